Context: an optimization exercise on an open-source flow, tuned for small area. The choices shown serve that exercise and are no tape-out recipe. Where RTL was checked, it was by simulation tests only, not by an equivalence proof against the original. Runs are listed by start time; runs that overlapped did not see each other's results, and the first one shown may already differ from the original design. The series may have gaps, and a smaller design here may also do less where the tests do not look. Function not checked in runs 4 and 7: the RTL went through the layout flow alone. Power figures rest on the tool's default switching activity, not on a simulated workload.

==> flow/design.v <==
module tv80_alu ( 
  Q, F_Out, 
  Arith16, Z16, ALU_Op, IR, ISet, BusA, BusB, F_In
  );
  parameter		Mode   = 0;
  parameter		Flag_C = 0;
  parameter		Flag_N = 1;
  parameter		Flag_P = 2;
  parameter		Flag_X = 3;
  parameter		Flag_H = 4;
  parameter		Flag_Y = 5;
  parameter		Flag_Z = 6;
  parameter		Flag_S = 7;
  input 		Arith16;
  input 		Z16;
  input [3:0]           ALU_Op ;
  input [5:0]           IR;
  input [1:0]           ISet;
  input [7:0]           BusA;
  input [7:0]           BusB;
  input [7:0]           F_In;
  output [7:0]          Q;
  output [7:0]          F_Out;
  reg [7:0]             Q;
  reg [7:0]             F_Out;
  function [4:0] AddSub4;
    input [3:0] A;
    input [3:0] B;
    input Sub;
    input Carry_In;
    begin
      AddSub4 = { 1'b0, A } + { 1'b0, (Sub)?~B:B } + {4'h0,Carry_In};
    end
  endfunction  
  function [3:0] AddSub3;
    input [2:0] A;
    input [2:0] B;
    input Sub;
    input Carry_In;
    begin
      AddSub3 = { 1'b0, A } + { 1'b0, (Sub)?~B:B } + {3'h0,Carry_In};
    end
  endfunction  
  function [1:0] AddSub1;
    input A;
    input B;
    input Sub;
    input Carry_In;
    begin
      AddSub1 = { 1'b0, A } + { 1'b0, (Sub)?~B:B } + {1'h0,Carry_In};
    end
  endfunction  
  reg UseCarry;
  reg Carry7_v;
  reg OverFlow_v;
  reg HalfCarry_v;
  reg Carry_v;
  reg [7:0] Q_v;
  reg [7:0] BitMask;
  always @( ALU_Op or BusA or BusB or F_In or IR)
    begin
      case (IR[5:3])
        3'b000 : BitMask = 8'b00000001;
        3'b001 : BitMask = 8'b00000010;
        3'b010 : BitMask = 8'b00000100; 
        3'b011 : BitMask = 8'b00001000; 
        3'b100 : BitMask = 8'b00010000; 
        3'b101 : BitMask = 8'b00100000; 
        3'b110 : BitMask = 8'b01000000; 
        default: BitMask = 8'b10000000; 
      endcase  
      UseCarry = ~ ALU_Op[2] && ALU_Op[0];
      { HalfCarry_v, Q_v[3:0] } = AddSub4(BusA[3:0], BusB[3:0], ALU_Op[1], ALU_Op[1] ^ (UseCarry && F_In[Flag_C]) );
      { Carry7_v, Q_v[6:4]  } = AddSub3(BusA[6:4], BusB[6:4], ALU_Op[1], HalfCarry_v);
      { Carry_v, Q_v[7] } = AddSub1(BusA[7], BusB[7], ALU_Op[1], Carry7_v);
      OverFlow_v = Carry_v ^ Carry7_v;
    end  
  reg [7:0] Q_t;
  reg [8:0] DAA_Q;
  always @ ( ALU_Op or Arith16 or BitMask or BusA or BusB
	    or Carry_v or F_In or HalfCarry_v or IR or ISet
	    or OverFlow_v or Q_v or Z16)
    begin
      Q_t = 8'hxx;
      DAA_Q = {9{1'bx}};
      F_Out = F_In;
      case (ALU_Op)
	4'b0000, 4'b0001,  4'b0010, 4'b0011, 4'b0100, 4'b0101, 4'b0110, 4'b0111 :
          begin
	    F_Out[Flag_N] = 1'b0;
	    F_Out[Flag_C] = 1'b0;
	    case (ALU_Op[2:0])
	      3'b000, 3'b001 :  
                begin
		  Q_t = Q_v;
		  F_Out[Flag_C] = Carry_v;
		  F_Out[Flag_H] = HalfCarry_v;
		  F_Out[Flag_P] = OverFlow_v;
                end
	      3'b010, 3'b011, 3'b111 :  
                begin
		  Q_t = Q_v;
		  F_Out[Flag_N] = 1'b1;
		  F_Out[Flag_C] = ~ Carry_v;
		  F_Out[Flag_H] = ~ HalfCarry_v;
		  F_Out[Flag_P] = OverFlow_v;
                end
	      3'b100 :  
                begin
		  Q_t[7:0] = BusA & BusB;
		  F_Out[Flag_H] = 1'b1;
                end
	      3'b101 :  
                begin
		  Q_t[7:0] = BusA ^ BusB;
		  F_Out[Flag_H] = 1'b0;
                end
	      default :  
                begin
		  Q_t[7:0] = BusA | BusB;
		  F_Out[Flag_H] = 1'b0;
                end
	    endcase  
	    if (ALU_Op[2:0] == 3'b111 ) 
              begin  
		F_Out[Flag_X] = BusB[3];
		F_Out[Flag_Y] = BusB[5];
	      end 
            else 
              begin
		F_Out[Flag_X] = Q_t[3];
		F_Out[Flag_Y] = Q_t[5];
	      end
	    if (Q_t[7:0] == 8'b00000000 ) 
              begin
		F_Out[Flag_Z] = 1'b1;
		if (Z16 == 1'b1 ) 
                  begin
		    F_Out[Flag_Z] = F_In[Flag_Z];	 
		  end
	      end 
            else 
              begin
		F_Out[Flag_Z] = 1'b0;
	      end  
	    F_Out[Flag_S] = Q_t[7];
	    case (ALU_Op[2:0])
	      3'b000, 3'b001, 3'b010, 3'b011, 3'b111 :  
                ;
	      default :
	        F_Out[Flag_P] = ~(^Q_t);                    
	    endcase  
	    if (Arith16 == 1'b1 ) 
              begin
		F_Out[Flag_S] = F_In[Flag_S];
		F_Out[Flag_Z] = F_In[Flag_Z];
		F_Out[Flag_P] = F_In[Flag_P];
	      end
          end  
	4'b1100 :
          begin
	    F_Out[Flag_H] = F_In[Flag_H];
	    F_Out[Flag_C] = F_In[Flag_C];
	    DAA_Q[7:0] = BusA;
	    DAA_Q[8] = 1'b0;
	    if (F_In[Flag_N] == 1'b0 ) 
              begin
		if (DAA_Q[3:0] > 9 || F_In[Flag_H] == 1'b1 ) 
                  begin
		    if ((DAA_Q[3:0] > 9) ) 
                      begin
			F_Out[Flag_H] = 1'b1;
		      end 
                    else 
                      begin
			F_Out[Flag_H] = 1'b0;
		      end
		    DAA_Q = DAA_Q + 6;
		  end  
		if (DAA_Q[8:4] > 9 || F_In[Flag_C] == 1'b1 ) 
                  begin
		    DAA_Q = DAA_Q + 96;  
		  end
	      end 
            else 
              begin
		if (DAA_Q[3:0] > 9 || F_In[Flag_H] == 1'b1 ) 
                  begin
		    if (DAA_Q[3:0] > 5 ) 
                      begin
			F_Out[Flag_H] = 1'b0;
		      end
		    DAA_Q[7:0] = DAA_Q[7:0] - 6;
		  end
		if (BusA > 153 || F_In[Flag_C] == 1'b1 ) 
                  begin
		    DAA_Q = DAA_Q - 352;  
		  end
	      end  
	    F_Out[Flag_X] = DAA_Q[3];
	    F_Out[Flag_Y] = DAA_Q[5];
	    F_Out[Flag_C] = F_In[Flag_C] || DAA_Q[8];
	    Q_t = DAA_Q[7:0];
	    if (DAA_Q[7:0] == 8'b00000000 ) 
              begin
		F_Out[Flag_Z] = 1'b1;
	      end 
            else 
              begin
		F_Out[Flag_Z] = 1'b0;
	      end
	    F_Out[Flag_S] = DAA_Q[7];
	    F_Out[Flag_P] = ~ (^DAA_Q);
          end  
	4'b1101, 4'b1110 :
          begin
	    Q_t[7:4] = BusA[7:4];
	    if (ALU_Op[0] == 1'b1 ) 
              begin
		Q_t[3:0] = BusB[7:4];
	      end 
            else 
              begin
		Q_t[3:0] = BusB[3:0];
	      end
	    F_Out[Flag_H] = 1'b0;
	    F_Out[Flag_N] = 1'b0;
	    F_Out[Flag_X] = Q_t[3];
	    F_Out[Flag_Y] = Q_t[5];
	    if (Q_t[7:0] == 8'b00000000 ) 
              begin
		F_Out[Flag_Z] = 1'b1;
	      end 
            else 
              begin
		F_Out[Flag_Z] = 1'b0;
	      end
	    F_Out[Flag_S] = Q_t[7];
            F_Out[Flag_P] = ~(^Q_t);
          end  
	4'b1001 :
          begin
	    Q_t[7:0] = BusB & BitMask;
	    F_Out[Flag_S] = Q_t[7];
	    if (Q_t[7:0] == 8'b00000000 ) 
              begin
		F_Out[Flag_Z] = 1'b1;
		F_Out[Flag_P] = 1'b1;
	      end 
            else 
              begin
		F_Out[Flag_Z] = 1'b0;
		F_Out[Flag_P] = 1'b0;
	      end
	    F_Out[Flag_H] = 1'b1;
	    F_Out[Flag_N] = 1'b0;
	    F_Out[Flag_X] = 1'b0;
	    F_Out[Flag_Y] = 1'b0;
	    if (IR[2:0] != 3'b110 ) 
              begin
		F_Out[Flag_X] = BusB[3];
		F_Out[Flag_Y] = BusB[5];
	      end
          end  
	4'b1010 :
	  Q_t[7:0] = BusB | BitMask;
	4'b1011 :
	  Q_t[7:0] = BusB & ~ BitMask;
	4'b1000 :
          begin
	    case (IR[5:3])
	      3'b000 :  
                begin
		  Q_t[7:1] = BusA[6:0];
		  Q_t[0] = BusA[7];
		  F_Out[Flag_C] = BusA[7];
                end
	      3'b010 :  
                begin
		  Q_t[7:1] = BusA[6:0];
		  Q_t[0] = F_In[Flag_C];
		  F_Out[Flag_C] = BusA[7];
                end
	      3'b001 :  
                begin
		  Q_t[6:0] = BusA[7:1];
		  Q_t[7] = BusA[0];
		  F_Out[Flag_C] = BusA[0];
                end
	      3'b011 :  
                begin                        
		  Q_t[6:0] = BusA[7:1];
		  Q_t[7] = F_In[Flag_C];
		  F_Out[Flag_C] = BusA[0];
                end
	      3'b100 :  
                begin
		  Q_t[7:1] = BusA[6:0];
		  Q_t[0] = 1'b0;
		  F_Out[Flag_C] = BusA[7];
                end
	      3'b110 :  
                begin
		  if (Mode == 3 ) 
                    begin
		      Q_t[7:4] = BusA[3:0];
		      Q_t[3:0] = BusA[7:4];
		      F_Out[Flag_C] = 1'b0;                            
		    end 
                  else 
                    begin
		      Q_t[7:1] = BusA[6:0];
		      Q_t[0] = 1'b1;
		      F_Out[Flag_C] = BusA[7];
		    end  
                end  
	      3'b101 :  
                begin
		  Q_t[6:0] = BusA[7:1];
		  Q_t[7] = BusA[7];
		  F_Out[Flag_C] = BusA[0];
                end
	      default :  
                begin
		  Q_t[6:0] = BusA[7:1];
		  Q_t[7] = 1'b0;
		  F_Out[Flag_C] = BusA[0];
                end
	    endcase  
	    F_Out[Flag_H] = 1'b0;
	    F_Out[Flag_N] = 1'b0;
	    F_Out[Flag_X] = Q_t[3];
	    F_Out[Flag_Y] = Q_t[5];
	    F_Out[Flag_S] = Q_t[7];
	    if (Q_t[7:0] == 8'b00000000 ) 
              begin
		F_Out[Flag_Z] = 1'b1;
	      end 
            else 
              begin
		F_Out[Flag_Z] = 1'b0;
	      end
            F_Out[Flag_P] = ~(^Q_t);
	    if (ISet == 2'b00 ) 
              begin
		F_Out[Flag_P] = F_In[Flag_P];
		F_Out[Flag_S] = F_In[Flag_S];
		F_Out[Flag_Z] = F_In[Flag_Z];
	      end
          end  
	default :
	  ;
      endcase  
      Q = Q_t;
    end  
endmodule  
module tv80_reg ( 
  DOBH, DOAL, DOCL, DOBL, DOCH, DOAH, 
  AddrC, AddrA, AddrB, DIH, DIL, clk, CEN, WEH, WEL
  );
    input  [2:0] AddrC;
    output [7:0] DOBH;
    input  [2:0] AddrA;
    input  [2:0] AddrB;
    input  [7:0] DIH;
    output [7:0] DOAL;
    output [7:0] DOCL;
    input  [7:0] DIL;
    output [7:0] DOBL;
    output [7:0] DOCH;
    output [7:0] DOAH;
    input  clk, CEN, WEH, WEL;
  reg [7:0] RegsH [0:7];
  reg [7:0] RegsL [0:7];
  always @(posedge clk)
    begin
      if (CEN)
        begin
          if (WEH) RegsH[AddrA] <= DIH;
          if (WEL) RegsL[AddrA] <= DIL;
        end
    end
  assign DOAH = RegsH[AddrA];
  assign DOAL = RegsL[AddrA];
  assign DOBH = RegsH[AddrB];
  assign DOBL = RegsL[AddrB];
  assign DOCH = RegsH[AddrC];
  assign DOCL = RegsL[AddrC];
  wire [7:0] B = RegsH[0];
  wire [7:0] C = RegsL[0];
  wire [7:0] D = RegsH[1];
  wire [7:0] E = RegsL[1];
  wire [7:0] H = RegsH[2];
  wire [7:0] L = RegsL[2];
  wire [15:0] IX = { RegsH[3], RegsL[3] };
  wire [15:0] IY = { RegsH[7], RegsL[7] };
endmodule
module tv80_mcode
  ( 
  MCycles, TStates, Prefix, Inc_PC, Inc_WZ, IncDec_16, Read_To_Reg,
  Read_To_Acc, Set_BusA_To, Set_BusB_To, ALU_Op, Save_ALU, PreserveC,
  Arith16, Set_Addr_To, IORQ, Jump, JumpE, JumpXY, Call, RstP, LDZ,
  LDW, LDSPHL, Special_LD, ExchangeDH, ExchangeRp, ExchangeAF,
  ExchangeRS, I_DJNZ, I_CPL, I_CCF, I_SCF, I_RETN, I_BT, I_BC, I_BTR,
  I_RLD, I_RRD, I_INRC, SetDI, SetEI, IMode, Halt, NoRead, Write,
  IR, ISet, MCycle, F, NMICycle, IntCycle
  );
  parameter             Mode   = 0;
  parameter             Flag_C = 0;
  parameter             Flag_N = 1;
  parameter             Flag_P = 2;
  parameter             Flag_X = 3;
  parameter             Flag_H = 4;
  parameter             Flag_Y = 5;
  parameter             Flag_Z = 6;
  parameter             Flag_S = 7;
  input [7:0]           IR;
  input [1:0]           ISet                    ;
  input [6:0]           MCycle                  ;
  input [7:0]           F                       ;
  input                 NMICycle                ;
  input                 IntCycle                ;
  output [2:0]          MCycles                 ;
  output [2:0]          TStates                 ;
  output [1:0]          Prefix                  ;  
  output                Inc_PC                  ;
  output                Inc_WZ                  ;
  output [3:0]          IncDec_16               ;  
  output                Read_To_Reg             ;
  output                Read_To_Acc             ;
  output [3:0]          Set_BusA_To     ;  
  output [3:0]          Set_BusB_To     ;  
  output [3:0]          ALU_Op                  ;
  output                Save_ALU                ;
  output                PreserveC               ;
  output                Arith16                 ;
  output [2:0]          Set_Addr_To             ;  
  output                IORQ                    ;
  output                Jump                    ;
  output                JumpE                   ;
  output                JumpXY                  ;
  output                Call                    ;
  output                RstP                    ;
  output                LDZ                     ;
  output                LDW                     ;
  output                LDSPHL                  ;
  output [2:0]          Special_LD              ;  
  output                ExchangeDH              ;
  output                ExchangeRp              ;
  output                ExchangeAF              ;
  output                ExchangeRS              ;
  output                I_DJNZ                  ;
  output                I_CPL                   ;
  output                I_CCF                   ;
  output                I_SCF                   ;
  output                I_RETN                  ;
  output                I_BT                    ;
  output                I_BC                    ;
  output                I_BTR                   ;
  output                I_RLD                   ;
  output                I_RRD                   ;
  output                I_INRC                  ;
  output                SetDI                   ;
  output                SetEI                   ;
  output [1:0]          IMode                   ;
  output                Halt                    ;
  output                NoRead                  ;
  output                Write   ;
  reg [2:0]             MCycles                 ;
  reg [2:0]             TStates                 ;
  reg [1:0]             Prefix                  ;  
  reg                   Inc_PC                  ;
  reg                   Inc_WZ                  ;
  reg [3:0]             IncDec_16               ;  
  reg                   Read_To_Reg             ;
  reg                   Read_To_Acc             ;
  reg [3:0]             Set_BusA_To     ;  
  reg [3:0]             Set_BusB_To     ;  
  reg [3:0]             ALU_Op                  ;
  reg                   Save_ALU                ;
  reg                   PreserveC               ;
  reg                   Arith16                 ;
  reg [2:0]             Set_Addr_To             ;  
  reg                   IORQ                    ;
  reg                   Jump                    ;
  reg                   JumpE                   ;
  reg                   JumpXY                  ;
  reg                   Call                    ;
  reg                   RstP                    ;
  reg                   LDZ                     ;
  reg                   LDW                     ;
  reg                   LDSPHL                  ;
  reg [2:0]             Special_LD              ;  
  reg                   ExchangeDH              ;
  reg                   ExchangeRp              ;
  reg                   ExchangeAF              ;
  reg                   ExchangeRS              ;
  reg                   I_DJNZ                  ;
  reg                   I_CPL                   ;
  reg                   I_CCF                   ;
  reg                   I_SCF                   ;
  reg                   I_RETN                  ;
  reg                   I_BT                    ;
  reg                   I_BC                    ;
  reg                   I_BTR                   ;
  reg                   I_RLD                   ;
  reg                   I_RRD                   ;
  reg                   I_INRC                  ;
  reg                   SetDI                   ;
  reg                   SetEI                   ;
  reg [1:0]             IMode                   ;
  reg                   Halt                    ;
  reg                   NoRead                  ;
  reg                   Write   ;
  parameter             aNone   = 3'b111;
  parameter             aBC     = 3'b000;
  parameter             aDE     = 3'b001;
  parameter             aXY     = 3'b010;
  parameter             aIOA    = 3'b100;
  parameter             aSP     = 3'b101;
  parameter             aZI     = 3'b110;
  function is_cc_true;
    input [7:0] FF;
    input [2:0] cc;
    begin
      if (Mode == 3 )
        begin
          case (cc)
            3'b000  : is_cc_true = FF[7] == 1'b0;  
            3'b001  : is_cc_true = FF[7] == 1'b1;  
            3'b010  : is_cc_true = FF[4] == 1'b0;  
            3'b011  : is_cc_true = FF[4] == 1'b1;  
            3'b100  : is_cc_true = 0;
            3'b101  : is_cc_true = 0;
            3'b110  : is_cc_true = 0;
            3'b111  : is_cc_true = 0;
          endcase
        end
      else
        begin
          case (cc)
            3'b000  : is_cc_true = FF[6] == 1'b0;  
            3'b001  : is_cc_true = FF[6] == 1'b1;  
            3'b010  : is_cc_true = FF[0] == 1'b0;  
            3'b011  : is_cc_true = FF[0] == 1'b1;  
            3'b100  : is_cc_true = FF[2] == 1'b0;  
            3'b101  : is_cc_true = FF[2] == 1'b1;  
            3'b110  : is_cc_true = FF[7] == 1'b0;  
            3'b111  : is_cc_true = FF[7] == 1'b1;  
          endcase
        end
    end
  endfunction  
  reg [2:0] DDD;
  reg [2:0] SSS;
  reg [1:0] DPAIR;
  always @ ( F or IR or ISet or IntCycle or MCycle
            or NMICycle)
    begin
      DDD = IR[5:3];
      SSS = IR[2:0];
      DPAIR = IR[5:4];
      MCycles = 3'b001;
      if (MCycle[0] )
        begin
          TStates = 3'b100;
        end
      else
        begin
          TStates = 3'b011;
        end
      Prefix = 2'b00;
      Inc_PC = 1'b0;
      Inc_WZ = 1'b0;
      IncDec_16 = 4'b0000;
      Read_To_Acc = 1'b0;
      Read_To_Reg = 1'b0;
      Set_BusB_To = 4'b0000;
      Set_BusA_To = 4'b0000;
      ALU_Op = { 1'b0, IR[5:3] };
      Save_ALU = 1'b0;
      PreserveC = 1'b0;
      Arith16 = 1'b0;
      IORQ = 1'b0;
      Set_Addr_To = aNone;
      Jump = 1'b0;
      JumpE = 1'b0;
      JumpXY = 1'b0;
      Call = 1'b0;
      RstP = 1'b0;
      LDZ = 1'b0;
      LDW = 1'b0;
      LDSPHL = 1'b0;
      Special_LD = 3'b000;
      ExchangeDH = 1'b0;
      ExchangeRp = 1'b0;
      ExchangeAF = 1'b0;
      ExchangeRS = 1'b0;
      I_DJNZ = 1'b0;
      I_CPL = 1'b0;
      I_CCF = 1'b0;
      I_SCF = 1'b0;
      I_RETN = 1'b0;
      I_BT = 1'b0;
      I_BC = 1'b0;
      I_BTR = 1'b0;
      I_RLD = 1'b0;
      I_RRD = 1'b0;
      I_INRC = 1'b0;
      SetDI = 1'b0;
      SetEI = 1'b0;
      IMode = 2'b11;
      Halt = 1'b0;
      NoRead = 1'b0;
      Write = 1'b0;
      case (ISet)
        2'b00  :
          begin
            casez (IR)
              8'b01zzzzzz :
                begin
                  if (IR[5:0] == 6'b110110)
                    Halt = 1'b1;
                  else if (IR[2:0] == 3'b110)
                    begin
                      MCycles = 3'b010;
                      if (MCycle[0])
                        Set_Addr_To = aXY;
                      if (MCycle[1])
                        begin
                          Set_BusA_To[2:0] = DDD;
                          Read_To_Reg = 1'b1;
                        end
                    end  
                  else if (IR[5:3] == 3'b110)
                    begin
                      MCycles = 3'b010;
                      if (MCycle[0])
                        begin
                          Set_Addr_To = aXY;
                          Set_BusB_To[2:0] = SSS;
                          Set_BusB_To[3] = 1'b0;
                        end
                      if (MCycle[1])
                        Write = 1'b1;
                    end  
                  else
                    begin
                      Set_BusB_To[2:0] = SSS;
                      ExchangeRp = 1'b1;
                      Set_BusA_To[2:0] = DDD;
                      Read_To_Reg = 1'b1;
                    end  
                end  
              8'b00zzz110 :
                begin
                  if (IR[5:3] == 3'b110)
                    begin
                      MCycles = 3'b011;
                      if (MCycle[1])
                        begin
                          Inc_PC = 1'b1;
                          Set_Addr_To = aXY;
                          Set_BusB_To[2:0] = SSS;
                          Set_BusB_To[3] = 1'b0;
                        end
                      if (MCycle[2])
                        Write = 1'b1;
                    end  
                  else
                    begin
                      MCycles = 3'b010;
                      if (MCycle[1])
                        begin
                          Inc_PC = 1'b1;
                          Set_BusA_To[2:0] = DDD;
                          Read_To_Reg = 1'b1;
                        end
                    end
                end
              8'b00001010  :
                begin
                  MCycles = 3'b010;
                  if (MCycle[0])
                    Set_Addr_To = aBC;
                  if (MCycle[1])
                    Read_To_Acc = 1'b1;
                end  
              8'b00011010  :
                begin
                  MCycles = 3'b010;
                  if (MCycle[0])
                    Set_Addr_To = aDE;
                  if (MCycle[1])
                    Read_To_Acc = 1'b1;
                end  
              8'b00111010  :
                begin
                  if (Mode == 3 )
                    begin
                      MCycles = 3'b010;
                      if (MCycle[0])
                        Set_Addr_To = aXY;
                      if (MCycle[1])
                        begin
                          Read_To_Acc = 1'b1;
                          IncDec_16 = 4'b1110;
                        end
                    end
                  else
                    begin
                      MCycles = 3'b100;
                      if (MCycle[1])
                        begin
                          Inc_PC = 1'b1;
                          LDZ = 1'b1;
                        end
                      if (MCycle[2])
                        begin
                          Set_Addr_To = aZI;
                          Inc_PC = 1'b1;
                        end
                      if (MCycle[3])
                        begin
                          Read_To_Acc = 1'b1;
                        end
                    end  
                end  
              8'b00000010  :
                begin
                  MCycles = 3'b010;
                  if (MCycle[0])
                    begin
                      Set_Addr_To = aBC;
                      Set_BusB_To = 4'b0111;
                    end
                  if (MCycle[1])
                    begin
                      Write = 1'b1;
                    end
                end  
              8'b00010010  :
                begin
                  MCycles = 3'b010;
                  case (1'b1)  
                    MCycle[0] :
                      begin
                        Set_Addr_To = aDE;
                        Set_BusB_To = 4'b0111;
                      end
                    MCycle[1] :
                      Write = 1'b1;
                    default :;
                  endcase  
                end  
              8'b00110010  :
                begin
                  if (Mode == 3 )
                    begin
                      MCycles = 3'b010;
                      case (1'b1)  
                        MCycle[0] :
                          begin
                            Set_Addr_To = aXY;
                            Set_BusB_To = 4'b0111;
                          end
                        MCycle[1] :
                          begin
                            Write = 1'b1;
                            IncDec_16 = 4'b1110;
                          end
                        default :;
                      endcase  
                    end
                  else
                    begin
                      MCycles = 3'b100;
                      case (1'b1)  
                        MCycle[1] :
                          begin
                            Inc_PC = 1'b1;
                            LDZ = 1'b1;
                          end
                        MCycle[2] :
                          begin
                            Set_Addr_To = aZI;
                            Inc_PC = 1'b1;
                            Set_BusB_To = 4'b0111;
                          end
                        MCycle[3] :
                          begin
                            Write = 1'b1;
                          end
                        default :;
                      endcase
                    end  
                end  
              8'b00000001,8'b00010001,8'b00100001,8'b00110001  :
                begin
                  MCycles = 3'b011;
                  case (1'b1)  
                    MCycle[1] :
                      begin
                        Inc_PC = 1'b1;
                        Read_To_Reg = 1'b1;
                        if (DPAIR == 2'b11 )
                          begin
                            Set_BusA_To[3:0] = 4'b1000;
                          end
                        else
                          begin
                            Set_BusA_To[2:1] = DPAIR;
                            Set_BusA_To[0] = 1'b1;
                          end
                      end  
                    MCycle[2] :
                      begin
                        Inc_PC = 1'b1;
                        Read_To_Reg = 1'b1;
                        if (DPAIR == 2'b11 )
                          begin
                            Set_BusA_To[3:0] = 4'b1001;
                          end
                        else
                          begin
                            Set_BusA_To[2:1] = DPAIR;
                            Set_BusA_To[0] = 1'b0;
                          end
                      end  
                    default :;
                  endcase  
                end  
              8'b00101010  :
                begin
                  if (Mode == 3 )
                    begin
                      MCycles = 3'b010;
                      case (1'b1)  
                        MCycle[0] :
                          Set_Addr_To = aXY;
                        MCycle[1] :
                          begin
                            Read_To_Acc = 1'b1;
                            IncDec_16 = 4'b0110;
                          end
                        default :;
                      endcase
                    end
                  else
                    begin
                      MCycles = 3'b101;
                      case (1'b1)  
                        MCycle[1] :
                          begin
                            Inc_PC = 1'b1;
                            LDZ = 1'b1;
                          end
                        MCycle[2] :
                          begin
                            Set_Addr_To = aZI;
                            Inc_PC = 1'b1;
                            LDW = 1'b1;
                          end
                        MCycle[3] :
                          begin
                            Set_BusA_To[2:0] = 3'b101;  
                            Read_To_Reg = 1'b1;
                            Inc_WZ = 1'b1;
                            Set_Addr_To = aZI;
                          end
                        MCycle[4] :
                          begin
                            Set_BusA_To[2:0] = 3'b100;  
                            Read_To_Reg = 1'b1;
                          end
                        default :;
                      endcase
                    end  
                end  
              8'b00100010  :
                begin
                  if (Mode == 3 )
                    begin
                      MCycles = 3'b010;
                      case (1'b1)  
                        MCycle[0] :
                          begin
                            Set_Addr_To = aXY;
                            Set_BusB_To = 4'b0111;
                          end
                        MCycle[1] :
                          begin
                            Write = 1'b1;
                            IncDec_16 = 4'b0110;
                          end
                        default :;
                      endcase
                    end
                  else
                    begin
                      MCycles = 3'b101;
                      case (1'b1)  
                        MCycle[1] :
                          begin
                            Inc_PC = 1'b1;
                            LDZ = 1'b1;
                          end
                        MCycle[2] :
                          begin
                            Set_Addr_To = aZI;
                            Inc_PC = 1'b1;
                            LDW = 1'b1;
                            Set_BusB_To = 4'b0101;  
                          end
                        MCycle[3] :
                          begin
                            Inc_WZ = 1'b1;
                            Set_Addr_To = aZI;
                            Write = 1'b1;
                            Set_BusB_To = 4'b0100;  
                          end
                        MCycle[4] :
                          Write = 1'b1;
                        default :;
                      endcase
                    end  
                end  
              8'b11111001  :
                begin
                  TStates = 3'b110;
                  LDSPHL = 1'b1;
                end
              8'b11zz0101 :
                begin
                  MCycles = 3'b011;
                  case (1'b1)  
                    MCycle[0] :
                      begin
                        TStates = 3'b101;
                        IncDec_16 = 4'b1111;
                        Set_Addr_To = aSP;
                        if (DPAIR == 2'b11 )
                          begin
                            Set_BusB_To = 4'b0111;
                          end
                        else
                          begin
                            Set_BusB_To[2:1] = DPAIR;
                            Set_BusB_To[0] = 1'b0;
                            Set_BusB_To[3] = 1'b0;
                          end
                      end  
                    MCycle[1] :
                      begin
                        IncDec_16 = 4'b1111;
                        Set_Addr_To = aSP;
                        if (DPAIR == 2'b11 )
                          begin
                            Set_BusB_To = 4'b1011;
                          end
                        else
                          begin
                            Set_BusB_To[2:1] = DPAIR;
                            Set_BusB_To[0] = 1'b1;
                            Set_BusB_To[3] = 1'b0;
                          end
                        Write = 1'b1;
                      end  
                    MCycle[2] :
                      Write = 1'b1;
                    default :;
                  endcase  
                end  
              8'b11zz0001 :
                begin
                  MCycles = 3'b011;
                  case (1'b1)  
                    MCycle[0] :
                      Set_Addr_To = aSP;
                    MCycle[1] :
                      begin
                        IncDec_16 = 4'b0111;
                        Set_Addr_To = aSP;
                        Read_To_Reg = 1'b1;
                        if (DPAIR == 2'b11 )
                          begin
                            Set_BusA_To[3:0] = 4'b1011;
                          end
                        else
                          begin
                            Set_BusA_To[2:1] = DPAIR;
                            Set_BusA_To[0] = 1'b1;
                          end
                      end  
                    MCycle[2] :
                      begin
                        IncDec_16 = 4'b0111;
                        Read_To_Reg = 1'b1;
                        if (DPAIR == 2'b11 )
                          begin
                            Set_BusA_To[3:0] = 4'b0111;
                          end
                        else
                          begin
                            Set_BusA_To[2:1] = DPAIR;
                            Set_BusA_To[0] = 1'b0;
                          end
                      end  
                    default :;
                  endcase  
                end  
              8'b11101011  :
                begin
                  if (Mode != 3 )
                    begin
                      ExchangeDH = 1'b1;
                    end
                end
              8'b00001000  :
                begin
                  if (Mode == 3 )
                    begin
                      MCycles = 3'b101;
                      case (1'b1)  
                        MCycle[1] :
                          begin
                            Inc_PC = 1'b1;
                            LDZ = 1'b1;
                          end
                        MCycle[2] :
                          begin
                            Set_Addr_To = aZI;
                            Inc_PC = 1'b1;
                            LDW = 1'b1;
                            Set_BusB_To = 4'b1000;
                          end
                        MCycle[3] :
                          begin
                            Inc_WZ = 1'b1;
                            Set_Addr_To = aZI;
                            Write = 1'b1;
                            Set_BusB_To = 4'b1001;
                          end
                        MCycle[4] :
                          Write = 1'b1;
                        default :;
                      endcase
                    end
                  else if (Mode < 2 )
                    begin
                      ExchangeAF = 1'b1;
                    end
                end  
              8'b11011001  :
                begin
                  if (Mode == 3 )
                    begin
                      MCycles = 3'b011;
                      case (1'b1)  
                        MCycle[0] :
                          Set_Addr_To = aSP;
                        MCycle[1] :
                          begin
                            IncDec_16 = 4'b0111;
                            Set_Addr_To = aSP;
                            LDZ = 1'b1;
                          end
                        MCycle[2] :
                          begin
                            Jump = 1'b1;
                            IncDec_16 = 4'b0111;
                            I_RETN = 1'b1;
                            SetEI = 1'b1;
                          end
                        default :;
                      endcase
                    end
                  else if (Mode < 2 )
                    begin
                      ExchangeRS = 1'b1;
                    end
                end  
              8'b11100011  :
                begin
                  if (Mode != 3 )
                    begin
                      MCycles = 3'b101;
                      case (1'b1)  
                        MCycle[0] :
                          Set_Addr_To = aSP;
                        MCycle[1] :
                          begin
                            Read_To_Reg = 1'b1;
                            Set_BusA_To = 4'b0101;
                            Set_BusB_To = 4'b0101;
                            Set_Addr_To = aSP;
                          end
                        MCycle[2] :
                          begin
                            IncDec_16 = 4'b0111;
                            Set_Addr_To = aSP;
                            TStates = 3'b100;
                            Write = 1'b1;
                          end
                        MCycle[3] :
                          begin
                            Read_To_Reg = 1'b1;
                            Set_BusA_To = 4'b0100;
                            Set_BusB_To = 4'b0100;
                            Set_Addr_To = aSP;
                          end
                        MCycle[4] :
                          begin
                            IncDec_16 = 4'b1111;
                            TStates = 3'b101;
                            Write = 1'b1;
                          end
                        default :;
                      endcase
                    end  
                end  
              8'b10zzzzzz :
                begin
                  if (IR[2:0] == 3'b110)
                    begin
                      MCycles = 3'b010;
                      case (1'b1)  
                        MCycle[0] :
                          Set_Addr_To = aXY;
                        MCycle[1] :
                          begin
                            Read_To_Reg = 1'b1;
                            Save_ALU = 1'b1;
                            Set_BusB_To[2:0] = SSS;
                            Set_BusA_To[2:0] = 3'b111;
                          end
                        default :;
                      endcase  
                    end  
                  else
                    begin
                      Set_BusB_To[2:0] = SSS;
                      Set_BusA_To[2:0] = 3'b111;
                      Read_To_Reg = 1'b1;
                      Save_ALU = 1'b1;
                    end  
                end  
              8'b11zzz110 :
                begin
                  MCycles = 3'b010;
                  if (MCycle[1] )
                    begin
                      Inc_PC = 1'b1;
                      Read_To_Reg = 1'b1;
                      Save_ALU = 1'b1;
                      Set_BusB_To[2:0] = SSS;
                      Set_BusA_To[2:0] = 3'b111;
                    end
                end
              8'b00zzz100 :
                begin
                  if (IR[5:3] == 3'b110)
                    begin
                      MCycles = 3'b011;
                      case (1'b1)  
                        MCycle[0] :
                          Set_Addr_To = aXY;
                        MCycle[1] :
                          begin
                            TStates = 3'b100;
                            Set_Addr_To = aXY;
                            Read_To_Reg = 1'b1;
                            Save_ALU = 1'b1;
                            PreserveC = 1'b1;
                            ALU_Op = 4'b0000;
                            Set_BusB_To = 4'b1010;
                            Set_BusA_To[2:0] = DDD;
                          end  
                        MCycle[2] :
                          Write = 1'b1;
                        default :;
                      endcase  
                    end  
                  else
                    begin
                      Set_BusB_To = 4'b1010;
                      Set_BusA_To[2:0] = DDD;
                      Read_To_Reg = 1'b1;
                      Save_ALU = 1'b1;
                      PreserveC = 1'b1;
                      ALU_Op = 4'b0000;
                    end
                end
              8'b00zzz101 :
                begin
                  if (IR[5:3] == 3'b110)
                    begin
                      MCycles = 3'b011;
                      case (1'b1)  
                        MCycle[0] :
                          Set_Addr_To = aXY;
                        MCycle[1] :
                          begin
                            TStates = 3'b100;
                            Set_Addr_To = aXY;
                            ALU_Op = 4'b0010;
                            Read_To_Reg = 1'b1;
                            Save_ALU = 1'b1;
                            PreserveC = 1'b1;
                            Set_BusB_To = 4'b1010;
                            Set_BusA_To[2:0] = DDD;
                          end  
                        MCycle[2] :
                          Write = 1'b1;
                        default :;
                      endcase  
                    end
                  else
                    begin
                      Set_BusB_To = 4'b1010;
                      Set_BusA_To[2:0] = DDD;
                      Read_To_Reg = 1'b1;
                      Save_ALU = 1'b1;
                      PreserveC = 1'b1;
                      ALU_Op = 4'b0010;
                    end
                end
              8'b00100111  :
                begin
                  Set_BusA_To[2:0] = 3'b111;
                  Read_To_Reg = 1'b1;
                  ALU_Op = 4'b1100;
                  Save_ALU = 1'b1;
                end
              8'b00101111  :
                I_CPL = 1'b1;
              8'b00111111  :
                I_CCF = 1'b1;
              8'b00110111  :
                I_SCF = 1'b1;
              8'b00000000  :
                begin
                  if (NMICycle == 1'b1 )
                    begin
                      MCycles = 3'b011;
                      case (1'b1)  
                        MCycle[0] :
                          begin
                            TStates = 3'b101;
                            IncDec_16 = 4'b1111;
                            Set_Addr_To = aSP;
                            Set_BusB_To = 4'b1101;
                          end
                        MCycle[1] :
                          begin
                            TStates = 3'b100;
                            Write = 1'b1;
                            IncDec_16 = 4'b1111;
                            Set_Addr_To = aSP;
                            Set_BusB_To = 4'b1100;
                          end
                        MCycle[2] :
                          begin
                            TStates = 3'b100;
                            Write = 1'b1;
                          end
                        default :;
                      endcase  
                    end
                  else if (IntCycle == 1'b1 )
                    begin
                      MCycles = 3'b101;
                      case (1'b1)  
                        MCycle[0] :
                          begin
                            LDZ = 1'b1;
                            TStates = 3'b101;
                            IncDec_16 = 4'b1111;
                            Set_Addr_To = aSP;
                            Set_BusB_To = 4'b1101;
                          end
                        MCycle[1] :
                          begin
                            TStates = 3'b100;
                            Write = 1'b1;
                            IncDec_16 = 4'b1111;
                            Set_Addr_To = aSP;
                            Set_BusB_To = 4'b1100;
                          end
                        MCycle[2] :
                          begin
                            TStates = 3'b100;
                            Write = 1'b1;
                          end
                        MCycle[3] :
                          begin
                            Inc_PC = 1'b1;
                            LDZ = 1'b1;
                          end
                        MCycle[4] :
                          Jump = 1'b1;
                        default :;
                      endcase
                    end
                end  
              8'b11110011  :
                SetDI = 1'b1;
              8'b11111011  :
                SetEI = 1'b1;
              8'b00zz1001  :
                begin
                  MCycles = 3'b011;
                  case (1'b1)  
                    MCycle[1] :
                      begin
                        NoRead = 1'b1;
                        ALU_Op = 4'b0000;
                        Read_To_Reg = 1'b1;
                        Save_ALU = 1'b1;
                        Set_BusA_To[2:0] = 3'b101;
                        case (IR[5:4])
                          0,1,2  :
                            begin
                              Set_BusB_To[2:1] = IR[5:4];
                              Set_BusB_To[0] = 1'b1;
                            end
                          default :
                            Set_BusB_To = 4'b1000;
                        endcase  
                        TStates = 3'b100;
                        Arith16 = 1'b1;
                      end  
                    MCycle[2] :
                      begin
                        NoRead = 1'b1;
                        Read_To_Reg = 1'b1;
                        Save_ALU = 1'b1;
                        ALU_Op = 4'b0001;
                        Set_BusA_To[2:0] = 3'b100;
                        case (IR[5:4])
                          0,1,2  :
                            Set_BusB_To[2:1] = IR[5:4];
                          default :
                            Set_BusB_To = 4'b1001;
                        endcase
                        Arith16 = 1'b1;
                      end  
                    default :;
                  endcase  
                end  
              8'b00zz0011 :
                begin
                  TStates = 3'b110;
                  IncDec_16[3:2] = 2'b01;
                  IncDec_16[1:0] = DPAIR;
                end
              8'b00zz1011 :
                begin
                  TStates = 3'b110;
                  IncDec_16[3:2] = 2'b11;
                  IncDec_16[1:0] = DPAIR;
                end
              8'b00000111,
                  8'b00010111,
                  8'b00001111,
                  8'b00011111 :
                    begin
                      Set_BusA_To[2:0] = 3'b111;
                      ALU_Op = 4'b1000;
                      Read_To_Reg = 1'b1;
                      Save_ALU = 1'b1;
                    end  
              8'b11000011  :
                begin
                  MCycles = 3'b011;
                  if (MCycle[1])
                    begin
                      Inc_PC = 1'b1;
                      LDZ = 1'b1;
                    end
                  if (MCycle[2])
                    begin
                      Inc_PC = 1'b1;
                      Jump = 1'b1;
                    end
                end  
              8'b11zzz010  :
                begin
                  if (IR[5] == 1'b1 && Mode == 3 )
                    begin
                      case (IR[4:3])
                        2'b00  :
                          begin
                            MCycles = 3'b010;
                            case (1'b1)  
                              MCycle[0] :
                                begin
                                  Set_Addr_To = aBC;
                                  Set_BusB_To   = 4'b0111;
                                end
                              MCycle[1] :
                                begin
                                  Write = 1'b1;
                                  IORQ = 1'b1;
                                end
                              default :;
                            endcase  
                          end  
                        2'b01  :
                          begin
                            MCycles = 3'b100;
                            case (1'b1)  
                              MCycle[1] :
                                begin
                                  Inc_PC = 1'b1;
                                  LDZ = 1'b1;
                                end
                              MCycle[2] :
                                begin
                                  Set_Addr_To = aZI;
                                  Inc_PC = 1'b1;
                                  Set_BusB_To = 4'b0111;
                                end
                              MCycle[3] :
                                Write = 1'b1;
                              default :;
                            endcase  
                          end  
                        2'b10  :
                          begin
                            MCycles = 3'b010;
                            case (1'b1)  
                              MCycle[0] :
                                Set_Addr_To = aBC;
                              MCycle[1] :
                                begin
                                  Read_To_Acc = 1'b1;
                                  IORQ = 1'b1;
                                end
                              default :;
                            endcase  
                          end  
                        2'b11  :
                          begin
                            MCycles = 3'b100;
                            case (1'b1)  
                              MCycle[1] :
                                begin
                                  Inc_PC = 1'b1;
                                  LDZ = 1'b1;
                                end
                              MCycle[2] :
                                begin
                                  Set_Addr_To = aZI;
                                  Inc_PC = 1'b1;
                                end
                              MCycle[3] :
                                Read_To_Acc = 1'b1;
                              default :;
                            endcase  
                          end
                      endcase
                    end
                  else
                    begin
                      MCycles = 3'b011;
                      case (1'b1)  
                        MCycle[1] :
                          begin
                            Inc_PC = 1'b1;
                            LDZ = 1'b1;
                          end
                        MCycle[2] :
                          begin
                            Inc_PC = 1'b1;
                            if (is_cc_true(F, IR[5:3]) )
                              begin
                                Jump = 1'b1;
                              end
                          end
                        default :;
                      endcase
                    end  
                end  
              8'b00011000  :
                begin
                  if (Mode != 2 )
                    begin
                      MCycles = 3'b011;
                      case (1'b1)  
                        MCycle[1] :
                          Inc_PC = 1'b1;
                        MCycle[2] :
                          begin
                            NoRead = 1'b1;
                            JumpE = 1'b1;
                            TStates = 3'b101;
                          end
                        default :;
                      endcase
                    end  
                end  
              8'b001zz000  :
                begin
                  if (Mode != 2 )
                    begin
                      MCycles = 3'd3;
                      case (1'b1)  
                        MCycle[1] :
                          begin
                            Inc_PC = 1'b1;
                            case (IR[4:3])
                              0 : MCycles = (F[Flag_Z]) ? 3'd2 : 3'd3;
                              1 : MCycles = (!F[Flag_Z]) ? 3'd2 : 3'd3;
                              2 : MCycles = (F[Flag_C]) ? 3'd2 : 3'd3;
                              3 : MCycles = (!F[Flag_C]) ? 3'd2 : 3'd3;
                            endcase
                          end
                        MCycle[2] :
                          begin
                            NoRead = 1'b1;
                            JumpE = 1'b1;
                            TStates = 3'd5;
                          end
                        default :;
                      endcase
                    end  
                end  
              8'b11101001  :
                JumpXY = 1'b1;
              8'b00010000  :
                begin
                  if (Mode == 3 )
                    begin
                      I_DJNZ = 1'b1;
                    end
                  else if (Mode < 2 )
                    begin
                      MCycles = 3'b011;
                      case (1'b1)  
                        MCycle[0] :
                          begin
                            TStates = 3'b101;
                            I_DJNZ = 1'b1;
                            Set_BusB_To = 4'b1010;
                            Set_BusA_To[2:0] = 3'b000;
                            Read_To_Reg = 1'b1;
                            Save_ALU = 1'b1;
                            ALU_Op = 4'b0010;
                          end
                        MCycle[1] :
                          begin
                            I_DJNZ = 1'b1;
                            Inc_PC = 1'b1;
                          end
                        MCycle[2] :
                          begin
                            NoRead = 1'b1;
                            JumpE = 1'b1;
                            TStates = 3'b101;
                          end
                        default :;
                      endcase
                    end  
                end  
              8'b11001101  :
                begin
                  MCycles = 3'b101;
                  case (1'b1)  
                    MCycle[1] :
                      begin
                        Inc_PC = 1'b1;
                        LDZ = 1'b1;
                      end
                    MCycle[2] :
                      begin
                        IncDec_16 = 4'b1111;
                        Inc_PC = 1'b1;
                        TStates = 3'b100;
                        Set_Addr_To = aSP;
                        LDW = 1'b1;
                        Set_BusB_To = 4'b1101;
                      end
                    MCycle[3] :
                      begin
                        Write = 1'b1;
                        IncDec_16 = 4'b1111;
                        Set_Addr_To = aSP;
                        Set_BusB_To = 4'b1100;
                      end
                    MCycle[4] :
                      begin
                        Write = 1'b1;
                        Call = 1'b1;
                      end
                    default :;
                  endcase  
                end  
              8'b11zzz100  :
                begin
                  if (IR[5] == 1'b0 || Mode != 3 )
                    begin
                      MCycles = 3'b101;
                      case (1'b1)  
                        MCycle[1] :
                          begin
                            Inc_PC = 1'b1;
                            LDZ = 1'b1;
                          end
                        MCycle[2] :
                          begin
                            Inc_PC = 1'b1;
                            LDW = 1'b1;
                            if (is_cc_true(F, IR[5:3]) )
                              begin
                                IncDec_16 = 4'b1111;
                                Set_Addr_To = aSP;
                                TStates = 3'b100;
                                Set_BusB_To = 4'b1101;
                              end
                            else
                              begin
                                MCycles = 3'b011;
                              end  
                          end  
                        MCycle[3] :
                          begin
                            Write = 1'b1;
                            IncDec_16 = 4'b1111;
                            Set_Addr_To = aSP;
                            Set_BusB_To = 4'b1100;
                          end
                        MCycle[4] :
                          begin
                            Write = 1'b1;
                            Call = 1'b1;
                          end
                        default :;
                      endcase
                    end  
                end  
              8'b11001001  :
                begin
                  MCycles = 3'b011;
                  case (1'b1)  
                    MCycle[0] :
                      begin
                        TStates = 3'b101;
                        Set_Addr_To = aSP;
                      end
                    MCycle[1] :
                      begin
                        IncDec_16 = 4'b0111;
                        Set_Addr_To = aSP;
                        LDZ = 1'b1;
                      end
                    MCycle[2] :
                      begin
                        Jump = 1'b1;
                        IncDec_16 = 4'b0111;
                      end
                    default :;
                  endcase  
                end  
              8'b11000000,8'b11001000,8'b11010000,8'b11011000,8'b11100000,8'b11101000,8'b11110000,8'b11111000  :
                begin
                  if (IR[5] == 1'b1 && Mode == 3 )
                    begin
                      case (IR[4:3])
                        2'b00  :
                          begin
                            MCycles = 3'b011;
                            case (1'b1)  
                              MCycle[1] :
                                begin
                                  Inc_PC = 1'b1;
                                  Set_Addr_To = aIOA;
                                  Set_BusB_To   = 4'b0111;
                                end
                              MCycle[2] :
                                Write = 1'b1;
                              default :;
                            endcase  
                          end  
                        2'b01  :
                          begin
                            MCycles = 3'b011;
                            case (1'b1)  
                              MCycle[1] :
                                begin
                                  ALU_Op = 4'b0000;
                                  Inc_PC = 1'b1;
                                  Read_To_Reg = 1'b1;
                                  Save_ALU = 1'b1;
                                  Set_BusA_To = 4'b1000;
                                  Set_BusB_To = 4'b0110;
                                end
                              MCycle[2] :
                                begin
                                  NoRead = 1'b1;
                                  Read_To_Reg = 1'b1;
                                  Save_ALU = 1'b1;
                                  ALU_Op = 4'b0001;
                                  Set_BusA_To = 4'b1001;
                                  Set_BusB_To = 4'b1110;         
                                end
                              default :;
                            endcase  
                          end  
                        2'b10  :
                          begin
                            MCycles = 3'b011;
                            case (1'b1)  
                              MCycle[1] :
                                begin
                                  Inc_PC = 1'b1;
                                  Set_Addr_To = aIOA;
                                end
                              MCycle[2] :
                                Read_To_Acc = 1'b1;
                              default :;
                            endcase  
                          end  
                        2'b11  :
                          begin
                            MCycles = 3'b101;
                            case (1'b1)  
                              MCycle[1] :
                                begin
                                  Inc_PC = 1'b1;
                                  LDZ = 1'b1;
                                end
                              MCycle[2] :
                                begin
                                  Set_Addr_To = aZI;
                                  Inc_PC = 1'b1;
                                  LDW = 1'b1;
                                end
                              MCycle[3] :
                                begin
                                  Set_BusA_To[2:0] = 3'b101;  
                                  Read_To_Reg = 1'b1;
                                  Inc_WZ = 1'b1;
                                  Set_Addr_To = aZI;
                                end
                              MCycle[4] :
                                begin
                                  Set_BusA_To[2:0] = 3'b100;  
                                  Read_To_Reg = 1'b1;
                                end
                              default :;
                            endcase  
                          end  
                      endcase  
                    end
                  else
                    begin
                      MCycles = 3'b011;
                      case (1'b1)  
                        MCycle[0] :
                          begin
                            if (is_cc_true(F, IR[5:3]) )
                              begin
                                Set_Addr_To = aSP;
                              end
                            else
                              begin
                                MCycles = 3'b001;
                              end
                            TStates = 3'b101;
                          end  
                        MCycle[1] :
                          begin
                            IncDec_16 = 4'b0111;
                            Set_Addr_To = aSP;
                            LDZ = 1'b1;
                          end
                        MCycle[2] :
                          begin
                            Jump = 1'b1;
                            IncDec_16 = 4'b0111;
                          end
                        default :;
                      endcase
                    end  
                end  
              8'b11000111,8'b11001111,8'b11010111,8'b11011111,8'b11100111,8'b11101111,8'b11110111,8'b11111111  :
                begin
                  MCycles = 3'b011;
                  case (1'b1)  
                    MCycle[0] :
                      begin
                        TStates = 3'b101;
                        IncDec_16 = 4'b1111;
                        Set_Addr_To = aSP;
                        Set_BusB_To = 4'b1101;
                      end
                    MCycle[1] :
                      begin
                        Write = 1'b1;
                        IncDec_16 = 4'b1111;
                        Set_Addr_To = aSP;
                        Set_BusB_To = 4'b1100;
                      end
                    MCycle[2] :
                      begin
                        Write = 1'b1;
                        RstP = 1'b1;
                      end
                    default :;
                  endcase  
                end  
              8'b11011011  :
                begin
                  if (Mode != 3 )
                    begin
                      MCycles = 3'b011;
                      case (1'b1)  
                        MCycle[1] :
                          begin
                            Inc_PC = 1'b1;
                            Set_Addr_To = aIOA;
                          end
                        MCycle[2] :
                          begin
                            Read_To_Acc = 1'b1;
                            IORQ = 1'b1;
                          end
                        default :;
                      endcase
                    end  
                end  
              8'b11010011  :
                begin
                  if (Mode != 3 )
                    begin
                      MCycles = 3'b011;
                      case (1'b1)  
                        MCycle[1] :
                          begin
                            Inc_PC = 1'b1;
                            Set_Addr_To = aIOA;
                            Set_BusB_To = 4'b0111;
                          end
                        MCycle[2] :
                          begin
                            Write = 1'b1;
                            IORQ = 1'b1;
                          end
                        default :;
                      endcase
                    end  
                end  
              8'b11001011  :
                begin
                  if (Mode != 2 )
                    begin
                      Prefix = 2'b01;
                    end
                end
              8'b11101101  :
                begin
                  if (Mode < 2 )
                    begin
                      Prefix = 2'b10;
                    end
                end
              8'b11011101,8'b11111101  :
                begin
                  if (Mode < 2 )
                    begin
                      Prefix = 2'b11;
                    end
                end
            endcase  
          end  
        2'b01  :
          begin
            Set_BusA_To[2:0] = IR[2:0];
            Set_BusB_To[2:0] = IR[2:0];
            casez (IR)
              8'b00000000,8'b00000001,8'b00000010,8'b00000011,8'b00000100,8'b00000101,8'b00000111,
              8'b00010000,8'b00010001,8'b00010010,8'b00010011,8'b00010100,8'b00010101,8'b00010111,
              8'b00001000,8'b00001001,8'b00001010,8'b00001011,8'b00001100,8'b00001101,8'b00001111,
              8'b00011000,8'b00011001,8'b00011010,8'b00011011,8'b00011100,8'b00011101,8'b00011111,
              8'b00100000,8'b00100001,8'b00100010,8'b00100011,8'b00100100,8'b00100101,8'b00100111,
              8'b00101000,8'b00101001,8'b00101010,8'b00101011,8'b00101100,8'b00101101,8'b00101111,
              8'b00110000,8'b00110001,8'b00110010,8'b00110011,8'b00110100,8'b00110101,8'b00110111,
              8'b00111000,8'b00111001,8'b00111010,8'b00111011,8'b00111100,8'b00111101,8'b00111111 :
                begin
                  if (MCycle[0] ) begin
                    ALU_Op = 4'b1000;
                    Read_To_Reg = 1'b1;
                    Save_ALU = 1'b1;
                  end
                end  
              8'b00zzz110  :
                begin
                  MCycles = 3'b011;
                  case (1'b1)  
                    MCycle[0], MCycle[6] :
                      Set_Addr_To = aXY;
                    MCycle[1] :
                      begin
                        ALU_Op = 4'b1000;
                        Read_To_Reg = 1'b1;
                        Save_ALU = 1'b1;
                        Set_Addr_To = aXY;
                        TStates = 3'b100;
                      end
                    MCycle[2] :
                      Write = 1'b1;
                    default :;
                  endcase  
                end  
              8'b01000000,8'b01000001,8'b01000010,8'b01000011,8'b01000100,8'b01000101,8'b01000111,
                  8'b01001000,8'b01001001,8'b01001010,8'b01001011,8'b01001100,8'b01001101,8'b01001111,
                  8'b01010000,8'b01010001,8'b01010010,8'b01010011,8'b01010100,8'b01010101,8'b01010111,
                  8'b01011000,8'b01011001,8'b01011010,8'b01011011,8'b01011100,8'b01011101,8'b01011111,
                  8'b01100000,8'b01100001,8'b01100010,8'b01100011,8'b01100100,8'b01100101,8'b01100111,
                  8'b01101000,8'b01101001,8'b01101010,8'b01101011,8'b01101100,8'b01101101,8'b01101111,
                  8'b01110000,8'b01110001,8'b01110010,8'b01110011,8'b01110100,8'b01110101,8'b01110111,
                  8'b01111000,8'b01111001,8'b01111010,8'b01111011,8'b01111100,8'b01111101,8'b01111111 :
                    begin
                      if (MCycle[0] )
                        begin
                          Set_BusB_To[2:0] = IR[2:0];
                          ALU_Op = 4'b1001;
                        end
                    end  
              8'b01000110,8'b01001110,8'b01010110,8'b01011110,8'b01100110,8'b01101110,8'b01110110,8'b01111110  :
                begin
                  MCycles = 3'b010;
                  case (1'b1)  
                    MCycle[0], MCycle[6] :
                      Set_Addr_To = aXY;
                    MCycle[1] :
                      begin
                        ALU_Op = 4'b1001;
                        TStates = 3'b100;
                      end
                    default :;
                  endcase  
                end  
              8'b11000000,8'b11000001,8'b11000010,8'b11000011,8'b11000100,8'b11000101,8'b11000111,
                  8'b11001000,8'b11001001,8'b11001010,8'b11001011,8'b11001100,8'b11001101,8'b11001111,
                  8'b11010000,8'b11010001,8'b11010010,8'b11010011,8'b11010100,8'b11010101,8'b11010111,
                  8'b11011000,8'b11011001,8'b11011010,8'b11011011,8'b11011100,8'b11011101,8'b11011111,
                  8'b11100000,8'b11100001,8'b11100010,8'b11100011,8'b11100100,8'b11100101,8'b11100111,
                  8'b11101000,8'b11101001,8'b11101010,8'b11101011,8'b11101100,8'b11101101,8'b11101111,
                  8'b11110000,8'b11110001,8'b11110010,8'b11110011,8'b11110100,8'b11110101,8'b11110111,
                  8'b11111000,8'b11111001,8'b11111010,8'b11111011,8'b11111100,8'b11111101,8'b11111111 :
                    begin
                      if (MCycle[0] )
                        begin
                          ALU_Op = 4'b1010;
                          Read_To_Reg = 1'b1;
                          Save_ALU = 1'b1;
                        end
                    end  
              8'b11000110,8'b11001110,8'b11010110,8'b11011110,8'b11100110,8'b11101110,8'b11110110,8'b11111110  :
                begin
                  MCycles = 3'b011;
                  case (1'b1)  
                    MCycle[0], MCycle[6] :
                      Set_Addr_To = aXY;
                    MCycle[1] :
                      begin
                        ALU_Op = 4'b1010;
                        Read_To_Reg = 1'b1;
                        Save_ALU = 1'b1;
                        Set_Addr_To = aXY;
                        TStates = 3'b100;
                      end
                    MCycle[2] :
                      Write = 1'b1;
                    default :;
                  endcase  
                end  
              8'b10000000,8'b10000001,8'b10000010,8'b10000011,8'b10000100,8'b10000101,8'b10000111,
                  8'b10001000,8'b10001001,8'b10001010,8'b10001011,8'b10001100,8'b10001101,8'b10001111,
                  8'b10010000,8'b10010001,8'b10010010,8'b10010011,8'b10010100,8'b10010101,8'b10010111,
                  8'b10011000,8'b10011001,8'b10011010,8'b10011011,8'b10011100,8'b10011101,8'b10011111,
                  8'b10100000,8'b10100001,8'b10100010,8'b10100011,8'b10100100,8'b10100101,8'b10100111,
                  8'b10101000,8'b10101001,8'b10101010,8'b10101011,8'b10101100,8'b10101101,8'b10101111,
                  8'b10110000,8'b10110001,8'b10110010,8'b10110011,8'b10110100,8'b10110101,8'b10110111,
                  8'b10111000,8'b10111001,8'b10111010,8'b10111011,8'b10111100,8'b10111101,8'b10111111 :
                    begin
                      if (MCycle[0] )
                        begin
                          ALU_Op = 4'b1011;
                          Read_To_Reg = 1'b1;
                          Save_ALU = 1'b1;
                        end
                    end  
              8'b10000110,8'b10001110,8'b10010110,8'b10011110,8'b10100110,8'b10101110,8'b10110110,8'b10111110  :
                begin
                  MCycles = 3'b011;
                  case (1'b1)  
                    MCycle[0], MCycle[6] :
                      Set_Addr_To = aXY;
                    MCycle[1] :
                      begin
                        ALU_Op = 4'b1011;
                        Read_To_Reg = 1'b1;
                        Save_ALU = 1'b1;
                        Set_Addr_To = aXY;
                        TStates = 3'b100;
                      end
                    MCycle[2] :
                      Write = 1'b1;
                    default :;
                  endcase  
                end  
            endcase  
          end  
        default :
          begin : default_ed_block
            casez (IR)
              8'b01010111  :
                begin
                  Special_LD = 3'b100;
                  TStates = 3'b101;
                end
              8'b01011111  :
                begin
                  Special_LD = 3'b101;
                  TStates = 3'b101;
                end
              8'b01000111  :
                begin
                  Special_LD = 3'b110;
                  TStates = 3'b101;
                end
              8'b01001111  :
                begin
                  Special_LD = 3'b111;
                  TStates = 3'b101;
                end
              8'b01001011,8'b01011011,8'b01101011,8'b01111011  :
                begin
                  MCycles = 3'b101;
                  case (1'b1)  
                    MCycle[1] :
                      begin
                        Inc_PC = 1'b1;
                        LDZ = 1'b1;
                      end
                    MCycle[2] :
                      begin
                        Set_Addr_To = aZI;
                        Inc_PC = 1'b1;
                        LDW = 1'b1;
                      end
                    MCycle[3] :
                      begin
                        Read_To_Reg = 1'b1;
                        if (IR[5:4] == 2'b11 )
                          begin
                            Set_BusA_To = 4'b1000;
                          end
                        else
                          begin
                            Set_BusA_To[2:1] = IR[5:4];
                            Set_BusA_To[0] = 1'b1;
                          end
                        Inc_WZ = 1'b1;
                        Set_Addr_To = aZI;
                      end  
                    MCycle[4] :
                      begin
                        Read_To_Reg = 1'b1;
                        if (IR[5:4] == 2'b11 )
                          begin
                            Set_BusA_To = 4'b1001;
                          end
                        else
                          begin
                            Set_BusA_To[2:1] = IR[5:4];
                            Set_BusA_To[0] = 1'b0;
                          end
                      end  
                    default :;
                  endcase  
                end  
              8'b01000011,8'b01010011,8'b01100011,8'b01110011  :
                begin
                  MCycles = 3'b101;
                  case (1'b1)  
                    MCycle[1] :
                      begin
                        Inc_PC = 1'b1;
                        LDZ = 1'b1;
                      end
                    MCycle[2] :
                      begin
                        Set_Addr_To = aZI;
                        Inc_PC = 1'b1;
                        LDW = 1'b1;
                        if (IR[5:4] == 2'b11 )
                          begin
                            Set_BusB_To = 4'b1000;
                          end
                        else
                          begin
                            Set_BusB_To[2:1] = IR[5:4];
                            Set_BusB_To[0] = 1'b1;
                            Set_BusB_To[3] = 1'b0;
                          end
                      end  
                    MCycle[3] :
                      begin
                        Inc_WZ = 1'b1;
                        Set_Addr_To = aZI;
                        Write = 1'b1;
                        if (IR[5:4] == 2'b11 )
                          begin
                            Set_BusB_To = 4'b1001;
                          end
                        else
                          begin
                            Set_BusB_To[2:1] = IR[5:4];
                            Set_BusB_To[0] = 1'b0;
                            Set_BusB_To[3] = 1'b0;
                          end
                      end  
                    MCycle[4] :
                      begin
                        Write = 1'b1;
                      end
                    default :;
                  endcase  
                end  
              8'b10100000 , 8'b10101000 , 8'b10110000 , 8'b10111000  :
                begin
                  MCycles = 3'b100;
                  case (1'b1)  
                    MCycle[0] :
                      begin
                        Set_Addr_To = aXY;
                        IncDec_16 = 4'b1100;  
                      end
                    MCycle[1] :
                      begin
                        Set_BusB_To = 4'b0110;
                        Set_BusA_To[2:0] = 3'b111;
                        ALU_Op = 4'b0000;
                        Set_Addr_To = aDE;
                        if (IR[3] == 1'b0 )
                          begin
                            IncDec_16 = 4'b0110;  
                          end
                        else
                          begin
                            IncDec_16 = 4'b1110;
                          end
                      end  
                    MCycle[2] :
                      begin
                        I_BT = 1'b1;
                        TStates = 3'b101;
                        Write = 1'b1;
                        if (IR[3] == 1'b0 )
                          begin
                            IncDec_16 = 4'b0101;  
                          end
                        else
                          begin
                            IncDec_16 = 4'b1101;
                          end
                      end  
                    MCycle[3] :
                      begin
                        NoRead = 1'b1;
                        TStates = 3'b101;
                      end
                    default :;
                  endcase  
                end  
              8'b10100001 , 8'b10101001 , 8'b10110001 , 8'b10111001  :
                begin
                  MCycles = 3'b100;
                  case (1'b1)  
                    MCycle[0] :
                      begin
                        Set_Addr_To = aXY;
                        IncDec_16 = 4'b1100;  
                      end
                    MCycle[1] :
                      begin
                        Set_BusB_To = 4'b0110;
                        Set_BusA_To[2:0] = 3'b111;
                        ALU_Op = 4'b0111;
                        Save_ALU = 1'b1;
                        PreserveC = 1'b1;
                        if (IR[3] == 1'b0 )
                          begin
                            IncDec_16 = 4'b0110;
                          end
                        else
                          begin
                            IncDec_16 = 4'b1110;
                          end
                      end  
                    MCycle[2] :
                      begin
                        NoRead = 1'b1;
                        I_BC = 1'b1;
                        TStates = 3'b101;
                      end
                    MCycle[3] :
                      begin
                        NoRead = 1'b1;
                        TStates = 3'b101;
                      end
                    default :;
                  endcase  
                end  
              8'b01000100,8'b01001100,8'b01010100,8'b01011100,8'b01100100,8'b01101100,8'b01110100,8'b01111100  :
                begin
                  ALU_Op = 4'b0010;
                  Set_BusB_To = 4'b0111;
                  Set_BusA_To = 4'b1010;
                  Read_To_Acc = 1'b1;
                  Save_ALU = 1'b1;
                end
              8'b01000110,8'b01001110,8'b01100110,8'b01101110  :
                begin
                  IMode = 2'b00;
                end
              8'b01010110,8'b01110110  :
                IMode = 2'b01;
              8'b01011110,8'b01110111  :
                IMode = 2'b10;
              8'b01001010,8'b01011010,8'b01101010,8'b01111010  :
                begin
                  MCycles = 3'b011;
                  case (1'b1)  
                    MCycle[1] :
                      begin
                        NoRead = 1'b1;
                        ALU_Op = 4'b0001;
                        Read_To_Reg = 1'b1;
                        Save_ALU = 1'b1;
                        Set_BusA_To[2:0] = 3'b101;
                        case (IR[5:4])
                          0,1,2  :
                            begin
                              Set_BusB_To[2:1] = IR[5:4];
                              Set_BusB_To[0] = 1'b1;
                            end
                          default :
                            Set_BusB_To = 4'b1000;
                        endcase
                        TStates = 3'b100;
                      end  
                    MCycle[2] :
                      begin
                        NoRead = 1'b1;
                        Read_To_Reg = 1'b1;
                        Save_ALU = 1'b1;
                        ALU_Op = 4'b0001;
                        Set_BusA_To[2:0] = 3'b100;
                        case (IR[5:4])
                          0,1,2  :
                            begin
                              Set_BusB_To[2:1] = IR[5:4];
                              Set_BusB_To[0] = 1'b0;
                            end
                          default :
                            Set_BusB_To = 4'b1001;
                        endcase  
                      end  
                    default :;
                  endcase  
                end  
              8'b01000010,8'b01010010,8'b01100010,8'b01110010  :
                begin
                  MCycles = 3'b011;
                  case (1'b1)  
                    MCycle[1] :
                      begin
                        NoRead = 1'b1;
                        ALU_Op = 4'b0011;
                        Read_To_Reg = 1'b1;
                        Save_ALU = 1'b1;
                        Set_BusA_To[2:0] = 3'b101;
                        case (IR[5:4])
                          0,1,2  :
                            begin
                              Set_BusB_To[2:1] = IR[5:4];
                              Set_BusB_To[0] = 1'b1;
                            end
                          default :
                            Set_BusB_To = 4'b1000;
                        endcase
                        TStates = 3'b100;
                      end  
                    MCycle[2] :
                      begin
                        NoRead = 1'b1;
                        ALU_Op = 4'b0011;
                        Read_To_Reg = 1'b1;
                        Save_ALU = 1'b1;
                        Set_BusA_To[2:0] = 3'b100;
                        case (IR[5:4])
                          0,1,2  :
                            Set_BusB_To[2:1] = IR[5:4];
                          default :
                            Set_BusB_To = 4'b1001;
                        endcase
                      end  
                    default :;
                  endcase  
                end  
              8'b01101111  :
                begin
                  MCycles = 3'b100;
                  case (1'b1)  
                    MCycle[1] :
                      begin
                        NoRead = 1'b1;
                        Set_Addr_To = aXY;
                      end
                    MCycle[2] :
                      begin
                        Read_To_Reg = 1'b1;
                        Set_BusB_To[2:0] = 3'b110;
                        Set_BusA_To[2:0] = 3'b111;
                        ALU_Op = 4'b1101;
                        TStates = 3'b100;
                        Set_Addr_To = aXY;
                        Save_ALU = 1'b1;
                      end
                    MCycle[3] :
                      begin
                        I_RLD = 1'b1;
                        Write = 1'b1;
                      end
                    default :;
                  endcase  
                end  
              8'b01100111  :
                begin
                  MCycles = 3'b100;
                  case (1'b1)  
                    MCycle[1] :
                      Set_Addr_To = aXY;
                    MCycle[2] :
                      begin
                        Read_To_Reg = 1'b1;
                        Set_BusB_To[2:0] = 3'b110;
                        Set_BusA_To[2:0] = 3'b111;
                        ALU_Op = 4'b1110;
                        TStates = 3'b100;
                        Set_Addr_To = aXY;
                        Save_ALU = 1'b1;
                      end
                    MCycle[3] :
                      begin
                        I_RRD = 1'b1;
                        Write = 1'b1;
                      end
                    default :;
                  endcase  
                end  
              8'b01000101,8'b01001101,8'b01010101,8'b01011101,8'b01100101,8'b01101101,8'b01110101,8'b01111101  :
                begin
                  MCycles = 3'b011;
                  case (1'b1)  
                    MCycle[0] :
                      Set_Addr_To = aSP;
                    MCycle[1] :
                      begin
                        IncDec_16 = 4'b0111;
                        Set_Addr_To = aSP;
                        LDZ = 1'b1;
                      end
                    MCycle[2] :
                      begin
                        Jump = 1'b1;
                        IncDec_16 = 4'b0111;
                        I_RETN = 1'b1;
                      end
                    default :;
                  endcase  
                end  
              8'b01000000,8'b01001000,8'b01010000,8'b01011000,8'b01100000,8'b01101000,8'b01110000,8'b01111000  :
                begin
                  MCycles = 3'b010;
                  case (1'b1)  
                    MCycle[0] :
                      Set_Addr_To = aBC;
                    MCycle[1] :
                      begin
                        IORQ = 1'b1;
                        if (IR[5:3] != 3'b110 )
                          begin
                            Read_To_Reg = 1'b1;
                            Set_BusA_To[2:0] = IR[5:3];
                          end
                        I_INRC = 1'b1;
                      end
                    default :;
                  endcase  
                end  
              8'b01000001,8'b01001001,8'b01010001,8'b01011001,8'b01100001,8'b01101001,8'b01110001,8'b01111001  :
                begin
                  MCycles = 3'b010;
                  case (1'b1)  
                    MCycle[0] :
                      begin
                        Set_Addr_To = aBC;
                        Set_BusB_To[2:0]        = IR[5:3];
                        if (IR[5:3] == 3'b110 )
                          begin
                            Set_BusB_To[3] = 1'b1;
                          end
                      end
                    MCycle[1] :
                      begin
                        Write = 1'b1;
                        IORQ = 1'b1;
                      end
                    default :;
                  endcase  
                end  
              8'b10100010 , 8'b10101010 , 8'b10110010 , 8'b10111010  :
                begin
                  MCycles = 3'b100;
                  case (1'b1)  
                    MCycle[0] :
                      begin
                        Set_Addr_To = aBC;
                        Set_BusB_To = 4'b1010;
                        Set_BusA_To = 4'b0000;
                        Read_To_Reg = 1'b1;
                        Save_ALU = 1'b1;
                        ALU_Op = 4'b0010;
                      end
                    MCycle[1] :
                      begin
                        IORQ = 1'b1;
                        Set_BusB_To = 4'b0110;
                        Set_Addr_To = aXY;
                      end
                    MCycle[2] :
                      begin
                        if (IR[3] == 1'b0 )
                          begin
			    IncDec_16 = 4'b0110;
                          end
                        else
                          begin
			    IncDec_16 = 4'b1110;
                          end
                        TStates = 3'b100;
                        Write = 1'b1;
                        I_BTR = 1'b1;
                      end  
                    MCycle[3] :
                      begin
                        NoRead = 1'b1;
                        TStates = 3'b101;
                      end
                    default :;
                  endcase  
                end  
              8'b10100011 , 8'b10101011 , 8'b10110011 , 8'b10111011  :
                begin
                  MCycles = 3'b100;
                  case (1'b1)  
                    MCycle[0] :
                      begin
                        TStates = 3'b101;
                        Set_Addr_To = aXY;
                        Set_BusB_To = 4'b1010;
                        Set_BusA_To = 4'b0000;
                        Read_To_Reg = 1'b1;
                        Save_ALU = 1'b1;
                        ALU_Op = 4'b0010;
                      end
                    MCycle[1] :
                      begin
                        Set_BusB_To = 4'b0110;
                        Set_Addr_To = aBC;
                        if (IR[3] == 1'b0 )
                          begin
                            IncDec_16 = 4'b0110;
                          end
                        else
                          begin
                            IncDec_16 = 4'b1110;
                          end
                      end
                    MCycle[2] :
                      begin
                        if (IR[3] == 1'b0 )
                          begin
                            IncDec_16 = 4'b0010;
                          end
                        else
                          begin
                            IncDec_16 = 4'b1010;
                          end
                        IORQ = 1'b1;
                        Write = 1'b1;
                        I_BTR = 1'b1;
                      end  
                    MCycle[3] :
                      begin
                        NoRead = 1'b1;
                        TStates = 3'b101;
                      end
                    default :;
                  endcase  
                end  
              default : ;
            endcase  
          end  
      endcase  
      if (Mode == 1 )
        begin
          if (MCycle[0] )
            begin
            end
          else
            begin
              TStates = 3'b011;
            end
        end
      if (Mode == 3 )
        begin
          if (MCycle[0] )
            begin
            end
          else
            begin
              TStates = 3'b100;
            end
        end
      if (Mode < 2 )
        begin
          if (MCycle[5] )
            begin
              Inc_PC = 1'b1;
              if (Mode == 1 )
                begin
                  Set_Addr_To = aXY;
                  TStates = 3'b100;
                  Set_BusB_To[2:0] = SSS;
                  Set_BusB_To[3] = 1'b0;
                end
              if (IR == 8'b00110110 || IR == 8'b11001011 )
                begin
                  Set_Addr_To = aNone;
                end
            end
          if (MCycle[6] )
            begin
              if (Mode == 0 )
                begin
                  TStates = 3'b101;
                end
              if (ISet != 2'b01 )
                begin
                  Set_Addr_To = aXY;
                end
              Set_BusB_To[2:0] = SSS;
              Set_BusB_To[3] = 1'b0;
              if (IR == 8'b00110110 || ISet == 2'b01 )
                begin
                  Inc_PC = 1'b1;
                end
              else
                begin
                  NoRead = 1'b1;
                end
            end
        end  
    end  
endmodule  
module tv80_core ( 
  m1_n, iorq, no_read, write, rfsh_n, halt_n, busak_n, A, dout, mc,
  ts, intcycle_n, IntE, stop,
  reset_n, clk, cen, wait_n, int_n, nmi_n, busrq_n, dinst, di
  );
  parameter Mode = 1;    
  parameter IOWait = 1;  
  parameter Flag_C = 0;
  parameter Flag_N = 1;
  parameter Flag_P = 2;
  parameter Flag_X = 3;
  parameter Flag_H = 4;
  parameter Flag_Y = 5;
  parameter Flag_Z = 6;
  parameter Flag_S = 7;
  input     reset_n;
  input     clk;
  input     cen;
  input     wait_n;
  input     int_n;
  input     nmi_n;
  input     busrq_n;
  output    m1_n;
  output    iorq;
  output    no_read;
  output    write;
  output    rfsh_n;
  output    halt_n;
  output    busak_n;
  output [15:0] A;
  input [7:0]   dinst;
  input [7:0]   di;
  output [7:0]  dout;
  output [6:0]  mc;
  output [6:0]  ts;
  output        intcycle_n;
  output        IntE;
  output        stop;
  reg    m1_n;
  reg    iorq;
  reg    halt_n;
  reg    busak_n;
  reg [15:0] A;
  reg [7:0]  dout;
  reg [6:0]  mc;
  reg [6:0]  ts;
  reg   intcycle_n;
  reg   IntE;
  reg   stop;
  parameter     aNone    = 3'b111;
  parameter     aBC      = 3'b000;
  parameter     aDE      = 3'b001;
  parameter     aXY      = 3'b010;
  parameter     aIOA     = 3'b100;
  parameter     aSP      = 3'b101;
  parameter     aZI      = 3'b110;
  reg [7:0]     ACC, F;
  reg [7:0]     Ap, Fp;
  reg [7:0]     I;
  reg [15:0]    SP, PC;
  reg [7:0]     RegDIH;
  reg [7:0]     RegDIL;
  wire [15:0]   RegBusA;
  wire [15:0]   RegBusB;
  wire [15:0]   RegBusC;
  reg [2:0]     RegAddrA_r;
  reg [2:0]     RegAddrA;
  reg [2:0]     RegAddrB_r;
  reg [2:0]     RegAddrB;
  reg [2:0]     RegAddrC;
  reg           RegWEH;
  reg           RegWEL;
  reg           Alternate;
  reg [15:0]    TmpAddr;         
  reg [7:0]     IR;              
  reg [1:0]     ISet;            
  reg [15:0]    RegBusA_r;
  reg [15:0]    ID16;
  reg [7:0]     Save_Mux;
  reg [6:0]     tstate;
  reg [6:0]     mcycle;
  reg           last_mcycle, last_tstate;
  reg           IntE_FF1;
  reg           IntE_FF2;
  reg           Halt_FF;
  reg           BusReq_s;
  reg           BusAck;
  reg           ClkEn;
  reg           NMI_s;
  reg           INT_s;
  reg [1:0]     IStatus;
  reg [7:0]     DI_Reg;
  reg           T_Res;
  reg [1:0]     XY_State;
  reg [2:0]     Pre_XY_F_M;
  reg           NextIs_XY_Fetch;
  reg           XY_Ind;
  reg           No_BTR;
  reg           BTR_r;
  reg           Auto_Wait;
  reg           Auto_Wait_t1;
  reg           Auto_Wait_t2;
  reg           IncDecZ;
  reg [7:0]     BusB;
  reg [7:0]     BusA;
  wire [7:0]    ALU_Q;
  wire [7:0]    F_Out;
  reg [4:0]     Read_To_Reg_r;
  reg           Arith16_r;
  reg           Z16_r;
  reg [3:0]     ALU_Op_r;
  reg           Save_ALU_r;
  reg           PreserveC_r;
  reg [2:0]     mcycles;
  wire [2:0]    mcycles_d;
  wire [2:0]    tstates;
  reg           IntCycle;
  reg           NMICycle;
  wire          Inc_PC;
  wire          Inc_WZ;
  wire [3:0]    IncDec_16;
  wire [1:0]    Prefix;
  wire          Read_To_Acc;
  wire          Read_To_Reg;
  wire [3:0]     Set_BusB_To;
  wire [3:0]     Set_BusA_To;
  wire [3:0]     ALU_Op;
  wire           Save_ALU;
  wire           PreserveC;
  wire           Arith16;
  wire [2:0]     Set_Addr_To;
  wire           Jump;
  wire           JumpE;
  wire           JumpXY;
  wire           Call;
  wire           RstP;
  wire           LDZ;
  wire           LDW;
  wire           LDSPHL;
  wire           iorq_i;
  wire [2:0]     Special_LD;
  wire           ExchangeDH;
  wire           ExchangeRp;
  wire           ExchangeAF;
  wire           ExchangeRS;
  wire           I_DJNZ;
  wire           I_CPL;
  wire           I_CCF;
  wire           I_SCF;
  wire           I_RETN;
  wire           I_BT;
  wire           I_BC;
  wire           I_BTR;
  wire           I_RLD;
  wire           I_RRD;
  wire           I_INRC;
  wire           SetDI;
  wire           SetEI;
  wire [1:0]     IMode;
  wire           Halt;
  reg [15:0]     PC16;
  reg [15:0]     PC16_B;
  reg [15:0]     SP16, SP16_A, SP16_B;
  reg [15:0]     ID16_B;
  reg            Oldnmi_n;
  tv80_mcode #(Mode, Flag_C, Flag_N, Flag_P, Flag_X, Flag_H, Flag_Y, Flag_Z, Flag_S) i_mcode
    (
     .IR                   (IR),
     .ISet                 (ISet),
     .MCycle               (mcycle),
     .F                    (F),
     .NMICycle             (NMICycle),
     .IntCycle             (IntCycle),
     .MCycles              (mcycles_d),
     .TStates              (tstates),
     .Prefix               (Prefix),
     .Inc_PC               (Inc_PC),
     .Inc_WZ               (Inc_WZ),
     .IncDec_16            (IncDec_16),
     .Read_To_Acc          (Read_To_Acc),
     .Read_To_Reg          (Read_To_Reg),
     .Set_BusB_To          (Set_BusB_To),
     .Set_BusA_To          (Set_BusA_To),
     .ALU_Op               (ALU_Op),
     .Save_ALU             (Save_ALU),
     .PreserveC            (PreserveC),
     .Arith16              (Arith16),
     .Set_Addr_To          (Set_Addr_To),
     .IORQ                 (iorq_i),
     .Jump                 (Jump),
     .JumpE                (JumpE),
     .JumpXY               (JumpXY),
     .Call                 (Call),
     .RstP                 (RstP),
     .LDZ                  (LDZ),
     .LDW                  (LDW),
     .LDSPHL               (LDSPHL),
     .Special_LD           (Special_LD),
     .ExchangeDH           (ExchangeDH),
     .ExchangeRp           (ExchangeRp),
     .ExchangeAF           (ExchangeAF),
     .ExchangeRS           (ExchangeRS),
     .I_DJNZ               (I_DJNZ),
     .I_CPL                (I_CPL),
     .I_CCF                (I_CCF),
     .I_SCF                (I_SCF),
     .I_RETN               (I_RETN),
     .I_BT                 (I_BT),
     .I_BC                 (I_BC),
     .I_BTR                (I_BTR),
     .I_RLD                (I_RLD),
     .I_RRD                (I_RRD),
     .I_INRC               (I_INRC),
     .SetDI                (SetDI),
     .SetEI                (SetEI),
     .IMode                (IMode),
     .Halt                 (Halt),
     .NoRead               (no_read),
     .Write                (write)
     );
  tv80_alu #(Mode, Flag_C, Flag_N, Flag_P, Flag_X, Flag_H, Flag_Y, Flag_Z, Flag_S) i_alu
    (
     .Arith16              (Arith16_r),
     .Z16                  (Z16_r),
     .ALU_Op               (ALU_Op_r),
     .IR                   (IR[5:0]),
     .ISet                 (ISet),
     .BusA                 (BusA),
     .BusB                 (BusB),
     .F_In                 (F),
     .Q                    (ALU_Q),
     .F_Out                (F_Out)
     );
  function [6:0] number_to_bitvec;
    input [2:0] num;
    begin
      case (num)
        1 : number_to_bitvec = 7'b0000001;
        2 : number_to_bitvec = 7'b0000010;
        3 : number_to_bitvec = 7'b0000100;
        4 : number_to_bitvec = 7'b0001000;
        5 : number_to_bitvec = 7'b0010000;
        6 : number_to_bitvec = 7'b0100000;
        7 : number_to_bitvec = 7'b1000000;
        default : number_to_bitvec = 7'bx;
      endcase  
    end
  endfunction  
  function [2:0] mcyc_to_number;
    input [6:0] mcyc;
    begin
      casez (mcyc)
        7'b1zzzzzz : mcyc_to_number = 3'h7;
        7'b01zzzzz : mcyc_to_number = 3'h6;
        7'b001zzzz : mcyc_to_number = 3'h5;
        7'b0001zzz : mcyc_to_number = 3'h4;
        7'b00001zz : mcyc_to_number = 3'h3;
        7'b000001z : mcyc_to_number = 3'h2;
        7'b0000001 : mcyc_to_number = 3'h1;
        default : mcyc_to_number = 3'h1;
      endcase
    end
  endfunction
  always @( mcycle or mcycles or tstate or tstates)
    begin
      case (mcycles)
        1 : last_mcycle = mcycle[0];
        2 : last_mcycle = mcycle[1];
        3 : last_mcycle = mcycle[2];
        4 : last_mcycle = mcycle[3];
        5 : last_mcycle = mcycle[4];
        6 : last_mcycle = mcycle[5];
        7 : last_mcycle = mcycle[6];
        default : last_mcycle = 1'bx;
      endcase  
      case (tstates)
        0 : last_tstate = tstate[0];
        1 : last_tstate = tstate[1];
        2 : last_tstate = tstate[2];
        3 : last_tstate = tstate[3];
        4 : last_tstate = tstate[4];
        5 : last_tstate = tstate[5];
        6 : last_tstate = tstate[6];
        default : last_tstate = 1'bx;
      endcase
    end  
  always @( ALU_Q or BusAck or BusB or DI_Reg
	   or ExchangeRp or IR or Save_ALU_r or Set_Addr_To or XY_Ind
	   or XY_State or cen or last_tstate or mcycle)
    begin
      ClkEn = cen && ~ BusAck;
      if (last_tstate)
        T_Res = 1'b1;
      else T_Res = 1'b0;
      if (XY_State != 2'b00 && XY_Ind == 1'b0 &&
          ((Set_Addr_To == aXY) ||
           (mcycle[0] && IR == 8'b11001011) ||
           (mcycle[0] && IR == 8'b00110110)))
        NextIs_XY_Fetch = 1'b1;
      else
        NextIs_XY_Fetch = 1'b0;
      if (ExchangeRp)
        Save_Mux = BusB;
      else if (!Save_ALU_r)
        Save_Mux = DI_Reg;
      else
        Save_Mux = ALU_Q;
    end  
  always @ (posedge clk or negedge reset_n)
    begin
      if (reset_n == 1'b0 )
        begin
          PC <= 0;   
          A <= 0;
          TmpAddr <= 0;
          IR <= 8'b00000000;
          ISet <= 2'b00;
          XY_State <= 2'b00;
          IStatus <= 2'b00;
          mcycles <= 3'b000;
          dout <= 8'b00000000;
          ACC <= 8'hFF;
          F <= 8'hFF;
          Ap <= 8'hFF;
          Fp <= 8'hFF;
          I <= 0;
          SP <= 16'hFFFF;
          Alternate <= 1'b0;
          Read_To_Reg_r <= 5'b00000;
          Arith16_r <= 1'b0;
          BTR_r <= 1'b0;
          Z16_r <= 1'b0;
          ALU_Op_r <= 4'b0000;
          Save_ALU_r <= 1'b0;
          PreserveC_r <= 1'b0;
          XY_Ind <= 1'b0;
        end
      else
        begin
          if (ClkEn == 1'b1 )
            begin
              ALU_Op_r <= 4'b0000;
              Save_ALU_r <= 1'b0;
              Read_To_Reg_r <= 5'b00000;
              mcycles <= mcycles_d;
              if (IMode != 2'b11 )
                begin
                  IStatus <= IMode;
                end
              Arith16_r <= Arith16;
              PreserveC_r <= PreserveC;
              if (ISet == 2'b10 && ALU_Op[2] == 1'b0 && ALU_Op[0] == 1'b1 && mcycle[2] )
                begin
                  Z16_r <= 1'b1;
                end
              else
                begin
                  Z16_r <= 1'b0;
                end
              if (mcycle[0] && (tstate[1] | tstate[2] | tstate[3] ))
                begin
                  if (tstate[2] && wait_n == 1'b1 )
                    begin
                      if (Jump == 1'b0 && Call == 1'b0 && NMICycle == 1'b0 && IntCycle == 1'b0 && ~ (Halt_FF == 1'b1 || Halt == 1'b1) )
                        begin
                          PC <= PC16;
                        end
                      if (IntCycle == 1'b1 && IStatus == 2'b01 )
                        begin
                          IR <= 8'b11111111;
                        end
                      else if (Halt_FF == 1'b1 || (IntCycle == 1'b1 && IStatus == 2'b10) || NMICycle == 1'b1 )
                        begin
                          IR <= 8'b00000000;
			  TmpAddr[7:0] <= dinst;  
                        end
                      else
                        begin
                          IR <= dinst;
                        end
                      ISet <= 2'b00;
                      if (Prefix != 2'b00 )
                        begin
                          if (Prefix == 2'b11 )
                            begin
                              if (IR[5] == 1'b1 )
                                begin
                                  XY_State <= 2'b10;
                                end
                              else
                                begin
                                  XY_State <= 2'b01;
                                end
                            end
                          else
                            begin
                              if (Prefix == 2'b10 )
                                begin
                                  XY_State <= 2'b00;
                                  XY_Ind <= 1'b0;
                                end
                              ISet <= Prefix;
                            end
                        end
                      else
                        begin
                          XY_State <= 2'b00;
                          XY_Ind <= 1'b0;
                        end
                    end  
                end
              else
                begin
                  if (mcycle[5] )
                    begin
                      XY_Ind <= 1'b1;
                      if (Prefix == 2'b01 )
                        begin
                          ISet <= 2'b01;
                        end
                    end
                  if (T_Res == 1'b1 )
                    begin
                      BTR_r <= (I_BT || I_BC || I_BTR) && ~ No_BTR;
                      if (Jump == 1'b1 )
                        begin
                          A[15:8] <= DI_Reg;
                          A[7:0] <= TmpAddr[7:0];
                          PC[15:8] <= DI_Reg;
                          PC[7:0] <= TmpAddr[7:0];
                        end
                      else if (JumpXY == 1'b1 )
                        begin
                          A <= RegBusC;
                          PC <= RegBusC;
                        end else if (Call == 1'b1 || RstP == 1'b1 )
                          begin
                            A <= TmpAddr;
                            PC <= TmpAddr;
                          end
                        else if (last_mcycle && NMICycle == 1'b1 )
                          begin
                            A <= 16'b0000000001100110;
                            PC <= 16'b0000000001100110;
                          end
                        else if (mcycle[2] && IntCycle == 1'b1 && IStatus == 2'b10 )
                          begin
                            A[15:8] <= I;
                            A[7:0] <= TmpAddr[7:0];
                            PC[15:8] <= I;
                            PC[7:0] <= TmpAddr[7:0];
                          end
                        else
                          begin
                            case (Set_Addr_To)
                              aXY :
                                begin
                                  if (XY_State == 2'b00 )
                                    begin
                                      A <= RegBusC;
                                    end
                                  else
                                    begin
                                      if (NextIs_XY_Fetch == 1'b1 )
                                        begin
                                          A <= PC;
                                        end
                                      else
                                        begin
                                          A <= TmpAddr;
                                        end
                                    end  
                                end  
                              aIOA :
                                begin
                                  if (Mode == 3 )
                                    begin
                                      A[15:8] <= 8'hFF;
                                    end
                                  else if (Mode == 2 )
                                    begin
                                      A[15:8] <= DI_Reg;
                                    end
                                  else
                                    begin
                                      A[15:8] <= ACC;
                                    end
                                  A[7:0] <= DI_Reg;
                                end  
                              aSP :
                                begin
                                  A <= SP;
                                end
                              aBC :
                                begin
                                  if (Mode == 3 && iorq_i == 1'b1 )
                                    begin
                                      A[15:8] <= 8'hFF;
                                      A[7:0] <= RegBusC[7:0];
                                    end
                                  else
                                    begin
                                      A <= RegBusC;
                                    end
                                end  
                              aDE :
                                begin
                                  A <= RegBusC;
                                end
                              aZI :
                                begin
                                  if (Inc_WZ == 1'b1 )
                                    begin
                                      A <= TmpAddr + 1;
                                    end
                                  else
                                    begin
                                      A[15:8] <= DI_Reg;
                                      A[7:0] <= TmpAddr[7:0];
                                    end
                                end  
                              default   :
                                begin
                                  A <= PC;
                                end
                            endcase  
                          end  
                      Save_ALU_r <= Save_ALU;
                      ALU_Op_r <= ALU_Op;
                      if (I_CPL == 1'b1 )
                        begin
                          ACC <= ~ ACC;
                          F[Flag_Y] <= ~ ACC[5];
                          F[Flag_H] <= 1'b1;
                          F[Flag_X] <= ~ ACC[3];
                          F[Flag_N] <= 1'b1;
                        end
                      if (I_CCF == 1'b1 )
                        begin
                          F[Flag_C] <= ~ F[Flag_C];
                          F[Flag_Y] <= ACC[5];
                          F[Flag_H] <= F[Flag_C];
                          F[Flag_X] <= ACC[3];
                          F[Flag_N] <= 1'b0;
                        end
                      if (I_SCF == 1'b1 )
                        begin
                          F[Flag_C] <= 1'b1;
                          F[Flag_Y] <= ACC[5];
                          F[Flag_H] <= 1'b0;
                          F[Flag_X] <= ACC[3];
                          F[Flag_N] <= 1'b0;
                        end
                    end  
                  if (tstate[2] && wait_n == 1'b1 )
                    begin
                      if (ISet == 2'b01 && mcycle[6] )
                        begin
                          IR <= dinst;
                        end
                      if (JumpE == 1'b1 )
                        begin
                          PC <= PC16;
                        end
                      else if (Inc_PC == 1'b1 )
                        begin
                          PC <= PC16;
                        end
                      if (BTR_r == 1'b1 )
                        begin
                          PC <= PC16;
                        end
                      if (RstP == 1'b1 )
                        begin
                          TmpAddr <= { 10'h0, IR[5:3], 3'h0 };
                        end
                    end
                  if (tstate[3] && mcycle[5] )
                    begin
                      TmpAddr <= SP16;
                    end
                  if ((tstate[2] && wait_n == 1'b1) || (tstate[4] && mcycle[0]) )
                    begin
                      if (IncDec_16[2:0] == 3'b111 )
                        begin
                          SP <= SP16;
                        end
                    end
                  if (LDSPHL == 1'b1 )
                    begin
                      SP <= RegBusC;
                    end
                  if (ExchangeAF == 1'b1 )
                    begin
                      Ap <= ACC;
                      ACC <= Ap;
                      Fp <= F;
                      F <= Fp;
                    end
                  if (ExchangeRS == 1'b1 )
                    begin
                      Alternate <= ~ Alternate;
                    end
                end  
              if (tstate[3] )
                begin
                  if (LDZ == 1'b1 )
                    begin
                      TmpAddr[7:0] <= DI_Reg;
                    end
                  if (LDW == 1'b1 )
                    begin
                      TmpAddr[15:8] <= DI_Reg;
                    end
                  if (Special_LD[2] == 1'b1 )
                    begin
                      case (Special_LD[1:0])
                        2'b00 :
                          begin
                            ACC <= I;
                            F[Flag_P] <= IntE_FF2;
			    F[Flag_Z] <= (I == 0);
			    F[Flag_S] <= I[7];
			    F[Flag_H] <= 0;
			    F[Flag_N] <= 0;
                          end
                        2'b01 :
                          begin
                            ACC <= 0;
                            F[Flag_P] <= IntE_FF2;
			    F[Flag_Z] <= (I == 0);
			    F[Flag_S] <= I[7];
			    F[Flag_H] <= 0;
			    F[Flag_N] <= 0;
                          end
                        2'b10 :
                          I <= ACC;
                        default : ;
                      endcase
                    end
                end  
              if ((I_DJNZ == 1'b0 && Save_ALU_r == 1'b1) || ALU_Op_r == 4'b1001 )
                begin
                  if (Mode == 3 )
                    begin
                      F[6] <= F_Out[6];
                      F[5] <= F_Out[5];
                      F[7] <= F_Out[7];
                      if (PreserveC_r == 1'b0 )
                        begin
                          F[4] <= F_Out[4];
                        end
                    end
                  else
                    begin
                      F[7:1] <= F_Out[7:1];
                      if (PreserveC_r == 1'b0 )
                        begin
                          F[Flag_C] <= F_Out[0];
                        end
                    end
                end  
              if (T_Res == 1'b1 && I_INRC == 1'b1 )
                begin
                  F[Flag_H] <= 1'b0;
                  F[Flag_N] <= 1'b0;
                  if (DI_Reg[7:0] == 8'b00000000 )
                    begin
                      F[Flag_Z] <= 1'b1;
                    end
                  else
                    begin
                      F[Flag_Z] <= 1'b0;
                    end
                  F[Flag_S] <= DI_Reg[7];
                  F[Flag_P] <= ~ (^DI_Reg[7:0]);
                end  
              if (tstate[1] && Auto_Wait_t1 == 1'b0 )
                begin
                  dout <= BusB;
                  if (I_RLD == 1'b1 )
                    begin
                      dout[3:0] <= BusA[3:0];
                      dout[7:4] <= BusB[3:0];
                    end
                  if (I_RRD == 1'b1 )
                    begin
                      dout[3:0] <= BusB[7:4];
                      dout[7:4] <= BusA[3:0];
                    end
                end
              if (T_Res == 1'b1 )
                begin
                  Read_To_Reg_r[3:0] <= Set_BusA_To;
                  Read_To_Reg_r[4] <= Read_To_Reg;
                  if (Read_To_Acc == 1'b1 )
                    begin
                      Read_To_Reg_r[3:0] <= 4'b0111;
                      Read_To_Reg_r[4] <= 1'b1;
                    end
                end
              if (tstate[1] && I_BT == 1'b1 )
                begin
                  F[Flag_X] <= ALU_Q[3];
                  F[Flag_Y] <= ALU_Q[1];
                  F[Flag_H] <= 1'b0;
                  F[Flag_N] <= 1'b0;
                end
              if (I_BC == 1'b1 || I_BT == 1'b1 )
                begin
                  F[Flag_P] <= IncDecZ;
                end
              if ((tstate[1] && Save_ALU_r == 1'b0 && Auto_Wait_t1 == 1'b0) ||
                  (Save_ALU_r == 1'b1 && ALU_Op_r != 4'b0111) )
                begin
                  case (Read_To_Reg_r)
                    5'b10111 :
                      ACC <= Save_Mux;
                    5'b10110 :
                      dout <= Save_Mux;
                    5'b11000 :
                      SP[7:0] <= Save_Mux;
                    5'b11001 :
                      SP[15:8] <= Save_Mux;
                    5'b11011 :
                      F <= Save_Mux;
                    default : ;
                  endcase
                end  
            end  
        end  
    end
  always @ (posedge clk)
    begin
      if (ClkEn == 1'b1 )
        begin
          RegAddrA_r <=  { Alternate, Set_BusA_To[2:1] };
          if (XY_Ind == 1'b0 && XY_State != 2'b00 && Set_BusA_To[2:1] == 2'b10 )
            begin
              RegAddrA_r <= { XY_State[1],  2'b11 };
            end
          RegAddrB_r <= { Alternate, Set_BusB_To[2:1] };
          if (XY_Ind == 1'b0 && XY_State != 2'b00 && Set_BusB_To[2:1] == 2'b10 )
            begin
              RegAddrB_r <= { XY_State[1],  2'b11 };
            end
          RegAddrC <= { Alternate,  Set_Addr_To[1:0] };
          if ((JumpXY == 1'b1 || LDSPHL == 1'b1) )
            begin
              RegAddrC <= { Alternate, 2'b10 };
            end
          if (((JumpXY == 1'b1 || LDSPHL == 1'b1) && XY_State != 2'b00) || (mcycle[5]) )
            begin
              RegAddrC <= { XY_State[1],  2'b11 };
            end
          if (I_DJNZ == 1'b1 && Save_ALU_r == 1'b1 && Mode < 2 )
            begin
              IncDecZ <= F_Out[Flag_Z];
            end
          if ((tstate[2] || (tstate[3] && mcycle[0])) && IncDec_16[2:0] == 3'b100 )
            begin
              if (ID16 == 0 )
                begin
                  IncDecZ <= 1'b0;
                end
              else
                begin
                  IncDecZ <= 1'b1;
                end
            end
          RegBusA_r <= RegBusA;
        end
    end  
  always @( Alternate or ExchangeDH or IncDec_16
	   or RegAddrA_r or RegAddrB_r or XY_State or mcycle or tstate)
    begin
      if ((tstate[2] || (tstate[3] && mcycle[0] && IncDec_16[2] == 1'b1)) && XY_State == 2'b00)
        RegAddrA = { Alternate, IncDec_16[1:0] };
      else if ((tstate[2] || (tstate[3] && mcycle[0] && IncDec_16[2] == 1'b1)) && IncDec_16[1:0] == 2'b10)
        RegAddrA = { XY_State[1], 2'b11 };
      else if (ExchangeDH == 1'b1 && tstate[3])
        RegAddrA = { Alternate, 2'b10 };
      else if (ExchangeDH == 1'b1 && tstate[4])
        RegAddrA = { Alternate, 2'b01 };
      else
        RegAddrA = RegAddrA_r;
      if (ExchangeDH == 1'b1 && tstate[3])
        RegAddrB = { Alternate, 2'b01 };
      else
        RegAddrB = RegAddrB_r;
    end  
  always @( ALU_Op_r or Auto_Wait_t1 or ExchangeDH
	   or IncDec_16 or Read_To_Reg_r or Save_ALU_r or mcycle
	   or tstate or wait_n)
    begin
      RegWEH = 1'b0;
      RegWEL = 1'b0;
      if ((tstate[1] && ~Save_ALU_r && ~Auto_Wait_t1) ||
          (Save_ALU_r && (ALU_Op_r != 4'b0111)) )
        begin
          case (Read_To_Reg_r)
            5'b10000 , 5'b10001 , 5'b10010 , 5'b10011 , 5'b10100 , 5'b10101 :
              begin
                RegWEH = ~ Read_To_Reg_r[0];
                RegWEL = Read_To_Reg_r[0];
              end  
            default : ;
          endcase  
        end  
      if (ExchangeDH && (tstate[3] || tstate[4]) )
        begin
          RegWEH = 1'b1;
          RegWEL = 1'b1;
        end
      if (IncDec_16[2] && ((tstate[2] && wait_n && ~mcycle[0]) || (tstate[3] && mcycle[0])) )
        begin
          case (IncDec_16[1:0])
            2'b00 , 2'b01 , 2'b10 :
              begin
                RegWEH = 1'b1;
                RegWEL = 1'b1;
              end  
            default : ;
          endcase
        end
    end  
  always @( ExchangeDH or ID16 or IncDec_16 or RegBusA_r
	   or RegBusB or Save_Mux or mcycle or tstate)
    begin
      RegDIH = Save_Mux;
      RegDIL = Save_Mux;
      if (ExchangeDH == 1'b1 && tstate[3] )
        begin
          RegDIH = RegBusB[15:8];
          RegDIL = RegBusB[7:0];
        end
      else if (ExchangeDH == 1'b1 && tstate[4] )
        begin
          RegDIH = RegBusA_r[15:8];
          RegDIL = RegBusA_r[7:0];
        end
      else if (IncDec_16[2] == 1'b1 && ((tstate[2] && ~mcycle[0]) || (tstate[3] && mcycle[0])) )
        begin
          RegDIH = ID16[15:8];
          RegDIL = ID16[7:0];
        end
    end
  tv80_reg i_reg
    (
     .clk                  (clk),
     .CEN                  (ClkEn),
     .WEH                  (RegWEH),
     .WEL                  (RegWEL),
     .AddrA                (RegAddrA),
     .AddrB                (RegAddrB),
     .AddrC                (RegAddrC),
     .DIH                  (RegDIH),
     .DIL                  (RegDIL),
     .DOAH                 (RegBusA[15:8]),
     .DOAL                 (RegBusA[7:0]),
     .DOBH                 (RegBusB[15:8]),
     .DOBL                 (RegBusB[7:0]),
     .DOCH                 (RegBusC[15:8]),
     .DOCL                 (RegBusC[7:0])
     );
  always @ (posedge clk)
    begin
      if (ClkEn == 1'b1 )
        begin
          case (Set_BusB_To)
            4'b0111 :
              BusB <= ACC;
            4'b0000 , 4'b0001 , 4'b0010 , 4'b0011 , 4'b0100 , 4'b0101 :
              begin
                if (Set_BusB_To[0] == 1'b1 )
                  begin
                    BusB <= RegBusB[7:0];
                  end
                else
                  begin
                    BusB <= RegBusB[15:8];
                  end
              end
            4'b0110 :
              BusB <= DI_Reg;
            4'b1000 :
              BusB <= SP[7:0];
            4'b1001 :
              BusB <= SP[15:8];
            4'b1010 :
              BusB <= 8'b00000001;
            4'b1011 :
              BusB <= F;
            4'b1100 :
              BusB <= PC[7:0];
            4'b1101 :
              BusB <= PC[15:8];
            4'b1110 :
              BusB <= 8'b00000000;
            default :
              BusB <= 8'h0;
          endcase
          case (Set_BusA_To)
            4'b0111 :
              BusA <= ACC;
            4'b0000 , 4'b0001 , 4'b0010 , 4'b0011 , 4'b0100 , 4'b0101 :
              begin
                if (Set_BusA_To[0] == 1'b1 )
                  begin
                    BusA <= RegBusA[7:0];
                  end
                else
                  begin
                    BusA <= RegBusA[15:8];
                  end
              end
            4'b0110 :
              BusA <= DI_Reg;
            4'b1000 :
              BusA <= SP[7:0];
            4'b1001 :
              BusA <= SP[15:8];
            4'b1010 :
              BusA <= 8'b00000000;
            default :
              BusA <=  8'h0;
          endcase
        end
    end
  assign rfsh_n = 1'b1;
  always @( BusAck or Halt_FF or I_DJNZ or IntCycle
	   or IntE_FF1 or di or iorq_i or mcycle or tstate)
    begin
      mc = mcycle;
      ts = tstate;
      DI_Reg = di;
      halt_n = ~ Halt_FF;
      busak_n = ~ BusAck;
      intcycle_n = ~ IntCycle;
      IntE = IntE_FF1;
      iorq = iorq_i;
      stop = I_DJNZ;
    end
  always @ (posedge clk or negedge reset_n)
    begin : sync_inputs
      if (~reset_n)
        begin
          BusReq_s <= 1'b0;
          INT_s <= 1'b0;
          NMI_s <= 1'b0;
          Oldnmi_n <= 1'b0;
        end
      else
        begin
          if (cen == 1'b1 )
            begin
              BusReq_s <= ~ busrq_n;
              INT_s <= ~ int_n;
              if (NMICycle == 1'b1 )
                begin
                  NMI_s <= 1'b0;
                end
              else if (nmi_n == 1'b0 && Oldnmi_n == 1'b1 )
                begin
                  NMI_s <= 1'b1;
                end
              Oldnmi_n <= nmi_n;
            end
        end
    end
  always @ (posedge clk or negedge reset_n)
    begin
      if (reset_n == 1'b0 )
        begin
          mcycle <= 7'b0000001;
          tstate <= 7'b0000001;
          Pre_XY_F_M <= 3'b000;
          Halt_FF <= 1'b0;
          BusAck <= 1'b0;
          NMICycle <= 1'b0;
          IntCycle <= 1'b0;
          IntE_FF1 <= 1'b0;
          IntE_FF2 <= 1'b0;
          No_BTR <= 1'b0;
          Auto_Wait_t1 <= 1'b0;
          Auto_Wait_t2 <= 1'b0;
          m1_n <= 1'b1;
        end
      else
        begin
          if (cen == 1'b1 )
            begin
              if (T_Res == 1'b1 )
                begin
                  Auto_Wait_t1 <= 1'b0;
                end
              else
                begin
		  Auto_Wait_t1 <= Auto_Wait || (iorq_i & ~Auto_Wait_t2);
                end
              Auto_Wait_t2 <= Auto_Wait_t1 & !T_Res;
              No_BTR <= (I_BT && (~ IR[4] || ~ F[Flag_P])) ||
                        (I_BC && (~ IR[4] || F[Flag_Z] || ~ F[Flag_P])) ||
                        (I_BTR && (~ IR[4] || F[Flag_Z]));
              if (tstate[2] )
                begin
                  if (SetEI == 1'b1 )
                    begin
                      if (!NMICycle)
                        IntE_FF1 <= 1'b1;
                      IntE_FF2 <= 1'b1;
                    end
                  if (I_RETN == 1'b1 )
                    begin
                      IntE_FF1 <= IntE_FF2;
                    end
                end
              if (tstate[3] )
                begin
                  if (SetDI == 1'b1 )
                    begin
                      IntE_FF1 <= 1'b0;
                      IntE_FF2 <= 1'b0;
                    end
                end
              if (IntCycle == 1'b1 || NMICycle == 1'b1 )
                begin
                  Halt_FF <= 1'b0;
                end
              if (mcycle[0] && tstate[2] && wait_n == 1'b1 )
                begin
                  m1_n <= 1'b1;
                end
              if (BusReq_s == 1'b1 && BusAck == 1'b1 )
                begin
                end
              else
                begin
                  BusAck <= 1'b0;
                  if (tstate[2] && wait_n == 1'b0 )
                    begin
                    end
                  else if (T_Res == 1'b1 )
                    begin
                      if (Halt == 1'b1 )
                        begin
                          Halt_FF <= 1'b1;
                        end
                      if (BusReq_s == 1'b1 )
                        begin
                          BusAck <= 1'b1;
                        end
                      else
                        begin
                          tstate <= 7'b0000010;
                          if (NextIs_XY_Fetch == 1'b1 )
                            begin
                              mcycle <= 7'b0100000;
                              Pre_XY_F_M <= mcyc_to_number(mcycle);
                              if (IR == 8'b00110110 && Mode == 0 )
                                begin
                                  Pre_XY_F_M <= 3'b010;
                                end
                            end
                          else if ((mcycle[6]) || (mcycle[5] && Mode == 1 && ISet != 2'b01) )
                            begin
                              mcycle <= number_to_bitvec(Pre_XY_F_M + 1);
                            end
                          else if ((last_mcycle) ||
                                   No_BTR == 1'b1 ||
                                   (mcycle[1] && I_DJNZ == 1'b1 && IncDecZ == 1'b1) )
                            begin
                              m1_n <= 1'b0;
                              mcycle <= 7'b0000001;
                              IntCycle <= 1'b0;
                              NMICycle <= 1'b0;
                              if (NMI_s == 1'b1 && Prefix == 2'b00 )
                                begin
                                  NMICycle <= 1'b1;
                                  IntE_FF1 <= 1'b0;
                                end
                              else if ((IntE_FF1 == 1'b1 && INT_s == 1'b1) && Prefix == 2'b00 && SetEI == 1'b0 )
                                begin
                                  IntCycle <= 1'b1;
                                  IntE_FF1 <= 1'b0;
                                  IntE_FF2 <= 1'b0;
                                end
                            end
                          else
                            begin
                              mcycle <= { mcycle[5:0], mcycle[6] };
                            end
                        end
                    end
                  else
                    begin    
                      if ( ~(Auto_Wait == 1'b1 && Auto_Wait_t2 == 1'b0) &&
                           ~(IOWait == 1 && iorq_i == 1'b1 && Auto_Wait_t1 == 1'b0) )
                        begin
                          tstate <= { tstate[5:0], tstate[6] };
                        end
                    end
                end
              if (tstate[0])
                begin
                  m1_n <= 1'b0;
                end
            end
        end
    end
  always @( BTR_r or DI_Reg or IncDec_16 or JumpE or PC
	   or RegBusA or RegBusC or SP or tstate)
    begin
      if (JumpE == 1'b1 )
        begin
          PC16_B = { {8{DI_Reg[7]}}, DI_Reg };
        end
      else if (BTR_r == 1'b1 )
        begin
          PC16_B = -2;
        end
      else
        begin
          PC16_B = 1;
        end
      if (tstate[3])
        begin
          SP16_A = RegBusC;
          SP16_B = { {8{DI_Reg[7]}}, DI_Reg };
        end
      else
        begin
          SP16_A = SP;
          if (IncDec_16[3] == 1'b1)
            SP16_B = -1;
          else
            SP16_B = 1;
        end
      if (IncDec_16[3])
        ID16_B = -1;
      else
        ID16_B = 1;
      ID16 = RegBusA + ID16_B;
      PC16 = PC + PC16_B;
      SP16 = SP16_A + SP16_B;
    end  
  always @( IntCycle or NMICycle or mcycle)
    begin
      Auto_Wait = 1'b0;
      if (IntCycle == 1'b1 || NMICycle == 1'b1 )
        begin
          if (mcycle[0] )
            begin
              Auto_Wait = 1'b1;
            end
        end
    end  
endmodule  
module tv80s ( 
  m1_n, mreq_n, iorq_n, rd_n, wr_n, rfsh_n, halt_n, busak_n, A, dout,
  reset_n, clk, cen, wait_n, int_n, nmi_n, busrq_n, di
  );
  parameter Mode = 0;     
  parameter T2Write = 0;  
  parameter IOWait  = 1;  
  input         reset_n;
  input         clk;
  input         cen;
  input         wait_n;
  input         int_n;
  input         nmi_n;
  input         busrq_n;
  output        m1_n;
  output        mreq_n;
  output        iorq_n;
  output        rd_n;
  output        wr_n;
  output        rfsh_n;
  output        halt_n;
  output        busak_n;
  output [15:0] A;
  input [7:0]   di;
  output [7:0]  dout;
  reg           mreq_n;
  reg           iorq_n;
  reg           rd_n;
  reg           wr_n;
  wire          intcycle_n;
  wire          no_read;
  wire          write;
  wire          iorq;
  reg [7:0]     di_reg;
  wire [6:0]    mcycle;
  wire [6:0]    tstate;
  tv80_core #(Mode, IOWait) i_tv80_core
    (
     .cen (cen),
     .m1_n (m1_n),
     .iorq (iorq),
     .no_read (no_read),
     .write (write),
     .rfsh_n (rfsh_n),
     .halt_n (halt_n),
     .wait_n (wait_n),
     .int_n (int_n),
     .nmi_n (nmi_n),
     .reset_n (reset_n),
     .busrq_n (busrq_n),
     .busak_n (busak_n),
     .clk (clk),
     .IntE (),
     .stop (),
     .A (A),
     .dinst (di),
     .di (di_reg),
     .dout (dout),
     .mc (mcycle),
     .ts (tstate),
     .intcycle_n (intcycle_n)
     );
  always @(posedge clk or negedge reset_n)
    begin
      if (!reset_n)
        begin
          rd_n   <= 1'b1;
          wr_n   <= 1'b1;
          iorq_n <= 1'b1;
          mreq_n <= 1'b1;
          di_reg <= 0;
        end
      else
        begin
          rd_n <= 1'b1;
          wr_n <= 1'b1;
          iorq_n <= 1'b1;
          mreq_n <= 1'b1;
          if (mcycle[0])
            begin
              if (tstate[1] || (tstate[2] && wait_n == 1'b0))
                begin
                  rd_n <= ~ intcycle_n;
                  mreq_n <= ~ intcycle_n;
                  iorq_n <= intcycle_n;
                end
            end  
          else
            begin
              if ((tstate[1] || (tstate[2] && wait_n == 1'b0)) && no_read == 1'b0 && write == 1'b0)
                begin
                  rd_n <= 1'b0;
                  iorq_n <= ~ iorq;
                  mreq_n <= iorq;
                end
              if (T2Write == 0)
                begin
                  if (tstate[2] && write == 1'b1)
                    begin
                      wr_n <= 1'b0;
                      iorq_n <= ~ iorq;
                      mreq_n <= iorq;
                    end
                end
              else
                begin
                  if ((tstate[1] || (tstate[2] && wait_n == 1'b0)) && write == 1'b1)
                    begin
                      wr_n <= 1'b0;
                      iorq_n <= ~ iorq;
                      mreq_n <= iorq;
                  end
                end  
            end  
          if (tstate[2] && wait_n == 1'b1)
            di_reg <= di;
        end  
    end  
endmodule  
==> flow/run.sh <==
#!/bin/bash
# synth_recipe.tcl (not shown) runs the flow's synth.tcl, then flattens the netlist and writes it again
# the make line also repeats each setting of config.mk as NAME=value (left out here)
make -C /OpenROAD-flow-scripts/flow DESIGN_CONFIG=/design/flow/config.mk WORK_HOME=/design/flow/orfs CLKGATE_MAP_FILE= SYNTH_SCRIPT=/design/flow/synth_recipe.tcl finish
==> flow/config.mk <==
export PLATFORM = sky130hd
export DESIGN_NAME = tv80s
export DESIGN_NICKNAME = tv80s
export VERILOG_FILES = /design/flow/design.v
export SDC_FILE = /design/flow/constraint.sdc
export NUM_CORES = 4
export LEC_CHECK = 0
export CAP_MARGIN = 20
export CORE_MARGIN = 2
export CORE_UTILIZATION = 40
export SLEW_MARGIN = 20
==> flow/constraint.sdc <==
create_clock -name core_clock -period 12.0 [get_ports {clk}]
set_input_delay 2.4000 -clock core_clock [delete_from_list [all_inputs] [get_ports {clk}]]
set_output_delay 2.4000 -clock core_clock [all_outputs]
set_load 0.01 [all_outputs]
==> impl_metrics.json, run 1 <==
{
  "drt-initial-drc-count": 5891,
  "cts_sinks": 358,
  "synthArstFlopShare": 0.525,
  "wl_per_cell_um": 35.7,
  "yosysWarnings": 5,
  "start_util": 0.402,
  "die_area_um2": 87600,
  "gp_congestion": 1.09,
  "status": "no timing/DRC/antenna violations",
  "synth_edf_count": 170,
  "syn_to_final_growth_pct": 10.1,
  "layout_common_cells": "nand2_1, nor2_1, a21oi_1, o21ai_0, edfxtp_1",
  "drtPass1Iterations": 9,
  "drc": 0,
  "crit_arrival_ns": 10.24,
  "cts_tree": "yes",
  "grtUsageTotal": 0.439,
  "viasPerCell": 7.09,
  "root_buffer": "clkbuf_16",
  "slew_headroom": 0.130,
  "postRouteAntennaNets": 0,
  "cp_max_fo": 39,
  "syn_area_um2": 34100,
  "fin_crit_ns": 9.95,
  "syn_area_per_cell_um2": 7.69,
  "ys_seq_elements": 358,
  "nFillCells": 8759,
  "post_cts_resized": 0,
  "ys_types": 113,
  "cts_hold_buf": 0,
  "cts_buffers": 45,
  "crit_type": "flop to flop",
  "seq_area_frac_synth": 0.290,
  "layout.nets": 4459,
  "synthFlopType": "edfxtp_1",
  "clock_latency_ns": 0.63,
  "holdWs_ns": 0.479,
  "grt_pass1_vias": 35800,
  "num_rows": 107,
  "grt_pass1_wl_mm": 276,
  "antenna_found_initial": 7,
  "finalSetupViolations": 0,
  "clock_skew_ns": 0.0282,
  "layout_commonest_cell": "nand2_1",
  "drive_above_1_share": 0.109,
  "grt_setup_unrepaired": "false",
  "worst_pin_slew_ns": 1.30,
  "cts.htree.levels": 2,
  "synth_fp_nets": 4560,
  "fin_util": 0.442,
  "path_clk_slew_ns": 0.07,
  "final_hold_viol_count": 0,
  "hold_class": "flop to flop",
  "slew_viol_final": 0,
  "start_kind": "flop",
  "setup_tns_ns": 0,
  "grt_max_degree": 75,
  "critPathRequiredTime_ns": 12.30,
  "routed_wl_mm": 197,
  "dr_total_vias": 39100,
  "die_w_um": 296,
  "worstSetupEndpointType": "flop",
  "post-cts-setup-buffer-count": 0,
  "die_h_um": 296,
  "dp_hpwl_mm": 148,
  "fin_crit_sh": 0.829,
  "core_um2": 84900,
  "clock.fmax_ghz": 0.101,
  "syn_inst": 4436,
  "top_regs": "i_tv80_core.i_reg.RegsH: 64 flops, i_tv80_core.i_reg.RegsL: 64 flops",
  "grt_overflow": 0,
  "cts_buffer_depth": 3,
  "ios": 47,
  "drv_cap": 0,
  "io_buffers": 45
}
-- worst max-delay path, cell delays in order (launching register included) --
cell       delay, ns
dfrtp_1         0.66
inv_1           0.22
ha_1            0.47
buf_4           0.30
nand4b_1        0.37
o211a_1         0.37
nand4_1         0.34
nand4b_1        0.54
a2111oi_2       1.06
mux2_2          0.46
o311ai_1        0.13
o311ai_1        0.26
nor2_4          0.35
buf_4           0.48
nand2_1         0.11
a311o_1         0.32
a21oi_1         0.41
ha_1            0.38
and3_1          0.29
nand3_1         0.12
o2111ai_1       0.19
a2111oi_2       0.50
o311ai_1        0.17
a21oi_1         0.20
xnor2_1         0.12
o31ai_1         0.75
-- per-layer routing --
metal / GRT usage / vias up / wire length (um)
met5: 0 / - / 41
met4: 0.267 / 6 / 14900
met3: 0.111 / 663 / 23700
met2: 0.636 / 2929 / 80800
met1: 0.586 / 19100 / 77300
li1: - / 16400 / -
-- cell families after synthesis --
| family | after synthesis | synth area share |
|---|---|---|
| xor+xnor | 104 | 0.0273 |
| flops | 358 | 0.290 |
| compound gates | 1562 | 0.296 |
| buf+inv | 486 | 0.0559 |
| fa+ha+maj | 114 | 0.0432 |
| simple gates | 1631 | 0.220 |
| mux | 180 | 0.0676 |
| other cells | 1 | 0.000110 |
-- final timing paths --
kind / start / to / slack, ns / cells after the start
max in group asynchronous: reset_n / i_tv80_core.tstate[3]$_DFFE_PN0P_ / 7.98 / 3
setup / recovery: i_tv80_core.IR[6]$_DFFE_PN0P_ / i_tv80_core.i_reg.RegsH[6][7]$_DFFE_PP_ / 2.05 / 25
min in group asynchronous: reset_n / i_tv80_core.dout[6]$_DFFE_PN0P_ / 1.81 / 1
hold / removal: i_tv80_core.Read_To_Reg_r[4]$_DFFE_PN0P_ / i_tv80_core.Read_To_Reg_r[4]$_DFFE_PN0P_ / 0.48 / 2
setup reg to reg: i_tv80_core.IR[6]$_DFFE_PN0P_ / i_tv80_core.i_reg.RegsH[6][7]$_DFFE_PP_ / 2.05 / 25
hold reg to reg: i_tv80_core.Read_To_Reg_r[4]$_DFFE_PN0P_ / i_tv80_core.Read_To_Reg_r[4]$_DFFE_PN0P_ / 0.48 / 2
-- stage by stage --
stage | setup WS (ns) | instance area (um2) | instances
CTS | 2.39 | 37500 | 5514
global placement | 2.66 | 36000 | 5431
global route | 1.60 | 37500 | 5514
finish | 2.05 | 37500 | 5517
detailed placement | 2.44 | 36100 | 5432
floorplan | 4.71 | 34100 | 4436
-- synthesized netlist by cell type (56+ instances only) --
master      n  area share
o21ai_0   345       0.051
a21oi_1   427       0.063
dfrtp_1   133       0.098
a31oi_1    72       0.013
nor3_1     91       0.013
inv_1     121       0.013
a22oi_1    58       0.013
a221oi_1   56       0.014
mux2i_1   102       0.030
ha_1      101       0.037
edfxtp_1  170        0.15
xnor2_1    68       0.017
nand3_1   140       0.021
nor2_1    467       0.051
a211oi_1   74       0.016
nand2_1   586       0.064
clkbuf_1  297       0.033
o22ai_1    86       0.016
-- final cells by class --
type,count,area [um2],area share
clock inverter,28,287,0.00763
tap,1144,1430,0.0381
clock buffer,54,1180,0.0314
antenna,3,7.51,0.000200
sequential,358,9890,0.263
timing repair buffer,212,1720,0.0457
inverter,126,474,0.0126
multi-input combinational,3592,22600,0.601
Power of run 1 is left out: the tool's default activity adds up to more than one toggle a clock period on the data nets, which glitch-free logic cannot reach.
==> run 2: changes to the inputs <==
--- a/flow/design.v
+++ b/flow/design.v
@@ -382,16 +382,23 @@
     end
-  assign DOAH = RegsH[AddrA];
-  assign DOAL = RegsL[AddrA];
-  assign DOBH = RegsH[AddrB];
-  assign DOBL = RegsL[AddrB];
-  assign DOCH = RegsH[AddrC];
-  assign DOCL = RegsL[AddrC];
-  wire [7:0] B = RegsH[0];
-  wire [7:0] C = RegsL[0];
-  wire [7:0] D = RegsH[1];
-  wire [7:0] E = RegsL[1];
-  wire [7:0] H = RegsH[2];
-  wire [7:0] L = RegsL[2];
-  wire [15:0] IX = { RegsH[3], RegsL[3] };
-  wire [15:0] IY = { RegsH[7], RegsL[7] };
+  wire [7:0] selA = 8'b1 << AddrA;
+  wire [7:0] selB = 8'b1 << AddrB;
+  wire [7:0] selC = 8'b1 << AddrC;
+  function [7:0] rd;
+    input [7:0] sel;
+    input [63:0] r;
+    integer k;
+    begin
+      rd = 8'h00;
+      for (k = 0; k < 8; k = k + 1)
+        rd = rd | (r[k*8 +: 8] & {8{sel[k]}});
+    end
+  endfunction
+  wire [63:0] allH = { RegsH[7], RegsH[6], RegsH[5], RegsH[4], RegsH[3], RegsH[2], RegsH[1], RegsH[0] };
+  wire [63:0] allL = { RegsL[7], RegsL[6], RegsL[5], RegsL[4], RegsL[3], RegsL[2], RegsL[1], RegsL[0] };
+  assign DOAH = rd(selA, allH);
+  assign DOAL = rd(selA, allL);
+  assign DOBH = rd(selB, allH);
+  assign DOBL = rd(selB, allL);
+  assign DOCH = rd(selC, allH);
+  assign DOCL = rd(selC, allL);
 endmodule
@@ -2661,4 +2668,6 @@
   reg [7:0]     Save_Mux;
-  reg [6:0]     tstate;
-  reg [6:0]     mcycle;
+  reg [2:0]     tst;    
+  reg [2:0]     mcyc;   
+  wire [6:0]    tstate = 7'b1 << tst;
+  wire [6:0]    mcycle = 7'b1 << (mcyc - 3'd1);
   reg           last_mcycle, last_tstate;
@@ -2845,25 +2854,7 @@
   endfunction
-  always @( mcycle or mcycles or tstate or tstates)
+  always @( mcyc or mcycles or tst or tstates)
     begin
-      case (mcycles)
-        1 : last_mcycle = mcycle[0];
-        2 : last_mcycle = mcycle[1];
-        3 : last_mcycle = mcycle[2];
-        4 : last_mcycle = mcycle[3];
-        5 : last_mcycle = mcycle[4];
-        6 : last_mcycle = mcycle[5];
-        7 : last_mcycle = mcycle[6];
-        default : last_mcycle = 1'bx;
-      endcase  
-      case (tstates)
-        0 : last_tstate = tstate[0];
-        1 : last_tstate = tstate[1];
-        2 : last_tstate = tstate[2];
-        3 : last_tstate = tstate[3];
-        4 : last_tstate = tstate[4];
-        5 : last_tstate = tstate[5];
-        6 : last_tstate = tstate[6];
-        default : last_tstate = 1'bx;
-      endcase
-    end  
+      last_mcycle = (mcyc == mcycles);
+      last_tstate = (tst == tstates);
+    end
   always @( ALU_Q or BusAck or BusB or DI_Reg
@@ -2896,3 +2887,3 @@
           A <= 0;
-          TmpAddr <= 0;
+          ;
           IR <= 8'b00000000;
@@ -2902,17 +2893,17 @@
           mcycles <= 3'b000;
-          dout <= 8'b00000000;
-          ACC <= 8'hFF;
-          F <= 8'hFF;
-          Ap <= 8'hFF;
-          Fp <= 8'hFF;
+          ;
+          ;
+          ;
+          ;
+          ;
           I <= 0;
-          SP <= 16'hFFFF;
+          ;
           Alternate <= 1'b0;
           Read_To_Reg_r <= 5'b00000;
-          Arith16_r <= 1'b0;
+          ;
           BTR_r <= 1'b0;
-          Z16_r <= 1'b0;
-          ALU_Op_r <= 4'b0000;
+          ;
+          ;
           Save_ALU_r <= 1'b0;
-          PreserveC_r <= 1'b0;
+          ;
           XY_Ind <= 1'b0;
@@ -2923,3 +2914,3 @@
             begin
-              ALU_Op_r <= 4'b0000;
+              ;
               Save_ALU_r <= 1'b0;
@@ -2931,7 +2922,7 @@
                 end
-              Arith16_r <= Arith16;
-              PreserveC_r <= PreserveC;
+              ;
+              ;
               if (ISet == 2'b10 && ALU_Op[2] == 1'b0 && ALU_Op[0] == 1'b1 && mcycle[2] )
                 begin
-                  Z16_r <= 1'b1;
+                  ;
                 end
@@ -2939,3 +2930,3 @@
                 begin
-                  Z16_r <= 1'b0;
+                  ;
                 end
@@ -2956,3 +2947,3 @@
                           IR <= 8'b00000000;
-			  TmpAddr[7:0] <= dinst;  
+			  ;
                         end
@@ -3110,2 +3101,426 @@
                       Save_ALU_r <= Save_ALU;
+                      ;
+                      if (I_CPL == 1'b1 )
+                        begin
+                          ;
+                          ;
+                          ;
+                          ;
+                          ;
+                        end
+                      if (I_CCF == 1'b1 )
+                        begin
+                          ;
+                          ;
+                          ;
+                          ;
+                          ;
+                        end
+                      if (I_SCF == 1'b1 )
+                        begin
+                          ;
+                          ;
+                          ;
+                          ;
+                          ;
+                        end
+                    end  
+                  if (tstate[2] && wait_n == 1'b1 )
+                    begin
+                      if (ISet == 2'b01 && mcycle[6] )
+                        begin
+                          IR <= dinst;
+                        end
+                      if (JumpE == 1'b1 )
+                        begin
+                          PC <= PC16;
+                        end
+                      else if (Inc_PC == 1'b1 )
+                        begin
+                          PC <= PC16;
+                        end
+                      if (BTR_r == 1'b1 )
+                        begin
+                          PC <= PC16;
+                        end
+                      if (RstP == 1'b1 )
+                        begin
+                          ;
+                        end
+                    end
+                  if (tstate[3] && mcycle[5] )
+                    begin
+                      ;
+                    end
+                  if ((tstate[2] && wait_n == 1'b1) || (tstate[4] && mcycle[0]) )
+                    begin
+                      if (IncDec_16[2:0] == 3'b111 )
+                        begin
+                          ;
+                        end
+                    end
+                  if (LDSPHL == 1'b1 )
+                    begin
+                      ;
+                    end
+                  if (ExchangeAF == 1'b1 )
+                    begin
+                      ;
+                      ;
+                      ;
+                      ;
+                    end
+                  if (ExchangeRS == 1'b1 )
+                    begin
+                      Alternate <= ~ Alternate;
+                    end
+                end  
+              if (tstate[3] )
+                begin
+                  if (LDZ == 1'b1 )
+                    begin
+                      ;
+                    end
+                  if (LDW == 1'b1 )
+                    begin
+                      ;
+                    end
+                  if (Special_LD[2] == 1'b1 )
+                    begin
+                      case (Special_LD[1:0])
+                        2'b00 :
+                          begin
+                            ;
+                            ;
+			    ;
+			    ;
+			    ;
+			    ;
+                          end
+                        2'b01 :
+                          begin
+                            ;
+                            ;
+			    ;
+			    ;
+			    ;
+			    ;
+                          end
+                        2'b10 :
+                          I <= ACC;
+                        default : ;
+                      endcase
+                    end
+                end  
+              if ((I_DJNZ == 1'b0 && Save_ALU_r == 1'b1) || ALU_Op_r == 4'b1001 )
+                begin
+                  if (Mode == 3 )
+                    begin
+                      ;
+                      ;
+                      ;
+                      if (PreserveC_r == 1'b0 )
+                        begin
+                          ;
+                        end
+                    end
+                  else
+                    begin
+                      ;
+                      if (PreserveC_r == 1'b0 )
+                        begin
+                          ;
+                        end
+                    end
+                end  
+              if (T_Res == 1'b1 && I_INRC == 1'b1 )
+                begin
+                  ;
+                  ;
+                  if (DI_Reg[7:0] == 8'b00000000 )
+                    begin
+                      ;
+                    end
+                  else
+                    begin
+                      ;
+                    end
+                  ;
+                  ;
+                end  
+              if (tstate[1] && Auto_Wait_t1 == 1'b0 )
+                begin
+                  ;
+                  if (I_RLD == 1'b1 )
+                    begin
+                      ;
+                      ;
+                    end
+                  if (I_RRD == 1'b1 )
+                    begin
+                      ;
+                      ;
+                    end
+                end
+              if (T_Res == 1'b1 )
+                begin
+                  Read_To_Reg_r[3:0] <= Set_BusA_To;
+                  Read_To_Reg_r[4] <= Read_To_Reg;
+                  if (Read_To_Acc == 1'b1 )
+                    begin
+                      Read_To_Reg_r[3:0] <= 4'b0111;
+                      Read_To_Reg_r[4] <= 1'b1;
+                    end
+                end
+              if (tstate[1] && I_BT == 1'b1 )
+                begin
+                  ;
+                  ;
+                  ;
+                  ;
+                end
+              if (I_BC == 1'b1 || I_BT == 1'b1 )
+                begin
+                  ;
+                end
+              if ((tstate[1] && Save_ALU_r == 1'b0 && Auto_Wait_t1 == 1'b0) ||
+                  (Save_ALU_r == 1'b1 && ALU_Op_r != 4'b0111) )
+                begin
+                  case (Read_To_Reg_r)
+                    5'b10111 :
+                      ;
+                    5'b10110 :
+                      ;
+                    5'b11000 :
+                      ;
+                    5'b11001 :
+                      ;
+                    5'b11011 :
+                      ;
+                    default : ;
+                  endcase
+                end  
+            end  
+        end  
+    end
+  always @(posedge clk)
+    begin
+      if (1'b0)
+        begin
+          ;
+          ;
+          TmpAddr <= 0;
+          ;
+          ;
+          ;
+          ;
+          ;
+          dout <= 8'b00000000;
+          ACC <= 8'hFF;
+          F <= 8'hFF;
+          Ap <= 8'hFF;
+          Fp <= 8'hFF;
+          ;
+          SP <= 16'hFFFF;
+          ;
+          ;
+          Arith16_r <= 1'b0;
+          ;
+          Z16_r <= 1'b0;
+          ALU_Op_r <= 4'b0000;
+          ;
+          PreserveC_r <= 1'b0;
+          ;
+        end
+      else
+        begin
+          if (ClkEn == 1'b1 )
+            begin
+              ALU_Op_r <= 4'b0000;
+              ;
+              ;
+              ;
+              if (IMode != 2'b11 )
+                begin
+                  ;
+                end
+              Arith16_r <= Arith16;
+              PreserveC_r <= PreserveC;
+              if (ISet == 2'b10 && ALU_Op[2] == 1'b0 && ALU_Op[0] == 1'b1 && mcycle[2] )
+                begin
+                  Z16_r <= 1'b1;
+                end
+              else
+                begin
+                  Z16_r <= 1'b0;
+                end
+              if (mcycle[0] && (tstate[1] | tstate[2] | tstate[3] ))
+                begin
+                  if (tstate[2] && wait_n == 1'b1 )
+                    begin
+                      if (Jump == 1'b0 && Call == 1'b0 && NMICycle == 1'b0 && IntCycle == 1'b0 && ~ (Halt_FF == 1'b1 || Halt == 1'b1) )
+                        begin
+                          ;
+                        end
+                      if (IntCycle == 1'b1 && IStatus == 2'b01 )
+                        begin
+                          ;
+                        end
+                      else if (Halt_FF == 1'b1 || (IntCycle == 1'b1 && IStatus == 2'b10) || NMICycle == 1'b1 )
+                        begin
+                          ;
+			  TmpAddr[7:0] <= dinst;  
+                        end
+                      else
+                        begin
+                          ;
+                        end
+                      ;
+                      if (Prefix != 2'b00 )
+                        begin
+                          if (Prefix == 2'b11 )
+                            begin
+                              if (IR[5] == 1'b1 )
+                                begin
+                                  ;
+                                end
+                              else
+                                begin
+                                  ;
+                                end
+                            end
+                          else
+                            begin
+                              if (Prefix == 2'b10 )
+                                begin
+                                  ;
+                                  ;
+                                end
+                              ;
+                            end
+                        end
+                      else
+                        begin
+                          ;
+                          ;
+                        end
+                    end  
+                end
+              else
+                begin
+                  if (mcycle[5] )
+                    begin
+                      ;
+                      if (Prefix == 2'b01 )
+                        begin
+                          ;
+                        end
+                    end
+                  if (T_Res == 1'b1 )
+                    begin
+                      ;
+                      if (Jump == 1'b1 )
+                        begin
+                          ;
+                          ;
+                          ;
+                          ;
+                        end
+                      else if (JumpXY == 1'b1 )
+                        begin
+                          ;
+                          ;
+                        end else if (Call == 1'b1 || RstP == 1'b1 )
+                          begin
+                            ;
+                            ;
+                          end
+                        else if (last_mcycle && NMICycle == 1'b1 )
+                          begin
+                            ;
+                            ;
+                          end
+                        else if (mcycle[2] && IntCycle == 1'b1 && IStatus == 2'b10 )
+                          begin
+                            ;
+                            ;
+                            ;
+                            ;
+                          end
+                        else
+                          begin
+                            case (Set_Addr_To)
+                              aXY :
+                                begin
+                                  if (XY_State == 2'b00 )
+                                    begin
+                                      ;
+                                    end
+                                  else
+                                    begin
+                                      if (NextIs_XY_Fetch == 1'b1 )
+                                        begin
+                                          ;
+                                        end
+                                      else
+                                        begin
+                                          ;
+                                        end
+                                    end  
+                                end  
+                              aIOA :
+                                begin
+                                  if (Mode == 3 )
+                                    begin
+                                      ;
+                                    end
+                                  else if (Mode == 2 )
+                                    begin
+                                      ;
+                                    end
+                                  else
+                                    begin
+                                      ;
+                                    end
+                                  ;
+                                end  
+                              aSP :
+                                begin
+                                  ;
+                                end
+                              aBC :
+                                begin
+                                  if (Mode == 3 && iorq_i == 1'b1 )
+                                    begin
+                                      ;
+                                      ;
+                                    end
+                                  else
+                                    begin
+                                      ;
+                                    end
+                                end  
+                              aDE :
+                                begin
+                                  ;
+                                end
+                              aZI :
+                                begin
+                                  if (Inc_WZ == 1'b1 )
+                                    begin
+                                      ;
+                                    end
+                                  else
+                                    begin
+                                      ;
+                                      ;
+                                    end
+                                end  
+                              default   :
+                                begin
+                                  ;
+                                end
+                            endcase  
+                          end  
+                      ;
                       ALU_Op_r <= ALU_Op;
@@ -3140,3 +3555,3 @@
                         begin
-                          IR <= dinst;
+                          ;
                         end
@@ -3144,3 +3559,3 @@
                         begin
-                          PC <= PC16;
+                          ;
                         end
@@ -3148,3 +3563,3 @@
                         begin
-                          PC <= PC16;
+                          ;
                         end
@@ -3152,3 +3567,3 @@
                         begin
-                          PC <= PC16;
+                          ;
                         end
@@ -3183,3 +3598,3 @@
                     begin
-                      Alternate <= ~ Alternate;
+                      ;
                     end
@@ -3218,3 +3633,3 @@
                         2'b10 :
-                          I <= ACC;
+                          ;
                         default : ;
@@ -3275,8 +3690,8 @@
                 begin
-                  Read_To_Reg_r[3:0] <= Set_BusA_To;
-                  Read_To_Reg_r[4] <= Read_To_Reg;
+                  ;
+                  ;
                   if (Read_To_Acc == 1'b1 )
                     begin
-                      Read_To_Reg_r[3:0] <= 4'b0111;
-                      Read_To_Reg_r[4] <= 1'b1;
+                      ;
+                      ;
                     end
@@ -3556,4 +3971,4 @@
         begin
-          mcycle <= 7'b0000001;
-          tstate <= 7'b0000001;
+          mcyc <= 3'd1;
+          tst <= 3'd0;
           Pre_XY_F_M <= 3'b000;
@@ -3636,7 +4051,7 @@
                         begin
-                          tstate <= 7'b0000010;
+                          tst <= 3'd1;
                           if (NextIs_XY_Fetch == 1'b1 )
                             begin
-                              mcycle <= 7'b0100000;
-                              Pre_XY_F_M <= mcyc_to_number(mcycle);
+                              mcyc <= 3'd6;
+                              Pre_XY_F_M <= mcyc;
                               if (IR == 8'b00110110 && Mode == 0 )
@@ -3648,3 +4063,3 @@
                             begin
-                              mcycle <= number_to_bitvec(Pre_XY_F_M + 1);
+                              mcyc <= Pre_XY_F_M + 3'd1;
                             end
@@ -3655,3 +4070,3 @@
                               m1_n <= 1'b0;
-                              mcycle <= 7'b0000001;
+                              mcyc <= 3'd1;
                               IntCycle <= 1'b0;
@@ -3672,3 +4087,3 @@
                             begin
-                              mcycle <= { mcycle[5:0], mcycle[6] };
+                              mcyc <= mcyc + 3'd1;
                             end
@@ -3681,3 +4096,3 @@
                         begin
-                          tstate <= { tstate[5:0], tstate[6] };
+                          tst <= (tst == 3'd6) ? 3'd0 : tst + 3'd1;
                         end
@@ -3810,3 +4225,2 @@
           mreq_n <= 1'b1;
-          di_reg <= 0;
         end
@@ -3854,6 +4268,7 @@
             end  
-          if (tstate[2] && wait_n == 1'b1)
-            di_reg <= di;
         end  
     end  
+  always @(posedge clk)
+    if (tstate[2] && wait_n == 1'b1)
+      di_reg <= di;
 endmodule  
==> run 2 against run 1 <==
Still clean on timing, DRC and antenna. Count of clock-buffer cells in the layout fell by 4. Cell count is 5.1% lower. Utilization is 0.50 points higher. Critical endpoint is now i_tv80_core.i_reg.RegsH[5][6]$_DFFE_PP_.
==> impl_metrics.json, run 2 <==
{
  "status": "no timing/DRC/antenna violations",
  "cts_buffer_depth": 3,
  "cts_hold_buf": 0,
  "die_w_um": 292,
  "dp_hpwl_mm": 150,
  "synth_most_common_cell": "nand2_1",
  "cts_sinks": 350,
  "syn_area_per_cell_um2": 7.93,
  "leakage_nw": 13.5,
  "cp_max_fo": 29,
  "seq_area_frac_synth": 0.303,
  "num_rows": 105,
  "grtUsageTotal": 0.450,
  "grt_setup_unrepaired": "false",
  "layout_commonest_cell": "nand2_1",
  "synth_common_cells": "nand2_1, nor2_1, a21oi_1",
  "grt_overflow": 0,
  "dr_total_vias": 38000,
  "drv_cap": 0,
  "grt_pass1_wl_mm": 275,
  "finalSetupViolations": 0,
  "synthFlopType": "edfxtp_1",
  "cts_buffers": 44,
  "critPathRequiredTime_ns": 12.30,
  "min_to": "i_tv80_core.A[15]$_DFFE_PN0P_",
  "syn_area_um2": 33200,
  "worst_path_max_delay_cell": "nor4b_1",
  "clock.fmax_ghz": 0.101,
  "core_um2": 82100,
  "gp_congestion": 1.09,
  "final_cells": 5234,
  "grt_max_degree": 79,
  "vdd_ir_drop_max_mv": 0.140,
  "io_buffers": 45,
  "die_h_um": 292,
  "start_util": 0.404,
  "ys_seq_elements": 350,
  "crit-reg2reg-capture": "i_tv80_core.i_reg.RegsH[5][6]$_DFFE_PP_",
  "yosysTopAreaCellShare": 0.233,
  "layout_common_cells": "nand2_1, nor2_1, a21oi_1, o21ai_0, edfxtp_1",
  "max_stage_delay_ns": 0.74,
  "final_hold_viol_count": 0,
  "worstHoldPathCells": 2,
  "post-cts-setup-buffer-count": 0,
  "synth_fp_nets": 4318,
  "hold_class": "flop to flop",
  "start_kind": "flop",
  "routed_wl_mm": 198,
  "layout.nets": 4253,
  "power_density_nw_per_um2": 213,
  "top_regs": "i_tv80_core.i_reg.RegsH: 64 flops, i_tv80_core.i_reg.RegsL: 64 flops",
  "cts_tree": "yes",
  "ff2ff_path_depth": 27,
  "viasPerCell": 7.26,
  "clock_latency_ns": 0.62,
  "slew_viol_final": 0,
  "antenna_found_initial": 15,
  "crit_type": "flop to flop",
  "synth_area_leaders": "edfxtp_1, dfrtp_1, a21oi_1, nand2_1, nor2_1",
  "r2r_slack_ns": 2.06,
  "drt-initial-drc-count": 6624,
  "placed_cells": 5146,
  "drive_above_1_share": 0.0977,
  "fin_crit_sh": 0.828,
  "worstSetupEndpointType": "flop",
  "syn_to_final_growth_pct": 10.7,
  "cts.htree.levels": 2,
  "ios": 47,
  "postRouteAntennaNets": 0,
  "cpLargestDelayFamily": "simple AND/OR/NAND/NOR gates",
  "yosysTopAreaCell": "edfxtp_1",
  "worstReg2RegStart": "i_tv80_core.IR[6]$_DFFE_PN0P_",
  "grt_pass1_vias": 34900,
  "wl_per_cell_um": 37.8,
  "synth_edf_count": 257,
  "drtPass1Iterations": 9,
  "syn_inst": 4187,
  "drc": 0,
  "yosysWarnings": 5,
  "root_buffer": "clkbuf_16",
  "holdCritStartpoint": "i_tv80_core.A[15]$_DFFE_PN0P_",
  "fin_crit_ns": 9.94,
  "holdWs_ns": 0.482,
  "die_area_um2": 85300,
  "clock_skew_ns": 0.0459,
  "synthArstFlopShare": 0.266,
  "ys_types": 103,
  "crit_arrival_ns": 10.24,
  "path_clk_slew_ns": 0.06,
  "worst_pin_slew_ns": 1.26,
  "setup_tns_ns": 0,
  "path_buf_inv": 1,
  "power_mw": 7.82,
  "post_cts_resized": 0,
  "slew_headroom": 0.154
}
[run 2: worst max path at each step]
| stage | startpoint | endpoint | slack (ns) | depth (start not counted) |
|---|---|---|---|---|
| final | i_tv80_core.IR[6]$_DFFE_PN0P_ | i_tv80_core.i_reg.RegsH[5][6]$_DFFE_PP_ | 2.06 | 27 |
| after global routing | i_tv80_core.IR[6]$_DFFE_PN0P_ | i_tv80_core.i_reg.RegsH[7][6]$_DFFE_PP_ | 1.47 | 27 |
| after CTS | i_tv80_core.IR[6]$_DFFE_PN0P_ | i_tv80_core.i_reg.RegsH[6][6]$_DFFE_PP_ | 2.35 | 27 |
| after detailed placement | i_tv80_core.IR[6]$_DFFE_PN0P_ | i_tv80_core.i_reg.RegsH[4][6]$_DFFE_PP_ | 2.35 | 27 |
| after global placement | i_tv80_core.IR[6]$_DFFE_PN0P_ | i_tv80_core.i_reg.RegsH[6][6]$_DFFE_PP_ | 2.38 | 27 |
| after floorplan | i_tv80_core.IR[6]$_DFFE_PN0P_ | i_tv80_core.i_reg.RegsH[0][6]$_DFFE_PP_ | 4.22 | 33 |
[run 2: final cells by class]
class	instances	area [um2]
fill	8233	45400
tap	1070	1340
multi-input combinational	3381	21500
inverter	127	479
clock buffer	50	1120
antenna	8	20.0
sequential	350	10100
clock inverter	30	408
timing repair buffer	218	1780
[run 2: stage by stage]
step	worst slack, ns	cell area [um2]	util
detailed placement	2.35	35200	0.428
global route	1.47	36700	0.447
global placement	2.38	35100	0.428
CTS	2.35	36700	0.447
floorplan	4.22	33200	-
finish	2.06	36700	0.447
[run 2: tightest hold or removal path: cells and delay by family, from the launching register on]
kind,cells,cell delay (ns)
DFF,1,0.34
AOI/OAI and AO/OA,1,0.06
and+or+nand+nor,1,0.04
[run 2: per-layer routing]
layer	part of all wire	wire, um	vias up	track usage
met3	0.14	27000	614	0.145
met1	0.41	81300	18700	0.629
met2	0.40	78900	2937	0.627
met5	0.00055	108	-	0
met4	0.053	10500	16	0.199
li1	-	-	15800	-
[run 2: power by group]
part           total (mW)  leakage [nW]  switching [mW]  internal, mW
registers            1.84          3.49           0.311          1.53
logic                4.54          9.27            3.07          1.48
clock network        1.44         0.730           0.601         0.835
total                7.82          13.5            3.98          3.84
[run 2: cells by family after synthesis]
logic type | Yosys count | share of synthesized area
compound gates | 1465 | 0.289
flops | 350 | 0.303
simple gates | 1488 | 0.211
xor+xnor | 115 | 0.0304
buf+inv | 456 | 0.0541
mux | 196 | 0.0674
other cells | 1 | 0.000113
fa+ha+maj | 116 | 0.0455
==> run 3: changes to the inputs <==
==> flow/design.v: back to that of run 1 <==
--- a/flow/config.mk
+++ b/flow/config.mk
@@ -7,5 +7,6 @@
 export LEC_CHECK = 0
-export CAP_MARGIN = 20
+export CAP_MARGIN = 0
 export CORE_MARGIN = 2
 export CORE_UTILIZATION = 40
-export SLEW_MARGIN = 20
+export CTS_BUF_LIST = sky130_fd_sc_hd__clkbuf_4
+export SLEW_MARGIN = 0
==> run 3 against run 2 <==
Still clean. Cell count increased by 7.5%. Via count increased by 3.5%. Sequential share of layout area decreased by 0.93 points. First-iteration DRC count decreased by 8.0%. Wire length decreased by 0.56%. Setup slack improved by 0.066 ns. Global-route usage decreased by 0.93 points. Clock skew increased by 0.11 ns. Cell area increased by 1.7%. Fmax increased by 0.66%. Hold slack improved by 0.00092 ns.
==> impl_metrics.json, run 3 <==
{
  "fin_crit_ns": 9.88,
  "cts_buffers": 103,
  "drv_cap": 0,
  "ys_types": 113,
  "post-cts-setup-buffer-count": 0,
  "yosysWarnings": 5,
  "cp-endpoint": "i_tv80_core.i_reg.RegsH[0][7]$_DFFE_PP_",
  "syn_inst": 4436,
  "holdWs_ns": 0.483,
  "ys_seq_elements": 358,
  "slew_viol_final": 0,
  "worst_path_max_delay_cell": "a2111oi_2",
  "status": "no timing/DRC/antenna violations",
  "grt_pass1_wl_mm": 276,
  "drive_above_1_share": 0.126,
  "cp_max_fo": 39,
  "cts_hold_buf": 0,
  "max_stage_delay_ns": 1.06,
  "synthArstFlopShare": 0.525,
  "cpLargestDelayFamily": "compound AO/OA/AOI/OAI gates",
  "die_w_um": 296,
  "io_buffers": 45,
  "top_regs": "i_tv80_core.i_reg.RegsH: 64 flops, i_tv80_core.i_reg.RegsL: 64 flops",
  "synth_most_common_cell": "nand2_1",
  "r2r_slack_ns": 2.12,
  "die_h_um": 296,
  "critPathRequiredTime_ns": 12.66,
  "gp_congestion": 1.09,
  "grt_setup_unrepaired": "false",
  "start_util": 0.402,
  "drc": 0,
  "syn_area_um2": 34100,
  "start_kind": "flop",
  "syn_to_final_growth_pct": 9.57,
  "syn_area_per_cell_um2": 7.69,
  "slew_headroom": 0.0913,
  "path_buf_inv": 3,
  "met3_usage": 0.129,
  "root_buffer": "clkbuf_4",
  "top_usage_layer": "met2",
  "yosysTopAreaCell": "edfxtp_1",
  "post_cts_resized": 0,
  "fin_crit_sh": 0.823,
  "setup_tns_ns": 0,
  "finalSetupViolations": 0,
  "layout_common_cells": "nand2_1, nor2_1, a21oi_1, o21ai_0, edfxtp_1",
  "crit_top_cell": "o311ai_1",
  "layout_commonest_cell": "nand2_1",
  "fin_util": 0.440,
  "cts.htree.levels": 3,
  "globalRouteMet1Util": 0.575,
  "crit_arrival_ns": 10.54,
  "final_hold_viol_count": 0,
  "drtPass1Iterations": 10,
  "grtUsageTotal": 0.440,
  "grt_pass1_vias": 36100,
  "cts_sinks": 358,
  "holdCritStartpoint": "i_tv80_core.Read_To_Reg_r[4]$_DFFE_PN0P_",
  "path_clk_slew_ns": 0.07,
  "antenna_found_initial": 10,
  "clock.fmax_ghz": 0.101,
  "crit-reg2reg-capture": "i_tv80_core.i_reg.RegsH[0][7]$_DFFE_PP_",
  "grt_overflow": 0,
  "clock_latency_ns": 1.03,
  "cp-startpoint": "i_tv80_core.IR[6]$_DFFE_PN0P_",
  "ff2ff_path_depth": 25,
  "met2_usage": 0.637,
  "ios": 47,
  "core_um2": 84900,
  "num_rows": 107,
  "synth_common_cells": "nand2_1, nor2_1, a21oi_1",
  "synth_edf_count": 170,
  "grt_max_degree": 75,
  "dr_total_vias": 39300,
  "worst_pin_slew_ns": 1.35,
  "viasPerCell": 6.99,
  "postRouteAntennaNets": 0,
  "synthFlopType": "edfxtp_1",
  "crit_type": "flop to flop",
  "drt-initial-drc-count": 6093,
  "wl_per_cell_um": 35.0,
  "die_area_um2": 87600,
  "cts_tree": "yes",
  "clock_skew_ns": 0.156,
  "nFillCells": 8871,
  "synth_area_leaders": "edfxtp_1, dfrtp_1, nand2_1, a21oi_1, nor2_1",
  "cts_buffer_depth": 3,
  "dp_hpwl_mm": 147,
  "hold_class": "flop to flop",
  "cp_num_cells": 25,
  "routed_wl_mm": 197,
  "seq_area_frac_synth": 0.290,
  "worstReg2RegStart": "i_tv80_core.IR[6]$_DFFE_PN0P_",
  "worstSetupEndpointType": "flop",
  "yosysTopAreaCellShare": 0.150,
  "synth_fp_nets": 4560,
  "layout.nets": 4516
}
## run 3: cell types whose count changed after synthesis, moves of 23 or more
cell and change:
dfstp_2 +49, o21ai_0 +45, nand4_1 -23, a21oi_1 +31, a221oi_1 +29, clkbuf_1 +36, dfrtp_1 +46, nor2_1 +66
edfxtp_1 -87, a22oi_1 -29, mux2i_1 -36, nand2_1 +100
## run 3: per-stage QoR
stage | cell area (um2) | setup slack [ns] | instances
after CTS | 37400 | 2.47 | 5622
after detailed placement | 36000 | 2.49 | 5431
after global routing | 37400 | 1.67 | 5625
after global placement | 36000 | 2.66 | 5431
final | 37400 | 2.12 | 5628
after floorplan | 34100 | 4.71 | 4436
## run 3: layer usage
| metal | vias to the layer above | routed length (um) |
|---|---|---|
| li1 | 16600 | - |
| met1 | 19000 | 75700 |
| met2 | 2990 | 81500 |
| met3 | 709 | 24900 |
| met4 | 8 | 14700 |
| met5 | - | 54 |
## run 3: area by class of cell
type                    count  area [um2]  area share
flip-flops and latches    358        9890       0.265
clock inverters            44         211     0.00566
inverters                 126         474      0.0127
well taps                1144        1430      0.0383
repair buffers            211        1710      0.0458
clock buffers             147        1100      0.0295
diodes                      6        15.0    0.000402
multi-input cells        3592       22500       0.603
## run 3: cells by family after synthesis
family                     after synthesis  synth area share
AOI/OAI and AO/OA                     1562             0.296
DFF                                    358             0.290
xor gates and xnor gates               104            0.0273
other                                    1          0.000110
buffers and inverters                  486            0.0559
adders and majority gates              114            0.0432
muxes                                  180            0.0676
and+or+nand+nor                       1631             0.220
## run 3: how the worst min path moves through the flow
stage | cells past startpoint | to | slack [ns]
global placement | 2 | i_tv80_core.Read_To_Reg_r[4]$_DFFE_PN0P_ | 0.46
finish | 2 | i_tv80_core.Read_To_Reg_r[4]$_DFFE_PN0P_ | 0.48
CTS | 2 | i_tv80_core.Read_To_Reg_r[4]$_DFFE_PN0P_ | 0.48
global route | 2 | i_tv80_core.Read_To_Reg_r[4]$_DFFE_PN0P_ | 0.50
floorplan | 2 | i_tv80_core.Read_To_Reg_r[4]$_DFFE_PN0P_ | 0.45
detailed placement | 2 | i_tv80_core.Read_To_Reg_r[4]$_DFFE_PN0P_ | 0.47
## run 3: worst reg2reg max path, cell delays in order, from the launching register on
cell and delay [ns]:
dfrtp_1 0.66, inv_1 0.22, ha_1 0.47, buf_4 0.30, nand4b_1 0.37, o211a_1 0.36
nand4_1 0.33, nand4b_1 0.53, a2111oi_2 1.07, mux2_2 0.46, o311ai_1 0.13, o311ai_1 0.27
nor2_4 0.35, buf_4 0.48, nand2_1 0.12, a311o_1 0.33, a21oi_1 0.44, ha_1 0.39
and3_1 0.29, nand3_1 0.12, o2111ai_1 0.19, a2111oi_2 0.47, o311ai_1 0.18, a21oi_1 0.20
xnor2_1 0.12, o31ai_1 0.73
Power of run 3 is not shown: default switching activity piles up to over one toggle a cycle in this logic, so the estimate is an artifact.
==> run 4: changes to the inputs <==
--- a/flow/design.v
+++ b/flow/design.v
@@ -1,3 +1,3 @@
 module tv80_alu ( 
-  Q, F_Out, 
+  Q, F_Out,
   Arith16, Z16, ALU_Op, IR, ISet, BusA, BusB, F_In
@@ -25,332 +25,133 @@
   reg [7:0]             F_Out;
-  function [4:0] AddSub4;
-    input [3:0] A;
-    input [3:0] B;
-    input Sub;
-    input Carry_In;
-    begin
-      AddSub4 = { 1'b0, A } + { 1'b0, (Sub)?~B:B } + {4'h0,Carry_In};
-    end
-  endfunction  
-  function [3:0] AddSub3;
-    input [2:0] A;
-    input [2:0] B;
-    input Sub;
-    input Carry_In;
-    begin
-      AddSub3 = { 1'b0, A } + { 1'b0, (Sub)?~B:B } + {3'h0,Carry_In};
+  wire op_arith = ~ALU_Op[3] & ~(ALU_Op[2] & ~(ALU_Op[1] & ALU_Op[0]));  
+  wire op_logic = ~ALU_Op[3] & ALU_Op[2] & ~(ALU_Op[1] & ALU_Op[0]);     
+  wire op_daa   = ALU_Op == 4'b1100;
+  wire op_rot   = ALU_Op == 4'b1000;
+  wire op_bit   = ALU_Op == 4'b1001;
+  wire op_set   = ALU_Op == 4'b1010;
+  wire op_res   = ALU_Op == 4'b1011;
+  wire op_rxd   = ALU_Op == 4'b1101 || ALU_Op == 4'b1110;
+  wire op_cp    = ALU_Op[2:0] == 3'b111;
+  wire fc = F_In[Flag_C];
+  wire fh = F_In[Flag_H];
+  wire fn = F_In[Flag_N];
+  wire       lo_gt9  = BusA[3] & (BusA[2] | BusA[1]);
+  wire       hi_gt9  = BusA[7] & (BusA[6] | BusA[5]);
+  wire       hi_eq9  = BusA[7] & ~BusA[6] & ~BusA[5] & BusA[4];
+  wire       lowc    = lo_gt9 | fh;
+  wire       highc   = fc | (fn ? (BusA > 8'd153) : (hi_gt9 | (hi_eq9 & lo_gt9)));
+  wire       sub     = op_daa ? fn : ALU_Op[1];
+  wire       cin     = op_daa ? fn : (ALU_Op[1] ^ (~ALU_Op[2] & ALU_Op[0] & fc));
+  wire [7:0] addb    = op_daa ? {1'b0, highc, highc, 2'b00, lowc, lowc, 1'b0} : BusB;
+  wire [7:0] bx      = addb ^ {8{sub}};
+  wire [4:0] s_lo    = {1'b0, BusA[3:0]} + {1'b0, bx[3:0]} + {4'b0, cin};
+  wire [3:0] s_mid   = {1'b0, BusA[6:4]} + {1'b0, bx[6:4]} + {3'b0, s_lo[4]};
+  wire [1:0] s_hi    = {1'b0, BusA[7]} + {1'b0, bx[7]} + {1'b0, s_mid[3]};
+  wire [7:0] sum     = {s_hi[0], s_mid[2:0], s_lo[3:0]};
+  wire       hc      = s_lo[4];
+  wire       c7      = s_mid[3];
+  wire       cy      = s_hi[1];
+  wire [7:0] mask    = 8'b1 << IR[5:3];
+  wire       bitop   = ALU_Op[3];
+  wire [7:0] lx      = bitop ? (op_res ? ~mask : mask) : BusA;
+  wire       l_and   = bitop ? ~op_set : (ALU_Op[1:0] == 2'b00);
+  wire       l_xor   = ~bitop & (ALU_Op[1:0] == 2'b01);
+  wire [7:0] lq      = l_and ? (lx & BusB) : l_xor ? (lx ^ BusB) : (lx | BusB);
+  reg        inL, inR;
+  always @*
+    begin
+      case (IR[5:4])
+        2'b00 : inL = BusA[7];
+        2'b01 : inL = fc;
+        2'b10 : inL = 1'b0;
+        default : inL = 1'b1;
+      endcase
+      case (IR[5:4])
+        2'b00 : inR = BusA[0];
+        2'b01 : inR = fc;
+        2'b10 : inR = BusA[7];
+        default : inR = 1'b0;
+      endcase
     end
-  endfunction  
-  function [1:0] AddSub1;
-    input A;
-    input B;
-    input Sub;
-    input Carry_In;
-    begin
-      AddSub1 = { 1'b0, A } + { 1'b0, (Sub)?~B:B } + {1'h0,Carry_In};
+  wire       left    = ~IR[3];
+  wire [7:0] rq      = left ? {BusA[6:0], inL} : {inR, BusA[7:1]};
+  wire [7:0] xq      = {BusA[7:4], ALU_Op[0] ? BusB[7:4] : BusB[3:0]};
+  reg [7:0]  Q_t;
+  always @*
+    begin
+      if (op_arith | op_daa)
+        Q_t = sum;
+      else if (op_rot)
+        Q_t = rq;
+      else if (op_rxd)
+        Q_t = xq;
+      else
+        Q_t = lq;
     end
-  endfunction  
-  reg UseCarry;
-  reg Carry7_v;
-  reg OverFlow_v;
-  reg HalfCarry_v;
-  reg Carry_v;
-  reg [7:0] Q_v;
-  reg [7:0] BitMask;
-  always @( ALU_Op or BusA or BusB or F_In or IR)
-    begin
-      case (IR[5:3])
-        3'b000 : BitMask = 8'b00000001;
-        3'b001 : BitMask = 8'b00000010;
-        3'b010 : BitMask = 8'b00000100; 
-        3'b011 : BitMask = 8'b00001000; 
-        3'b100 : BitMask = 8'b00010000; 
-        3'b101 : BitMask = 8'b00100000; 
-        3'b110 : BitMask = 8'b01000000; 
-        default: BitMask = 8'b10000000; 
-      endcase  
-      UseCarry = ~ ALU_Op[2] && ALU_Op[0];
-      { HalfCarry_v, Q_v[3:0] } = AddSub4(BusA[3:0], BusB[3:0], ALU_Op[1], ALU_Op[1] ^ (UseCarry && F_In[Flag_C]) );
-      { Carry7_v, Q_v[6:4]  } = AddSub3(BusA[6:4], BusB[6:4], ALU_Op[1], HalfCarry_v);
-      { Carry_v, Q_v[7] } = AddSub1(BusA[7], BusB[7], ALU_Op[1], Carry7_v);
-      OverFlow_v = Carry_v ^ Carry7_v;
-    end  
-  reg [7:0] Q_t;
-  reg [8:0] DAA_Q;
-  always @ ( ALU_Op or Arith16 or BitMask or BusA or BusB
-	    or Carry_v or F_In or HalfCarry_v or IR or ISet
-	    or OverFlow_v or Q_v or Z16)
+  wire       zero    = (Q_t == 8'h00);
+  wire       par     = ~(^Q_t);
+  wire       x_ge60  = lowc ? ((BusA >= 8'h66) | (BusA < 8'h06)) : (BusA >= 8'h60);
+  wire       daa8    = fn ? (highc & x_ge60) : cy;
+  always @*
     begin
-      Q_t = 8'hxx;
-      DAA_Q = {9{1'bx}};
-      F_Out = F_In;
-      case (ALU_Op)
-	4'b0000, 4'b0001,  4'b0010, 4'b0011, 4'b0100, 4'b0101, 4'b0110, 4'b0111 :
-          begin
-	    F_Out[Flag_N] = 1'b0;
-	    F_Out[Flag_C] = 1'b0;
-	    case (ALU_Op[2:0])
-	      3'b000, 3'b001 :  
-                begin
-		  Q_t = Q_v;
-		  F_Out[Flag_C] = Carry_v;
-		  F_Out[Flag_H] = HalfCarry_v;
-		  F_Out[Flag_P] = OverFlow_v;
-                end
-	      3'b010, 3'b011, 3'b111 :  
-                begin
-		  Q_t = Q_v;
-		  F_Out[Flag_N] = 1'b1;
-		  F_Out[Flag_C] = ~ Carry_v;
-		  F_Out[Flag_H] = ~ HalfCarry_v;
-		  F_Out[Flag_P] = OverFlow_v;
-                end
-	      3'b100 :  
-                begin
-		  Q_t[7:0] = BusA & BusB;
-		  F_Out[Flag_H] = 1'b1;
-                end
-	      3'b101 :  
-                begin
-		  Q_t[7:0] = BusA ^ BusB;
-		  F_Out[Flag_H] = 1'b0;
-                end
-	      default :  
-                begin
-		  Q_t[7:0] = BusA | BusB;
-		  F_Out[Flag_H] = 1'b0;
-                end
-	    endcase  
-	    if (ALU_Op[2:0] == 3'b111 ) 
-              begin  
-		F_Out[Flag_X] = BusB[3];
-		F_Out[Flag_Y] = BusB[5];
-	      end 
-            else 
-              begin
-		F_Out[Flag_X] = Q_t[3];
-		F_Out[Flag_Y] = Q_t[5];
-	      end
-	    if (Q_t[7:0] == 8'b00000000 ) 
-              begin
-		F_Out[Flag_Z] = 1'b1;
-		if (Z16 == 1'b1 ) 
-                  begin
-		    F_Out[Flag_Z] = F_In[Flag_Z];	 
-		  end
-	      end 
-            else 
-              begin
-		F_Out[Flag_Z] = 1'b0;
-	      end  
-	    F_Out[Flag_S] = Q_t[7];
-	    case (ALU_Op[2:0])
-	      3'b000, 3'b001, 3'b010, 3'b011, 3'b111 :  
-                ;
-	      default :
-	        F_Out[Flag_P] = ~(^Q_t);                    
-	    endcase  
-	    if (Arith16 == 1'b1 ) 
-              begin
-		F_Out[Flag_S] = F_In[Flag_S];
-		F_Out[Flag_Z] = F_In[Flag_Z];
-		F_Out[Flag_P] = F_In[Flag_P];
-	      end
-          end  
-	4'b1100 :
-          begin
-	    F_Out[Flag_H] = F_In[Flag_H];
-	    F_Out[Flag_C] = F_In[Flag_C];
-	    DAA_Q[7:0] = BusA;
-	    DAA_Q[8] = 1'b0;
-	    if (F_In[Flag_N] == 1'b0 ) 
-              begin
-		if (DAA_Q[3:0] > 9 || F_In[Flag_H] == 1'b1 ) 
-                  begin
-		    if ((DAA_Q[3:0] > 9) ) 
-                      begin
-			F_Out[Flag_H] = 1'b1;
-		      end 
-                    else 
-                      begin
-			F_Out[Flag_H] = 1'b0;
-		      end
-		    DAA_Q = DAA_Q + 6;
-		  end  
-		if (DAA_Q[8:4] > 9 || F_In[Flag_C] == 1'b1 ) 
-                  begin
-		    DAA_Q = DAA_Q + 96;  
-		  end
-	      end 
-            else 
-              begin
-		if (DAA_Q[3:0] > 9 || F_In[Flag_H] == 1'b1 ) 
-                  begin
-		    if (DAA_Q[3:0] > 5 ) 
-                      begin
-			F_Out[Flag_H] = 1'b0;
-		      end
-		    DAA_Q[7:0] = DAA_Q[7:0] - 6;
-		  end
-		if (BusA > 153 || F_In[Flag_C] == 1'b1 ) 
-                  begin
-		    DAA_Q = DAA_Q - 352;  
-		  end
-	      end  
-	    F_Out[Flag_X] = DAA_Q[3];
-	    F_Out[Flag_Y] = DAA_Q[5];
-	    F_Out[Flag_C] = F_In[Flag_C] || DAA_Q[8];
-	    Q_t = DAA_Q[7:0];
-	    if (DAA_Q[7:0] == 8'b00000000 ) 
-              begin
-		F_Out[Flag_Z] = 1'b1;
-	      end 
-            else 
-              begin
-		F_Out[Flag_Z] = 1'b0;
-	      end
-	    F_Out[Flag_S] = DAA_Q[7];
-	    F_Out[Flag_P] = ~ (^DAA_Q);
-          end  
-	4'b1101, 4'b1110 :
-          begin
-	    Q_t[7:4] = BusA[7:4];
-	    if (ALU_Op[0] == 1'b1 ) 
-              begin
-		Q_t[3:0] = BusB[7:4];
-	      end 
-            else 
-              begin
-		Q_t[3:0] = BusB[3:0];
-	      end
-	    F_Out[Flag_H] = 1'b0;
-	    F_Out[Flag_N] = 1'b0;
-	    F_Out[Flag_X] = Q_t[3];
-	    F_Out[Flag_Y] = Q_t[5];
-	    if (Q_t[7:0] == 8'b00000000 ) 
-              begin
-		F_Out[Flag_Z] = 1'b1;
-	      end 
-            else 
-              begin
-		F_Out[Flag_Z] = 1'b0;
-	      end
-	    F_Out[Flag_S] = Q_t[7];
-            F_Out[Flag_P] = ~(^Q_t);
-          end  
-	4'b1001 :
-          begin
-	    Q_t[7:0] = BusB & BitMask;
-	    F_Out[Flag_S] = Q_t[7];
-	    if (Q_t[7:0] == 8'b00000000 ) 
-              begin
-		F_Out[Flag_Z] = 1'b1;
-		F_Out[Flag_P] = 1'b1;
-	      end 
-            else 
-              begin
-		F_Out[Flag_Z] = 1'b0;
-		F_Out[Flag_P] = 1'b0;
-	      end
-	    F_Out[Flag_H] = 1'b1;
-	    F_Out[Flag_N] = 1'b0;
-	    F_Out[Flag_X] = 1'b0;
-	    F_Out[Flag_Y] = 1'b0;
-	    if (IR[2:0] != 3'b110 ) 
-              begin
-		F_Out[Flag_X] = BusB[3];
-		F_Out[Flag_Y] = BusB[5];
-	      end
-          end  
-	4'b1010 :
-	  Q_t[7:0] = BusB | BitMask;
-	4'b1011 :
-	  Q_t[7:0] = BusB & ~ BitMask;
-	4'b1000 :
-          begin
-	    case (IR[5:3])
-	      3'b000 :  
-                begin
-		  Q_t[7:1] = BusA[6:0];
-		  Q_t[0] = BusA[7];
-		  F_Out[Flag_C] = BusA[7];
-                end
-	      3'b010 :  
-                begin
-		  Q_t[7:1] = BusA[6:0];
-		  Q_t[0] = F_In[Flag_C];
-		  F_Out[Flag_C] = BusA[7];
-                end
-	      3'b001 :  
-                begin
-		  Q_t[6:0] = BusA[7:1];
-		  Q_t[7] = BusA[0];
-		  F_Out[Flag_C] = BusA[0];
-                end
-	      3'b011 :  
-                begin                        
-		  Q_t[6:0] = BusA[7:1];
-		  Q_t[7] = F_In[Flag_C];
-		  F_Out[Flag_C] = BusA[0];
-                end
-	      3'b100 :  
-                begin
-		  Q_t[7:1] = BusA[6:0];
-		  Q_t[0] = 1'b0;
-		  F_Out[Flag_C] = BusA[7];
-                end
-	      3'b110 :  
-                begin
-		  if (Mode == 3 ) 
-                    begin
-		      Q_t[7:4] = BusA[3:0];
-		      Q_t[3:0] = BusA[7:4];
-		      F_Out[Flag_C] = 1'b0;                            
-		    end 
-                  else 
-                    begin
-		      Q_t[7:1] = BusA[6:0];
-		      Q_t[0] = 1'b1;
-		      F_Out[Flag_C] = BusA[7];
-		    end  
-                end  
-	      3'b101 :  
-                begin
-		  Q_t[6:0] = BusA[7:1];
-		  Q_t[7] = BusA[7];
-		  F_Out[Flag_C] = BusA[0];
-                end
-	      default :  
-                begin
-		  Q_t[6:0] = BusA[7:1];
-		  Q_t[7] = 1'b0;
-		  F_Out[Flag_C] = BusA[0];
-                end
-	    endcase  
-	    F_Out[Flag_H] = 1'b0;
-	    F_Out[Flag_N] = 1'b0;
-	    F_Out[Flag_X] = Q_t[3];
-	    F_Out[Flag_Y] = Q_t[5];
-	    F_Out[Flag_S] = Q_t[7];
-	    if (Q_t[7:0] == 8'b00000000 ) 
-              begin
-		F_Out[Flag_Z] = 1'b1;
-	      end 
-            else 
-              begin
-		F_Out[Flag_Z] = 1'b0;
-	      end
-            F_Out[Flag_P] = ~(^Q_t);
-	    if (ISet == 2'b00 ) 
-              begin
-		F_Out[Flag_P] = F_In[Flag_P];
-		F_Out[Flag_S] = F_In[Flag_S];
-		F_Out[Flag_Z] = F_In[Flag_Z];
-	      end
-          end  
-	default :
-	  ;
-      endcase  
       Q = Q_t;
-    end  
+      F_Out = F_In;
+      if (~ALU_Op[3])
+        begin
+          F_Out[Flag_N] = op_arith & ALU_Op[1];
+          F_Out[Flag_C] = op_arith & (cy ^ ALU_Op[1]);
+          F_Out[Flag_H] = op_arith ? (hc ^ ALU_Op[1]) : (ALU_Op[1:0] == 2'b00);
+          F_Out[Flag_X] = op_cp ? BusB[3] : Q_t[3];
+          F_Out[Flag_Y] = op_cp ? BusB[5] : Q_t[5];
+          if (Arith16)
+            begin
+              F_Out[Flag_S] = F_In[Flag_S];
+              F_Out[Flag_Z] = F_In[Flag_Z];
+              F_Out[Flag_P] = F_In[Flag_P];
+            end
+          else
+            begin
+              F_Out[Flag_S] = Q_t[7];
+              F_Out[Flag_Z] = zero & ~(Z16 & ~F_In[Flag_Z]);
+              F_Out[Flag_P] = op_arith ? (cy ^ c7) : par;
+            end
+        end
+      else if (op_daa)
+        begin
+          F_Out[Flag_H] = fn ? (fh & ~(BusA[3:0] > 4'd5)) : lo_gt9;
+          F_Out[Flag_C] = fc | daa8;
+          F_Out[Flag_X] = Q_t[3];
+          F_Out[Flag_Y] = Q_t[5];
+          F_Out[Flag_Z] = zero;
+          F_Out[Flag_S] = Q_t[7];
+          F_Out[Flag_P] = par ^ daa8;
+        end
+      else if (op_rot | op_rxd)
+        begin
+          if (op_rot)
+            F_Out[Flag_C] = left ? BusA[7] : BusA[0];
+          F_Out[Flag_H] = 1'b0;
+          F_Out[Flag_N] = 1'b0;
+          F_Out[Flag_X] = Q_t[3];
+          F_Out[Flag_Y] = Q_t[5];
+          if (op_rot && ISet == 2'b00)
+            ;
+          else
+            begin
+              F_Out[Flag_S] = Q_t[7];
+              F_Out[Flag_Z] = zero;
+              F_Out[Flag_P] = par;
+            end
+        end
+      else if (op_bit)
+        begin
+          F_Out[Flag_S] = Q_t[7];
+          F_Out[Flag_Z] = zero;
+          F_Out[Flag_P] = zero;
+          F_Out[Flag_H] = 1'b1;
+          F_Out[Flag_N] = 1'b0;
+          F_Out[Flag_X] = (IR[2:0] != 3'b110) & BusB[3];
+          F_Out[Flag_Y] = (IR[2:0] != 3'b110) & BusB[5];
+        end
+    end
 endmodule  
@@ -382,16 +183,23 @@
     end
-  assign DOAH = RegsH[AddrA];
-  assign DOAL = RegsL[AddrA];
-  assign DOBH = RegsH[AddrB];
-  assign DOBL = RegsL[AddrB];
-  assign DOCH = RegsH[AddrC];
-  assign DOCL = RegsL[AddrC];
-  wire [7:0] B = RegsH[0];
-  wire [7:0] C = RegsL[0];
-  wire [7:0] D = RegsH[1];
-  wire [7:0] E = RegsL[1];
-  wire [7:0] H = RegsH[2];
-  wire [7:0] L = RegsL[2];
-  wire [15:0] IX = { RegsH[3], RegsL[3] };
-  wire [15:0] IY = { RegsH[7], RegsL[7] };
+  wire [7:0] selA = 8'b1 << AddrA;
+  wire [7:0] selB = 8'b1 << AddrB;
+  wire [7:0] selC = 8'b1 << AddrC;
+  function [7:0] rd;
+    input [7:0] sel;
+    input [63:0] r;
+    integer k;
+    begin
+      rd = 8'h00;
+      for (k = 0; k < 8; k = k + 1)
+        rd = rd | (r[k*8 +: 8] & {8{sel[k]}});
+    end
+  endfunction
+  wire [63:0] allH = { RegsH[7], RegsH[6], RegsH[5], RegsH[4], RegsH[3], RegsH[2], RegsH[1], RegsH[0] };
+  wire [63:0] allL = { RegsL[7], RegsL[6], RegsL[5], RegsL[4], RegsL[3], RegsL[2], RegsL[1], RegsL[0] };
+  assign DOAH = rd(selA, allH);
+  assign DOAL = rd(selA, allL);
+  assign DOBH = rd(selB, allH);
+  assign DOBL = rd(selB, allL);
+  assign DOCH = rd(selC, allH);
+  assign DOCL = rd(selC, allL);
 endmodule
@@ -2658,7 +2466,8 @@
   reg [1:0]     ISet;            
-  reg [15:0]    RegBusA_r;
   reg [15:0]    ID16;
   reg [7:0]     Save_Mux;
-  reg [6:0]     tstate;
-  reg [6:0]     mcycle;
+  reg [2:0]     tst;    
+  reg [2:0]     mcyc;   
+  wire [6:0]    tstate = 7'b1 << tst;
+  wire [6:0]    mcycle = 7'b1 << (mcyc - 3'd1);
   reg           last_mcycle, last_tstate;
@@ -2845,25 +2654,7 @@
   endfunction
-  always @( mcycle or mcycles or tstate or tstates)
+  always @( mcyc or mcycles or tst or tstates)
     begin
-      case (mcycles)
-        1 : last_mcycle = mcycle[0];
-        2 : last_mcycle = mcycle[1];
-        3 : last_mcycle = mcycle[2];
-        4 : last_mcycle = mcycle[3];
-        5 : last_mcycle = mcycle[4];
-        6 : last_mcycle = mcycle[5];
-        7 : last_mcycle = mcycle[6];
-        default : last_mcycle = 1'bx;
-      endcase  
-      case (tstates)
-        0 : last_tstate = tstate[0];
-        1 : last_tstate = tstate[1];
-        2 : last_tstate = tstate[2];
-        3 : last_tstate = tstate[3];
-        4 : last_tstate = tstate[4];
-        5 : last_tstate = tstate[5];
-        6 : last_tstate = tstate[6];
-        default : last_tstate = 1'bx;
-      endcase
-    end  
+      last_mcycle = (mcyc == mcycles);
+      last_tstate = (tst == tstates);
+    end
   always @( ALU_Q or BusAck or BusB or DI_Reg
@@ -2896,3 +2687,3 @@
           A <= 0;
-          TmpAddr <= 0;
+          ;
           IR <= 8'b00000000;
@@ -2902,17 +2693,17 @@
           mcycles <= 3'b000;
-          dout <= 8'b00000000;
-          ACC <= 8'hFF;
-          F <= 8'hFF;
-          Ap <= 8'hFF;
-          Fp <= 8'hFF;
+          ;
+          ;
+          ;
+          ;
+          ;
           I <= 0;
-          SP <= 16'hFFFF;
+          ;
           Alternate <= 1'b0;
           Read_To_Reg_r <= 5'b00000;
-          Arith16_r <= 1'b0;
+          ;
           BTR_r <= 1'b0;
-          Z16_r <= 1'b0;
-          ALU_Op_r <= 4'b0000;
+          ;
+          ;
           Save_ALU_r <= 1'b0;
-          PreserveC_r <= 1'b0;
+          ;
           XY_Ind <= 1'b0;
@@ -2923,3 +2714,3 @@
             begin
-              ALU_Op_r <= 4'b0000;
+              ;
               Save_ALU_r <= 1'b0;
@@ -2931,7 +2722,7 @@
                 end
-              Arith16_r <= Arith16;
-              PreserveC_r <= PreserveC;
+              ;
+              ;
               if (ISet == 2'b10 && ALU_Op[2] == 1'b0 && ALU_Op[0] == 1'b1 && mcycle[2] )
                 begin
-                  Z16_r <= 1'b1;
+                  ;
                 end
@@ -2939,3 +2730,3 @@
                 begin
-                  Z16_r <= 1'b0;
+                  ;
                 end
@@ -2956,3 +2747,3 @@
                           IR <= 8'b00000000;
-			  TmpAddr[7:0] <= dinst;  
+			  ;
                         end
@@ -3110,2 +2901,426 @@
                       Save_ALU_r <= Save_ALU;
+                      ;
+                      if (I_CPL == 1'b1 )
+                        begin
+                          ;
+                          ;
+                          ;
+                          ;
+                          ;
+                        end
+                      if (I_CCF == 1'b1 )
+                        begin
+                          ;
+                          ;
+                          ;
+                          ;
+                          ;
+                        end
+                      if (I_SCF == 1'b1 )
+                        begin
+                          ;
+                          ;
+                          ;
+                          ;
+                          ;
+                        end
+                    end  
+                  if (tstate[2] && wait_n == 1'b1 )
+                    begin
+                      if (ISet == 2'b01 && mcycle[6] )
+                        begin
+                          IR <= dinst;
+                        end
+                      if (JumpE == 1'b1 )
+                        begin
+                          PC <= PC16;
+                        end
+                      else if (Inc_PC == 1'b1 )
+                        begin
+                          PC <= PC16;
+                        end
+                      if (BTR_r == 1'b1 )
+                        begin
+                          PC <= PC16;
+                        end
+                      if (RstP == 1'b1 )
+                        begin
+                          ;
+                        end
+                    end
+                  if (tstate[3] && mcycle[5] )
+                    begin
+                      ;
+                    end
+                  if ((tstate[2] && wait_n == 1'b1) || (tstate[4] && mcycle[0]) )
+                    begin
+                      if (IncDec_16[2:0] == 3'b111 )
+                        begin
+                          ;
+                        end
+                    end
+                  if (LDSPHL == 1'b1 )
+                    begin
+                      ;
+                    end
+                  if (ExchangeAF == 1'b1 )
+                    begin
+                      ;
+                      ;
+                      ;
+                      ;
+                    end
+                  if (ExchangeRS == 1'b1 )
+                    begin
+                      Alternate <= ~ Alternate;
+                    end
+                end  
+              if (tstate[3] )
+                begin
+                  if (LDZ == 1'b1 )
+                    begin
+                      ;
+                    end
+                  if (LDW == 1'b1 )
+                    begin
+                      ;
+                    end
+                  if (Special_LD[2] == 1'b1 )
+                    begin
+                      case (Special_LD[1:0])
+                        2'b00 :
+                          begin
+                            ;
+                            ;
+			    ;
+			    ;
+			    ;
+			    ;
+                          end
+                        2'b01 :
+                          begin
+                            ;
+                            ;
+			    ;
+			    ;
+			    ;
+			    ;
+                          end
+                        2'b10 :
+                          I <= ACC;
+                        default : ;
+                      endcase
+                    end
+                end  
+              if ((I_DJNZ == 1'b0 && Save_ALU_r == 1'b1) || ALU_Op_r == 4'b1001 )
+                begin
+                  if (Mode == 3 )
+                    begin
+                      ;
+                      ;
+                      ;
+                      if (PreserveC_r == 1'b0 )
+                        begin
+                          ;
+                        end
+                    end
+                  else
+                    begin
+                      ;
+                      if (PreserveC_r == 1'b0 )
+                        begin
+                          ;
+                        end
+                    end
+                end  
+              if (T_Res == 1'b1 && I_INRC == 1'b1 )
+                begin
+                  ;
+                  ;
+                  if (DI_Reg[7:0] == 8'b00000000 )
+                    begin
+                      ;
+                    end
+                  else
+                    begin
+                      ;
+                    end
+                  ;
+                  ;
+                end  
+              if (tstate[1] && Auto_Wait_t1 == 1'b0 )
+                begin
+                  ;
+                  if (I_RLD == 1'b1 )
+                    begin
+                      ;
+                      ;
+                    end
+                  if (I_RRD == 1'b1 )
+                    begin
+                      ;
+                      ;
+                    end
+                end
+              if (T_Res == 1'b1 )
+                begin
+                  Read_To_Reg_r[3:0] <= Set_BusA_To;
+                  Read_To_Reg_r[4] <= Read_To_Reg;
+                  if (Read_To_Acc == 1'b1 )
+                    begin
+                      Read_To_Reg_r[3:0] <= 4'b0111;
+                      Read_To_Reg_r[4] <= 1'b1;
+                    end
+                end
+              if (tstate[1] && I_BT == 1'b1 )
+                begin
+                  ;
+                  ;
+                  ;
+                  ;
+                end
+              if (I_BC == 1'b1 || I_BT == 1'b1 )
+                begin
+                  ;
+                end
+              if ((tstate[1] && Save_ALU_r == 1'b0 && Auto_Wait_t1 == 1'b0) ||
+                  (Save_ALU_r == 1'b1 && ALU_Op_r != 4'b0111) )
+                begin
+                  case (Read_To_Reg_r)
+                    5'b10111 :
+                      ;
+                    5'b10110 :
+                      ;
+                    5'b11000 :
+                      ;
+                    5'b11001 :
+                      ;
+                    5'b11011 :
+                      ;
+                    default : ;
+                  endcase
+                end  
+            end  
+        end  
+    end
+  always @(posedge clk)
+    begin
+      if (1'b0)
+        begin
+          ;
+          ;
+          TmpAddr <= 0;
+          ;
+          ;
+          ;
+          ;
+          ;
+          dout <= 8'b00000000;
+          ACC <= 8'hFF;
+          F <= 8'hFF;
+          Ap <= 8'hFF;
+          Fp <= 8'hFF;
+          ;
+          SP <= 16'hFFFF;
+          ;
+          ;
+          Arith16_r <= 1'b0;
+          ;
+          Z16_r <= 1'b0;
+          ALU_Op_r <= 4'b0000;
+          ;
+          PreserveC_r <= 1'b0;
+          ;
+        end
+      else
+        begin
+          if (ClkEn == 1'b1 )
+            begin
+              ALU_Op_r <= 4'b0000;
+              ;
+              ;
+              ;
+              if (IMode != 2'b11 )
+                begin
+                  ;
+                end
+              Arith16_r <= Arith16;
+              PreserveC_r <= PreserveC;
+              if (ISet == 2'b10 && ALU_Op[2] == 1'b0 && ALU_Op[0] == 1'b1 && mcycle[2] )
+                begin
+                  Z16_r <= 1'b1;
+                end
+              else
+                begin
+                  Z16_r <= 1'b0;
+                end
+              if (mcycle[0] && (tstate[1] | tstate[2] | tstate[3] ))
+                begin
+                  if (tstate[2] && wait_n == 1'b1 )
+                    begin
+                      if (Jump == 1'b0 && Call == 1'b0 && NMICycle == 1'b0 && IntCycle == 1'b0 && ~ (Halt_FF == 1'b1 || Halt == 1'b1) )
+                        begin
+                          ;
+                        end
+                      if (IntCycle == 1'b1 && IStatus == 2'b01 )
+                        begin
+                          ;
+                        end
+                      else if (Halt_FF == 1'b1 || (IntCycle == 1'b1 && IStatus == 2'b10) || NMICycle == 1'b1 )
+                        begin
+                          ;
+			  TmpAddr[7:0] <= dinst;  
+                        end
+                      else
+                        begin
+                          ;
+                        end
+                      ;
+                      if (Prefix != 2'b00 )
+                        begin
+                          if (Prefix == 2'b11 )
+                            begin
+                              if (IR[5] == 1'b1 )
+                                begin
+                                  ;
+                                end
+                              else
+                                begin
+                                  ;
+                                end
+                            end
+                          else
+                            begin
+                              if (Prefix == 2'b10 )
+                                begin
+                                  ;
+                                  ;
+                                end
+                              ;
+                            end
+                        end
+                      else
+                        begin
+                          ;
+                          ;
+                        end
+                    end  
+                end
+              else
+                begin
+                  if (mcycle[5] )
+                    begin
+                      ;
+                      if (Prefix == 2'b01 )
+                        begin
+                          ;
+                        end
+                    end
+                  if (T_Res == 1'b1 )
+                    begin
+                      ;
+                      if (Jump == 1'b1 )
+                        begin
+                          ;
+                          ;
+                          ;
+                          ;
+                        end
+                      else if (JumpXY == 1'b1 )
+                        begin
+                          ;
+                          ;
+                        end else if (Call == 1'b1 || RstP == 1'b1 )
+                          begin
+                            ;
+                            ;
+                          end
+                        else if (last_mcycle && NMICycle == 1'b1 )
+                          begin
+                            ;
+                            ;
+                          end
+                        else if (mcycle[2] && IntCycle == 1'b1 && IStatus == 2'b10 )
+                          begin
+                            ;
+                            ;
+                            ;
+                            ;
+                          end
+                        else
+                          begin
+                            case (Set_Addr_To)
+                              aXY :
+                                begin
+                                  if (XY_State == 2'b00 )
+                                    begin
+                                      ;
+                                    end
+                                  else
+                                    begin
+                                      if (NextIs_XY_Fetch == 1'b1 )
+                                        begin
+                                          ;
+                                        end
+                                      else
+                                        begin
+                                          ;
+                                        end
+                                    end  
+                                end  
+                              aIOA :
+                                begin
+                                  if (Mode == 3 )
+                                    begin
+                                      ;
+                                    end
+                                  else if (Mode == 2 )
+                                    begin
+                                      ;
+                                    end
+                                  else
+                                    begin
+                                      ;
+                                    end
+                                  ;
+                                end  
+                              aSP :
+                                begin
+                                  ;
+                                end
+                              aBC :
+                                begin
+                                  if (Mode == 3 && iorq_i == 1'b1 )
+                                    begin
+                                      ;
+                                      ;
+                                    end
+                                  else
+                                    begin
+                                      ;
+                                    end
+                                end  
+                              aDE :
+                                begin
+                                  ;
+                                end
+                              aZI :
+                                begin
+                                  if (Inc_WZ == 1'b1 )
+                                    begin
+                                      ;
+                                    end
+                                  else
+                                    begin
+                                      ;
+                                      ;
+                                    end
+                                end  
+                              default   :
+                                begin
+                                  ;
+                                end
+                            endcase  
+                          end  
+                      ;
                       ALU_Op_r <= ALU_Op;
@@ -3140,3 +3355,3 @@
                         begin
-                          IR <= dinst;
+                          ;
                         end
@@ -3144,3 +3359,3 @@
                         begin
-                          PC <= PC16;
+                          ;
                         end
@@ -3148,3 +3363,3 @@
                         begin
-                          PC <= PC16;
+                          ;
                         end
@@ -3152,3 +3367,3 @@
                         begin
-                          PC <= PC16;
+                          ;
                         end
@@ -3183,3 +3398,3 @@
                     begin
-                      Alternate <= ~ Alternate;
+                      ;
                     end
@@ -3218,3 +3433,3 @@
                         2'b10 :
-                          I <= ACC;
+                          ;
                         default : ;
@@ -3275,8 +3490,8 @@
                 begin
-                  Read_To_Reg_r[3:0] <= Set_BusA_To;
-                  Read_To_Reg_r[4] <= Read_To_Reg;
+                  ;
+                  ;
                   if (Read_To_Acc == 1'b1 )
                     begin
-                      Read_To_Reg_r[3:0] <= 4'b0111;
-                      Read_To_Reg_r[4] <= 1'b1;
+                      ;
+                      ;
                     end
@@ -3352,3 +3567,2 @@
             end
-          RegBusA_r <= RegBusA;
         end
@@ -3408,3 +3622,3 @@
     end  
-  always @( ExchangeDH or ID16 or IncDec_16 or RegBusA_r
+  always @( ExchangeDH or ID16 or IncDec_16 or BusA or BusB
 	   or RegBusB or Save_Mux or mcycle or tstate)
@@ -3420,4 +3634,4 @@
         begin
-          RegDIH = RegBusA_r[15:8];
-          RegDIL = RegBusA_r[7:0];
+          RegDIH = BusA;
+          RegDIL = BusB;
         end
@@ -3509,2 +3723,7 @@
           endcase
+          if (ExchangeDH == 1'b1 && tstate[3])
+            begin
+              BusA <= RegBusA[15:8];
+              BusB <= RegBusA[7:0];
+            end
         end
@@ -3556,4 +3775,4 @@
         begin
-          mcycle <= 7'b0000001;
-          tstate <= 7'b0000001;
+          mcyc <= 3'd1;
+          tst <= 3'd0;
           Pre_XY_F_M <= 3'b000;
@@ -3636,7 +3855,7 @@
                         begin
-                          tstate <= 7'b0000010;
+                          tst <= 3'd1;
                           if (NextIs_XY_Fetch == 1'b1 )
                             begin
-                              mcycle <= 7'b0100000;
-                              Pre_XY_F_M <= mcyc_to_number(mcycle);
+                              mcyc <= 3'd6;
+                              Pre_XY_F_M <= mcyc;
                               if (IR == 8'b00110110 && Mode == 0 )
@@ -3648,3 +3867,3 @@
                             begin
-                              mcycle <= number_to_bitvec(Pre_XY_F_M + 1);
+                              mcyc <= Pre_XY_F_M + 3'd1;
                             end
@@ -3655,3 +3874,3 @@
                               m1_n <= 1'b0;
-                              mcycle <= 7'b0000001;
+                              mcyc <= 3'd1;
                               IntCycle <= 1'b0;
@@ -3672,3 +3891,3 @@
                             begin
-                              mcycle <= { mcycle[5:0], mcycle[6] };
+                              mcyc <= mcyc + 3'd1;
                             end
@@ -3681,3 +3900,3 @@
                         begin
-                          tstate <= { tstate[5:0], tstate[6] };
+                          tst <= (tst == 3'd6) ? 3'd0 : tst + 3'd1;
                         end
@@ -3810,3 +4029,2 @@
           mreq_n <= 1'b1;
-          di_reg <= 0;
         end
@@ -3854,6 +4072,7 @@
             end  
-          if (tstate[2] && wait_n == 1'b1)
-            di_reg <= di;
         end  
     end  
+  always @(posedge clk)
+    if (tstate[2] && wait_n == 1'b1)
+      di_reg <= di;
 endmodule  
--- a/flow/config.mk
+++ b/flow/config.mk
@@ -7,6 +7,6 @@
 export LEC_CHECK = 0
-export CAP_MARGIN = 0
+export CAP_MARGIN = 20
 export CORE_MARGIN = 2
 export CORE_UTILIZATION = 40
-export CTS_BUF_LIST = sky130_fd_sc_hd__clkbuf_4
-export SLEW_MARGIN = 0
+export GPL_TIMING_DRIVEN = 0
+export SLEW_MARGIN = 20
==> run 4 against run 3 <==
The layout now fails its checks (setup timing). Synthesized area decreased by 6.1%. Count of clock-buffer cells in the layout shrank 97. Utilization rose by 1.5 points. Cell area is 3.5% lower. Global-route usage increased by 4.8 points. Via count about the same. Hold slack worse by 0.024 ns. Die area down 6.0%. First-iteration DRC count rose by 25%. Clock skew is 0.098 ns lower. Sequential cell count down 24. Largest cell class unchanged. Highest routed layer unchanged.
==> impl_metrics.json, run 4 <==
{
  "fin_ws_ns": -0.122,
  "ys_seq_elements": 334,
  "crit-reg2reg-capture": "i_tv80_core.i_reg.RegsL[1][3]$_DFFE_PP_",
  "holdWs_ns": 0.459,
  "yosysTopAreaCell": "edfxtp_1",
  "root_buffer": "clkbuf_16",
  "layout_commonest_cell": "nand2_1",
  "synth_top_family_by_area": "compound AO/OA/AOI/OAI gates",
  "synth_area_leaders": "edfxtp_1, dfrtp_1, a21oi_1, nand2_1, o21ai_0",
  "leakage_nw": 13.5,
  "max_stage_delay_ns": 0.98,
  "postLayoutCellArea_um2": 36100,
  "synth_fp_nets": 4197,
  "path_clk_slew_ns": 0.06,
  "core_um2": 79100,
  "holdCritStartpoint": "i_tv80_core.F[1]$_DFFE_PP_",
  "synthMuxAreaShare": 0.0668,
  "dp_hpwl_mm": 162,
  "drv_cap": 0,
  "drtPass1Iterations": 11,
  "drive_above_1_share": 0.0751,
  "final_hold_viol_count": 0,
  "cts_tree": "yes",
  "ios": 47,
  "io_buffers": 45,
  "crit_top_cell": "clkbuf_1",
  "drt-initial-drc-count": 7620,
  "post-cts-setup-buffer-count": 0,
  "cts_buffers": 42,
  "die_w_um": 287,
  "fin_util": 0.456,
  "cts_hold_buf": 0,
  "grt_max_degree": 77,
  "power_density_nw_per_um2": 196,
  "cts_buffer_depth": 3,
  "ys_types": 103,
  "synth_edf_count": 241,
  "top_regs": "i_tv80_core.i_reg.RegsH: 64 flops, i_tv80_core.i_reg.RegsL: 64 flops",
  "routed_wl_mm": 208,
  "drc": 0,
  "synth_common_cells": "nand2_1, a21oi_1, nor2_1",
  "worstHoldPathCells": 0,
  "regArea_um2": 9570,
  "placed_area_um2": 34500,
  "yosysWarnings": 5,
  "syn_area_per_cell_um2": 7.84,
  "fin_crit_sh": 1.01,
  "layout.nets": 4327,
  "synth-compound-area-share": 0.303,
  "start_util": 0.405,
  "vdd_ir_drop_max_mv": 0.180,
  "antenna_found_initial": 17,
  "gp_congestion": 1.14,
  "worstReg2RegStart": "i_tv80_core.IR[3]$_DFFE_PN0P_",
  "status": "failed layout checks",
  "yosysTopAreaCellShare": 0.226,
  "multi_input_area_um2": 21000,
  "worst_pin_slew_ns": 1.44,
  "start_kind": "flop",
  "crit_arrival_ns": 12.33,
  "grt_overflow": 0,
  "die_area_um2": 82400,
  "r2r_slack_ns": -0.12,
  "grt_pass1_vias": 35300,
  "synthArstFlopShare": 0.278,
  "postRouteAntennaNets": 0,
  "clock.fmax_ghz": 0.0825,
  "ff2ff_path_depth": 27,
  "worstSetupEndpointType": "flop",
  "so_faults": "setup timing",
  "syn_area_um2": 32000,
  "seq_area_frac_synth": 0.299,
  "finalSetupViolations": 8,
  "min_to": "i_tv80_core.Fp[1]$_DFFE_PP_",
  "grtUsageTotal": 0.488,
  "cts.htree.levels": 2,
  "worst_path_max_delay_cell": "o311ai_0",
  "critPathRequiredTime_ns": 12.21,
  "synth-adder-area-share": 0.0390,
  "slew_headroom": 0.0260,
  "fin_crit_ns": 12.12,
  "viasPerCell": 7.42,
  "die_h_um": 287,
  "num_rows": 103,
  "synth_most_common_cell": "nand2_1",
  "grt_pass1_wl_mm": 284,
  "syn_inst": 4087,
  "syn_to_final_growth_pct": 12.6,
  "cp_max_fo": 10,
  "wl_per_cell_um": 39.2,
  "crit_type": "flop to flop",
  "yosys.area_share.simple": 0.209,
  "nFillCells": 8082,
  "yosys.area_share.xor_xnor": 0.0276,
  "power_mw": 7.07,
  "clock_latency_ns": 0.64,
  "synthFlopType": "edfxtp_1",
  "layout_common_cells": "nand2_1, a21oi_1, nor2_1, o21ai_0, edfxtp_1",
  "clock_skew_ns": 0.0582,
  "grt_setup_unrepaired": "false",
  "setup_tns_ns": -0.962,
  "dr_total_vias": 39400,
  "slew_viol_final": 0,
  "hold_class": "flop to flop",
  "cts_sinks": 334
}
[run 4: worst max-delay path by stage]
stage                                          startpoint                                 endpoint  slack [ns]  cells after the start
after floorplan           i_tv80_core.mcyc[0]$_DFFE_PN1P_            i_tv80_core.IncDecZ$_DFFE_PP_        4.51                     36
after global placement      i_tv80_core.IR[3]$_DFFE_PN0P_  i_tv80_core.i_reg.RegsL[5][3]$_DFFE_PP_       -0.07                     27
after detailed placement    i_tv80_core.IR[3]$_DFFE_PN0P_  i_tv80_core.i_reg.RegsL[5][3]$_DFFE_PP_        0.60                     27
after CTS                   i_tv80_core.IR[3]$_DFFE_PN0P_  i_tv80_core.i_reg.RegsL[3][3]$_DFFE_PP_        0.59                     27
after global routing        i_tv80_core.IR[3]$_DFFE_PN0P_  i_tv80_core.i_reg.RegsL[0][3]$_DFFE_PP_        0.07                     27
final                       i_tv80_core.IR[3]$_DFFE_PN0P_  i_tv80_core.i_reg.RegsL[1][3]$_DFFE_PP_       -0.12                     27
[run 4: cells by family after synthesis]
| logic type | count (synthesis) |
|---|---|
| AND/OR/NAND/NOR | 1423 |
| XOR/XNOR | 101 |
| multiplexers | 188 |
| buffers and inverters | 441 |
| flip-flops | 334 |
| other | 1 |
| AO/OA/AOI/OAI | 1504 |
| adder cells (fa/ha/maj) | 95 |
[run 4: layout make-up]
type	count	share of cell area
Inverter	136	0.0142
Sequential cell	334	0.265
Buffer	305	0.0352
Clock buffer	50	0.0320
Tap cell	1050	0.0364
Clock inverter	26	0.00971
Timing Repair Buffer	86	0.0236
Multi-Input combinational cell	3312	0.583
Antenna cell	9	0.000625
[run 4: routing by layer]
layer	vias to the layer above	GRT usage	part of all wire
met1	18900	0.659	0.39
met2	3825	0.647	0.37
li1	15800	-	-
met5	-	0	0.00050
met3	828	0.236	0.17
met4	16	0.224	0.061
[run 4: power breakdown]
group | leakage (nW) | switching (mW) | internal, mW | total (mW)
logic | 9.44 | 2.79 | 1.22 | 4.02
clock network | 0.739 | 0.579 | 0.828 | 1.41
registers | 3.32 | 0.213 | 1.43 | 1.65
total | 13.5 | 3.58 | 3.49 | 7.07
[run 4: what timing repair did]
| action | CTS | global route |
|---|---|---|
| resized for setup | 0 | 3 |
| endpoints found under the setup margin | 0 | 8 |
| endpoints found under the hold margin | 0 | 0 |
[run 4: critical path, delay by kind of cell (launching register included)]
kind / cells / cell delay [ns]
DFF: 1 / 0.59
buffers and inverters: 13 / 6.62
xor gates and xnor gates: 1 / 0.17
and+or+nand+nor: 2 / 0.28
AOI/OAI and AO/OA: 10 / 3.78
adders and majority gates: 1 / 0.27
[run 4: stage by stage]
stage,instances,setup WS (ns)
after floorplan,4087,4.51
after global placement,5182,-0.0701
after detailed placement,5221,0.602
after CTS,5297,0.594
after global routing,5299,0.0743
final,5308,-0.122
## Run 5: large edit since run 4, in outline
flow/design.v: 4078 -> 22467 lines; modules unchanged: 0
  tv80s: edited, 119 -> 22467 lines, shown in part
  removed: tv80_alu, tv80_reg, tv80_mcode, tv80_core
==> module tv80s, changes in run 5, first 74 of 22586 lines <==
@@ -1,119 +1,22467 @@
-module tv80s ( 
-  m1_n, mreq_n, iorq_n, rd_n, wr_n, rfsh_n, halt_n, busak_n, A, dout,
-  reset_n, clk, cen, wait_n, int_n, nmi_n, busrq_n, di
-  );
-  parameter Mode = 0;     
-  parameter T2Write = 0;  
-  parameter IOWait  = 1;  
-  input         reset_n;
-  input         clk;
-  input         cen;
-  input         wait_n;
-  input         int_n;
-  input         nmi_n;
-  input         busrq_n;
-  output        m1_n;
-  output        mreq_n;
-  output        iorq_n;
-  output        rd_n;
-  output        wr_n;
-  output        rfsh_n;
-  output        halt_n;
-  output        busak_n;
+module tv80s(m1_n, mreq_n, iorq_n, rd_n, wr_n, rfsh_n, halt_n, busak_n, A, dout, reset_n, clk, cen, wait_n, int_n, nmi_n, busrq_n, di);
+  output m1_n;
+  reg m1_n;
+  output mreq_n;
+  reg mreq_n;
+  output iorq_n;
+  reg iorq_n;
+  output rd_n;
+  reg rd_n;
+  output wr_n;
+  reg wr_n;
+  output rfsh_n;
+  wire rfsh_n;
+  output halt_n;
+  wire halt_n;
+  output busak_n;
+  wire busak_n;
   output [15:0] A;
-  input [7:0]   di;
-  output [7:0]  dout;
-  reg           mreq_n;
-  reg           iorq_n;
-  reg           rd_n;
-  reg           wr_n;
-  wire          intcycle_n;
-  wire          no_read;
-  wire          write;
-  wire          iorq;
-  reg [7:0]     di_reg;
-  wire [6:0]    mcycle;
-  wire [6:0]    tstate;
-  tv80_core #(Mode, IOWait) i_tv80_core
-    (
-     .cen (cen),
-     .m1_n (m1_n),
-     .iorq (iorq),
-     .no_read (no_read),
-     .write (write),
-     .rfsh_n (rfsh_n),
-     .halt_n (halt_n),
-     .wait_n (wait_n),
-     .int_n (int_n),
-     .nmi_n (nmi_n),
-     .reset_n (reset_n),
-     .busrq_n (busrq_n),
-     .busak_n (busak_n),
-     .clk (clk),
-     .IntE (),
-     .stop (),
-     .A (A),
-     .dinst (di),
removed: flow/run.sh
==> flow/flow/run.sh (new file) <==
#!/bin/bash
# Own layout flow: the standard flow, with one extra step after synthesis
# that re-maps the combinational logic of the synthesized netlist for small
# area (flow/remap.tcl). The standard synthesis's registers (instances, names
# and cell types) are left untouched. Each tool's output goes to a log here.
set -euo pipefail
W=$(pwd)
R=$W/orfs/results/${FLOW_PLATFORM}/tv80s/base
LIBF=$FLOW_HOME/platforms/${FLOW_PLATFORM}/lib/sky130_fd_sc_hd__tt_025C_1v80.lib

# 1. standard synthesis (unchanged)
bash standard.sh synth > $W/1_synth.log 2>&1

# 2. area re-mapping of the combinational logic
cp $R/1_2_yosys.v $W/1_2_yosys.std.v
DONT_USE=$(sed -n '/^export DONT_USE_CELLS/,/^#/p' $FLOW_HOME/platforms/${FLOW_PLATFORM}/config.mk | grep -o 'sky130_fd_sc_hd__[a-z0-9_]*' | tr '\n' ' ')
REMAP_LIB=$LIBF REMAP_TOP=$FLOW_TOP REMAP_IN=$W/1_2_yosys.std.v REMAP_OUT=$W/1_2_yosys.remap.v \
REMAP_DONT_USE="$DONT_USE" REMAP_ABC_ARGS="" \
  yosys -c $W/flow/remap.tcl > $W/2_remap.log 2>&1
cp $W/1_2_yosys.remap.v $R/1_2_yosys.v
rm -f $R/1_synth.odb $R/1_synth.sdc

# 3. the rest of the standard flow on the re-mapped netlist
bash standard.sh finish > $W/3_layout.log 2>&1
==> flow/flow/remap.tcl (new file) <==
# Re-map the combinational logic of a synthesized netlist for small area.
# Registers (flip-flop instances, names and cell types) are kept as they are.
set lib $::env(REMAP_LIB)
set top $::env(REMAP_TOP)
yosys read_liberty -ignore_miss_func $lib
yosys read_verilog $::env(REMAP_IN)
yosys hierarchy -top $top
# keep sequential cells and tie cells as instances, inline every other cell
yosys setattr -mod -set keep_hierarchy 1 sky130_fd_sc_hd__df* sky130_fd_sc_hd__edf* sky130_fd_sc_hd__sdf* sky130_fd_sc_hd__sedf* sky130_fd_sc_hd__dl* sky130_fd_sc_hd__conb_1
yosys flatten
yosys opt_clean -purge
set dont_use {}
foreach c $::env(REMAP_DONT_USE) { lappend dont_use -dont_use $c }
yosys abc -liberty $lib {*}$dont_use {*}$::env(REMAP_ABC_ARGS)
yosys opt_clean -purge
yosys hilomap -singleton -hicell sky130_fd_sc_hd__conb_1 HI -locell sky130_fd_sc_hd__conb_1 LO
yosys splitnets
yosys opt_clean -purge
yosys insbuf -buf sky130_fd_sc_hd__buf_4 A X
yosys blackbox =A:keep_hierarchy
yosys select -module $top
yosys stat -liberty $lib
yosys select -clear
yosys write_verilog -noexpr -nohex -nodec -noattr -selected $::env(REMAP_OUT)
==> flow/standard.sh (new file) <==
#!/bin/bash
# synth_recipe.tcl (not shown) runs the flow's synth.tcl, then flattens the netlist and writes it again
# the make line also repeats each setting of config.mk as NAME=value (left out here)
make -C /OpenROAD-flow-scripts/flow DESIGN_CONFIG=/design/flow/config.mk WORK_HOME=/design/flow/orfs CLKGATE_MAP_FILE= SYNTH_SCRIPT=/design/flow/synth_recipe.tcl "${@:-finish}"
--- a/flow/config.mk
+++ b/flow/config.mk
@@ -10,3 +10,2 @@
 export CORE_UTILIZATION = 40
-export GPL_TIMING_DRIVEN = 0
 export SLEW_MARGIN = 20
==> run 5 against run 4 <==
The run now finishes clean. Wire length shrank 21%. Synthesized area shrank 18%. Sequential power grew 15%. Utilization grew 0.87 points. Largest cell class unchanged. Highest routed layer unchanged.
==> impl_metrics.json, run 5 <==
{
  "placed_cells": 4306,
  "start_kind": "flop",
  "syn_area_per_cell_um2": 8.04,
  "drt-initial-drc-count": 6299,
  "drive_above_1_share": 0.0720,
  "grtUsageTotal": 0.474,
  "viasPerCell": 7.41,
  "power_mw": 8.84,
  "worstHoldPathCells": 2,
  "placed_area_um2": 28900,
  "drt-met1-wl_mm": 60.8,
  "synth_fp_nets": 3290,
  "finalSetupViolations": 0,
  "slew_viol_final": 0,
  "cp_max_fo": 39,
  "gp_congestion": 1.07,
  "yosysWarnings": 1,
  "top_regs": "i_tv80_core.i_reg.RegsH: 64 flops, i_tv80_core.i_reg.RegsL: 64 flops",
  "ff2ff_path_depth": 23,
  "slew_headroom": 0.202,
  "routed-wl-met3_mm": 22.5,
  "p_sw_mw": 4.82,
  "io_buffers": 45,
  "clock.fmax_ghz": 0.103,
  "fin_crit_ns": 9.69,
  "layout.nets": 3499,
  "clkPwrFrac": 0.157,
  "power_density_nw_per_um2": 290,
  "pre_cts_slack_ns": 2.74,
  "combPwrFrac": 0.628,
  "layout_common_cells": "nand2_1, nor2_1, a21oi_1, o21ai_0, edfxtp_1",
  "cp_cell_sequence": "buf_4 > clkinv_1 > nor3_1 > o31a_1 > o31ai_1 > nor4b_1 > a221oi_1 > a211oi_1 > and3_1 > o211a_1 > nand3_1 > o221a_1 > a21oi_1 > a21oi_1 > o2111ai_1 > a211oi_1 > o311ai_0 > a21oi_1 > o21bai_1 > nor4_1 > a311o_1 > nor2b_1 > o32ai_1",
  "syn_to_final_growth_pct": 15.5,
  "core_um2": 65500,
  "final_hold_viol_count": 0,
  "crit_top_cell": "a21oi_1",
  "grt_overflow": 0,
  "critPathRequiredTime_ns": 12.26,
  "cts.htree.levels": 2,
  "vdd_ir_drop_max_mv": 0.176,
  "postLayoutCellArea_um2": 30400,
  "worstSetupEndpointType": "flop",
  "post_cts_resized": 0,
  "routed.top_layer": "met5",
  "postRouteAntennaNets": 0,
  "clock_latency_ns": 0.61,
  "worst_path_max_delay_cell": "a211oi_1",
  "syn_inst": 3275,
  "dp_hpwl_mm": 125,
  "cts_sinks": 334,
  "crit_arrival_ns": 9.94,
  "swShare": 0.545,
  "root_buffer": "clkbuf_16",
  "internal_power_mw": 4.02,
  "cts_buffers": 40,
  "status": "no timing/DRC/antenna violations",
  "crit_type": "flop to flop",
  "ios": 47,
  "dr_total_vias": 32500,
  "cts_hold_buf": 0,
  "num_rows": 94,
  "path_clk_slew_ns": 0.06,
  "drtPass1Iterations": 10,
  "clock_skew_ns": 0.0331,
  "drv_cap": 0,
  "cts_tree": "yes",
  "pwr-share-seq": 0.215,
  "grt_max_degree": 57,
  "layout_commonest_cell": "nand2_1",
  "fin_crit_sh": 0.807,
  "wl_per_cell_um": 37.5,
  "die_w_um": 261,
  "cts_buffer_depth": 3,
  "grt_setup_unrepaired": "false",
  "routed_wl_mm": 165,
  "wl_met2_mm": 67.7,
  "drc": 0,
  "grt_pass1_wl_mm": 229,
  "final_cells": 4385,
  "fin_ws_ns": 2.31,
  "grt_pass1_vias": 29800,
  "syn_area_um2": 26300,
  "antenna_found_initial": 11,
  "start_util": 0.402,
  "holdWs_ns": 0.468,
  "setup_tns_ns": 0,
  "max_stage_delay_ns": 0.94,
  "leakage_nw": 10.5,
  "hold_class": "flop to flop",
  "fin_util": 0.464,
  "worst_pin_slew_ns": 1.19,
  "post-cts-setup-buffer-count": 0,
  "die_area_um2": 67900,
  "die_h_um": 261
}
[run 5: layout make-up]
cell class                      instances  area, um2
Fill cell                            6634      35100
Clock buffer                           48       1070
Inverter                               55        209
Sequential cell                       334       9570
Tap cell                              864       1080
Clock inverter                         26        390
Multi-Input combinational cell       2862      16500
Timing Repair Buffer                  191       1540
Antenna cell                            5       12.5
[run 5: path summary, 6_finish.rpt]
kind                                                from                                       to  slack [ns]
min                                     A[4]$_DFFE_PN0P_                         A[4]$_DFFE_PN0P_        0.47
min reg2reg                             A[4]$_DFFE_PN0P_                         A[4]$_DFFE_PN0P_        0.47
min in group asynchronous                        reset_n         i_tv80_core.IntE_FF2$_DFFE_PN0P_        1.78
max in group asynchronous                        reset_n                         A[2]$_DFFE_PN0P_        8.85
max reg2reg                i_tv80_core.IR[3]$_DFFE_PN0P_  i_tv80_core.i_reg.RegsH[2][6]$_DFFE_PP_        2.31
max                        i_tv80_core.IR[3]$_DFFE_PN0P_  i_tv80_core.i_reg.RegsH[2][6]$_DFFE_PP_        2.31
[run 5: power by group through the flow]
stage          clock [mW]  sequential (mW)  combinational (mW)
2_1_floorplan           0             1.79                3.06
3_5_place_dp            0             1.88                5.19
4_1_cts              1.39             1.86                5.22
3_3_place_gp            0             1.88                5.23
6_report             1.39             1.90                5.55
5_1_grt              1.43             1.89                5.73
[run 5: layer usage]
layer,vias to the layer above,global-route usage
met3,733,0.146
met2,2886,0.690
met4,8,0.309
li1,13300,-
met1,15500,0.606
met5,-,0
[run 5: critical path: cells and delay by family, from the launching register on]
family,cells,cell delay (ns)
flops,1,0.76
simple gates,6,1.68
compound gates,15,5.80
buf+inv,2,1.09
==> run 6: changes to the inputs <==
--- a/flow/flow/run.sh
+++ b/flow/flow/run.sh
@@ -17,3 +17,3 @@
 REMAP_LIB=$LIBF REMAP_TOP=$FLOW_TOP REMAP_IN=$W/1_2_yosys.std.v REMAP_OUT=$W/1_2_yosys.remap.v \
-REMAP_DONT_USE="$DONT_USE" REMAP_ABC_ARGS="" \
+REMAP_DONT_USE="$DONT_USE" REMAP_ABC_ARGS="-script $W/flow/remap.abc" \
   yosys -c $W/flow/remap.tcl > $W/2_remap.log 2>&1
@@ -23,2 +23,3 @@
 # 3. the rest of the standard flow on the re-mapped netlist
-bash standard.sh finish > $W/3_layout.log 2>&1
+CTS_ARGS="-sink_clustering_enable -repair_clock_nets -dont_use_dummy_load -sink_clustering_size 25 -sink_clustering_max_diameter 60 -buf_list sky130_fd_sc_hd__clkbuf_16"
+bash standard.sh finish "CTS_ARGS=$CTS_ARGS" > $W/3_layout.log 2>&1
==> flow/flow/remap.abc (new file) <==
strash
dc2
&get -n
&dch -f
&nf -R 1000
&put
strash
dc2
&get -n
&dch -f
&nf -R 1000
&put
strash
dc2
&get -n
&dch -f
&nf -R 1000
&put
--- a/flow/config.mk
+++ b/flow/config.mk
@@ -10,2 +10,4 @@
 export CORE_UTILIZATION = 40
+export GPL_TIMING_DRIVEN = 0
+export SETUP_SLACK_MARGIN = 0.5
 export SLEW_MARGIN = 20
==> run 6 against run 5 <==
Clock power shrank 27%. Critical endpoint is now i_tv80_core.i_reg.RegsH[3][6]$_DFFE_PP_. Highest routed layer is now met4. Setup slack lost 1.3 ns. Largest power group unchanged. Sequential power grew 14%. Still clean on timing, DRC and antenna. Fmax shrank 12%. Largest cell class unchanged. Sequential cell count is the same.
==> impl_metrics.json, run 6 <==
{
  "finalSetupViolations": 0,
  "cts_buffers": 38,
  "die_w_um": 256,
  "grt_max_degree": 72,
  "power_density_nw_per_um2": 283,
  "vdd_ir_drop_max_mv": 0.157,
  "crit_type": "flop to flop",
  "grt_overflow": 0,
  "grt_setup_unrepaired": "false",
  "status": "no timing/DRC/antenna violations",
  "fin_util": 0.461,
  "critPathRequiredTime_ns": 12.25,
  "top_regs": "i_tv80_core.i_reg.RegsH: 64 flops, i_tv80_core.i_reg.RegsL: 64 flops",
  "cts_sinks": 334,
  "worst_pin_slew_ns": 1.26,
  "cts_hold_buf": 0,
  "postLayoutCellArea_um2": 29000,
  "die_h_um": 256,
  "root_buffer": "clkbuf_16",
  "fin_crit_sh": 0.919,
  "cts.htree.levels": 2,
  "placed_area_um2": 27900,
  "setup_tns_ns": 0,
  "die_area_um2": 65600,
  "path_clk_slew_ns": 0.08,
  "grtUsageTotal": 0.418,
  "drive_above_1_share": 0.0691,
  "antenna_found_initial": 1,
  "leakage_nw": 9.90,
  "syn_area_per_cell_um2": 8.07,
  "max_stage_delay_ns": 0.58,
  "core_um2": 63000,
  "cts_tree": "yes",
  "io_buffers": 45,
  "cpLargestDelayFamily": "compound AO/OA/AOI/OAI gates",
  "drt-initial-drc-count": 5465,
  "fin_crit_ns": 11.02,
  "viasPerCell": 7.34,
  "worst_path_max_delay_cell": "dfrtp_2",
  "dp_hpwl_mm": 106,
  "num_rows": 92,
  "syn_inst": 3151,
  "routed_wl_mm": 142,
  "crit_arrival_ns": 11.27,
  "start_util": 0.404,
  "clock_skew_ns": 0.0812,
  "syn_area_um2": 25400,
  "fin_ws_ns": 0.977,
  "grt_pass1_vias": 27600,
  "yosysWarnings": 1,
  "drtPass1Iterations": 10,
  "layout_commonest_cell": "nand2_1",
  "worstSetupEndpointType": "flop",
  "syn_to_final_growth_pct": 14.2,
  "cts_buffer_depth": 3,
  "ios": 47,
  "final_hold_viol_count": 0,
  "start_kind": "flop",
  "layout_common_cells": "nand2_1, nor2_1, a21oi_1, o21ai_0, edfxtp_1",
  "drc": 0,
  "pre_cts_slack_ns": -0.682,
  "layout.nets": 3316,
  "drv_cap": 0,
  "grt_pass1_wl_mm": 202,
  "synth_fp_nets": 3166,
  "crit_top_cell": "a21oi_1",
  "postRouteAntennaNets": 0,
  "clock_latency_ns": 0.61,
  "slew_headroom": 0.161,
  "cp_max_fo": 35,
  "clock.fmax_ghz": 0.0907,
  "placed_cells": 4099,
  "wl_per_cell_um": 34.3,
  "dr_total_vias": 30500,
  "slew_viol_final": 0,
  "hold_class": "flop to flop",
  "final_cells": 4148,
  "gp_congestion": 1.04,
  "nFillCells": 6331,
  "path_buf_inv": 1
}
## run 6: final timing paths
check	startpoint	endpoint	slack (ns)	cells after the start
hold / removal	A[12]$_DFFE_PN0P_	A[12]$_DFFE_PN0P_	0.48	2
setup / recovery	i_tv80_core.IR[4]$_DFFE_PN0P_	i_tv80_core.i_reg.RegsH[3][6]$_DFFE_PP_	0.98	44
max in group asynchronous	reset_n	i_tv80_core.PC[12]$_DFFE_PN0P_	9.54	2
hold reg to reg	A[12]$_DFFE_PN0P_	A[12]$_DFFE_PN0P_	0.48	2
min in group asynchronous	reset_n	i_tv80_core.Read_To_Reg_r[2]$_DFFE_PN0P_	1.78	1
setup reg to reg	i_tv80_core.IR[4]$_DFFE_PN0P_	i_tv80_core.i_reg.RegsH[3][6]$_DFFE_PP_	0.98	44
## run 6: area by class of cell
class | count | area (um2) | share of cell area
well taps | 846 | 1060 | 0.0364
clock buffers | 38 | 951 | 0.0327
repair buffers | 110 | 1190 | 0.0411
inverters | 55 | 215 | 0.00741
diodes | 3 | 7.51 | 0.000259
flip-flops and latches | 334 | 9590 | 0.330
plain buffers | 24 | 180 | 0.00620
multi-input cells | 2738 | 15800 | 0.546
## run 6: report_power, final
group / switching [mW] / internal (mW)
Sequential: 0.571 / 1.59
Combinational: 3.44 / 1.61
Clock: 0.469 / 0.554
## run 6: what timing repair did
item                                    in CTS  in global routing
hold endpoints to repair                     0                  0
setup buffers                                0                  6
gates resized for setup                     21                 19
pin swaps                                    0                  2
cloned                                       0                  0
endpoints found under the setup margin      41                 41
## run 6: worst register-to-register path: cells and delay by family (launching register included)
kind / cells / cell delay, ns
AO/OA/AOI/OAI: 22 / 4.85
adder cells (fa/ha/maj): 1 / 0.47
buffers and inverters: 1 / 0.26
flip-flops: 1 / 0.58
AND/OR/NAND/NOR: 20 / 4.58
## run 6: stage by stage
step / total power, mW / hold WS (ns)
5_1_grt: 8.51 / 0.516
6_report: 8.23 / 0.485
3_5_place_dp: 6.90 / 0.472
4_1_cts: 7.94 / 0.488
2_1_floorplan: 4.77 / 0.450
3_3_place_gp: 6.72 / 0.469
## run 6: layer usage
metal,vias up,wire (um),track usage
li1,12700,-,-
met1,14900,56000,0.575
met2,2451,60300,0.616
met3,446,18400,0.0993
met4,0,7850,0.198
met5,-,0,0
--- run 7: outline of the changes from run 6 ---
flow/design.v: 22467 -> 22058 lines; modules unchanged: 0
  tv80s: edited, 22467 -> 22058 lines, shown in part
==> module tv80s as of run 7, first 106 of 22058 lines <==
module tv80s(m1_n, mreq_n, iorq_n, rd_n, wr_n, rfsh_n, halt_n, busak_n, A, dout, reset_n, clk, cen, wait_n, int_n, nmi_n, busrq_n, di);
  output m1_n;
  reg m1_n;
  output mreq_n;
  reg mreq_n;
  output iorq_n;
  reg iorq_n;
  output rd_n;
  reg rd_n;
  output wr_n;
  reg wr_n;
  output rfsh_n;
  wire rfsh_n;
  output halt_n;
  wire halt_n;
  output busak_n;
  wire busak_n;
  output [15:0] A;
  reg [15:0] A;
  output [7:0] dout;
  reg [7:0] dout;
  input reset_n;
  wire reset_n;
  input clk;
  wire clk;
  input cen;
  wire cen;
  input wait_n;
  wire wait_n;
  input int_n;
  wire int_n;
  input nmi_n;
  wire nmi_n;
  input busrq_n;
  wire busrq_n;
  input [7:0] di;
  wire [7:0] di;
  wire _00000_;
  wire _00001_;
  wire _00002_;
  wire _00003_;
  wire _00004_;
  wire _00005_;
  wire _00006_;
  wire _00007_;
  wire _00008_;
  wire _00009_;
  wire _00010_;
  wire _00011_;
  wire _00012_;
  wire _00013_;
  wire _00014_;
  wire _00015_;
  wire _00016_;
  wire _00017_;
  wire _00018_;
  wire _00019_;
  wire _00020_;
  wire _00021_;
  wire _00022_;
  wire _00023_;
  wire _00024_;
  wire _00025_;
  wire _00026_;
  wire _00027_;
  wire _00028_;
  wire _00029_;
  wire _00030_;
  wire _00031_;
  wire _00032_;
  wire _00033_;
  wire _00034_;
  wire _00035_;
  wire _00036_;
  wire _00037_;
  wire _00038_;
  wire _00039_;
  wire _00040_;
  wire _00041_;
  wire _00042_;
  wire _00043_;
  wire _00044_;
  wire _00045_;
  wire _00046_;
  wire _00047_;
  wire _00048_;
  wire _00049_;
  wire _00050_;
  wire _00051_;
  wire _00052_;
  wire _00053_;
  wire _00054_;
  wire _00055_;
  wire _00056_;
  wire _00057_;
  wire _00058_;
  wire _00059_;
  wire _00060_;
  wire _00061_;
  wire _00062_;
  wire _00063_;
  wire _00064_;
  wire _00065_;
  wire _00066_;
  wire _00067_;
  wire _00068_;
--- a/flow/flow/run.sh
+++ b/flow/flow/run.sh
@@ -24,2 +24,2 @@
 CTS_ARGS="-sink_clustering_enable -repair_clock_nets -dont_use_dummy_load -sink_clustering_size 25 -sink_clustering_max_diameter 60 -buf_list sky130_fd_sc_hd__clkbuf_16"
-bash standard.sh finish "CTS_ARGS=$CTS_ARGS" > $W/3_layout.log 2>&1
+bash standard.sh finish "CTS_ARGS=$CTS_ARGS" "BUFFER_PORTS_ARGS=-buffer_cell sky130_fd_sc_hd__buf_2" > $W/3_layout.log 2>&1
--- a/flow/flow/remap.tcl
+++ b/flow/flow/remap.tcl
@@ -18,3 +18,3 @@
 yosys opt_clean -purge
-yosys insbuf -buf sky130_fd_sc_hd__buf_4 A X
+yosys insbuf -buf sky130_fd_sc_hd__buf_1 A X
 yosys blackbox =A:keep_hierarchy
--- a/flow/config.mk
+++ b/flow/config.mk
@@ -9,5 +9,5 @@
 export CORE_MARGIN = 2
-export CORE_UTILIZATION = 40
+export CORE_UTILIZATION = 50
 export GPL_TIMING_DRIVEN = 0
-export SETUP_SLACK_MARGIN = 0.5
+export SETUP_SLACK_MARGIN = 0.6
 export SLEW_MARGIN = 20
==> run 7 against run 6 <==
Still clean. Synthesized cell count rose by 1.7%. Cell area fell by 1.9%. Count of clock-buffer cells in the layout fell by 4. Synthesized area rose by 0.70%. Critical path depth fell by 5. Wire length fell by 6.2%. Sequential share of layout area rose by 0.81 points. Sequential cell count did not move. Utilization rose by 10 points. Highest routed layer is now met5.
==> impl_metrics.json, run 7 <==
{
  "ios": 47,
  "cts_tree": "yes",
  "fin_crit_ns": 11.28,
  "cts.htree.levels": 2,
  "start_util": 0.508,
  "final_hold_viol_count": 0,
  "slew_headroom": 0.129,
  "syn_area_um2": 25600,
  "die_h_um": 230,
  "clock_latency_ns": 0.61,
  "clock_skew_ns": 0.0988,
  "grt_pass1_vias": 28800,
  "slew_viol_final": 0,
  "status": "no timing/DRC/antenna violations",
  "postRouteAntennaNets": 0,
  "root_buffer": "clkbuf_16",
  "finalSetupViolations": 0,
  "drv_cap": 0,
  "die_area_um2": 53000,
  "grt_overflow": 0,
  "layout_common_cells": "nand2_1, nor2_1, a21oi_1, o21ai_0, edfxtp_1",
  "drt-initial-drc-count": 6768,
  "viasPerCell": 7.81,
  "syn_inst": 3203,
  "crit_type": "flop to flop",
  "cts_buffer_depth": 3,
  "drtPass1Iterations": 10,
  "grt_pass1_wl_mm": 193,
  "fin_crit_sh": 0.940,
  "syn_to_final_growth_pct": 11.3,
  "grt_max_degree": 70,
  "crit_top_cell": "a21oi_1",
  "cp-startpoint": "i_tv80_core.IR[5]$_DFFE_PN0P_",
  "fin_ws_ns": 0.721,
  "cts_hold_buf": 0,
  "path_clk_slew_ns": 0.07,
  "placed_cells": 3963,
  "crit_arrival_ns": 11.50,
  "grt_setup_unrepaired": "false",
  "routed_wl_mm": 134,
  "pre_cts_slack_ns": 0.277,
  "drive_above_1_share": 0.0644,
  "num_rows": 82,
  "start_kind": "flop",
  "io_buffers": 45,
  "clock.fmax_ghz": 0.0887,
  "max_stage_delay_ns": 0.69,
  "worst_pin_slew_ns": 1.31,
  "dp_hpwl_mm": 97.8,
  "worst_path_max_delay_cell": "dfrtp_2",
  "die_w_um": 230,
  "cts_sinks": 334,
  "final_cells": 4013,
  "antenna_found_initial": 5,
  "dr_total_vias": 31400,
  "synth_fp_nets": 3218,
  "postLayoutCellArea_um2": 28500,
  "placed_area_um2": 27500,
  "gp_congestion": 1.14,
  "hold_class": "flop to flop",
  "layout_commonest_cell": "nand2_1",
  "core_um2": 50400,
  "grtUsageTotal": 0.489,
  "critPathRequiredTime_ns": 12.22,
  "layout.nets": 3356,
  "worstReg2RegStart": "i_tv80_core.IR[5]$_DFFE_PN0P_",
  "holdCritStartpoint": "i_tv80_core.No_BTR$_DFFE_PP_",
  "syn_area_per_cell_um2": 7.99,
  "cts_buffers": 34,
  "cp_max_fo": 16,
  "worstSetupEndpointType": "flop",
  "drc": 0,
  "wl_per_cell_um": 33.3,
  "top_regs": "i_tv80_core.i_reg.RegsH: 64 flops, i_tv80_core.i_reg.RegsL: 64 flops",
  "nFillCells": 4730,
  "yosysWarnings": 1
}
## run 7: changes by cell type in the layout (fill, tap and decap cells not counted), sizes merged, moves of 10 or more
cell | before | now
a21oi | 327 | 387
clkdlybuf4s50 | 44 | 0
buf | 89 | 122
nand2 | 440 | 461
nand2b | 45 | 30
nor2 | 417 | 430
a221oi | 42 | 53
a222oi | 67 | 56
mux2 | 9 | 20
o21a | 20 | 9
a221o | 5 | 15
o22ai | 87 | 77
## run 7: critical path: cells and delay by family (launching register included)
kind / cells / cell delay (ns)
compound gates: 19 / 4.54
xor+xnor: 2 / 1.05
fa+ha+maj: 1 / 0.25
buf+inv: 4 / 1.21
flops: 1 / 0.69
simple gates: 13 / 3.16
## run 7: path summary, 6_finish.rpt
path | end | slack, ns | cells past startpoint
max | i_tv80_core.i_reg.RegsH[1][7]$_DFFE_PP_ | 0.72 | 39
min | i_tv80_core.BTR_r$_DFFE_PN0P_ | 0.47 | 1
max reg2reg | i_tv80_core.i_reg.RegsH[1][7]$_DFFE_PP_ | 0.72 | 39
min reg2reg | i_tv80_core.BTR_r$_DFFE_PN0P_ | 0.47 | 1
max in group asynchronous | i_tv80_core.PC[14]$_DFFE_PN0P_ | 9.44 | 2
min in group asynchronous | i_tv80_core.INT_s$_DFFE_PN0P_ | 1.88 | 1
## run 7: what timing repair did
action,4_1_cts,5_1_grt
cloned,0,2
pin swaps,0,2
gates resized for setup,4,12
buffers inserted,0,7
setup endpoints to repair,16,25
endpoints found under the hold margin,0,0
## run 7: routing by layer
metal	vias up	share of wire	track usage
met1	14600	0.36	0.637
met2	3175	0.40	0.682
met4	4	0.072	0.270
met5	-	0.00020	0
li1	12800	-	-
met3	741	0.18	0.203
## run 7: metrics by stage
step	TNS, ns	util	hold slack, ns
3_5_place_dp	0	0.545	0.462
2_1_floorplan	0	-	0.436
6_report	0	0.565	0.474
4_1_cts	0	0.562	0.470
3_3_place_gp	-198.48	0.529	0.454
5_1_grt	0	0.565	0.492
## run 7: layout make-up
cell class	instances	area [um2]	area share
repair buffers	100	892	0.0313
inverters	52	214	0.00751
clock buffers	34	851	0.0299
flip-flops and latches	334	9630	0.338
multi-input cells	2794	16000	0.560
plain buffers	24	90.1	0.00316
diodes	2	5.00	0.000176
well taps	672	841	0.0295
repair inverters	1	5.00	0.000176
Power of run 7 is not shown: the default activity estimate is doubtful for this run.
==> run 8: changes to the inputs <==
==> flow/design.v: back to that of run 5 <==
--- a/flow/flow/remap.tcl
+++ b/flow/flow/remap.tcl
@@ -18,3 +18,3 @@
 yosys opt_clean -purge
-yosys insbuf -buf sky130_fd_sc_hd__buf_1 A X
+yosys insbuf -buf sky130_fd_sc_hd__buf_4 A X
 yosys blackbox =A:keep_hierarchy
--- a/flow/config.mk
+++ b/flow/config.mk
@@ -11,3 +11,3 @@
 export GPL_TIMING_DRIVEN = 0
-export SETUP_SLACK_MARGIN = 0.6
+export SETUP_SLACK_MARGIN = 0.5
 export SLEW_MARGIN = 20
==> run 8 against run 7 <==
Via count increased by 0.41%. Setup slack got worse by 0.13 ns. Fmax decreased by 1.1%. Synthesized area decreased by 0.70%. Critical endpoint is now i_tv80_core.i_reg.RegsH[1][6]$_DFFE_PP_. Largest cell class unchanged.
==> impl_metrics.json, run 8 <==
{
  "cts_tree": "yes",
  "worstSetupEndpointType": "flop",
  "vdd_ir_drop_max_mv": 0.162,
  "syn_area_per_cell_um2": 8.07,
  "postRouteAntennaNets": 0,
  "die_h_um": 229,
  "worst_pin_slew_ns": 1.27,
  "num_rows": 82,
  "pre_cts_slack_ns": -0.129,
  "die_area_um2": 52700,
  "drive_above_1_share": 0.0760,
  "cts.htree.levels": 1,
  "worst_path_max_delay_cell": "dfrtp_1",
  "syn_to_final_growth_pct": 11.0,
  "setup_tns_ns": 0,
  "fin_ws_ns": 0.593,
  "grt_pass1_vias": 29100,
  "drv_cap": 0,
  "cts_sinks": 334,
  "io_buffers": 45,
  "clock.fmax_ghz": 0.0877,
  "fin_crit_sh": 0.951,
  "hold_class": "flop to flop",
  "viasPerCell": 7.96,
  "die_w_um": 229,
  "syn_area_um2": 25400,
  "crit_arrival_ns": 11.66,
  "syn_inst": 3151,
  "final_hold_viol_count": 0,
  "layout.nets": 3293,
  "top_regs": "i_tv80_core.i_reg.RegsH: 64 flops, i_tv80_core.i_reg.RegsL: 64 flops",
  "nFillCells": 4600,
  "drtPass1Iterations": 14,
  "start_util": 0.507,
  "routed_wl_mm": 140,
  "critPathRequiredTime_ns": 12.25,
  "layout_common_cells": "nand2_1, nor2_1, o21ai_0, a21oi_1, edfxtp_1",
  "grt_pass1_wl_mm": 199,
  "slew_headroom": 0.145,
  "slew_viol_final": 0,
  "dp_hpwl_mm": 102,
  "grt_setup_unrepaired": "false",
  "layout_commonest_cell": "nand2_1",
  "antenna_found_initial": 7,
  "fin_crit_ns": 11.41,
  "grt_max_degree": 70,
  "clock_skew_ns": 0.100,
  "cts_buffers": 31,
  "dr_total_vias": 31500,
  "status": "no timing/DRC/antenna violations",
  "max_stage_delay_ns": 0.85,
  "ios": 47,
  "root_buffer": "clkbuf_16",
  "finalSetupViolations": 0,
  "power_density_nw_per_um2": 290,
  "synth_fp_nets": 3166,
  "leakage_nw": 9.69,
  "path_clk_slew_ns": 0.10,
  "cp_max_fo": 15,
  "start_kind": "flop",
  "crit_type": "flop to flop",
  "yosysWarnings": 1,
  "grtUsageTotal": 0.513,
  "gp_congestion": 1.11,
  "core_um2": 50200,
  "clock_latency_ns": 0.66,
  "cts_buffer_depth": 3,
  "grt_overflow": 0,
  "drc": 0,
  "drt-initial-drc-count": 7716,
  "wl_per_cell_um": 35.4
}
## run 8: what timing repair did
action	CTS	global route
resized for setup	9	23
setup buffers	0	0
endpoints found under the hold margin	0	0
gates cloned	0	0
hold buffers	0	0
setup endpoints to repair	25	49
## run 8: final timing paths
| path | endpoint | depth (start not counted) | startpoint | slack [ns] |
|---|---|---|---|---|
| max | i_tv80_core.i_reg.RegsH[1][6]$_DFFE_PP_ | 40 | i_tv80_core.IR[6]$_DFFE_PN0P_ | 0.59 |
| min | A[15]$_DFFE_PN0P_ | 2 | A[15]$_DFFE_PN0P_ | 0.49 |
| max reg2reg | i_tv80_core.i_reg.RegsH[1][6]$_DFFE_PP_ | 40 | i_tv80_core.IR[6]$_DFFE_PN0P_ | 0.59 |
| min reg2reg | A[15]$_DFFE_PN0P_ | 2 | A[15]$_DFFE_PN0P_ | 0.49 |
| max in group asynchronous | i_tv80_core.PC[12]$_DFFE_PN0P_ | 2 | reset_n | 9.63 |
| min in group asynchronous | i_tv80_core.mcyc[1]$_DFFE_PN0N_ | 1 | reset_n | 1.67 |
## run 8: final cells by class
cell class                 instances  area (um2)  area share
tap                              672         841      0.0298
antenna                            6        15.0    0.000532
clock buffer                      31         776      0.0275
multi-input combinational       2738       15800       0.560
timing repair buffer              94         800      0.0283
buffer                            24         180     0.00638
sequential                       334        9580       0.340
inverter                          55         215     0.00762
## run 8: metrics by stage
stage          hold slack, ns  power (mW)  cells   util  area (um2)
2_1_floorplan           0.450        4.77   3151      -       25400
3_3_place_gp            0.465        6.62   3868  0.528       26500
3_5_place_dp            0.477        6.82   3917  0.544       27300
4_1_cts                 0.491        7.70   3948  0.560       28100
5_1_grt                 0.529        8.32   3948  0.562       28200
6_report                0.493        8.17   3954  0.563       28200
## run 8: layer usage
| metal | track usage | vias to the layer above | part of all wire |
|---|---|---|---|
| met2 | 0.721 | 3347 | 0.40 |
| li1 | - | 12600 | - |
| met1 | 0.624 | 14500 | 0.33 |
| met5 | 0 | - | 0.00093 |
| met3 | 0.213 | 965 | 0.17 |
| met4 | 0.386 | 14 | 0.098 |
## run 8: worst max-delay path, delay by kind of cell (launching register included)
family,cells,cell delay (ns)
AOI/OAI and AO/OA,18,4.29
adders and majority gates,1,0.48
DFF,1,0.85
and+or+nand+nor,21,5.41
## run 8: report_power, final
part	switching [mW]	internal (mW)
clock	0.441	0.448
sequential	0.640	1.59
combinational	3.51	1.55
total	4.59	3.59
==> run 9: too many edits to list; what changed since run 8 <==
flow/design.v: 22467 -> 22072 lines; modules unchanged: 0
  tv80_mcode: new, 3906 lines, not shown
  tv80s: edited, 22467 -> 18166 lines, shown in part
==> module tv80s as of run 9, first 106 of 18166 lines <==
module tv80s(m1_n, mreq_n, iorq_n, rd_n, wr_n, rfsh_n, halt_n, busak_n, A, dout, reset_n, clk, cen, wait_n, int_n, nmi_n, busrq_n, di);
  output m1_n;
  reg m1_n;
  output mreq_n;
  reg mreq_n;
  output iorq_n;
  reg iorq_n;
  output rd_n;
  reg rd_n;
  output wr_n;
  reg wr_n;
  output rfsh_n;
  wire rfsh_n;
  output halt_n;
  wire halt_n;
  output busak_n;
  wire busak_n;
  output [15:0] A;
  reg [15:0] A;
  output [7:0] dout;
  reg [7:0] dout;
  input reset_n;
  wire reset_n;
  input clk;
  wire clk;
  input cen;
  wire cen;
  input wait_n;
  wire wait_n;
  input int_n;
  wire int_n;
  input nmi_n;
  wire nmi_n;
  input busrq_n;
  wire busrq_n;
  input [7:0] di;
  wire [7:0] di;
  wire _00000_;
  wire _00001_;
  wire _00002_;
  wire _00003_;
  wire _00004_;
  wire _00005_;
  wire _00006_;
  wire _00007_;
  wire _00008_;
  wire _00009_;
  wire _00010_;
  wire _00011_;
  wire _00012_;
  wire _00013_;
  wire _00014_;
  wire _00015_;
  wire _00016_;
  wire _00017_;
  wire _00018_;
  wire _00019_;
  wire _00020_;
  wire _00021_;
  wire _00022_;
  wire _00023_;
  wire _00024_;
  wire _00025_;
  wire _00026_;
  wire _00027_;
  wire _00028_;
  wire _00029_;
  wire _00030_;
  wire _00031_;
  wire _00032_;
  wire _00033_;
  wire _00034_;
  wire _00035_;
  wire _00036_;
  wire _00037_;
  wire _00038_;
  wire _00039_;
  wire _00040_;
  wire _00041_;
  wire _00042_;
  wire _00043_;
  wire _00044_;
  wire _00045_;
  wire _00046_;
  wire _00047_;
  wire _00048_;
  wire _00049_;
  wire _00050_;
  wire _00051_;
  wire _00052_;
  wire _00053_;
  wire _00054_;
  wire _00055_;
  wire _00056_;
  wire _00057_;
  wire _00058_;
  wire _00059_;
  wire _00060_;
  wire _00061_;
  wire _00062_;
  wire _00063_;
  wire _00064_;
  wire _00065_;
  wire _00066_;
  wire _00067_;
  wire _00068_;
--- a/flow/flow/remap.tcl
+++ b/flow/flow/remap.tcl
@@ -18,3 +18,3 @@
 yosys opt_clean -purge
-yosys insbuf -buf sky130_fd_sc_hd__buf_4 A X
+yosys insbuf -buf sky130_fd_sc_hd__buf_1 A X
 yosys blackbox =A:keep_hierarchy
--- a/flow/config.mk
+++ b/flow/config.mk
@@ -7,2 +7,3 @@
 export LEC_CHECK = 0
+export ABC_AREA = 1
 export CAP_MARGIN = 20
@@ -11,3 +12,4 @@
 export GPL_TIMING_DRIVEN = 0
-export SETUP_SLACK_MARGIN = 0.5
+export SETUP_SLACK_MARGIN = 0.6
 export SLEW_MARGIN = 20
+export SYNTH_HIERARCHICAL = 1
==> run 9 against run 8 <==
Cell area decreased by 0.39%. Clock skew is 0.011 ns lower. Critical path type unchanged. Hold slack improved by 0.015 ns. Non-clock buffer count grew 16.
==> impl_metrics.json, run 9 <==
{
  "status": "no timing/DRC/antenna violations",
  "postRouteAntennaNets": 0,
  "leakage_nw": 9.46,
  "grtUsageTotal": 0.525,
  "power_density_nw_per_um2": 302,
  "drt-initial-drc-count": 7711,
  "layout.nets": 3235,
  "gp_congestion": 1.08,
  "die_w_um": 228,
  "worstSetupEndpointType": "flop",
  "fin_crit_sh": 0.917,
  "grt_overflow": 0,
  "grt_pass1_wl_mm": 201,
  "cts_buffer_depth": 3,
  "crit_type": "flop to flop",
  "clock_skew_ns": 0.0889,
  "power_mw": 8.48,
  "finalSetupViolations": 0,
  "pre_cts_slack_ns": 0.406,
  "slew_headroom": 0.155,
  "clock.fmax_ghz": 0.0908,
  "die_h_um": 228,
  "combPwrFrac": 0.598,
  "cts_buffers": 34,
  "dr_total_vias": 31300,
  "max_stage_delay_ns": 0.86,
  "hold_class": "flop to flop",
  "root_buffer": "clkbuf_16",
  "swShare": 0.557,
  "grt_setup_unrepaired": "false",
  "syn_area_um2": 25000,
  "drive_above_1_share": 0.0758,
  "grt_pass1_vias": 28900,
  "top_regs": "i_tv80_core.i_reg.RegsH: 64 flops, i_tv80_core.i_reg.RegsL: 64 flops",
  "syn_inst": 3074,
  "regArea_um2": 9630,
  "cts_sinks": 334,
  "die_area_um2": 51900,
  "pwr-share-seq": 0.288,
  "slew_viol_final": 0,
  "path_clk_slew_ns": 0.10,
  "start_kind": "flop",
  "cp_max_fo": 28,
  "dp_hpwl_mm": 101,
  "core_um2": 49200,
  "placed_cells": 3840,
  "ff2ff_path_depth": 40,
  "cts_hold_buf": 0,
  "grt_max_degree": 61,
  "num_rows": 81,
  "clock_latency_ns": 0.61,
  "fin_ws_ns": 0.992,
  "cts_tree": "yes",
  "synth_fp_nets": 3089,
  "setup_tns_ns": 0,
  "worst_path_max_delay_cell": "nor2_1",
  "antenna_found_initial": 10,
  "placed_area_um2": 27100,
  "vdd_ir_drop_max_mv": 0.200,
  "fin_crit_ns": 11.01,
  "p_sw_mw": 4.72,
  "ios": 47,
  "critPathRequiredTime_ns": 12.30,
  "routed_wl_mm": 141,
  "syn_to_final_growth_pct": 12.3,
  "yosysWarnings": 7,
  "viasPerCell": 8.05,
  "layout_commonest_cell": "nor2_1",
  "final_cells": 3887,
  "layout_common_cells": "nor2_1, nand2_1, a21oi_1, o21ai_0, edfxtp_1",
  "nFillCells": 4426,
  "io_buffers": 45,
  "crit_top_cell": "o21ai_0",
  "postLayoutCellArea_um2": 28100,
  "drv_cap": 0,
  "worst_pin_slew_ns": 1.25,
  "drc": 0,
  "clkPwrFrac": 0.114,
  "crit_arrival_ns": 11.31,
  "multi_input_area_um2": 15500,
  "worstHoldPathCells": 2,
  "drtPass1Iterations": 22,
  "start_util": 0.509,
  "wl_per_cell_um": 36.3,
  "internal_power_mw": 3.76,
  "syn_area_per_cell_um2": 8.14,
  "final_hold_viol_count": 0,
  "cts.htree.levels": 2
}
run 9: cell types whose count changed in the layout (fill, tap and decap cells not counted), sizes merged, moves of 12 or more:
cell / delta
nand2: -58
o21ai: -35
nor2: +33
o22ai: -23
a211oi: -18
and3: +17
a222oi: +16
buf: +15
a21oi: -14
nand4: +14
mux2i: -13
xor2: +12
run 9: what timing repair did:
action,4_1_cts,5_1_grt
setup endpoints to repair,22,41
resized for setup,1,11
buffers inserted,0,5
run 9: power groups by stage:
| stage | Combinational [mW] | Sequential [mW] | Clock [mW] |
|---|---|---|---|
| final | 5.08 | 2.44 | 0.964 |
| after global routing | 5.24 | 2.40 | 0.978 |
| after CTS | 4.70 | 2.33 | 0.935 |
| after detailed placement | 4.67 | 2.35 | 0 |
| after global placement | 4.28 | 2.42 | 0 |
| after floorplan | 2.84 | 2.01 | 0 |
run 9: worst max-delay path, delay by kind of cell, from the launching register on:
family,cells,cell delay (ns)
flip-flops,1,0.68
buffers and inverters,5,1.30
AO/OA/AOI/OAI,17,3.48
AND/OR/NAND/NOR,16,4.56
XOR/XNOR,1,0.22
adder cells (fa/ha/maj),1,0.43
run 9: final cells by class:
cell class / instances / share of cell area
Clock buffer: 34 / 0.0303
Timing Repair Buffer: 110 / 0.0360
Multi-Input combinational cell: 2656 / 0.550
Buffer: 24 / 0.00320
Tap cell: 664 / 0.0295
Antenna cell: 5 / 0.000445
Sequential cell: 334 / 0.343
Inverter: 60 / 0.00832
run 9: final timing paths:
path / startpoint / end / slack, ns
worst max-delay path: i_tv80_core.IR[1]$_DFFE_PN0P_ / i_tv80_core.IncDecZ$_DFFE_PP_ / 0.99
min in group asynchronous: reset_n / i_tv80_core.INT_s$_DFFE_PN0P_ / 1.77
worst min register to register: A[8]$_DFFE_PN0P_ / A[8]$_DFFE_PN0P_ / 0.51
worst min-delay path: A[8]$_DFFE_PN0P_ / A[8]$_DFFE_PN0P_ / 0.51
worst max register to register: i_tv80_core.IR[1]$_DFFE_PN0P_ / i_tv80_core.IncDecZ$_DFFE_PP_ / 0.99
max in group asynchronous: reset_n / i_tv80_core.PC[1]$_DFFE_PN0P_ / 9.45
run 9: layer usage:
layer  vias up  routed length [um]  GRT usage
met4        10               13900      0.384
li1      12400                   -          -
met2      3486               54000      0.709
met1     14400               46700      0.639
met5         -                 152     0.0101
met3      1039               26300      0.260
run 9: per-stage QoR:
stage	hold WS (ns)	utilization
4_1_cts	0.503	0.569
6_report	0.508	0.572
5_1_grt	0.543	0.572
2_1_floorplan	0.437	-
3_3_place_gp	0.481	0.531
3_5_place_dp	0.479	0.552
==> run 10: changes to the inputs <==
--- a/flow/flow/run.sh
+++ b/flow/flow/run.sh
@@ -23,3 +23,3 @@
 # 3. the rest of the standard flow on the re-mapped netlist
-CTS_ARGS="-sink_clustering_enable -repair_clock_nets -dont_use_dummy_load -sink_clustering_size 25 -sink_clustering_max_diameter 60 -buf_list sky130_fd_sc_hd__clkbuf_16"
+CTS_ARGS="-sink_clustering_enable -repair_clock_nets -dont_use_dummy_load -sink_clustering_size 25 -sink_clustering_max_diameter 100 -buf_list sky130_fd_sc_hd__clkbuf_16"
 bash standard.sh finish "CTS_ARGS=$CTS_ARGS" "BUFFER_PORTS_ARGS=-buffer_cell sky130_fd_sc_hd__buf_2" > $W/3_layout.log 2>&1
==> run 10 against run 9 <==
Still clean on timing, DRC and antenna. Synthesized area unchanged. Utilization decreased by 0.74 points. Sequential cell count unchanged. Hold slack improved by 0.0021 ns. Critical path type unchanged. Critical endpoint unchanged. Largest cell class unchanged. Highest routed layer unchanged.
==> impl_metrics.json, run 10 <==
{
  "status": "no timing/DRC/antenna violations",
  "num_rows": 81,
  "io_buffers": 45,
  "start_kind": "flop",
  "root_buffer": "clkbuf_16",
  "start_util": 0.509,
  "cp-startpoint": "i_tv80_core.IR[1]$_DFFE_PN0P_",
  "cts_hold_buf": 0,
  "fin_util": 0.565,
  "antenna_found_initial": 12,
  "grt_pass1_vias": 28800,
  "leakage_nw": 9.27,
  "drive_above_1_share": 0.0709,
  "routed_wl_mm": 140,
  "core_um2": 49200,
  "wl_per_cell_um": 36.2,
  "grt_max_degree": 61,
  "fin_crit_sh": 0.915,
  "syn_to_final_growth_pct": 10.9,
  "syn_area_um2": 25000,
  "max_stage_delay_ns": 0.86,
  "viasPerCell": 8.02,
  "path_clk_slew_ns": 0.10,
  "worst_path_max_delay_cell": "nor2_1",
  "layout_commonest_cell": "nor2_1",
  "finalSetupViolations": 0,
  "fin_ws_ns": 1.02,
  "ios": 47,
  "nFillCells": 4470,
  "dr_total_vias": 31100,
  "final_hold_viol_count": 0,
  "drt-initial-drc-count": 7568,
  "syn_area_per_cell_um2": 8.14,
  "dp_hpwl_mm": 101,
  "worstSetupEndpointType": "flop",
  "drv_cap": 0,
  "die_h_um": 228,
  "hold_class": "flop to flop",
  "worstHoldPathCells": 2,
  "cts_buffer_depth": 3,
  "cp_max_fo": 28,
  "worst_pin_slew_ns": 1.25,
  "layout_common_cells": "nor2_1, nand2_1, a21oi_1, o21ai_0, edfxtp_1",
  "drc": 0,
  "critPathRequiredTime_ns": 12.27,
  "slew_headroom": 0.160,
  "grt_setup_unrepaired": "false",
  "power_density_nw_per_um2": 296,
  "crit_arrival_ns": 11.25,
  "postRouteAntennaNets": 0,
  "slew_viol_final": 0,
  "layout.nets": 3218,
  "yosysWarnings": 7,
  "fin_crit_ns": 10.98,
  "cts_tree": "yes",
  "clock_skew_ns": 0.110,
  "holdWs_ns": 0.510,
  "grt_pass1_wl_mm": 200,
  "final_cells": 3875,
  "cts_buffers": 20,
  "worstReg2RegStart": "i_tv80_core.IR[1]$_DFFE_PN0P_",
  "gp_congestion": 1.08,
  "die_w_um": 228,
  "cts.htree.levels": 1,
  "power_mw": 8.21,
  "vdd_ir_drop_max_mv": 0.218,
  "syn_inst": 3074,
  "cts_sinks": 334,
  "crit_type": "flop to flop",
  "synth_fp_nets": 3089,
  "ff2ff_path_depth": 40,
  "die_area_um2": 51900,
  "pre_cts_slack_ns": 0.406,
  "grt_overflow": 0,
  "crit_top_cell": "o21ai_0",
  "grtUsageTotal": 0.522,
  "drtPass1Iterations": 13,
  "clock.fmax_ghz": 0.0911,
  "top_regs": "i_tv80_core.i_reg.RegsH: 64 flops, i_tv80_core.i_reg.RegsL: 64 flops",
  "holdCritStartpoint": "A[8]$_DFFE_PN0P_",
  "placed_cells": 3840,
  "clock_latency_ns": 0.62
}
run 10: power breakdown:
group          switching (mW)  internal (mW)  total [mW]
combinational            3.49           1.58        5.08
clock                   0.406          0.298       0.704
sequential              0.759           1.68        2.43
run 10: worst max-delay path: cells and delay by family (launching register included):
kind | cells | cell delay, ns
and+or+nand+nor | 16 | 4.48
AOI/OAI and AO/OA | 17 | 3.41
buffers and inverters | 5 | 1.32
adders and majority gates | 1 | 0.42
xor gates and xnor gates | 1 | 0.23
DFF | 1 | 0.77
run 10: worst paths after layout:
kind | endpoint | slack, ns
max reg2reg | i_tv80_core.IncDecZ$_DFFE_PP_ | 1.02
min reg2reg | A[8]$_DFFE_PN0P_ | 0.51
min | A[8]$_DFFE_PN0P_ | 0.51
max in group asynchronous | i_tv80_core.PC[3]$_DFFE_PN0P_ | 9.47
min in group asynchronous | i_tv80_core.INT_s$_DFFE_PN0P_ | 1.75
max | i_tv80_core.IncDecZ$_DFFE_PP_ | 1.02
run 10: timing repair:
action | 4_1_cts | 5_1_grt
cloned | 0 | 0
gates resized for setup | 1 | 12
setup buffers | 0 | 5
endpoints found under the setup margin | 17 | 41
run 10: final cells by class:
class	count	area, um2	area share
clock buffers	20	500	0.0180
flip-flops and latches	334	9630	0.347
plain buffers	24	90.1	0.00325
well taps	664	831	0.0299
multi-input cells	2656	15500	0.557
repair buffers	107	986	0.0355
inverters	60	234	0.00843
diodes	10	25.0	0.000902
run 10: through the flow:
stage / area [um2] / setup TNS (ns)
2_1_floorplan: 25000 / 0
3_3_place_gp: 26100 / -69.88
3_5_place_dp: 27100 / 0
4_1_cts: 27600 / 0
5_1_grt: 27700 / 0
6_report: 27800 / 0
run 10: metal layers:
metal  wire length, um  global-route usage  vias to the layer above
met1             46800               0.640                    14300
met5               103              0.0165                        -
met3             26600               0.260                      988
met2             53500               0.707                     3441
met4             13400               0.361                        8
li1                  -                   -                    12300
==> run 11: changes to the inputs <==
--- a/flow/flow/run.sh
+++ b/flow/flow/run.sh
@@ -23,3 +23,3 @@
 # 3. the rest of the standard flow on the re-mapped netlist
-CTS_ARGS="-sink_clustering_enable -repair_clock_nets -dont_use_dummy_load -sink_clustering_size 25 -sink_clustering_max_diameter 100 -buf_list sky130_fd_sc_hd__clkbuf_16"
-bash standard.sh finish "CTS_ARGS=$CTS_ARGS" "BUFFER_PORTS_ARGS=-buffer_cell sky130_fd_sc_hd__buf_2" > $W/3_layout.log 2>&1
+CTS_ARGS="-sink_clustering_enable -repair_clock_nets -dont_use_dummy_load -sink_clustering_size 25 -sink_clustering_max_diameter 80 -buf_list sky130_fd_sc_hd__clkbuf_16"
+bash standard.sh finish "CTS_ARGS=$CTS_ARGS" "BUFFER_PORTS_ARGS=-buffer_cell sky130_fd_sc_hd__buf_1" > $W/3_layout.log 2>&1
--- a/flow/flow/remap.abc
+++ b/flow/flow/remap.abc
@@ -18 +18,19 @@
 &put
+strash
+dc2
+&get -n
+&dch -f
+&nf -R 1000
+&put
+strash
+dc2
+&get -n
+&dch -f
+&nf -R 1000
+&put
+strash
+dc2
+&get -n
+&dch -f
+&nf -R 1000
+&put
==> run 11 against run 10 <==
Utilization fell by 0.19 points. Clock power up 9.2%. Synthesized area down 0.43%. Still clean. Die area shrank 0.42%. Sequential cell count unchanged. Global-route usage fell by 1.2 points. Critical path type unchanged. Cell area shrank 0.54%.
==> impl_metrics.json, run 11 <==
{
  "slew_headroom": 0.112,
  "internal_power_mw": 2.97,
  "dp_hpwl_mm": 96.3,
  "crit_top_cell": "a21oi_1",
  "routed.top_layer": "met5",
  "clock.fmax_ghz": 0.0899,
  "layout_common_cells": "nand2_1, nor2_1, a21oi_1, o21ai_0, edfxtp_1",
  "dr_total_vias": 30600,
  "drt-initial-drc-count": 7027,
  "drtPass1Iterations": 15,
  "clkPwrFrac": 0.128,
  "p_sw_mw": 3.02,
  "pwr-share-seq": 0.338,
  "grtUsageTotal": 0.509,
  "vdd_ir_drop_max_mv": 0.174,
  "max_stage_delay_ns": 0.73,
  "syn_inst": 3042,
  "holdWs_ns": 0.520,
  "drive_above_1_share": 0.0542,
  "io_buffers": 45,
  "viasPerCell": 7.96,
  "routed_wl_mm": 134,
  "grt_setup_unrepaired": "false",
  "postRouteAntennaNets": 0,
  "antenna_found_initial": 14,
  "layout.nets": 3190,
  "status": "no timing/DRC/antenna violations",
  "grt_pass1_wl_mm": 192,
  "worstSetupEndpointType": "flop",
  "ios": 47,
  "power_density_nw_per_um2": 217,
  "yosysWarnings": 7,
  "worst_path_max_delay_cell": "dfrtp_4",
  "finalSetupViolations": 0,
  "syn_area_um2": 24900,
  "drc": 0,
  "routed-wl-met3_mm": 21.2,
  "cts_sinks": 334,
  "cts_buffer_depth": 3,
  "top_regs": "i_tv80_core.i_reg.RegsH: 64 flops, i_tv80_core.i_reg.RegsL: 64 flops",
  "cts_tree": "yes",
  "start_util": 0.508,
  "wl_met2_mm": 53.5,
  "clock_skew_ns": 0.0984,
  "start_kind": "flop",
  "synth_fp_nets": 3057,
  "nFillCells": 4587,
  "worst_pin_slew_ns": 1.33,
  "hold_class": "flop to flop",
  "crit_arrival_ns": 11.45,
  "swShare": 0.504,
  "combPwrFrac": 0.534,
  "die_area_um2": 51600,
  "drv_cap": 0,
  "num_rows": 81,
  "grt_overflow": 0,
  "final_hold_viol_count": 0,
  "fin_crit_sh": 0.927,
  "layout_commonest_cell": "nand2_1",
  "critPathRequiredTime_ns": 12.32,
  "cts.htree.levels": 1,
  "path_clk_slew_ns": 0.09,
  "grt_pass1_vias": 28400,
  "leakage_nw": 9.22,
  "core_um2": 49100,
  "die_h_um": 227,
  "die_w_um": 227,
  "grt_max_degree": 61,
  "syn_to_final_growth_pct": 10.8,
  "cp_max_fo": 30,
  "cts_hold_buf": 0,
  "r2r_slack_ns": 0.87,
  "root_buffer": "clkbuf_16",
  "syn_area_per_cell_um2": 8.19,
  "crit_type": "flop to flop",
  "clock_latency_ns": 0.64,
  "fin_crit_ns": 11.13,
  "cts_buffers": 24,
  "slew_viol_final": 0,
  "drt-met1-wl_mm": 44.3,
  "setup_tns_ns": 0,
  "gp_congestion": 1.06,
  "wl_per_cell_um": 34.8
}
==> run 11: cell count changes in the layout (fill, tap and decap cells not counted), sizes merged, moves of 11 or more <==
cell    before  now
nor4        29   18
o21ai      295  278
nor3       102   74
a221oi      49   36
nor2       450  430
a222oi      83  103
a21oi      313  291
a22oi       74   61
nand4       41   30
nand2      382  409
==> run 11: power by group through the flow <==
stage                     clock, mW  sequential [mW]  combinational, mW
final                         0.769             2.03               3.20
after global routing          0.795             2.01               3.35
after CTS                     0.757             1.97               3.00
after detailed placement          0             1.99               2.98
after global placement            0             2.00               2.81
after floorplan                   0             1.76               1.99
==> run 11: worst max-delay path, delay by kind of cell, from the launching register on <==
kind / cells / cell delay (ns)
xor+xnor: 1 / 0.13
simple gates: 16 / 4.02
flops: 1 / 0.73
buf+inv: 3 / 0.56
compound gates: 16 / 4.09
fa+ha+maj: 3 / 1.22
==> run 11: per-stage QoR <==
step                      utilization  instance area [um2]  cells  power [mW]  setup slack [ns]
after floorplan                     -                24900   3042        3.75              2.26
after global placement          0.528                25900   3751        4.81             -2.93
after detailed placement        0.548                26900   3809        4.98            0.0514
after CTS                       0.561                27500   3833        5.73             0.725
after global routing            0.563                27600   3839        6.16             0.714
final                           0.563                27600   3842        6.00             0.872
==> run 11: repair_timing <==
action | 4_1_cts | 5_1_grt
pin swaps | 0 | 0
setup endpoints to repair | 33 | 41
buffers inserted | 0 | 3
gates resized for setup | 4 | 13
==> run 11: area by class of cell <==
| type | count | area [um2] | share of cell area |
|---|---|---|---|
| Timing Repair Buffer | 107 | 947 | 0.0343 |
| Inverter | 62 | 244 | 0.00884 |
| Multi-Input combinational cell | 2622 | 15200 | 0.552 |
| Antenna cell | 5 | 12.5 | 0.000453 |
| Buffer | 24 | 90.1 | 0.00326 |
| Tap cell | 664 | 831 | 0.0301 |
| Sequential cell | 334 | 9640 | 0.349 |
| Clock buffer | 24 | 601 | 0.0218 |
==> run 11: metal layers <==
metal | GRT usage | vias to the layer above
li1 | - | 12200
met1 | 0.617 | 14100
met2 | 0.721 | 3192
met3 | 0.190 | 1027
met4 | 0.416 | 16
met5 | 0 | -
==> run 11: final timing paths <==
kind                                               start  cells past startpoint                                       to
min                                    A[10]$_DFFE_PN0P_                      1                        A[10]$_DFFE_PN0P_
max                        i_tv80_core.IR[7]$_DFFE_PN0P_                     39  i_tv80_core.i_reg.RegsH[0][6]$_DFFE_PP_
min in group asynchronous                        reset_n                      1            i_tv80_core.IR[7]$_DFFE_PN0P_
min reg2reg                            A[10]$_DFFE_PN0P_                      1                        A[10]$_DFFE_PN0P_
max reg2reg                i_tv80_core.IR[7]$_DFFE_PN0P_                     39  i_tv80_core.i_reg.RegsH[0][6]$_DFFE_PP_
max in group asynchronous                        reset_n                      2       i_tv80_core.Save_ALU_r$_DFFE_PN0P_
==> run 12: changes to the inputs <==
--- a/flow/flow/run.sh
+++ b/flow/flow/run.sh
@@ -23,3 +23,3 @@
 # 3. the rest of the standard flow on the re-mapped netlist
-CTS_ARGS="-sink_clustering_enable -repair_clock_nets -dont_use_dummy_load -sink_clustering_size 25 -sink_clustering_max_diameter 80 -buf_list sky130_fd_sc_hd__clkbuf_16"
+CTS_ARGS="-sink_clustering_enable -repair_clock_nets -dont_use_dummy_load -sink_clustering_size 30 -sink_clustering_max_diameter 80 -buf_list sky130_fd_sc_hd__clkbuf_16"
 bash standard.sh finish "CTS_ARGS=$CTS_ARGS" "BUFFER_PORTS_ARGS=-buffer_cell sky130_fd_sc_hd__buf_1" > $W/3_layout.log 2>&1
--- a/flow/config.mk
+++ b/flow/config.mk
@@ -8,3 +8,3 @@
 export ABC_AREA = 1
-export CAP_MARGIN = 20
+export CAP_MARGIN = 10
 export CORE_MARGIN = 2
@@ -13,3 +13,3 @@
 export SETUP_SLACK_MARGIN = 0.6
-export SLEW_MARGIN = 20
+export SLEW_MARGIN = 10
 export SYNTH_HIERARCHICAL = 1
==> run 12 against run 11 <==
Cell count barely moved. Count of clock-buffer cells in the layout did not move. Still clean on timing, DRC and antenna. Non-clock buffer count rose by 2. Global-route usage fell by 0.37 points. Sequential share of layout area barely moved. Total power barely moved. Sequential cell count did not move. Via count fell by 1.2%. Utilization barely moved. Synthesized area did not move. Clock power rose by 0.5%.
==> impl_metrics.json, run 12 <==
{
  "drt-initial-drc-count": 6883,
  "leakage_nw": 9.23,
  "crit_arrival_ns": 11.52,
  "finalSetupViolations": 0,
  "vdd_ir_drop_max_mv": 0.175,
  "path_buf_inv": 2,
  "io_buffers": 45,
  "crit_top_cell": "a21oi_1",
  "drtPass1Iterations": 11,
  "slew_headroom": 0.0573,
  "fin_util": 0.562,
  "grt_setup_unrepaired": "false",
  "num_rows": 81,
  "status": "no timing/DRC/antenna violations",
  "final_cells": 3841,
  "syn_inst": 3042,
  "worst_path_max_delay_cell": "dfrtp_2",
  "top_regs": "i_tv80_core.i_reg.RegsH: 64 flops, i_tv80_core.i_reg.RegsL: 64 flops",
  "grtUsageTotal": 0.505,
  "power_density_nw_per_um2": 217,
  "syn_to_final_growth_pct": 10.7,
  "gp_congestion": 1.06,
  "drive_above_1_share": 0.0526,
  "clock_latency_ns": 0.66,
  "max_stage_delay_ns": 0.88,
  "slew_viol_final": 0,
  "antenna_found_initial": 5,
  "fin_crit_sh": 0.932,
  "ios": 47,
  "worstSetupEndpointType": "flop",
  "hold_class": "flop to flop",
  "grt_pass1_wl_mm": 190,
  "wl_per_cell_um": 34.6,
  "grt_max_degree": 61,
  "start_kind": "flop",
  "final_hold_viol_count": 0,
  "root_buffer": "clkbuf_16",
  "die_area_um2": 51600,
  "worst_pin_slew_ns": 1.41,
  "cts_tree": "yes",
  "dp_hpwl_mm": 96.0,
  "power_mw": 5.99,
  "start_util": 0.508,
  "die_h_um": 227,
  "placed_cells": 3808,
  "syn_area_per_cell_um2": 8.19,
  "fin_crit_ns": 11.18,
  "cts_buffer_depth": 3,
  "layout.nets": 3192,
  "cpLargestDelayFamily": "simple AND/OR/NAND/NOR gates",
  "drv_cap": 0,
  "cts_hold_buf": 0,
  "routed_wl_mm": 133,
  "cts.htree.levels": 1,
  "drc": 0,
  "synth_fp_nets": 3057,
  "die_w_um": 227,
  "critPathRequiredTime_ns": 12.34,
  "cts_buffers": 24,
  "grt_pass1_vias": 28200,
  "cp_max_fo": 30,
  "layout_common_cells": "nand2_1, nor2_1, a21oi_1, o21ai_0, edfxtp_1",
  "path_clk_slew_ns": 0.11,
  "grt_overflow": 0,
  "viasPerCell": 7.87,
  "core_um2": 49100,
  "yosysWarnings": 7,
  "layout_commonest_cell": "nand2_1",
  "clock.fmax_ghz": 0.0894,
  "postRouteAntennaNets": 0,
  "clock_skew_ns": 0.151,
  "syn_area_um2": 24900,
  "dr_total_vias": 30200,
  "crit_type": "flop to flop",
  "cts_sinks": 334
}
## run 12: final cells by class
| type | instances | area, um2 |
|---|---|---|
| fill | 4606 | 21500 |
| multi-input combinational | 2622 | 15200 |
| sequential | 334 | 9630 |
| timing repair buffer | 109 | 977 |
| tap | 664 | 831 |
| clock buffer | 24 | 601 |
| inverter | 62 | 240 |
| buffer | 24 | 90.1 |
| antenna | 2 | 5.00 |
## run 12: what timing repair did
| action | CTS | global route |
|---|---|---|
| buffers inserted | 0 | 3 |
| setup endpoints to repair | 41 | 33 |
| gates resized for setup | 7 | 10 |
## run 12: through the flow
step | hold slack (ns) | setup TNS, ns | setup WS, ns | instance area (um2)
2_1_floorplan | 0.469 | 0 | 2.26 | 24900
4_1_cts | 0.523 | 0 | 0.789 | 27500
3_3_place_gp | 0.489 | -184.58 | -2.93 | 25900
3_5_place_dp | 0.502 | -3.46 | -0.230 | 26900
6_report | 0.519 | 0 | 0.817 | 27600
5_1_grt | 0.540 | 0 | 0.604 | 27600
## run 12: report_power, final
group / switching [mW] / internal [mW]
clock network: 0.421 / 0.352
logic: 2.10 / 1.11
registers: 0.498 / 1.52
total: 3.01 / 2.98
## run 12: path summary, 6_finish.rpt
check	start	slack [ns]	endpoint	depth (start not counted)
max reg2reg	i_tv80_core.IR[7]$_DFFE_PN0P_	0.82	i_tv80_core.i_reg.RegsH[2][6]$_DFFE_PP_	38
max in group asynchronous	reset_n	9.63	i_tv80_core.Save_ALU_r$_DFFE_PN0P_	2
min in group asynchronous	reset_n	1.76	i_tv80_core.NMI_s$_DFFE_PN0P_	1
min reg2reg	A[10]$_DFFE_PN0P_	0.52	A[10]$_DFFE_PN0P_	1
min	A[10]$_DFFE_PN0P_	0.52	A[10]$_DFFE_PN0P_	1
max	i_tv80_core.IR[7]$_DFFE_PN0P_	0.82	i_tv80_core.i_reg.RegsH[2][6]$_DFFE_PP_	38
## run 12: layer usage
| metal | share of wire | up-vias | track usage | routed length [um] |
|---|---|---|---|---|
| li1 | - | 12200 | - | - |
| met1 | 0.33 | 13900 | 0.624 | 44000 |
| met5 | 0.00020 | - | 0.00474 | 27 |
| met2 | 0.40 | 3149 | 0.724 | 53500 |
| met4 | 0.11 | 4 | 0.389 | 14100 |
| met3 | 0.16 | 919 | 0.174 | 21200 |
==> run 13: changes to the inputs <==
--- a/flow/flow/run.sh
+++ b/flow/flow/run.sh
@@ -23,3 +23,3 @@
 # 3. the rest of the standard flow on the re-mapped netlist
-CTS_ARGS="-sink_clustering_enable -repair_clock_nets -dont_use_dummy_load -sink_clustering_size 30 -sink_clustering_max_diameter 80 -buf_list sky130_fd_sc_hd__clkbuf_16"
+CTS_ARGS="-sink_clustering_enable -repair_clock_nets -dont_use_dummy_load -sink_clustering_size 25 -sink_clustering_max_diameter 80 -buf_list sky130_fd_sc_hd__clkbuf_16"
 bash standard.sh finish "CTS_ARGS=$CTS_ARGS" "BUFFER_PORTS_ARGS=-buffer_cell sky130_fd_sc_hd__buf_1" > $W/3_layout.log 2>&1
--- a/flow/config.mk
+++ b/flow/config.mk
@@ -8,8 +8,8 @@
 export ABC_AREA = 1
-export CAP_MARGIN = 10
+export CAP_MARGIN = 20
 export CORE_MARGIN = 2
-export CORE_UTILIZATION = 50
+export CORE_UTILIZATION = 57
 export GPL_TIMING_DRIVEN = 0
 export SETUP_SLACK_MARGIN = 0.6
-export SLEW_MARGIN = 10
+export SLEW_MARGIN = 20
 export SYNTH_HIERARCHICAL = 1
==> run 13 against run 12 <==
Global-route usage up 8.3 points. Via count up 4.0%. Critical path type unchanged. Clock skew down 0.097 ns. Total power up 0.11%. Die area down 12%. Sequential power about the same. Critical endpoint is now i_tv80_core.i_reg.RegsH[2][7]$_DFFE_PP_. Still clean on timing, DRC and antenna.
==> impl_metrics.json, run 13 <==
{
  "io_buffers": 45,
  "viasPerCell": 8.35,
  "clkPwrFrac": 0.124,
  "cts_buffer_depth": 3,
  "slew_headroom": 0.0945,
  "ff2ff_path_depth": 39,
  "cp_max_fo": 30,
  "slew_viol_final": 0,
  "clock_skew_ns": 0.0537,
  "cts_tree": "yes",
  "pwr-share-seq": 0.335,
  "layout_commonest_cell": "nand2_1",
  "worst_pin_slew_ns": 1.35,
  "path_buf_inv": 2,
  "combPwrFrac": 0.540,
  "drc": 0,
  "worst_path_max_delay_cell": "dfrtp_2",
  "top_usage_layer": "met2",
  "r2r_slack_ns": 0.60,
  "die_w_um": 213,
  "nFillCells": 3595,
  "placed_cells": 3720,
  "grt_pass1_vias": 29100,
  "top_regs": "i_tv80_core.i_reg.RegsH: 64 flops, i_tv80_core.i_reg.RegsL: 64 flops",
  "finalSetupViolations": 0,
  "yosysWarnings": 7,
  "status": "no timing/DRC/antenna violations",
  "grt_setup_unrepaired": "false",
  "final_cells": 3763,
  "worstSetupEndpointType": "flop",
  "vdd_ir_drop_max_mv": 0.210,
  "layout_common_cells": "nand2_1, nor2_1, a21oi_1, o21ai_0, edfxtp_1",
  "start_kind": "flop",
  "leakage_nw": 9.17,
  "postLayoutCellArea_um2": 27400,
  "max_stage_delay_ns": 0.93,
  "cts_buffers": 22,
  "setup_tns_ns": 0,
  "syn_area_um2": 24900,
  "clock.fmax_ghz": 0.0877,
  "drive_above_1_share": 0.0558,
  "power_density_nw_per_um2": 219,
  "cts.htree.levels": 1,
  "core_um2": 43100,
  "final_hold_viol_count": 0,
  "globalRouteMet1Util": 0.661,
  "drt-initial-drc-count": 8037,
  "grt_pass1_wl_mm": 194,
  "grt_max_degree": 87,
  "num_rows": 76,
  "fin_crit_sh": 0.950,
  "cts_hold_buf": 0,
  "grtUsageTotal": 0.588,
  "routed_wl_mm": 134,
  "hold_class": "flop to flop",
  "met2_usage": 0.802,
  "met3_usage": 0.325,
  "swShare": 0.511,
  "fin_crit_ns": 11.40,
  "die_h_um": 213,
  "critPathRequiredTime_ns": 12.33,
  "start_util": 0.579,
  "clock_latency_ns": 0.59,
  "syn_to_final_growth_pct": 10.1,
  "worstHoldPathCells": 2,
  "dr_total_vias": 31400,
  "drtPass1Iterations": 22,
  "gp_congestion": 1.12,
  "antenna_found_initial": 16,
  "placed_area_um2": 26600,
  "cp_num_cells": 39,
  "dp_hpwl_mm": 93.7,
  "wl_per_cell_um": 35.7,
  "cts_sinks": 334,
  "ios": 47,
  "synth_fp_nets": 3057,
  "crit_arrival_ns": 11.74,
  "crit_type": "flop to flop",
  "die_area_um2": 45400,
  "p_sw_mw": 3.06,
  "postRouteAntennaNets": 0,
  "cpLargestDelayFamily": "simple AND/OR/NAND/NOR gates",
  "layout.nets": 3187,
  "internal_power_mw": 2.93,
  "drv_cap": 0,
  "grt_overflow": 0,
  "syn_inst": 3042,
  "syn_area_per_cell_um2": 8.19,
  "root_buffer": "clkbuf_16",
  "path_clk_slew_ns": 0.10
}
[run 13: timing repair]
action | in CTS | in global routing
setup buffers | 0 | 5
gates resized for setup | 8 | 17
setup endpoints to repair | 37 | 41
hold endpoints to repair | 0 | 0
[run 13: routing by layer]
| metal | wire (um) | up-vias |
|---|---|---|
| met4 | 15800 | 10 |
| met1 | 40700 | 14200 |
| met5 | 145 | - |
| li1 | - | 12200 |
| met3 | 25500 | 1335 |
| met2 | 52100 | 3668 |
[run 13: cell type report]
cell class	instances	area, um2	share of cell area
buffer	24	90.1	0.00328
antenna	8	20.0	0.000730
multi-input combinational	2622	15300	0.558
sequential	334	9630	0.351
tap	585	732	0.0267
timing repair buffer	106	868	0.0317
clock buffer	22	551	0.0201
inverter	62	240	0.00876
[run 13: through the flow]
step / power, mW / utilization / hold slack, ns / worst slack (ns)
2_1_floorplan: 3.75 / - / 0.469 / 2.26
3_3_place_gp: 4.75 / 0.599 / 0.488 / -2.89
3_5_place_dp: 4.90 / 0.618 / 0.505 / -0.280
4_1_cts: 5.61 / 0.631 / 0.524 / 0.749
5_1_grt: 6.10 / 0.636 / 0.542 / 0.594
6_report: 6.00 / 0.637 / 0.530 / 0.596
[run 13: worst register-to-register path: cells and delay by family, from the launching register on]
| kind | cells | cell delay (ns) |
|---|---|---|
| xor gates and xnor gates | 1 | 0.18 |
| adders and majority gates | 3 | 1.26 |
| DFF | 1 | 0.93 |
| AOI/OAI and AO/OA | 16 | 4.10 |
| and+or+nand+nor | 17 | 4.36 |
| buffers and inverters | 2 | 0.30 |
[run 13: final timing paths]
path / startpoint / end
hold / removal: i_tv80_core.BusAck$_DFFE_PN0P_ / i_tv80_core.BusAck$_DFFE_PN0P_
hold reg to reg: i_tv80_core.BusAck$_DFFE_PN0P_ / i_tv80_core.BusAck$_DFFE_PN0P_
setup / recovery: i_tv80_core.IR[7]$_DFFE_PN0P_ / i_tv80_core.i_reg.RegsH[2][7]$_DFFE_PP_
max in group asynchronous: reset_n / i_tv80_core.PC[13]$_DFFE_PN0P_
setup reg to reg: i_tv80_core.IR[7]$_DFFE_PN0P_ / i_tv80_core.i_reg.RegsH[2][7]$_DFFE_PP_
min in group asynchronous: reset_n / i_tv80_core.XY_State[0]$_DFFE_PN0P_
[run 13: power by group through the flow]
stage	clock (mW)	combinational, mW	sequential [mW]
floorplan	0	1.99	1.76
global placement	0	2.76	1.99
detailed placement	0	2.93	1.97
CTS	0.714	2.95	1.95
global route	0.750	3.36	1.99
finish	0.746	3.24	2.01
==> run 14: changes to the inputs <==
--- a/flow/flow/run.sh
+++ b/flow/flow/run.sh
@@ -22,3 +22,5 @@
 
-# 3. the rest of the standard flow on the re-mapped netlist
+# 3. the rest of the standard flow on the re-mapped netlist; clock tree: sinks
+#    clustered in groups of up to 25 within 80 um, clkbuf_16 buffers, no dummy
+#    loads; every input and output port gets a buf_1 buffer
 CTS_ARGS="-sink_clustering_enable -repair_clock_nets -dont_use_dummy_load -sink_clustering_size 25 -sink_clustering_max_diameter 80 -buf_list sky130_fd_sc_hd__clkbuf_16"
--- a/flow/flow/remap.tcl
+++ b/flow/flow/remap.tcl
@@ -10,2 +10,5 @@
 yosys flatten
+# hide the names flatten gives to the inlined cells' pins, so that nets keep
+# their netlist names (output ports stay driven directly, with no buffer)
+yosys rename -hide w:_*_.*
 yosys opt_clean -purge
--- a/flow/config.mk
+++ b/flow/config.mk
@@ -10,3 +10,3 @@
 export CORE_MARGIN = 2
-export CORE_UTILIZATION = 57
+export CORE_UTILIZATION = 50
 export GPL_TIMING_DRIVEN = 0
==> run 14 against run 13 <==
Largest power group unchanged. Synthesized area down 0.36%. Die area increased by 13%. Setup slack better by 0.30 ns. Sequential cell count stayed put. Critical path depth decreased by 1. Largest cell class unchanged. Synthesized cell count down 0.79%. Critical endpoint is now i_tv80_core.i_reg.RegsH[0][7]$_DFFE_PP_. Clock power about the same. First-iteration DRC count decreased by 11%. Via count fell by 3.2%. Count of clock-buffer cells in the layout is 1 higher.
==> impl_metrics.json, run 14 <==
{
  "r2r_slack_ns": 0.89,
  "slew_headroom": 0.0761,
  "path_buf_inv": 2,
  "critPathRequiredTime_ns": 12.33,
  "crit-reg2reg-capture": "i_tv80_core.i_reg.RegsH[0][7]$_DFFE_PP_",
  "grt_pass1_vias": 28100,
  "syn_area_per_cell_um2": 8.23,
  "fin_crit_ns": 11.11,
  "synth_fp_nets": 3033,
  "worstSetupEndpointType": "flop",
  "die_area_um2": 51500,
  "start_kind": "flop",
  "clock_skew_ns": 0.0983,
  "cp-endpoint": "i_tv80_core.i_reg.RegsH[0][7]$_DFFE_PP_",
  "nFillCells": 4516,
  "ios": 47,
  "max_stage_delay_ns": 0.80,
  "fin_crit_sh": 0.926,
  "top_regs": "i_tv80_core.i_reg.RegsH: 64 flops, i_tv80_core.i_reg.RegsL: 64 flops",
  "cp-startpoint": "i_tv80_core.IR[6]$_DFFE_PN0P_",
  "globalRouteMet1Util": 0.608,
  "dp_hpwl_mm": 95.6,
  "gp_congestion": 1.11,
  "start_util": 0.507,
  "pre_cts_slack_ns": -0.620,
  "internal_power_mw": 2.95,
  "cts_hold_buf": 0,
  "viasPerCell": 7.97,
  "grt_overflow": 0,
  "fin_ws_ns": 0.892,
  "die_h_um": 227,
  "finalSetupViolations": 0,
  "io_buffers": 45,
  "syn_area_um2": 24800,
  "crit_type": "flop to flop",
  "yosysWarnings": 7,
  "ff2ff_path_depth": 38,
  "p_sw_mw": 3.02,
  "postRouteAntennaNets": 0,
  "worst_pin_slew_ns": 1.38,
  "drt-initial-drc-count": 7133,
  "drc": 0,
  "crit_arrival_ns": 11.44,
  "syn_to_final_growth_pct": 10.9,
  "root_buffer": "clkbuf_16",
  "met3_usage": 0.209,
  "slew_viol_final": 0,
  "routed_wl_mm": 134,
  "drive_above_1_share": 0.0578,
  "power_mw": 5.97,
  "num_rows": 81,
  "met2_usage": 0.720,
  "cts_tree": "yes",
  "layout_commonest_cell": "nand2_1",
  "antenna_found_initial": 11,
  "status": "no timing/DRC/antenna violations",
  "cts_buffer_depth": 3,
  "dr_total_vias": 30400,
  "cts.htree.levels": 1,
  "combPwrFrac": 0.533,
  "path_clk_slew_ns": 0.10,
  "grt_pass1_wl_mm": 190,
  "holdWs_ns": 0.519,
  "setup_tns_ns": 0,
  "die_w_um": 227,
  "hold_class": "flop to flop",
  "fin_util": 0.563,
  "grt_setup_unrepaired": "false",
  "leakage_nw": 9.20,
  "layout_common_cells": "nand2_1, nor2_1, a21oi_1, o21ai_0, edfxtp_1",
  "worstReg2RegStart": "i_tv80_core.IR[6]$_DFFE_PN0P_",
  "cts_sinks": 334,
  "cp_num_cells": 38,
  "worst_path_max_delay_cell": "dfrtp_2",
  "core_um2": 49000,
  "final_hold_viol_count": 0,
  "drv_cap": 0,
  "cts_buffers": 23,
  "clkPwrFrac": 0.125,
  "grt_max_degree": 72,
  "clock_latency_ns": 0.62,
  "wl_per_cell_um": 35.0,
  "drtPass1Iterations": 14,
  "vdd_ir_drop_max_mv": 0.192,
  "pwr-share-seq": 0.341,
  "cp_max_fo": 25,
  "clock.fmax_ghz": 0.0900,
  "syn_inst": 3018,
  "swShare": 0.506,
  "top_usage_layer": "met2",
  "grtUsageTotal": 0.508,
  "layout.nets": 3168,
  "power_density_nw_per_um2": 217,
  "cpLargestDelayFamily": "simple AND/OR/NAND/NOR gates"
}
[run 14: cell count changes in the layout (fill, tap and decap cells not counted), sizes merged]
| cell | before | now |
|---|---|---|
| buf | 129 | 110 |
| clkinvlp | 0 | 1 |
| diode | 8 | 3 |
| inv | 1 | 0 |
[run 14: repair_timing]
item,4_1_cts,5_1_grt
setup endpoints to repair,49,33
resized for setup,3,16
buffers inserted,1,7
gates cloned,0,0
pin swaps,0,0
[run 14: how the worst min path moves through the flow]
stage / startpoint / endpoint / cells past startpoint
after CTS: A[10]$_DFFE_PN0P_ / A[10]$_DFFE_PN0P_ / 1
after global placement: i_tv80_core.Oldnmi_n$_DFFE_PN0P_ / i_tv80_core.Oldnmi_n$_DFFE_PN0P_ / 2
after floorplan: i_tv80_core.NMI_s$_DFFE_PN0P_ / i_tv80_core.NMI_s$_DFFE_PN0P_ / 2
final: A[10]$_DFFE_PN0P_ / A[10]$_DFFE_PN0P_ / 1
after detailed placement: i_tv80_core.BusAck$_DFFE_PN0P_ / i_tv80_core.BusAck$_DFFE_PN0P_ / 2
after global routing: i_tv80_core.Oldnmi_n$_DFFE_PN0P_ / i_tv80_core.Oldnmi_n$_DFFE_PN0P_ / 2
[run 14: layer usage]
layer  part of all wire  up-vias
li1                   -    12100
met1               0.32    14100
met2               0.40     3178
met3               0.17     1000
met4               0.11       18
met5             0.0013        -
[run 14: area by class of cell]
| class | count | area (um2) | area share |
|---|---|---|---|
| clock buffers | 23 | 576 | 0.0209 |
| multi-input cells | 2622 | 15300 | 0.554 |
| inverters | 62 | 246 | 0.00895 |
| diodes | 3 | 7.51 | 0.000273 |
| well taps | 664 | 831 | 0.0302 |
| repair buffers | 110 | 982 | 0.0357 |
| flip-flops and latches | 334 | 9630 | 0.350 |
[run 14: worst reg2reg max path: cells and delay by family, from the launching register on]
family                     cells  cell delay (ns)
adders and majority gates      3             1.24
AOI/OAI and AO/OA             16             3.77
xor gates and xnor gates       1             0.18
DFF                            1             0.80
buffers and inverters          2             0.33
and+or+nand+nor               16             4.53
[run 14: power groups by stage]
| stage | Combinational (mW) | Sequential (mW) | Clock (mW) |
|---|---|---|---|
| floorplan | 1.94 | 1.78 | 0 |
| global placement | 2.77 | 2.02 | 0 |
| detailed placement | 2.94 | 2.01 | 0 |
| CTS | 2.96 | 1.99 | 0.730 |
| global route | 3.32 | 2.01 | 0.774 |
| finish | 3.18 | 2.04 | 0.747 |
[run 14: stage by stage]
stage	cell area, um2	cells
2_1_floorplan	24800	3018
3_3_place_gp	25800	3727
3_5_place_dp	26800	3781
4_1_cts	27400	3805
5_1_grt	27500	3815
6_report	27500	3818

## port drivers added, routing unchanged
The results above use ideal ports. As a check the final layouts listed here were re-extracted and re-timed, cells and wires unchanged. Step 1, drivers: a clkbuf_16 drives clk and a buf_2 each remaining input, both assumed. Step 2 times the ports against the registers' clock, not the clock port: input delays grow and output delays shrink by t, the midpoint of the rising clock arrivals with the driver on. Slacks: ideal / step 1 / step 2; pairs: ideal / step 1.
run	t, ns	setup WS [ns]	worst hold slack (ns)	worst register clock-pin slew, ns	cell pins on the clock port's net
run 1	0.688	2.054 / 2.054 / 2.054	0.479 / 0.479 / 0.479	0.07 / 0.07	1
run 2	0.673	2.059 / 2.059 / 2.059	0.482 / 0.482 / 0.482	0.07 / 0.07	1
run 3	1.012	2.124 / 2.124 / 2.124	0.483 / 0.483 / 0.483	0.08 / 0.08	1
run 4	0.677	-0.122 / -0.122 / -0.122	0.459 / 0.459 / 0.459	0.07 / 0.07	1
run 5	0.658	2.313 / 2.313 / 2.313	0.468 / 0.468 / 0.468	0.07 / 0.07	1
run 6	0.637	0.977 / 0.977 / 0.977	0.485 / 0.485 / 0.485	0.08 / 0.08	1
run 7	0.621	0.721 / 0.721 / 0.721	0.474 / 0.474 / 0.474	0.08 / 0.08	1
run 8	0.679	0.593 / 0.593 / 0.593	0.493 / 0.493 / 0.493	0.10 / 0.10	1
run 9	0.637	0.992 / 0.992 / 0.992	0.508 / 0.508 / 0.508	0.10 / 0.10	1
run 10	0.619	1.023 / 1.023 / 1.023	0.510 / 0.510 / 0.510	0.12 / 0.12	1
run 11	0.655	0.872 / 0.872 / 0.872	0.520 / 0.520 / 0.520	0.10 / 0.10	1
run 12	0.649	0.817 / 0.817 / 0.817	0.519 / 0.519 / 0.519	0.11 / 0.11	1
run 13	0.630	0.596 / 0.596 / 0.596	0.530 / 0.530 / 0.530	0.11 / 0.11	1
run 14	0.629	0.892 / 0.892 / 0.892	0.519 / 0.519 / 0.519	0.10 / 0.10	1
